From an optimization exercise on the open Yosys and OpenROAD flow, aimed at a short achievable clock period and few clock cycles; shortcuts taken in it are not production practice.
Where RTL was checked, it was by simulation tests only, not by an equivalence proof against the original.
The runs stand in the order in which they began. Some may have run side by side, so a run need not build on the results above it, and the first need not be the original design.
The series may have gaps, and a smaller design here may also do less where the tests do not look.
For runs 3 to 5 and 7, only the layout was checked, not whether the RTL still works.
Power is estimated from default activity; no workload was simulated.

==> flow/design.v <==
module extender (imm, imm_ext);
  input [15:0] imm;
  output reg [32-1:0] imm_ext;
  always @(*)
    if (imm[15] == 1)
      imm_ext = {16'b1111111111111111, imm};
    else
      imm_ext = {16'b0000000000000000, imm};
endmodule
module alu (val1, val2, opration, aluOut, zero, shamt);
    input [32-1:0] val1, val2;
    input [4-1:0] opration;
    input [4:0] shamt;
    output reg [32-1:0] aluOut;
    output zero;
    assign zero = (aluOut == 0);
    always @ ( * ) begin
    case (opration)
        4'b0001: aluOut <= val1 + val2;
        4'b0010: aluOut <= val1 - val2;
        4'b0100: aluOut <= val1 & val2;
        4'b0101:  aluOut <= val1 | val2;
        4'b1000: aluOut <= (val1 < val2) ? 1 : 0;
        4'b1110: aluOut <= ($unsigned(val1) < $unsigned(val2)) ? 1 : 0;
        4'b0011: aluOut <= val2 << shamt;
        4'b0110: aluOut <= val2 >> shamt;
        4'b0111: aluOut <= val2 << 16;
        4'b1010: aluOut <= val1 ^ val2;
        4'b1011: aluOut <= ~(val1 | val2);
        4'b1001: aluOut <= val1;
        4'b1100: aluOut <= $unsigned(val1) + $unsigned(val2);
        4'b1101: aluOut <= $unsigned(val1) - $unsigned(val2);
        4'b0000: aluOut <= 0;
        default: aluOut <= 0;
    endcase
    end
endmodule  
module decoder (
    input [32-1:0] instruction,
    output [6-1:0] opcode,
    output [6-1:0] funct,
    output [5-1:0] rs,
    output [5-1:0] rt,
    output [5-1:0] rd,
    output [16-1:0] imm,
    output [25:0] daddr,
    output [10:6] shamt
    );
    assign rs = instruction[25:21];
    assign rt = instruction[20:16];
    assign rd = instruction[15:11];
    assign funct = instruction[6-1:0];
    assign opcode = instruction[32-1:26];
    assign imm = instruction[16-1:0];
    assign daddr = instruction[25:0];
    assign shamt = instruction[10:6];
endmodule
module controller (opcode, funct, branch, jump, alu_op, mem_to_reg, mem_write, reg_dst, reg_write, alu_src, is_eq, jmp_src, jal);
    input [6-1:0] opcode;
    input [6-1:0] funct;
    output reg branch, jump ,reg_write, mem_to_reg, mem_write, reg_dst, alu_src, is_eq,jmp_src, jal;
    output reg [4-1:0] alu_op;
    always @ ( * ) begin
        jal <= 0;
        is_eq <= 0;
        reg_write <= 0;
        mem_to_reg <= 0;
        mem_write <= 0;
        reg_dst <= 0;
        alu_src <= 0;
        alu_op <= 0;
        branch <= 0;
        jump <= 0;
        jmp_src <= 0;
        if (opcode == 6'b000000) begin
            reg_write <= 1'b1;
            reg_dst <= 1'b1;
            jmp_src <= 1'b1;
            alu_op <= 4'b0000;
            case (funct)
                6'b100000: begin alu_op <= 4'b0001; end
                6'b100010: begin alu_op <= 4'b0010; end
                6'b100100: begin alu_op <= 4'b0100; end
                6'b100101: begin alu_op <= 4'b0101; end
                6'b101010: begin alu_op <= 4'b1000; end
                6'b101011: begin alu_op <= 4'b1110; end
                6'b100001: begin alu_op <= 4'b1100; end
                6'b100011: begin alu_op <= 4'b1101; end
                6'b000000: begin alu_op <= 4'b0011; end
                6'b000010: begin alu_op <= 4'b0110; end
                6'b100110: begin alu_op <= 4'b1010; end
                6'b100111: begin alu_op <= 4'b1011; end
                6'b001000: begin jump <= 1'b1; end
                6'b001001: begin jump <= 1'b1; jal <= 1'b1; alu_op <= 4'b1001; end
                default: begin alu_op <= 4'b0000; end
            endcase
        end else if (opcode == 6'b000101) begin 
            branch <= 1'b1;
            alu_op <= 4'b0010;
            is_eq <= 1'b0;
        end else if (opcode == 6'b100011) begin
            reg_write <= 1'b1;
            mem_to_reg <= 1'b1;
            alu_src <= 1'b1;
            alu_op <= 4'b0001;
        end else if (opcode == 6'b101011) begin
            mem_write <= 1'b1;
            alu_src <= 1'b1;
            alu_op <= 4'b0001;
        end else if (opcode == 6'b001000) begin
            reg_write <= 1'b1;
            alu_src <= 1'b1;
            alu_op <= 4'b0001;
        end else if(opcode == 6'b001001) begin
            reg_write <= 1'b1;
            alu_src <= 1'b1;
            alu_op <= 4'b1100;
        end else if (opcode == 6'b001010) begin
            reg_write <= 1'b1;
            alu_src <= 1'b1;
            alu_op <= 4'b1000;
        end else if (opcode == 6'b001100) begin
            reg_write <= 1'b1;
            alu_src <= 1'b1;
            alu_op <= 4'b0100;
        end else if (opcode == 6'b001101) begin
            reg_write <= 1'b1;
            alu_src <= 1'b1;
            alu_op <= 4'b0101;
        end else if (opcode == 6'b001111) begin
            reg_write <= 1'b1;
            alu_src <= 1'b1;
            alu_op <= 4'b0111;
        end else if (opcode == 6'b000100) begin
            branch <= 1'b1;
            alu_op <= 4'b0010;
            is_eq <= 1'b1;
        end else if (opcode == 6'b000010) begin
            jump <= 1'b1;
        end else if (opcode == 6'b000011) begin
            jump <= 1'b1;
            jal <= 1'b1;
            alu_op <= 4'b1001;
            reg_write <= 1'b1;
        end else begin
            reg_write <= 1'b0;
            mem_to_reg <= 1'b0;
            mem_write <= 1'b0;
            reg_dst <= 1'b0;
            alu_src <= 1'b0;
            alu_op <= 1'b0;
            branch <= 1'b0;
            jump <= 1'b0;
            is_eq <= 1'b0;
        end
    end
endmodule
module regfile (
    input         clk  ,
    input  [ 4:0] addr1,
    input  [ 4:0] addr2,
    output [31:0] data1,
    output [31:0] data2,
    input         write,
    input  [ 4:0] dest,
    input  [31:0] wdata
);
    reg [32-1:0] regMem [31:0];
    always @ (negedge clk) begin
      if (write) regMem[dest] <= wdata;
      regMem[0] <= 0;
    end
    assign data1 = (regMem[addr1]);
    assign data2 = (regMem[addr2]);
endmodule  
module mips_core (clk, rst, iaddr, idata, daddr, dwr, ddout, ddin);
	input  clk;
	input  rst;
	output [32-1:0]  iaddr;
	input  [32-1:0] idata;
	output [32-1:0]  daddr;
	output [32-1:0] ddout;
	input  [32-1:0] ddin;
	output        dwr;
	wire branch, jump, is_eq, jmp_src, jal;
	wire [25:0] address;
	wire [32-1:0] imm_ext;
	wire [5-1:0] rs;
	wire [5-1:0] rt;
	wire [5-1:0] rd;
	wire [15:0] imm;
	wire [6-1:0] opcode;
	wire [6-1:0] funct;
	wire reg_write, mem_to_reg, mem_write, reg_dst, alu_src;
	wire [4-1:0] alu_op;
	wire [4:0] shamt;
	wire [32-1:0] data1, data2;
	reg [5-1:0] write_reg;
	wire [32-1:0] result;
	wire [32-1:0] src_a;
	wire [32-1:0] src_b;
	wire [4-1:0] alucontrol;
	wire zero;
	wire [32-1:0] alu_out;
	reg [32-1:0] pc, pc_next;
	reg [32-1:0] instruction_pipeline_reg_fetch;
	reg [32-1:0] pc_plus_pipeline_reg_fetch;
	reg [5-1:0] rs_pipeline_reg_decode;
	reg [5-1:0] rt_pipeline_reg_decode;
	reg [5-1:0] rd_pipeline_reg_decode;
	reg [32-1:0] data1_pipeline_reg_decode;
	reg [32-1:0] data2_pipeline_reg_decode;
	reg [32-1:0] imm_ext_pipeline_reg_decode;
	reg [4-1:0] alu_op_pipeline_reg_decode;
	reg [4:0] shamt_pipeline_reg_decode;
	reg [4:0] write_reg_pipeline_reg_decode;
	reg reg_write_pipeline_reg_decode;
	reg mem_to_reg_pipeline_reg_decode;
	reg mem_write_pipeline_reg_decode;
	reg alu_src_pipeline_reg_decode;
	reg [32-1:0] data2_pipeline_reg_execute;
	reg [4:0] write_reg_pipeline_reg_execute;
	reg reg_write_pipeline_reg_execute;
	reg mem_to_reg_pipeline_reg_execute;
	reg mem_write_pipeline_reg_execute;
	reg [32-1:0] alu_out_pipeline_reg_execute;
	reg reg_write_pipeline_reg_memory;
	reg mem_to_reg_pipeline_reg_memory;
	reg [4:0] write_reg_pipeline_reg_memory;
	reg [32-1:0] alu_out_pipeline_reg_memory;
	reg [32-1:0] readdata_pipeline_reg_memory;
	reg lw_stall, branchstall;
	reg [1:0] ForwardAE, ForwardBE;
	reg taken;
	wire  flush_execute, stall_decode, stall_fetch;
	assign flush_execute = lw_stall | branchstall;
	assign stall_decode = lw_stall | branchstall;
	assign stall_fetch = lw_stall | branchstall;
	wire [32-1:0] real_data1, real_data2;
	wire ForwardAD, ForwardBD;
	always @(*) begin
		branchstall = 0;
		if (branch) begin
			if (reg_write_pipeline_reg_decode && 
				((write_reg_pipeline_reg_decode == rs) || (write_reg_pipeline_reg_decode == rt))) begin
				branchstall = 1;
			end 
			else begin
				if (mem_to_reg_pipeline_reg_execute && 
					((write_reg_pipeline_reg_execute == rs) || (write_reg_pipeline_reg_execute == rt)))
					branchstall = 1;
			end
			end else if (jump && jmp_src) begin 
			if (reg_write_pipeline_reg_decode && (write_reg_pipeline_reg_decode == rs)) begin
				branchstall = 1;
			end 
			else begin
				if (mem_to_reg_pipeline_reg_execute && (write_reg_pipeline_reg_execute == rs))
					branchstall = 1;
			end
		end
	end 
	always @(*) begin
		lw_stall <= 1'b0;
		if ((rs == rt_pipeline_reg_decode) || (rt == rt_pipeline_reg_decode)) begin
			if (mem_to_reg_pipeline_reg_decode) begin
				lw_stall <= 1'b1;
			end
		end
		if (rst)
			lw_stall <= 1'b0;
	end 
	always @(*) begin
		if ((rs_pipeline_reg_decode != 0) &&
		    (rs_pipeline_reg_decode == write_reg_pipeline_reg_execute) &&
			reg_write_pipeline_reg_execute) begin
			ForwardAE <= 2'b10;
		end
		else if ((rs_pipeline_reg_decode != 0) &&
				 (rs_pipeline_reg_decode == write_reg_pipeline_reg_memory) &&
				 reg_write_pipeline_reg_memory) begin
			ForwardAE <= 2'b01;
		end
		else begin
			ForwardAE <= 2'b00;
		end
		if ((rt_pipeline_reg_decode != 0) &&
			(rt_pipeline_reg_decode == write_reg_pipeline_reg_execute) &&
			reg_write_pipeline_reg_execute) begin
			ForwardBE <= 2'b10;
		end
		else if ((rt_pipeline_reg_decode != 0) &&
				 (rt_pipeline_reg_decode == write_reg_pipeline_reg_memory) &&
				 reg_write_pipeline_reg_memory) begin
			ForwardBE <= 2'b01;
		end
		else begin
			ForwardBE <= 2'b00;
		end
		if (rst) begin 
			ForwardBE <= 2'b00;
			ForwardAE <= 2'b00;
		end 
	end 
	assign ForwardAD = (rs != 0) && (rs == write_reg_pipeline_reg_execute) && reg_write_pipeline_reg_execute;
	assign ForwardBD = (rt != 0) && (rt == write_reg_pipeline_reg_execute) && reg_write_pipeline_reg_execute;
	always @(posedge clk) begin
		if (!stall_decode) begin 
			if (taken) begin
				instruction_pipeline_reg_fetch <= 0;
				pc_plus_pipeline_reg_fetch <= 0;
			end
			else begin
			instruction_pipeline_reg_fetch <= idata;
			pc_plus_pipeline_reg_fetch <= pc + 1;
			end
		end 
		if (!flush_execute) begin
			rs_pipeline_reg_decode <= (jal)? 5'b00000 : rs;
			rt_pipeline_reg_decode <= rt;
			rd_pipeline_reg_decode <= rd;
			shamt_pipeline_reg_decode <= shamt;
			data1_pipeline_reg_decode <= (jal)? pc_plus_pipeline_reg_fetch : data1;
			data2_pipeline_reg_decode <= data2;
			imm_ext_pipeline_reg_decode <= imm_ext;
			alu_op_pipeline_reg_decode <= alu_op;
			write_reg_pipeline_reg_decode <= write_reg;
			reg_write_pipeline_reg_decode <= reg_write;
			mem_to_reg_pipeline_reg_decode <= mem_to_reg;
			mem_write_pipeline_reg_decode <= mem_write;
			alu_src_pipeline_reg_decode <= alu_src;
		end 
		else begin
			rs_pipeline_reg_decode <= 0;
			rt_pipeline_reg_decode <= 0;
			rd_pipeline_reg_decode <= 0;
			data1_pipeline_reg_decode <= 0;
			data2_pipeline_reg_decode <= 0;
			shamt_pipeline_reg_decode <= 0;
			imm_ext_pipeline_reg_decode <= 0;
			alu_op_pipeline_reg_decode <= 0;
			write_reg_pipeline_reg_decode <= 0;
			reg_write_pipeline_reg_decode <= 0;
			mem_to_reg_pipeline_reg_decode <= 0;
			mem_write_pipeline_reg_decode <= 0;
			alu_src_pipeline_reg_decode <= 0;
		end
		data2_pipeline_reg_execute <= val2;
		write_reg_pipeline_reg_execute <= write_reg_pipeline_reg_decode;
		reg_write_pipeline_reg_execute <= reg_write_pipeline_reg_decode;
		mem_to_reg_pipeline_reg_execute <= mem_to_reg_pipeline_reg_decode;
		mem_write_pipeline_reg_execute <= mem_write_pipeline_reg_decode;
		alu_out_pipeline_reg_execute <= alu_out;
		reg_write_pipeline_reg_memory <= reg_write_pipeline_reg_execute;
		mem_to_reg_pipeline_reg_memory <= mem_to_reg_pipeline_reg_execute;
		write_reg_pipeline_reg_memory <= write_reg_pipeline_reg_execute;
		alu_out_pipeline_reg_memory <= alu_out_pipeline_reg_execute;
		readdata_pipeline_reg_memory <= ddin;
		if (rst)
		begin
			instruction_pipeline_reg_fetch <= 0;
			pc_plus_pipeline_reg_fetch <= 0;
			data1_pipeline_reg_decode <= 0;
			data2_pipeline_reg_decode <= 0;
			imm_ext_pipeline_reg_decode <= 0;
			alu_op_pipeline_reg_decode <= 0;
			shamt_pipeline_reg_decode <= 0;
			write_reg_pipeline_reg_decode <= 0;
			reg_write_pipeline_reg_decode <= 0;
			mem_to_reg_pipeline_reg_decode <= 0;
			mem_write_pipeline_reg_decode <= 0;
			alu_src_pipeline_reg_decode <= 0;
			data2_pipeline_reg_execute <= 0;
			write_reg_pipeline_reg_execute <= 0;
			reg_write_pipeline_reg_execute <= 0;
			mem_to_reg_pipeline_reg_execute <= 0;
			mem_write_pipeline_reg_execute <= 0;
			alu_out_pipeline_reg_execute <= 0;
			reg_write_pipeline_reg_memory <= 0;
			mem_to_reg_pipeline_reg_memory <= 0;
			write_reg_pipeline_reg_memory <= 0;
			alu_out_pipeline_reg_memory <= 0;
			readdata_pipeline_reg_memory <= 0;
		end
	end
	always @(posedge clk)
	begin
		if(rst)
			pc <= 0;
		else if (!stall_fetch)
			pc <= pc_next;
	end
	assign iaddr = pc;
	decoder decoder1(
		instruction_pipeline_reg_fetch,
		opcode,
		funct,
		rs,
		rt,
		rd,
		imm,
		address,
		shamt
	);
	controller controller(
		.opcode(opcode),
		.funct(funct),
		.branch(branch),
		.jump(jump),
		.alu_op(alu_op),
		.mem_to_reg(mem_to_reg),
		.mem_write(mem_write),
		.reg_dst(reg_dst), 
		.reg_write(reg_write),
		.alu_src(alu_src),
		.is_eq(is_eq),
		.jmp_src(jmp_src),
		.jal(jal)
	);
	always @(*)begin
		if (jal)begin
			write_reg = 5'b11111;
		end
		else if (reg_dst)begin
			write_reg = rd;
		end
		else begin
			write_reg = rt;
		end
	end 
	regfile regfile (
	.clk  (clk         ),
	.write(reg_write_pipeline_reg_memory),
	.addr1(rs          ),	
	.addr2(rt          ),
	.dest (write_reg_pipeline_reg_memory), 
	.wdata(result      ),
	.data1(data1	   ),
	.data2(data2	   )
	);
	assign real_data1 = (ForwardAD)? alu_out_pipeline_reg_execute : data1;
	assign real_data2 = (ForwardBD)? alu_out_pipeline_reg_execute : data2;
	always @(*)
	begin
		taken = 1'b1;
		if(jump) begin
			if (jmp_src)
				pc_next = real_data1;
			else
				pc_next = {pc_plus_pipeline_reg_fetch[31:13], address[12:0]};
		end else if(branch && ((is_eq && real_data1 == real_data2) || (!is_eq && real_data1 != real_data2))) begin 
				pc_next = pc_plus_pipeline_reg_fetch + imm_ext;
		end 
		else begin
			pc_next = pc + 1;
			taken = 1'b0;
		end 
		if(rst)
			taken = 1'b0;
	end
	extender extender (
		.imm(imm),
		.imm_ext(imm_ext)
	);
	wire [31:0] val1, val2;
	wire [4:0] shamtE;
	assign shamtE = shamt_pipeline_reg_decode;
	assign val1 = (ForwardAE[1])? alu_out_pipeline_reg_execute : (ForwardAE[0])? result : data1_pipeline_reg_decode;
	assign val2 = (ForwardBE[1])? alu_out_pipeline_reg_execute : (ForwardBE[0])? result : data2_pipeline_reg_decode;
	assign src_a = val1;
	assign src_b = alu_src_pipeline_reg_decode ? imm_ext_pipeline_reg_decode : val2;
	assign alucontrol = alu_op_pipeline_reg_decode;
	alu alu (
		.val1     (src_a     ),
		.val2     (src_b     ),
		.opration (alucontrol),
		.zero     (zero      ),
		.aluOut   (alu_out   ),
		.shamt	  (shamtE    )
	);
	assign daddr = alu_out_pipeline_reg_execute; 					  			 
	assign ddout = data2_pipeline_reg_execute;									 
	assign dwr   = mem_write_pipeline_reg_execute;
	assign result = mem_to_reg_pipeline_reg_memory ? readdata_pipeline_reg_memory : alu_out_pipeline_reg_memory;
endmodule 
==> flow/run.sh <==
#!/bin/bash
# synth_recipe.tcl (not shown) runs the flow's synth.tcl, then flattens the netlist and writes it again
# the make line also repeats each setting of config.mk as NAME=value (left out here)
make -C /OpenROAD-flow-scripts/flow DESIGN_CONFIG=/design/flow/config.mk WORK_HOME=/design/flow/orfs CLKGATE_MAP_FILE= SYNTH_SCRIPT=/design/flow/synth_recipe.tcl finish
==> flow/config.mk <==
export PLATFORM = sky130hd
export DESIGN_NAME = mips_core
export DESIGN_NICKNAME = mips_core
export VERILOG_FILES = /design/flow/design.v
export SDC_FILE = /design/flow/constraint.sdc
export NUM_CORES = 4
export LEC_CHECK = 0
export CAP_MARGIN = 20
export CORE_MARGIN = 2
export CORE_UTILIZATION = 40
export PLACE_DENSITY = 0.6
export SLEW_MARGIN = 20
==> flow/constraint.sdc <==
create_clock -name core_clock -period 11.0 [get_ports {clk}]
set_input_delay 2.2000 -clock core_clock [delete_from_list [all_inputs] [get_ports {clk}]]
set_output_delay 2.2000 -clock core_clock [all_outputs]
set_load 0.01 [all_outputs]
==> results by group, run 1 <==
Outcome
  • Status: timing/DRC/antenna clean

Setup path
  • CP Cell Sequence: mux2i_1, a22o_1, a221oi_1, o22ai_1, a211oi_2, a22o_1, mux2i_1, a211o_1, nor4_4, a31oi_4, nor2_8, buf_12, mux2i_1, a221o_1
  • Worst EP required: 11.71 ns
  • WS Path Type: register to register
  • Worst path bufs/invs: 1
  • Max incr delay on CP: 0.91 ns
  • CP delay by family, top: compound AO/OA/AOI/OAI gates
  • Crit path DAT: 11.15 ns
  • CP most frequent cell: mux2i_1
  • CP endpoint kind: register
  • Slowest-stage cell, CP: a211oi_2
  • Startpoint types: register
  • Max Fanout on Critical Path: 38

Routing
  • Initial DRC count: 9682
  • Routed met1 length: 113 mm
  • Wire per inst: 32.9 um
  • Met3 wire len: 37.5 mm
  • Via count: 62.4k
  • Detail Route Antenna Nets: 0
  • Number of iterations in the first detailed-routing pass: 9
  • Vias per cell: 6.47
  • Post-route DRC: 0
  • WL final: 318 mm
  • Met2 wire len: 142 mm
  • Top sig layer: met5

Global route
  • First-pass GRT wire length: 441 mm
  • Vias in the first global route: 61.2k
  • Gr ovfl total: 0
  • Initial antenna violation count: 27
  • Total Routing Usage GR: 0.331
  • Largest net degree at the start of global routing: 118

Power and ir drop
  • Total power: 0.0152 W
  • Power per cell area: 175 mW/mm^2
  • VDD IR-drop max: 0.134 mV
  • Leakage: 33.2 nW

Place
  • IO buf count: 162
  • Routability cong.: 0.994
  • Placed cells: 8364
  • HPWL Detailed: 207 mm
  • Pre-CTS setup slack: 0.748 ns

Clock tree
  • H-tree level count: 4
  • Clock latency on the worst-skew pair: 0.82 ns
  • Clock sinks: 1334
  • Setup Buffers After CTS: 0
  • Root Buffer: clkbuf_16
  • Num CTS Buffers: 154
  • CTS resizes: 0
  • Hold Buf Count CTS: 0
  • Worst-case clock buffer depth: 3
  • CTS tree: built
  • Reg clk slew, reported paths: 0.06 ns

Yosys
  • EDFF count, synth: 992
  • Mapped Cells: 6114
  • Number of synthesized register bits: 1334
  • Register area share after synthesis: 0.499
  • Ys Warns: 5
  • Main synth FF type: edfxtp_1
  • Syn avg cell area: 12.0 um^2
  • Netlist Area Pre-Place: 0.0734 mm^2
  • Async SR Flop Fraction: 0
  • Post-synthesis net count: 6317
  • Yosys cell types: 108

Timing
  • Pins Over Slew Limit: 0
  • Final worst setup slack: 0.559 ns
  • Worst-Margin Slew: 1.32 ns
  • Worst hold slack: 0.453 ns
  • RSZ-0062 raised after global routing: no
  • Max-slew headroom: 0.119
  • Hold Vio Cnt, Final: 0
  • Final Skew: 0.0663 ns
  • Endpoints failing setup: 0
  • Setup_tns: 0 ns

Die
  • IO Pins: 163
  • Die width: 432 um
  • Die Area: 0.187 mm^2
  • Die Y: 432 um
  • FP Rows: 157
  • Starting Density: 0.402
  • Core Area: 0.183 mm^2

Layout
  • Area Overhead vs Synth: 18.4%
  • Reg area: 0.0367 mm^2
  • Most frequent cells in the layout: inv_1, edfxtp_1, nor2_1
  • Fill cell count: 16.5k
  • Cell Count, Final, Fillers Out: 9654
  • Share of cells above drive strength 1: 0.148
  • Area of the multi-input gates: 0.0342 mm^2
  • Nets: 7334
  • Commonest non-fill, non-tap cell in the layout: inv_1

Flow run
  • MaxCap Viol Count: 0

Hold path
  • Worst min path class: register to register
path summary, 6_finish.rpt:
| check | start | end | slack [ns] | cells after the start |
|---|---|---|---|---|
| setup reg to reg | regfile.regMem[7][25] | pc[23] | 0.56 | 14 |
| setup / recovery | regfile.regMem[7][25] | pc[23] | 0.56 | 14 |
| hold reg to reg | mem_write_pipeline_reg_decode | mem_write_pipeline_reg_execute | 0.45 | 1 |
| hold / removal | mem_write_pipeline_reg_decode | mem_write_pipeline_reg_execute | 0.45 | 1 |
power by group:
part / leakage [nW] / internal (W) / total, W / switching, W
registers: 11.6 / 0.00547 / 0.00561 / 0.000146
clock network: 7.98 / 0.00379 / 0.00706 / 0.00326
logic: 13.6 / 0.000874 / 0.00252 / 0.00165
routing by layer:
layer  vias to the layer above  track usage
met5                         -            0
met4                        16        0.237
met3                      1011        0.102
met2                      4571        0.501
met1                     30906        0.400
li1                      25919            -
kinds of logic (layout without fill, tap and decap cells):
| logic type | Yosys count | count (layout) | share of synthesized area |
|---|---|---|---|
| compound gates | 1521 | 1521 | 0.144 |
| xor+xnor | 173 | 173 | 0.0206 |
| fa+ha+maj | 137 | 137 | 0.0236 |
| buf+inv | 633 | 1779 | 0.0412 |
| flops | 1334 | 1334 | 0.499 |
| mux | 856 | 856 | 0.176 |
| other cells | 0 | 9 | 0 |
| simple gates | 1460 | 1460 | 0.0951 |
stage by stage:
step,util,area [um^2]
floorplan,-,73400
global placement,0.424,77500
detailed placement,0.425,77600
CTS,0.475,86800
global route,0.476,86900
finish,0.476,87000
sequential cells by signal (all words and copies together), names as in the netlist, 4 cells and up:
register,count
regfile.regMem,992
data2_pipeline_reg_decode,32
pc,32
write_reg_pipeline_reg_memory,5
write_reg_pipeline_reg_decode,5
alu_op_pipeline_reg_decode,4
rs_pipeline_reg_decode,5
data2_pipeline_reg_execute,32
write_reg_pipeline_reg_execute,5
alu_out_pipeline_reg_execute,32
alu_out_pipeline_reg_memory,32
data1_pipeline_reg_decode,32
rt_pipeline_reg_decode,5
instruction_pipeline_reg_fetch,32
imm_ext_pipeline_reg_decode,16
readdata_pipeline_reg_memory,32
pc_plus_pipeline_reg_fetch,32
Yosys cell counts, types with 28 or more instances:
| master | instances | area [um^2] |
|---|---|---|
| a211oi_1 | 73 | 548 |
| a21oi_1 | 337 | 1690 |
| a221o_1 | 52 | 521 |
| a221oi_1 | 106 | 928 |
| a22oi_1 | 137 | 1030 |
| a31oi_1 | 59 | 369 |
| and3_1 | 48 | 300 |
| buf_1 | 42 | 158 |
| buf_2 | 83 | 415 |
| buf_4 | 56 | 420 |
| buf_6 | 41 | 462 |
| clkbuf_1 | 271 | 1020 |
| dfxtp_1 | 342 | 6850 |
| edfxtp_1 | 992 | 29800 |
| ha_1 | 135 | 1690 |
| inv_1 | 132 | 495 |
| mux2_2 | 111 | 1250 |
| mux2i_1 | 406 | 4060 |
| mux4_2 | 339 | 7630 |
| nand2_1 | 382 | 1430 |
| nand2b_1 | 35 | 219 |
| nand3_1 | 94 | 470 |
| nand4_1 | 70 | 438 |
| nor2_1 | 470 | 1760 |
| nor2b_1 | 118 | 738 |
| nor3_1 | 79 | 395 |
| nor4_1 | 31 | 194 |
| o211ai_1 | 49 | 368 |
| o21ai_0 | 231 | 1160 |
| o22ai_1 | 89 | 557 |
| or3_1 | 28 | 175 |
| xnor2_1 | 99 | 867 |
| xor2_1 | 74 | 648 |
final cells by class:
cell class                      count  area share
Clock buffer                      165      0.0454
Clock inverter                   1112      0.0606
Sequential cell                  1334       0.422
Inverter                          136     0.00587
Multi-Input combinational cell   4147       0.393
Antenna cell                        9    0.000259
Timing Repair Buffer              366      0.0385
Tap cell                         2385      0.0343
Testbench counts, summed over its fixed seeds: cycles 15,090.
==> run 2: changes to the inputs <==
==> flow/design.v (replaced) <==
module mips_core (clk, rst, iaddr, idata, daddr, dwr, ddout, ddin);
	input  clk;
	input  rst;
	output [31:0] iaddr;
	input  [31:0] idata;
	output [31:0] daddr;
	output        dwr;
	output [31:0] ddout;
	input  [31:0] ddin;
	reg [31:0] pc;
	reg        vD;
	reg [31:0] irD;
	reg [31:0] pcp1D;
	reg        vE;
	reg [31:0] aE, bE, sdE;
	reg        fA_M, fA_W, fB_M, fB_W, fS_M, fS_W;
	reg [4:0]  shE;
	reg        opAddE, opSubE, opSltE, opAndE, opOrE, opXorE, opNorE, opSllE, opSrlE, opPassE;
	reg        wenE, memtoregE, swE, brE, jregE;
	reg [4:0]  wdE;
	reg [31:0] altE, predE;
	reg [31:0] resM, sdM;
	reg        wenM, memtoregM, dwrM;
	reg [4:0]  wdM;
	reg [31:0] resW;
	reg        wenW;
	reg [4:0]  wdW;
	reg [31:0] rf [1:31];
	reg [31:0] ras;
	assign iaddr = pc;
	wire [31:0] pcp1 = pc + 32'd1;
	wire [5:0] opD = irD[31:26];
	wire [5:0] fnD = irD[5:0];
	wire [4:0] rsD = irD[25:21];
	wire [4:0] rtD = irD[20:16];
	wire [4:0] rdD = irD[15:11];
	wire [31:0] seD = {{16{irD[15]}}, irD[15:0]};
	wire rtypeD = (opD == 6'h00);
	wire fAddD  = rtypeD & ((fnD == 6'h20) | (fnD == 6'h21));
	wire fSubD  = rtypeD & ((fnD == 6'h22) | (fnD == 6'h23));
	wire fAndD  = rtypeD & (fnD == 6'h24);
	wire fOrD   = rtypeD & (fnD == 6'h25);
	wire fXorD  = rtypeD & (fnD == 6'h26);
	wire fNorD  = rtypeD & (fnD == 6'h27);
	wire fSltD  = rtypeD & ((fnD == 6'h2a) | (fnD == 6'h2b));
	wire fSllD  = rtypeD & (fnD == 6'h00);
	wire fSrlD  = rtypeD & (fnD == 6'h02);
	wire jrD    = rtypeD & (fnD == 6'h08);
	wire jalrD  = rtypeD & (fnD == 6'h09);
	wire rRegD  = fAddD | fSubD | fAndD | fOrD | fXorD | fNorD | fSltD;
	wire iAddD  = (opD == 6'h08) | (opD == 6'h09);
	wire iAndD  = (opD == 6'h0c);
	wire iOrD   = (opD == 6'h0d);
	wire iSltD  = (opD == 6'h0a);
	wire luiD   = (opD == 6'h0f);
	wire lwD    = (opD == 6'h23);
	wire swD    = (opD == 6'h2b);
	wire beqD   = (opD == 6'h04);
	wire bneD   = (opD == 6'h05);
	wire jD     = (opD == 6'h02);
	wire jalD   = (opD == 6'h03);
	wire usesRsD = rRegD | jrD | jalrD | iAddD | iAndD | iOrD | iSltD | lwD | swD | beqD | bneD;
	wire usesRtD = rRegD | fSllD | fSrlD | swD | beqD | bneD;
	wire [4:0] wdD = (jalD | jalrD) ? 5'd31 : rtypeD ? rdD : rtD;
	wire writesD = rtypeD | iAddD | iAndD | iOrD | iSltD | luiD | lwD | jalD;
	wire wenD = writesD & (wdD != 5'd0);
	wire [31:0] rfA = (rsD == 5'd0) ? 32'd0 : rf[rsD];
	wire [31:0] rfB = (rtD == 5'd0) ? 32'd0 : rf[rtD];
	wire [31:0] rsvD = (wenW && wdW == rsD) ? resW : rfA;
	wire [31:0] rtvD = (wenW && wdW == rtD) ? resW : rfB;
	wire stallD = vD & vE & memtoregE & wenE &
	              ((usesRsD & (wdE == rsD)) | (usesRtD & (wdE == rtD)));
	wire [31:0] brTgtD = pcp1D + seD;
	wire [31:0] jTgtD  = {pcp1D[31:13], irD[12:0]};
	wire immZeroD = (irD[15:0] == 16'd0);
	wire jSeqD = (irD[12:0] == pcp1D[12:0]);
	wire redirKindD = ((jD | jalD) & ~jSeqD) | (bneD & ~immZeroD) | jrD;
	wire [31:0] tgtD = (jD | jalD) ? jTgtD : bneD ? brTgtD : ras;
	wire [31:0] A  = fA_M ? resM : fA_W ? resW : aE;
	wire [31:0] B  = fB_M ? resM : fB_W ? resW : bE;
	wire [31:0] SD = fS_M ? resM : fS_W ? resW : sdE;
	wire subE = opSubE | opSltE;
	wire [32:0] sumE = {1'b0, A} + {1'b0, B ^ {32{subE}}} + {32'd0, subE};
	wire ltE = ~sumE[32];
	wire [31:0] resE =
		({32{opAddE | opSubE}} & sumE[31:0]) |
		({32{opSltE}} & {31'd0, ltE}) |
		({32{opAndE}} & (A & B)) |
		({32{opOrE}}  & (A | B)) |
		({32{opXorE}} & (A ^ B)) |
		({32{opNorE}} & ~(A | B)) |
		({32{opSllE}} & (B << shE)) |
		({32{opSrlE}} & (B >> shE)) |
		({32{opPassE}} & bE);
	wire eqE = (A == B);
	wire redirE = vE & ((brE & eqE) | (jregE & (A != predE)));
	wire [31:0] tgtE = jregE ? A : altE;
	wire redirD = vD & ~stallD & ~redirE & redirKindD;
	wire advD = vD & ~stallD & ~redirE;
	assign daddr = resM;
	assign ddout = sdM;
	assign dwr   = dwrM;
	always @(posedge clk) begin
		if (rst) begin
			pc <= 32'd0;
			vD <= 1'b0;
		end else if (redirE) begin
			pc <= tgtE;
			vD <= 1'b0;
		end else if (stallD) begin
			pc <= pc;
		end else if (redirD) begin
			pc <= tgtD;
			vD <= 1'b0;
		end else begin
			pc <= pcp1;
			vD <= 1'b1;
			irD <= idata;
			pcp1D <= pcp1;
		end
		if (rst) begin
			vE <= 1'b0;
			wenE <= 1'b0;
			memtoregE <= 1'b0;
			swE <= 1'b0;
			brE <= 1'b0;
			jregE <= 1'b0;
		end else begin
			vE <= advD;
			wenE <= advD & wenD;
			memtoregE <= advD & lwD;
			swE <= advD & swD;
			brE <= advD & (beqD | bneD) & ~immZeroD;
			jregE <= advD & (jrD | jalrD);
		end
		wdE <= wdD;
		aE <= rsvD;
		bE <= luiD ? {irD[15:0], 16'd0} :
		      (jalD | jalrD) ? pcp1D :
		      (iAddD | iAndD | iOrD | iSltD | lwD | swD) ? seD :
		      (rRegD | fSllD | fSrlD | beqD | bneD) ? rtvD : 32'd0;
		sdE <= rtvD;
		shE <= irD[10:6];
		fA_M <= wenE & (wdE == rsD);
		fA_W <= wenM & (wdM == rsD);
		fB_M <= (rRegD | fSllD | fSrlD | beqD | bneD) & wenE & (wdE == rtD);
		fB_W <= (rRegD | fSllD | fSrlD | beqD | bneD) & wenM & (wdM == rtD);
		fS_M <= wenE & (wdE == rtD);
		fS_W <= wenM & (wdM == rtD);
		opAddE <= fAddD | iAddD | lwD | swD;
		opSubE <= fSubD;
		opSltE <= fSltD | iSltD;
		opAndE <= fAndD | iAndD;
		opOrE  <= fOrD | iOrD;
		opXorE <= fXorD;
		opNorE <= fNorD;
		opSllE <= fSllD;
		opSrlE <= fSrlD;
		opPassE <= luiD | jalD | jalrD | (rtypeD & ~rRegD & ~fSllD & ~fSrlD);
		altE <= beqD ? brTgtD : pcp1D;
		predE <= jrD ? ras : pcp1D;
		if (rst)
			ras <= 32'd0;
		else if (advD & (jalD | jalrD))
			ras <= pcp1D;
		if (rst) begin
			wenM <= 1'b0;
			memtoregM <= 1'b0;
			dwrM <= 1'b0;
		end else begin
			wenM <= wenE;
			memtoregM <= memtoregE;
			dwrM <= swE;
		end
		wdM <= wdE;
		resM <= resE;
		sdM <= SD;
		if (rst)
			wenW <= 1'b0;
		else
			wenW <= wenM;
		wdW <= wdM;
		resW <= memtoregM ? ddin : resM;
		if (wenW)
			rf[wdW] <= resW;
	end
endmodule
--- a/flow/config.mk
+++ b/flow/config.mk
@@ -5,8 +5,10 @@
 export SDC_FILE = /design/flow/constraint.sdc
 export NUM_CORES = 4
 export LEC_CHECK = 0
+export ABC_CLOCK_PERIOD_IN_PS = 3000
 export CAP_MARGIN = 20
 export CORE_MARGIN = 2
-export CORE_UTILIZATION = 40
-export PLACE_DENSITY = 0.6
+export CORE_UTILIZATION = 30
+export PLACE_DENSITY = 0.5
+export SETUP_SLACK_MARGIN = 5
 export SLEW_MARGIN = 20
==> run 2 against run 1 <==
Against the previous run: sequential power rose by 9.1%; synthesized cell count shrank 11%; combinational power fell by 17%; clock-buffer cell count is 47 higher; routed wire length fell by 5.3%; highest routed layer unchanged; still clean on timing, DRC and antenna; clock skew fell by 0.0091 ns; final cell count is 7.6% lower; first-iteration DRC count decreased by 34%; largest cell class unchanged; power decreased by 11%; die area up 34%; critical path type unchanged.
==> results by group, run 2 <==
Clock tree
  • Clock sinks: 1433
  • Hold Buf Count CTS: 0
  • Reg clk slew, reported paths: 0.06 ns
  • H-tree level count: 4
  • Root Buffer: clkbuf_16
  • Worst-case clock buffer depth: 3
  • CTS tree: built
  • Clock latency on the worst-skew pair: 0.83 ns
  • Setup Buffers After CTS: 0
  • Num CTS Buffers: 161

Global route
  • Largest net degree at the start of global routing: 129
  • Initial antenna violation count: 26
  • Gr ovfl total: 0
  • Total Routing Usage GR: 0.235
  • First-pass GRT wire length: 415 mm
  • Vias in the first global route: 51.4k

Yosys
  • Yosys cell types: 89
  • Syn avg cell area: 13.5 um^2
  • Main synth FF type: edfxtp_1
  • Top cells by area, synth: edfxtp_1, mux4_2, dfxtp_1, mux2i_1, nand2_1
  • Async SR Flop Fraction: 0
  • Netlist Area Pre-Place: 0.0737 mm^2
  • Most frequent cell after synthesis: edfxtp_1
  • Number of synthesized register bits: 1433
  • EDFF count, synth: 1056
  • Register area share after synthesis: 0.532
  • Ys Warns: 1
  • Yosys top cell area share: 0.430
  • Post-synthesis net count: 5649
  • Top cells by count, synth: edfxtp_1, mux4_2, nand2_1
  • Cell taking the most area after synthesis: edfxtp_1
  • Mapped Cells: 5454

Routing
  • Initial DRC count: 6396
  • Via count: 51.8k
  • Vias per cell: 5.80
  • Post-route DRC: 0
  • WL final: 301 mm
  • Wire per inst: 33.7 um
  • Number of iterations in the first detailed-routing pass: 8
  • Detail Route Antenna Nets: 0

Timing
  • Worst hold slack: 0.396 ns
  • Setup_tns: 0 ns
  • Max-slew headroom: 0.104
  • Final period utilization: 0.535
  • Final Skew: 0.0572 ns
  • RSZ-0062 raised after global routing: no
  • Pins Over Slew Limit: 0
  • Hold Vio Cnt, Final: 0
  • Minimum clock period: 5.89 ns
  • Endpoints failing setup: 0
  • Worst-Margin Slew: 1.34 ns
  • Final worst setup slack: 5.11 ns
  • Peak Freq: 170 MHz

Layout
  • Largest register by flop count: rf
  • Share of cells above drive strength 1: 0.208
  • Area of the multi-input gates: 0.0328 mm^2
  • Commonest non-fill, non-tap cell in the layout: edfxtp_1
  • Fill cell count: 23.5k
  • Area Overhead vs Synth: 15.1%
  • Max reg flops: 992
  • Nets: 5758
  • Most frequent cells in the layout: edfxtp_1, mux4_2, nand2_1
  • Reg area: 0.0393 mm^2
  • Cell Count, Final, Fillers Out: 8925

Die
  • Die Y: 500 um
  • Core Area: 0.245 mm^2
  • Die Area: 0.250 mm^2
  • Starting Density: 0.301
  • Die width: 500 um
  • FP Rows: 182
  • IO Pins: 163

Setup path
  • Max incr delay on CP: 0.79 ns
  • Startpoint types: register
  • CP most frequent cell: buf_4
  • CP delay by family, top: simple AND/OR/NAND/NOR gates
  • Worst EP required: 11.70 ns
  • WS Path Type: register to register
  • Worst path bufs/invs: 5
  • R2R setup slack: 5.11 ns
  • Slowest-stage cell, CP: nor4_1
  • Max Fanout on Critical Path: 42
  • Crit path DAT: 6.59 ns
  • CP Cell Sequence: buf_4, mux2i_1, o21ai_0, buf_4, inv_1, ha_1, nor4_1, nand4_1, nor3_1, a21oi_4, buf_4, nand2_1, nor2_4, buf_4, mux2_1
  • CP endpoint kind: register

Power and ir drop
  • Switching power: 0.00382 W
  • Comb pwr share: 0.154
  • Reg power frac: 0.453
  • Internal power: 0.00969 W
  • Power per cell area: 159 mW/mm^2
  • VDD IR-drop max: 0.170 mV
  • Clock share of power: 0.393
  • Total power: 0.0135 W
  • Leakage: 28.8 nW
  • Sw frac: 0.283

Place
  • Pre-CTS setup slack: 4.84 ns
  • HPWL Detailed: 205 mm
  • Placed cells: 8619
  • Routability cong.: 0.950
  • IO buf count: 162

Hold path
  • Worst min path class: register to register

Flow run
  • MaxCap Viol Count: 0

Outcome
  • Status: timing/DRC/antenna clean
-- run 2: cell count changes after synthesis, moves of 69 or more --
cell / before / now
a21oi_1: 337 / 236
a221oi_1: 106 / 7
a22oi_1: 137 / 12
mux2i_1: 406 / 332
mux4_2: 339 / 589
nand2_1: 382 / 585
nor2_1: 470 / 271
nor2b_1: 118 / 45
o22ai_1: 89 / 20
-- run 2: final cells by class --
type / instances / share of cell area
Timing Repair Buffer: 358 / 0.0374
Inverter: 112 / 0.00495
Multi-Input combinational cell: 3497 / 0.386
Clock buffer: 212 / 0.0512
Tap cell: 3220 / 0.0475
Antenna cell: 7 / 0.000206
Sequential cell: 1433 / 0.463
Clock inverter: 86 / 0.00933
-- run 2: what timing repair did --
item                       CTS  global route
resized for setup            2             4
setup endpoints to repair   10            43
cloned                       0             1
pin swaps                    0             1
-- run 2: cells by family after synthesis --
kind of cell,count (synthesis),share of synthesized area
fa+ha+maj,129,0.0221
buf+inv,525,0.0278
simple gates,1190,0.0722
mux,992,0.236
compound gates,1046,0.0932
flops,1433,0.532
xor+xnor,139,0.0165
-- run 2: final timing paths --
| kind | endpoint | startpoint | depth (start not counted) |
|---|---|---|---|
| max | register | fA_W | 15 |
| min | wdM[3] | wdE[3] | 0 |
| max reg2reg | register | fA_W | 15 |
| min reg2reg | wdM[3] | wdE[3] | 0 |
-- run 2: stage by stage --
stage / area [um^2] / utilization
final: 84900 / 0.346
after global routing: 84900 / 0.346
after CTS: 84800 / 0.346
after detailed placement: 79700 / 0.325
after global placement: 79600 / 0.325
after floorplan: 73700 / -
-- run 2: per-layer routing --
metal,global-route usage,up-vias,routed length [um]
li1,-,21712,-
met1,0.313,26888,123000
met2,0.375,2619,139000
met3,0.0378,565,22600
met4,0.111,4,16200
met5,0,-,22
-- run 2: power by group through the flow --
stage	Clock [W]	Sequential (W)	Combinational (W)
after floorplan	0	0.00615	0.00119
after global placement	0	0.00623	0.00205
after detailed placement	0	0.00623	0.00205
after CTS	0.00541	0.00612	0.00206
after global routing	0.00561	0.00612	0.00218
final	0.00532	0.00612	0.00208
-- run 2: worst register-to-register path, stage by stage, from the launching register on --
cell	delay [ns]
dfxtp_2	0.31
buf_4	0.48
mux2i_1	0.55
o21ai_0	0.15
buf_4	0.25
inv_1	0.08
ha_1	0.29
nor4_1	0.79
nand4_1	0.19
nor3_1	0.63
a21oi_4	0.10
buf_4	0.30
nand2_1	0.54
nor2_4	0.26
buf_4	0.37
mux2_1	0.47
Testbench counts for the RTL of run 2, summed over its fixed seeds: cycles 14,659.
==> run 3: changes to the inputs <==
--- a/flow/design.v
+++ b/flow/design.v
@@ -11,6 +11,7 @@
 	reg        vD;
 	reg [31:0] irD;
 	reg [31:0] pcp1D;
+	reg [31:0] predD;
 	reg        vE;
 	reg [31:0] aE, bE, sdE;
 	reg        fA_M, fA_W, fB_M, fB_W, fS_M, fS_W;
@@ -27,8 +28,20 @@
 	reg [4:0]  wdW;
 	reg [31:0] rf [1:31];
 	reg [31:0] ras;
+	reg [31:0] jt [0:3];
+	reg [1:0]  pcloD, pcloE;
+	reg        jalrE;
 	assign iaddr = pc;
 	wire [31:0] pcp1 = pc + 32'd1;
+	wire [5:0] opF = idata[31:26];
+	wire [5:0] fnF = idata[5:0];
+	wire jF   = (opF == 6'h02) | (opF == 6'h03);
+	wire bneF = (opF == 6'h05) & (idata[15:0] != 16'd0);
+	wire jrF  = (opF == 6'h00) & (fnF == 6'h08);
+	wire jalrF = (opF == 6'h00) & (fnF == 6'h09);
+	wire [31:0] jTgtF = {pcp1[31:13], idata[12:0]};
+	wire [32:0] bTgtF = {pc, 1'b1} + {{16{idata[15]}}, idata[15:0], 1'b1};
+	wire [31:0] nextF = jF ? jTgtF : bneF ? bTgtF[32:1] : jrF ? ras : jalrF ? jt[pc[1:0]] : pcp1;
 	wire [5:0] opD = irD[31:26];
 	wire [5:0] fnD = irD[5:0];
 	wire [4:0] rsD = irD[25:21];
@@ -71,11 +84,7 @@
 	wire stallD = vD & vE & memtoregE & wenE &
 	              ((usesRsD & (wdE == rsD)) | (usesRtD & (wdE == rtD)));
 	wire [31:0] brTgtD = pcp1D + seD;
-	wire [31:0] jTgtD  = {pcp1D[31:13], irD[12:0]};
 	wire immZeroD = (irD[15:0] == 16'd0);
-	wire jSeqD = (irD[12:0] == pcp1D[12:0]);
-	wire redirKindD = ((jD | jalD) & ~jSeqD) | (bneD & ~immZeroD) | jrD;
-	wire [31:0] tgtD = (jD | jalD) ? jTgtD : bneD ? brTgtD : ras;
 	wire [31:0] A  = fA_M ? resM : fA_W ? resW : aE;
 	wire [31:0] B  = fB_M ? resM : fB_W ? resW : bE;
 	wire [31:0] SD = fS_M ? resM : fS_W ? resW : sdE;
@@ -95,7 +104,6 @@
 	wire eqE = (A == B);
 	wire redirE = vE & ((brE & eqE) | (jregE & (A != predE)));
 	wire [31:0] tgtE = jregE ? A : altE;
-	wire redirD = vD & ~stallD & ~redirE & redirKindD;
 	wire advD = vD & ~stallD & ~redirE;
 	assign daddr = resM;
 	assign ddout = sdM;
@@ -107,16 +115,15 @@
 		end else if (redirE) begin
 			pc <= tgtE;
 			vD <= 1'b0;
-		end else if (stallD) begin
-			pc <= pc;
-		end else if (redirD) begin
-			pc <= tgtD;
-			vD <= 1'b0;
-		end else begin
-			pc <= pcp1;
+		end else if (!stallD) begin
+			pc <= nextF;
 			vD <= 1'b1;
+		end
+		if (!stallD) begin
 			irD <= idata;
 			pcp1D <= pcp1;
+			predD <= nextF;
+			pcloD <= pc[1:0];
 		end
 		if (rst) begin
 			vE <= 1'b0;
@@ -125,7 +132,9 @@
 			swE <= 1'b0;
 			brE <= 1'b0;
 			jregE <= 1'b0;
+			jalrE <= 1'b0;
 		end else begin
+			jalrE <= advD & jalrD;
 			vE <= advD;
 			wenE <= advD & wenD;
 			memtoregE <= advD & lwD;
@@ -158,7 +167,15 @@
 		opSrlE <= fSrlD;
 		opPassE <= luiD | jalD | jalrD | (rtypeD & ~rRegD & ~fSllD & ~fSrlD);
 		altE <= beqD ? brTgtD : pcp1D;
-		predE <= jrD ? ras : pcp1D;
+		predE <= predD;
+		pcloE <= pcloD;
+		if (rst) begin
+			jt[0] <= 32'd0;
+			jt[1] <= 32'd0;
+			jt[2] <= 32'd0;
+			jt[3] <= 32'd0;
+		end else if (jalrE)
+			jt[pcloE] <= A;
 		if (rst)
 			ras <= 32'd0;
 		else if (advD & (jalD | jalrD))
==> flow/flow/run.sh (new file) <==
#!/bin/bash
# The standard layout, with the timing repair passes aiming for a setup slack
# well beyond the clock period's (the constraints themselves are unchanged).
set -euo pipefail
bash standard.sh SETUP_SLACK_MARGIN=7.5 TNS_END_PERCENT=20 finish > standard.log 2>&1
==> flow/standard.sh (new file) <==
#!/bin/bash
# synth_recipe.tcl (not shown) runs the flow's synth.tcl, then flattens the netlist and writes it again
# the make line also repeats each setting of config.mk as NAME=value (left out here)
make -C /OpenROAD-flow-scripts/flow DESIGN_CONFIG=/design/flow/config.mk WORK_HOME=/design/flow/orfs CLKGATE_MAP_FILE= SYNTH_SCRIPT=/design/flow/synth_recipe.tcl "${@:-finish}"
--- a/flow/config.mk
+++ b/flow/config.mk
@@ -10,5 +10,4 @@
 export CORE_MARGIN = 2
 export CORE_UTILIZATION = 30
 export PLACE_DENSITY = 0.5
-export SETUP_SLACK_MARGIN = 5
 export SLEW_MARGIN = 20
removed: flow/run.sh
==> run 3 against run 2 <==
Against the previous run: final area grew 16%; non-clock buffer count grew 271; sequential share of layout area shrank 0.96 points; clock skew grew 0.026 ns; power grew 9.7%; clock power grew 17%; sequential power grew about 10%; flip-flop and latch count grew 167; register-to-register slack gained 1.9 ns; routed wire length grew 10%; via count grew 8.9%; critical path depth grew 3.
==> results by group, run 3 <==
Timing
  • RSZ-0062 raised after global routing: yes
  • Setup_tns: 0 ns
  • Final period utilization: 0.400
  • Max-slew headroom: 0.244
  • Pins Over Slew Limit: 0
  • Minimum clock period: 4.40 ns
  • Worst-Margin Slew: 1.13 ns
  • Endpoints failing setup: 0
  • Hold Vio Cnt, Final: 0
  • Final Skew: 0.0831 ns
  • Final worst setup slack: 6.60 ns
  • Peak Freq: 227 MHz

Routing
  • Number of iterations in the first detailed-routing pass: 9
  • Detail Route Antenna Nets: 0
  • WL final: 331 mm
  • Post-route DRC: 0
  • Vias per cell: 5.69
  • Wire per inst: 33.4 um
  • Initial DRC count: 6495
  • Via count: 56.4k

Layout
  • Commonest non-fill, non-tap cell in the layout: edfxtp_1
  • Top flop regs: rf: 992 flops, jt: 128 flops
  • Most frequent cells in the layout: edfxtp_1, mux4_2, nor2_1
  • Share of cells above drive strength 1: 0.304
  • Final Util: 0.367
  • Fill cell count: 25.4k
  • Max reg flops: 992
  • Nets: 6420
  • Area Overhead vs Synth: 21.8%
  • Largest register by flop count: rf

Die
  • Die width: 522 um
  • Die Y: 522 um
  • Core Area: 0.267 mm^2
  • Starting Density: 0.301
  • FP Rows: 190
  • Die Area: 0.273 mm^2
  • IO Pins: 163

Yosys
  • Syn avg cell area: 13.9 um^2
  • Top cells by count, synth: edfxtp_1, mux4_2, nor2_1
  • Yosys top cell area share: 0.454
  • Async SR Flop Fraction: 0
  • Register area share after synthesis: 0.549
  • Cell taking the most area after synthesis: edfxtp_1
  • EDFF count, synth: 1218
  • Top cells by area, synth: edfxtp_1, mux4_2, dfxtp_1, mux2i_1, ha_1
  • Netlist Area Pre-Place: 0.0805 mm^2
  • Post-synthesis net count: 6035
  • Number of synthesized register bits: 1600
  • Mapped Cells: 5808
  • Main synth FF type: edfxtp_1
  • Yosys cell types: 90
  • Most frequent cell after synthesis: edfxtp_1
  • Ys Warns: 1

Hold path
  • Worst min path class: register to register
  • Hold path start: predD[30]

Setup path
  • RR Startpoint: fB_W
  • Crit path DAT: 5.17 ns
  • Max incr delay on CP: 0.37 ns
  • CP endpoint kind: register
  • CP Cell Sequence: buf_8, buf_12, inv_12, ha_4, inv_2, fa_2, a211oi_2, o211ai_1, buf_4, buf_6, a2111oi_4, nor3_2, a41oi_2, buf_4, xor2_4, a222oi_1, mux2_4, o21a_1
  • Slowest-stage cell, CP: fa_2
  • CP most frequent cell: buf_4
  • Worst setup path startpoint: idata[0]
  • R2R setup slack: 7.02 ns
  • WS Path Type: primary input to register
  • CP delay by family, top: compound AO/OA/AOI/OAI gates
  • Max Fanout on Critical Path: 3
  • Worst EP required: 11.77 ns
  • Worst path bufs/invs: 7
  • Startpoint types: primary input

Power and ir drop
  • Clock share of power: 0.418
  • Leakage: 34.1 nW
  • Power per cell area: 151 mW/mm^2
  • Total power: 0.0148 W
  • VDD IR-drop max: 0.139 mV
  • Sw frac: 0.266
  • Reg power frac: 0.455
  • Switching power: 0.00395 W
  • Internal power: 0.0109 W
  • Comb pwr share: 0.127

Global route
  • Total Routing Usage GR: 0.236
  • Gr ovfl total: 0
  • First-pass GRT wire length: 451 mm
  • Initial antenna violation count: 20
  • Vias in the first global route: 55.2k
  • Largest net degree at the start of global routing: 111

Clock tree
  • Num CTS Buffers: 181
  • CTS tree: built
  • Clock latency on the worst-skew pair: 0.88 ns
  • Root Buffer: clkbuf_16
  • H-tree level count: 4
  • Clock sinks: 1600
  • Reg clk slew, reported paths: 0.06 ns
  • Hold Buf Count CTS: 0
  • Worst-case clock buffer depth: 3

Flow run
  • MaxCap Viol Count: 0

Place
  • Pre-CTS setup slack: 4.52 ns
  • HPWL Detailed: 204 mm
  • Routability cong.: 0.945
  • IO buf count: 162

Outcome
  • Status: timing/DRC/antenna clean
## run 3: changes by cell type after synthesis, sizes merged, moves of 23 or more
| cell | before | now |
|---|---|---|
| nor2 | 271 | 481 |
| nand2 | 586 | 418 |
| edfxtp | 1056 | 1218 |
| buf | 117 | 151 |
| a21oi | 237 | 270 |
| ha | 127 | 158 |
| o211ai | 77 | 48 |
| xnor2 | 75 | 102 |
| nor2b | 45 | 19 |
| o21a | 32 | 56 |
| xor2 | 64 | 88 |
| mux4 | 589 | 612 |
## run 3: cell families (layout without fill, tap and decap cells)
logic type | after synthesis | in the layout | synth area share
flops | 1600 | 1600 | 0.549
simple gates | 1199 | 1200 | 0.0653
compound gates | 1060 | 1061 | 0.0854
mux | 1043 | 1043 | 0.227
buf+inv | 554 | 1088 | 0.0274
xor+xnor | 190 | 190 | 0.0207
fa+ha+maj | 162 | 162 | 0.0254
other cells | 0 | 20 | 0
## run 3: worst paths after layout
kind                             endpoint  cells after the start
worst max register to register   resM[29]                     14
worst min register to register  predE[30]                      0
worst max-delay path               pc[18]                     18
worst min-delay path            predE[30]                      0
## run 3: metal layers
metal | vias up | part of all wire | global-route usage
met5 | - | 0.000066 | 0
met2 | 2667 | 0.48 | 0.385
met4 | 4 | 0.064 | 0.131
met3 | 635 | 0.072 | 0.0356
li1 | 23566 | - | -
met1 | 29538 | 0.39 | 0.300
## run 3: area by class of cell
cell class | instances | area [um^2] | area share
inverter | 124 | 544 | 0.00555
antenna | 20 | 50.0 | 0.000510
timing repair buffer | 629 | 6400 | 0.0652
sequential | 1600 | 44500 | 0.454
timing repair inverter | 1 | 8.76 | 0.0000893
clock inverter | 95 | 1130 | 0.0115
tap | 3552 | 4440 | 0.0453
clock buffer | 239 | 4920 | 0.0502
multi-input combinational | 3656 | 36100 | 0.368
## run 3: what timing repair did
item | in CTS | in global routing
setup endpoints to repair | 637 | 580
pin swaps | 152 | 33
gates cloned | 19 | 4
setup buffers | 170 | 109
gates resized for setup | 618 | 331
## run 3: power by group through the flow
stage	clock network, W	logic, W	registers [W]
floorplan	0	0.000924	0.00682
global placement	0	0.00159	0.00690
detailed placement	0	0.00159	0.00690
CTS	0.00630	0.00180	0.00676
global route	0.00652	0.00196	0.00675
finish	0.00620	0.00188	0.00674
## run 3: through the flow
step / hold slack [ns] / instances / cell area, um^2
floorplan: 0.323 / 5808 / 80600
global placement: 0.325 / 9259 / 86600
detailed placement: 0.329 / 9260 / 86600
CTS: 0.321 / 9783 / 96600
global route: 0.325 / 9908 / 98100
finish: 0.336 / 9916 / 98100
==> run 4: changes to the inputs <==
--- a/flow/design.v
+++ b/flow/design.v
@@ -27,6 +27,7 @@
 	reg        wenW;
 	reg [4:0]  wdW;
 	reg [31:0] rf [1:31];
+	reg [31:0] rsOH, rtOH;    
 	reg [31:0] ras;
 	reg [31:0] jt [0:3];
 	reg [1:0]  pcloD, pcloE;
@@ -40,8 +41,22 @@
 	wire jrF  = (opF == 6'h00) & (fnF == 6'h08);
 	wire jalrF = (opF == 6'h00) & (fnF == 6'h09);
 	wire [31:0] jTgtF = {pcp1[31:13], idata[12:0]};
-	wire [32:0] bTgtF = {pc, 1'b1} + {{16{idata[15]}}, idata[15:0], 1'b1};
-	wire [31:0] nextF = jF ? jTgtF : bneF ? bTgtF[32:1] : jrF ? ras : jalrF ? jt[pc[1:0]] : pcp1;
+	wire [15:0] bg0 = {pc[15:1] & idata[15:1], pc[0] | idata[0]};
+	wire [15:0] bp0 = pc[15:0] ^ idata[15:0];
+	wire [15:0] bg1 = bg0 | (bp0 & {bg0[14:0], 1'b0});
+	wire [15:0] bp1 = bp0 & {bp0[14:0], 1'b0};
+	wire [15:0] bg2 = bg1 | (bp1 & {bg1[13:0], 2'b0});
+	wire [15:0] bp2 = bp1 & {bp1[13:0], 2'b0};
+	wire [15:0] bg3 = bg2 | (bp2 & {bg2[11:0], 4'b0});
+	wire [15:0] bp3 = bp2 & {bp2[11:0], 4'b0};
+	wire [15:0] bg4 = bg3 | (bp3 & {bg3[7:0], 8'b0});
+	wire [15:0] bTgtLo = bp0 ^ {bg4[14:0], 1'b1};
+	wire bC16 = bg4[15];
+	wire [15:0] pcHiP1 = pc[31:16] + 16'd1;
+	wire [15:0] pcHiM1 = pc[31:16] - 16'd1;
+	wire [15:0] bTgtHi = idata[15] ? (bC16 ? pc[31:16] : pcHiM1) : (bC16 ? pcHiP1 : pc[31:16]);
+	wire [31:0] bTgtF = {bTgtHi, bTgtLo};
+	wire [31:0] nextF = jF ? jTgtF : bneF ? bTgtF : jrF ? ras : jalrF ? jt[pc[1:0]] : pcp1;
 	wire [5:0] opD = irD[31:26];
 	wire [5:0] fnD = irD[5:0];
 	wire [4:0] rsD = irD[25:21];
@@ -77,8 +92,16 @@
 	wire [4:0] wdD = (jalD | jalrD) ? 5'd31 : rtypeD ? rdD : rtD;
 	wire writesD = rtypeD | iAddD | iAndD | iOrD | iSltD | luiD | lwD | jalD;
 	wire wenD = writesD & (wdD != 5'd0);
-	wire [31:0] rfA = (rsD == 5'd0) ? 32'd0 : rf[rsD];
-	wire [31:0] rfB = (rtD == 5'd0) ? 32'd0 : rf[rtD];
+	reg [31:0] rfA, rfB;
+	integer ri;
+	always @(*) begin
+		rfA = 32'd0;
+		rfB = 32'd0;
+		for (ri = 1; ri < 32; ri = ri + 1) begin
+			rfA = rfA | ({32{rsOH[ri]}} & rf[ri]);
+			rfB = rfB | ({32{rtOH[ri]}} & rf[ri]);
+		end
+	end
 	wire [31:0] rsvD = (wenW && wdW == rsD) ? resW : rfA;
 	wire [31:0] rtvD = (wenW && wdW == rtD) ? resW : rfB;
 	wire stallD = vD & vE & memtoregE & wenE &
@@ -102,6 +125,20 @@
 		({32{opSrlE}} & (B >> shE)) |
 		({32{opPassE}} & bE);
 	wire eqE = (A == B);
+	wire rsFromE = wenE & (wdE == rsD);
+	wire rtFromE = wenE & (wdE == rtD);
+	wire sumOpE = (opAddE | opSubE) & ~memtoregE;
+	wire [31:0] Ysum = B ^ {32{opSubE}};
+	wire [31:0] psum = A ^ Ysum;
+	wire [31:0] csum = {psum[30:0] | A[30:0], opSubE};
+	wire sumZeroD = (psum == csum);
+	wire resolvD = (rsD == rtD) |
+	               (sumOpE & rsFromE & (rtD == 5'd0)) |
+	               (sumOpE & rtFromE & (rsD == 5'd0));
+	wire eqD = (rsD == rtD) | sumZeroD;
+	wire brMayD = (beqD | bneD) & ~immZeroD;
+	wire redirD = vD & brMayD & resolvD & eqD & ~stallD & ~redirE;
+	wire [31:0] tgtD = beqD ? brTgtD : pcp1D;
 	wire redirE = vE & ((brE & eqE) | (jregE & (A != predE)));
 	wire [31:0] tgtE = jregE ? A : altE;
 	wire advD = vD & ~stallD & ~redirE;
@@ -115,12 +152,17 @@
 		end else if (redirE) begin
 			pc <= tgtE;
 			vD <= 1'b0;
+		end else if (redirD) begin
+			pc <= tgtD;
+			vD <= 1'b0;
 		end else if (!stallD) begin
 			pc <= nextF;
 			vD <= 1'b1;
 		end
 		if (!stallD) begin
 			irD <= idata;
+			rsOH <= 32'd1 << idata[25:21];
+			rtOH <= 32'd1 << idata[20:16];
 			pcp1D <= pcp1;
 			predD <= nextF;
 			pcloD <= pc[1:0];
@@ -139,7 +181,7 @@
 			wenE <= advD & wenD;
 			memtoregE <= advD & lwD;
 			swE <= advD & swD;
-			brE <= advD & (beqD | bneD) & ~immZeroD;
+			brE <= advD & brMayD & ~resolvD;
 			jregE <= advD & (jrD | jalrD);
 		end
 		wdE <= wdD;
==> flow/flow/run.sh (replaced) <==
#!/bin/bash
# The standard layout, with two changes to how it is made:
#  - the timing repair passes aim for a setup slack well beyond the clock
#    period's (the constraints themselves are unchanged);
#  - adders are left to ABC's delay-driven mapping instead of being mapped
#    to full-adder cells first (the registers are unchanged).
set -euo pipefail
bash standard.sh SETUP_SLACK_MARGIN=7.5 TNS_END_PERCENT=20 ADDER_MAP_FILE= finish > standard.log 2>&1
--- a/flow/config.mk
+++ b/flow/config.mk
@@ -5,7 +5,7 @@
 export SDC_FILE = /design/flow/constraint.sdc
 export NUM_CORES = 4
 export LEC_CHECK = 0
-export ABC_CLOCK_PERIOD_IN_PS = 3000
+export ABC_CLOCK_PERIOD_IN_PS = 1500
 export CAP_MARGIN = 20
 export CORE_MARGIN = 2
 export CORE_UTILIZATION = 30
==> run 4 against run 3 <==
Against the previous run: still clean; combinational power is 34% higher; clock power is essentially flat; area after synthesis shrank 2.4%; final cell count increased by 7.9%; global-route usage is 8.1 points higher; sequential power up 8.5%; hold slack got worse by 0.014 ns; die area down 2.4%; power rose by 8.1%; non-clock buffer count rose by 103.
==> results by group, run 4 <==
Outcome
  • Status: timing/DRC/antenna clean

Yosys
  • Number of synthesized register bits: 1652
  • Register area share after synthesis: 0.584
  • Top cells by count, synth: edfxtp_1, nor2_1, clkbuf_1
  • Ys Warns: 1
  • Post-synthesis net count: 6760
  • Most frequent cell after synthesis: edfxtp_1
  • Top cells by area, synth: edfxtp_1, dfxtp_1, a22oi_1, a221oi_1, a22o_1
  • Syn avg cell area: 11.7 um^2
  • Cell taking the most area after synthesis: edfxtp_1
  • Mapped Cells: 6694
  • Netlist Area Pre-Place: 0.0785 mm^2
  • EDFF count, synth: 1280
  • Yosys top cell area share: 0.489
  • Main synth FF type: edfxtp_1
  • Yosys cell types: 89
  • Async SR Flop Fraction: 0

Power and ir drop
  • VDD IR-drop max: 0.179 mV
  • Leakage: 32.3 nW
  • Power per cell area: 166 mW/mm^2
  • Total power: 0.0160 W

Place
  • Routability cong.: 0.992
  • Cell area after placement: 0.0851 mm^2
  • Placed cells: 10.1k
  • IO buf count: 162
  • HPWL Detailed: 262 mm

Setup path
  • Slowest-stage cell, CP: dfxtp_1
  • Max incr delay on CP: 0.76 ns
  • WS Path Type: register to register
  • Crit path DAT: 5.28 ns
  • CP Cell Sequence: mux2i_1, o21ai_2, nand2_1, and2_2, a221o_1, a221oi_1, nand3_1, o21ai_2, nand4_1, a2111oi_4, buf_6, buf_6, buf_12, buf_16, buf_6, mux2i_1, o21ai_1, nor2b_2
  • Startpoint types: register
  • CP endpoint kind: register
  • Worst EP required: 11.69 ns
  • Max Fanout on Critical Path: 8
  • CP most frequent cell: buf_6

Timing
  • Worst hold slack: 0.322 ns
  • Setup_tns: 0 ns
  • Pins Over Slew Limit: 0
  • Hold Vio Cnt, Final: 0
  • Minimum clock period: 4.59 ns
  • Peak Freq: 218 MHz
  • RSZ-0062 raised after global routing: yes
  • Max-slew headroom: 0.0896
  • Final period utilization: 0.417
  • Endpoints failing setup: 0
  • Worst-Margin Slew: 1.36 ns
  • Final Skew: 0.0892 ns

Layout
  • Most frequent cells in the layout: edfxtp_1, nor2_1, buf_4
  • Largest register by flop count: rf
  • Max reg flops: 992
  • Area Overhead vs Synth: 22.7%
  • Commonest non-fill, non-tap cell in the layout: edfxtp_1
  • Share of cells above drive strength 1: 0.198
  • Cell Count, Final, Fillers Out: 10.7k
  • Nets: 7105
  • Final Instance Area: 0.0963 mm^2
  • Top flop regs: rf: 992 flops, jt: 128 flops

Die
  • Die Y: 516 um
  • Die Area: 0.266 mm^2
  • FP Rows: 187
  • Core Area: 0.260 mm^2
  • Die width: 516 um
  • IO Pins: 163
  • Starting Density: 0.302

Clock tree
  • Clock latency on the worst-skew pair: 0.90 ns
  • Num CTS Buffers: 178
  • CTS tree: built
  • Reg clk slew, reported paths: 0.06 ns
  • Worst-case clock buffer depth: 3
  • Clock sinks: 1652
  • Hold Buf Count CTS: 0
  • H-tree level count: 4
  • Root Buffer: clkbuf_16

Global route
  • First-pass GRT wire length: 579 mm
  • Gr ovfl total: 0
  • Largest net degree at the start of global routing: 79
  • Initial antenna violation count: 37
  • Vias in the first global route: 66.7k
  • Total Routing Usage GR: 0.317

Routing
  • WL final: 435 mm
  • Via count: 70.3k
  • Detail Route Antenna Nets: 0
  • Initial DRC count: 13.5k
  • Post-route DRC: 0
  • Vias per cell: 6.57
  • Wire per inst: 40.7 um
  • Number of iterations in the first detailed-routing pass: 10

Flow run
  • MaxCap Viol Count: 0

Hold path
  • Worst min path class: register to register
## run 4: cell types whose count changed in the layout (fill, tap and decap cells not counted), sizes merged, moves of 116 or more
| cell | change |
|---|---|
| nand4 | +141 |
| a22o | +251 |
| mux4 | -535 |
| mux2i | -160 |
| a221oi | +257 |
| a22oi | +441 |
| xnor2 | +116 |
| ha | -158 |
## run 4: area by class of cell
type,instances,area [um^2]
diodes,13,32.5
clock buffers,228,4760
clock inverters,105,1170
fillers,25145,164000
inverters,73,280
multi-input cells,4401,32800
flip-flops and latches,1652,45900
well taps,3496,4370
repair buffers,732,7030
repair inverters,1,5.00
## run 4: critical path: cells and delay by family (launching register included)
kind                   cells  cell delay (ns)
flip-flops                 1             0.76
multiplexers               2             0.40
AND/OR/NAND/NOR            5             1.03
AO/OA/AOI/OAI              6             1.65
buffers and inverters      5             0.60
## run 4: power by group
part	switching [W]	internal, W
registers	0.000259	0.00705
logic	0.00169	0.000823
clock network	0.00273	0.00348
## run 4: logic make-up after synthesis
kind of cell	after synthesis	share of synthesized area
multiplexers	337	0.0568
adder cells (fa/ha/maj)	26	0.00331
AO/OA/AOI/OAI	2042	0.191
AND/OR/NAND/NOR	1685	0.0982
flip-flops	1652	0.584
buffers and inverters	643	0.0320
XOR/XNOR	309	0.0345
## run 4: timing repair
item,4_1_cts,5_1_grt
endpoints found under the hold margin,0,0
buffers inserted,189,55
endpoints found under the setup margin,519,523
resized for setup,613,78
pin swaps,125,57
cloned,20,1
## run 4: per-layer routing
metal  vias to the layer above  track usage  wire length (um)
met1                     34799        0.389            154000
li1                      27162            -                 -
met2                      6574        0.462            182000
met4                        34        0.224             38300
met5                         -            0               250
met3                      1726        0.110             61200
## run 4: stage by stage
step | worst slack [ns] | utilization
3_5_place_dp | 4.78 | 0.327
2_1_floorplan | 6.24 | -
4_1_cts | 6.58 | 0.367
5_1_grt | 6.33 | 0.371
6_report | 6.41 | 0.371
3_3_place_gp | 4.75 | 0.327
## run 4: path summary, 6_finish.rpt
path	cells past startpoint	slack, ns	startpoint	to
setup / recovery	18	6.41	bE[27]	register
hold / removal	0	0.32	predD[7]	predE[7]
setup reg to reg	18	6.41	bE[27]	register
hold reg to reg	0	0.32	predD[7]	predE[7]
==> run 5: changes to the inputs <==
--- a/flow/design.v
+++ b/flow/design.v
@@ -15,9 +15,10 @@
 	reg        vE;
 	reg [31:0] aE, bE, sdE;
 	reg        fA_M, fA_W, fB_M, fB_W, fS_M, fS_W;
+	reg        fA_L, fB_L, fS_L;    
 	reg [4:0]  shE;
 	reg        opAddE, opSubE, opSltE, opAndE, opOrE, opXorE, opNorE, opSllE, opSrlE, opPassE;
-	reg        wenE, memtoregE, swE, brE, jregE;
+	reg        wenE, memtoregE, swE, brE, brNtE, jregE;
 	reg [4:0]  wdE;
 	reg [31:0] altE, predE;
 	reg [31:0] resM, sdM;
@@ -37,24 +38,23 @@
 	wire [5:0] opF = idata[31:26];
 	wire [5:0] fnF = idata[5:0];
 	wire jF   = (opF == 6'h02) | (opF == 6'h03);
-	wire bneF = (opF == 6'h05) & (idata[15:0] != 16'd0);
+	wire shortF = (idata[15:7] == 9'h000) | (idata[15:7] == 9'h1ff);
+	wire bneF = (opF == 6'h05) & (idata[15:0] != 16'd0) & shortF;
 	wire jrF  = (opF == 6'h00) & (fnF == 6'h08);
 	wire jalrF = (opF == 6'h00) & (fnF == 6'h09);
 	wire [31:0] jTgtF = {pcp1[31:13], idata[12:0]};
-	wire [15:0] bg0 = {pc[15:1] & idata[15:1], pc[0] | idata[0]};
-	wire [15:0] bp0 = pc[15:0] ^ idata[15:0];
-	wire [15:0] bg1 = bg0 | (bp0 & {bg0[14:0], 1'b0});
-	wire [15:0] bp1 = bp0 & {bp0[14:0], 1'b0};
-	wire [15:0] bg2 = bg1 | (bp1 & {bg1[13:0], 2'b0});
-	wire [15:0] bp2 = bp1 & {bp1[13:0], 2'b0};
-	wire [15:0] bg3 = bg2 | (bp2 & {bg2[11:0], 4'b0});
-	wire [15:0] bp3 = bp2 & {bp2[11:0], 4'b0};
-	wire [15:0] bg4 = bg3 | (bp3 & {bg3[7:0], 8'b0});
-	wire [15:0] bTgtLo = bp0 ^ {bg4[14:0], 1'b1};
-	wire bC16 = bg4[15];
-	wire [15:0] pcHiP1 = pc[31:16] + 16'd1;
-	wire [15:0] pcHiM1 = pc[31:16] - 16'd1;
-	wire [15:0] bTgtHi = idata[15] ? (bC16 ? pc[31:16] : pcHiM1) : (bC16 ? pcHiP1 : pc[31:16]);
+	wire [7:0] bg0 = {pc[7:1] & idata[7:1], pc[0] | idata[0]};
+	wire [7:0] bp0 = pc[7:0] ^ idata[7:0];
+	wire [7:0] bg1 = bg0 | (bp0 & {bg0[6:0], 1'b0});
+	wire [7:0] bp1 = bp0 & {bp0[6:0], 1'b0};
+	wire [7:0] bg2 = bg1 | (bp1 & {bg1[5:0], 2'b0});
+	wire [7:0] bp2 = bp1 & {bp1[5:0], 2'b0};
+	wire [7:0] bg3 = bg2 | (bp2 & {bg2[3:0], 4'b0});
+	wire [7:0] bTgtLo = bp0 ^ {bg3[6:0], 1'b1};
+	wire bC8 = bg3[7];
+	wire [23:0] pcHiP1 = pc[31:8] + 24'd1;
+	wire [23:0] pcHiM1 = pc[31:8] - 24'd1;
+	wire [23:0] bTgtHi = idata[7] ? (bC8 ? pc[31:8] : pcHiM1) : (bC8 ? pcHiP1 : pc[31:8]);
 	wire [31:0] bTgtF = {bTgtHi, bTgtLo};
 	wire [31:0] nextF = jF ? jTgtF : bneF ? bTgtF : jrF ? ras : jalrF ? jt[pc[1:0]] : pcp1;
 	wire [5:0] opD = irD[31:26];
@@ -104,18 +104,20 @@
 	end
 	wire [31:0] rsvD = (wenW && wdW == rsD) ? resW : rfA;
 	wire [31:0] rtvD = (wenW && wdW == rtD) ? resW : rfB;
-	wire stallD = vD & vE & memtoregE & wenE &
-	              ((usesRsD & (wdE == rsD)) | (usesRtD & (wdE == rtD)));
+	wire stallD = 1'b0;
 	wire [31:0] brTgtD = pcp1D + seD;
 	wire immZeroD = (irD[15:0] == 16'd0);
-	wire [31:0] A  = fA_M ? resM : fA_W ? resW : aE;
-	wire [31:0] B  = fB_M ? resM : fB_W ? resW : bE;
-	wire [31:0] SD = fS_M ? resM : fS_W ? resW : sdE;
-	wire subE = opSubE | opSltE;
-	wire [32:0] sumE = {1'b0, A} + {1'b0, B ^ {32{subE}}} + {32'd0, subE};
-	wire ltE = ~sumE[32];
+	wire [31:0] Anl = fA_M ? resM : fA_W ? resW : aE;
+	wire [31:0] Bnl = fB_M ? resM : fB_W ? resW : bE;
+	wire [31:0] A  = fA_L ? ddin : Anl;
+	wire [31:0] B  = fB_L ? ddin : Bnl;
+	wire [31:0] SD = fS_L ? ddin : fS_M ? resM : fS_W ? resW : sdE;
+	wire [31:0] addE = A + B;
+	wire [31:0] subE = A - B;
+	wire ltE = (A < B);
 	wire [31:0] resE =
-		({32{opAddE | opSubE}} & sumE[31:0]) |
+		({32{opAddE}} & addE) |
+		({32{opSubE}} & subE) |
 		({32{opSltE}} & {31'd0, ltE}) |
 		({32{opAndE}} & (A & B)) |
 		({32{opOrE}}  & (A | B)) |
@@ -124,22 +126,43 @@
 		({32{opSllE}} & (B << shE)) |
 		({32{opSrlE}} & (B >> shE)) |
 		({32{opPassE}} & bE);
-	wire eqE = (A == B);
+	wire aR = ~fA_L & ~fA_M & ~fA_W;
+	wire aW = ~fA_L & ~fA_M & fA_W;
+	wire bR = ~fB_L & ~fB_M & ~fB_W;
+	wire bW = ~fB_L & ~fB_M & fB_W;
+	wire eqRegE = (aR & bR & (aE == bE)) |
+	           (aR & fB_M & (aE == resM)) |
+	           (aR & bW & (aE == resW)) |
+	           (fA_M & bR & (resM == bE)) |
+	           (fA_M & fB_M) |
+	           (fA_M & bW & (resM == resW)) |
+	           (aW & bR & (resW == bE)) |
+	           (aW & fB_M & (resW == resM)) |
+	           (aW & bW);
+	wire eqE = fA_L ? (fB_L | (ddin == Bnl)) : fB_L ? (ddin == Anl) : eqRegE;
+	wire predOkE = fA_L ? (ddin == predE) :
+	               (aR & (aE == predE)) | (fA_M & (resM == predE)) | (aW & (resW == predE));
 	wire rsFromE = wenE & (wdE == rsD);
 	wire rtFromE = wenE & (wdE == rtD);
 	wire sumOpE = (opAddE | opSubE) & ~memtoregE;
-	wire [31:0] Ysum = B ^ {32{opSubE}};
-	wire [31:0] psum = A ^ Ysum;
-	wire [31:0] csum = {psum[30:0] | A[30:0], opSubE};
-	wire sumZeroD = (psum == csum);
+	wire [31:0] Ysum = bE ^ {32{opSubE}};
+	wire [31:0] pszR = aE ^ Ysum;
+	wire [31:0] pszM = resM ^ Ysum;
+	wire [31:0] pszW = resW ^ Ysum;
+	wire szR = (pszR == {pszR[30:0] | aE[30:0], opSubE});
+	wire szM = (pszM == {pszM[30:0] | resM[30:0], opSubE});
+	wire szW = (pszW == {pszW[30:0] | resW[30:0], opSubE});
+	wire sumZeroD = (aR & szR) | (fA_M & szM) | (aW & szW);
 	wire resolvD = (rsD == rtD) |
-	               (sumOpE & rsFromE & (rtD == 5'd0)) |
-	               (sumOpE & rtFromE & (rsD == 5'd0));
+	               (sumOpE & ~fA_L & bR & rsFromE & (rtD == 5'd0)) |
+	               (sumOpE & ~fA_L & bR & rtFromE & (rsD == 5'd0));
 	wire eqD = (rsD == rtD) | sumZeroD;
 	wire brMayD = (beqD | bneD) & ~immZeroD;
-	wire redirD = vD & brMayD & resolvD & eqD & ~stallD & ~redirE;
-	wire [31:0] tgtD = beqD ? brTgtD : pcp1D;
-	wire redirE = vE & ((brE & eqE) | (jregE & (A != predE)));
+	wire shortD = (irD[15:7] == 9'h000) | (irD[15:7] == 9'h1ff);
+	wire brNtD = beqD | ~shortD;
+	wire redirD = vD & brMayD & resolvD & (eqD ^ (bneD & ~shortD)) & ~stallD & ~redirE;
+	wire [31:0] tgtD = brNtD ? brTgtD : pcp1D;
+	wire redirE = vE & ((brE & (eqE ^ brNtE)) | (jregE & ~predOkE));
 	wire [31:0] tgtE = jregE ? A : altE;
 	wire advD = vD & ~stallD & ~redirE;
 	assign daddr = resM;
@@ -173,6 +196,7 @@
 			memtoregE <= 1'b0;
 			swE <= 1'b0;
 			brE <= 1'b0;
+			brNtE <= 1'b0;
 			jregE <= 1'b0;
 			jalrE <= 1'b0;
 		end else begin
@@ -182,6 +206,7 @@
 			memtoregE <= advD & lwD;
 			swE <= advD & swD;
 			brE <= advD & brMayD & ~resolvD;
+			brNtE <= bneD & ~shortD;
 			jregE <= advD & (jrD | jalrD);
 		end
 		wdE <= wdD;
@@ -192,11 +217,14 @@
 		      (rRegD | fSllD | fSrlD | beqD | bneD) ? rtvD : 32'd0;
 		sdE <= rtvD;
 		shE <= irD[10:6];
-		fA_M <= wenE & (wdE == rsD);
+		fA_L <= wenE & memtoregE & (wdE == rsD);
+		fA_M <= wenE & ~memtoregE & (wdE == rsD);
 		fA_W <= wenM & (wdM == rsD);
-		fB_M <= (rRegD | fSllD | fSrlD | beqD | bneD) & wenE & (wdE == rtD);
+		fB_L <= (rRegD | fSllD | fSrlD | beqD | bneD) & wenE & memtoregE & (wdE == rtD);
+		fB_M <= (rRegD | fSllD | fSrlD | beqD | bneD) & wenE & ~memtoregE & (wdE == rtD);
 		fB_W <= (rRegD | fSllD | fSrlD | beqD | bneD) & wenM & (wdM == rtD);
-		fS_M <= wenE & (wdE == rtD);
+		fS_L <= wenE & memtoregE & (wdE == rtD);
+		fS_M <= wenE & ~memtoregE & (wdE == rtD);
 		fS_W <= wenM & (wdM == rtD);
 		opAddE <= fAddD | iAddD | lwD | swD;
 		opSubE <= fSubD;
@@ -208,7 +236,7 @@
 		opSllE <= fSllD;
 		opSrlE <= fSrlD;
 		opPassE <= luiD | jalD | jalrD | (rtypeD & ~rRegD & ~fSllD & ~fSrlD);
-		altE <= beqD ? brTgtD : pcp1D;
+		altE <= brNtD ? brTgtD : pcp1D;
 		predE <= predD;
 		pcloE <= pcloD;
 		if (rst) begin
@@ -220,7 +248,7 @@
 			jt[pcloE] <= A;
 		if (rst)
 			ras <= 32'd0;
-		else if (advD & (jalD | jalrD))
+		else if (vD & ~stallD & (jalD | jalrD))
 			ras <= pcp1D;
 		if (rst) begin
 			wenM <= 1'b0;
==> flow/flow/run.sh (replaced) <==
#!/bin/bash
# The standard layout, with these changes to how it is made:
#  - the timing repair passes aim for a setup slack well beyond the clock
#    period's (the constraints themselves are unchanged), over all endpoints;
#  - adders are left to ABC's delay-driven mapping instead of being mapped
#    to full-adder cells first (the registers are unchanged);
#  - every input and output port still gets its own buffer, but a buf_8
#    rather than the default smallest buffer.
set -euo pipefail
bash standard.sh SETUP_SLACK_MARGIN=7.5 TNS_END_PERCENT=100 ADDER_MAP_FILE= \
  'BUFFER_PORTS_ARGS=-buffer_cell sky130_fd_sc_hd__buf_8' finish > standard.log 2>&1
==> run 5 against run 4 <==
Against the previous run: synthesized cell count up 21%; flip-flop and latch count up 2; utilization up 0.17 points; final area up 10%; via count up 15%; critical path depth down 1; final cell count up 14%; clock-buffer cell count down 7; clock skew up 0.015 ns; routed wire length up 13%; non-clock buffer count up 44.
==> results by group, run 5 <==
Outcome
  • Status: timing/DRC/antenna clean

Die
  • Core Area: 0.285 mm^2
  • Die Y: 540 um
  • Starting Density: 0.302
  • IO Pins: 163
  • Die Area: 0.291 mm^2
  • FP Rows: 196
  • Die width: 540 um

Setup path
  • Max Fanout on Critical Path: 7
  • Crit path DAT: 5.47 ns
  • Max incr delay on CP: 0.44 ns
  • CP endpoint kind: register
  • Startpoint types: primary input
  • Slowest-stage cell, CP: a221oi_4
  • CP most frequent cell: buf_6
  • WS Path Type: primary input to register
  • CP delay by family, top: compound AO/OA/AOI/OAI gates
  • CP Cell Sequence: buf_8, xnor2_1, a221oi_4, nand2_2, o41ai_4, buf_4, a41oi_4, nand4bb_4, o221ai_4, a31oi_4, buf_6, buf_6, buf_6, o2111a_1, a31oi_1, a311oi_1, nand4b_1
  • Worst path bufs/invs: 5
  • Worst EP required: 11.68 ns

Power and ir drop
  • Switching power: 0.00536 W
  • VDD IR-drop max: 0.131 mV
  • Internal power: 0.0120 W
  • Power per cell area: 164 mW/mm^2
  • Total power: 0.0174 W
  • Comb pwr share: 0.197
  • Clock share of power: 0.387
  • Reg power frac: 0.417
  • Leakage: 36.2 nW
  • Sw frac: 0.309

Timing
  • Peak Freq: 209 MHz
  • Worst-Margin Slew: 1.36 ns
  • Endpoints failing setup: 0
  • Setup_tns: 0 ns
  • Max-slew headroom: 0.0925
  • Hold Vio Cnt, Final: 0
  • Minimum clock period: 4.79 ns
  • Final Skew: 0.104 ns
  • Final period utilization: 0.435
  • Final worst setup slack: 6.21 ns
  • RSZ-0062 raised after global routing: yes
  • Pins Over Slew Limit: 0

Clock tree
  • Reg clk slew, reported paths: 0.06 ns
  • Num CTS Buffers: 195
  • H-tree level count: 4
  • CTS tree: built
  • Root Buffer: clkbuf_16
  • Clock latency on the worst-skew pair: 0.90 ns
  • Worst-case clock buffer depth: 4
  • Clock sinks: 1654

Routing
  • Top sig layer: met5
  • Via count: 80.5k
  • Detail Route Antenna Nets: 0
  • Post-route DRC: 0
  • WL final: 491 mm
  • Vias per cell: 6.58
  • Met2 wire len: 195 mm
  • Wire per inst: 40.1 um
  • Met3 wire len: 74.5 mm
  • Routed met1 length: 189 mm
  • Number of iterations in the first detailed-routing pass: 14
  • Initial DRC count: 16.3k

Yosys
  • Number of synthesized register bits: 1654
  • Main synth FF type: edfxtp_1
  • Yosys cell types: 130
  • Top cells by area, synth: edfxtp_1, dfxtp_1, xnor2_1, a22oi_1, nor2_1
  • EDFF count, synth: 1120
  • Top cells by count, synth: edfxtp_1, nor2_1, clkbuf_1, nand2_1, dfxtp_1
  • Yosys top cell area share: 0.391
  • Syn avg cell area: 10.6 um^2
  • Post-synthesis net count: 8154
  • Ys Warns: 1
  • Most frequent cell after synthesis: edfxtp_1
  • Mapped Cells: 8088
  • Register area share after synthesis: 0.515
  • Async SR Flop Fraction: 0
  • Cell taking the most area after synthesis: edfxtp_1
  • Netlist Area Pre-Place: 0.0860 mm^2

Layout
  • Reg area: 0.0448 mm^2
  • Largest register by flop count: rf
  • Top flop regs: rf: 992 flops, jt: 128 flops
  • Final Util: 0.372
  • Fill cell count: 27.8k
  • Most frequent cells in the layout: edfxtp_1, nor2_1, nand2_1
  • Share of cells above drive strength 1: 0.241
  • Nets: 8366
  • Commonest non-fill, non-tap cell in the layout: edfxtp_1
  • Max reg flops: 992
  • Area Overhead vs Synth: 23.4%
  • Area of the multi-input gates: 0.0414 mm^2

Global route
  • First-pass GRT wire length: 651 mm
  • Gr ovfl total: 0
  • Total Routing Usage GR: 0.321
  • Initial antenna violation count: 24
  • Largest net degree at the start of global routing: 104
  • Vias in the first global route: 75.1k

Place
  • IO buf count: 162
  • Pre-CTS setup slack: 4.65 ns
  • Routability cong.: 0.973
  • HPWL Detailed: 298 mm

Hold path
  • Worst min path class: register to register

Flow run
  • MaxCap Viol Count: 0
==> run 5: changes by cell type after synthesis, sizes merged, moves of 46 or more <==
cell | before | now
nand2 | 457 | 573
a21oi | 294 | 449
nand3 | 145 | 191
nor2 | 557 | 673
nand4 | 160 | 207
xor2 | 91 | 235
dfxtp | 372 | 534
buf | 105 | 164
mux2i | 181 | 258
clkbuf | 465 | 608
edfxtp | 1280 | 1120
nor4 | 34 | 92
xnor2 | 218 | 433
==> run 5: per-layer routing <==
metal / up-vias / global-route usage
li1: 31473 / -
met5: - / 0
met3: 1635 / 0.118
met4: 4 / 0.167
met2: 7286 / 0.447
met1: 40130 / 0.431
==> run 5: final timing paths <==
check / startpoint / to / slack, ns / depth (start not counted)
max: ddin[6] / resM[28] / 6.21 / 17
min: predD[12] / predE[12] / 0.29 / 0
max reg2reg: fA_L / resM[28] / 6.28 / 20
min reg2reg: predD[12] / predE[12] / 0.29 / 0
==> run 5: power by group through the flow <==
| stage | logic, W | registers [W] | clock network [W] |
|---|---|---|---|
| floorplan | 0.00165 | 0.00720 | 0 |
| global placement | 0.00284 | 0.00736 | 0 |
| detailed placement | 0.00285 | 0.00736 | 0 |
| CTS | 0.00314 | 0.00721 | 0.00673 |
| global route | 0.00351 | 0.00722 | 0.00696 |
| finish | 0.00342 | 0.00723 | 0.00671 |
==> run 5: what timing repair did <==
action	in CTS	in global routing
gates cloned	20	4
endpoints found under the setup margin	464	256
hold buffers	0	0
buffers inserted	230	97
hold endpoints to repair	0	0
pin swaps	121	155
gates resized for setup	595	310
==> run 5: stage by stage <==
step | hold WS [ns] | instances | cell area (um^2)
5_1_grt | 0.307 | 12218 | 106000
4_1_cts | 0.290 | 12113 | 104000
2_1_floorplan | 0.310 | 8088 | 87000
3_5_place_dp | 0.312 | 11512 | 92800
3_3_place_gp | 0.310 | 11512 | 92700
6_report | 0.288 | 12230 | 106000
==> run 5: cell type report <==
type | instances | area share
antenna | 14 | 0.000330
clock buffer | 221 | 0.0482
clock inverter | 130 | 0.0126
inverter | 88 | 0.00354
multi-input combinational | 5585 | 0.390
sequential | 1654 | 0.422
tap | 3762 | 0.0443
timing repair buffer | 776 | 0.0793
==> run 5: cell families after synthesis <==
kind of cell	count (synthesis)	share of synthesized area
xor gates and xnor gates	668	0.0680
DFF	1654	0.515
adders and majority gates	38	0.00454
muxes	364	0.0510
buffers and inverters	860	0.0450
AOI/OAI and AO/OA	2304	0.195
and+or+nand+nor	2200	0.121
==> run 6: changes to the inputs <==
--- a/flow/design.v
+++ b/flow/design.v
@@ -30,7 +30,7 @@
 	reg [31:0] rf [1:31];
 	reg [31:0] rsOH, rtOH;    
 	reg [31:0] ras;
-	reg [31:0] jt [0:3];
+	reg [31:0] jt0, jt1, jt2, jt3;    
 	reg [1:0]  pcloD, pcloE;
 	reg        jalrE;
 	assign iaddr = pc;
@@ -56,7 +56,8 @@
 	wire [23:0] pcHiM1 = pc[31:8] - 24'd1;
 	wire [23:0] bTgtHi = idata[7] ? (bC8 ? pc[31:8] : pcHiM1) : (bC8 ? pcHiP1 : pc[31:8]);
 	wire [31:0] bTgtF = {bTgtHi, bTgtLo};
-	wire [31:0] nextF = jF ? jTgtF : bneF ? bTgtF : jrF ? ras : jalrF ? jt[pc[1:0]] : pcp1;
+	wire [31:0] jtF = pc[1] ? (pc[0] ? jt3 : jt2) : (pc[0] ? jt1 : jt0);
+	wire [31:0] nextF = jF ? jTgtF : bneF ? bTgtF : jrF ? ras : jalrF ? jtF : pcp1;
 	wire [5:0] opD = irD[31:26];
 	wire [5:0] fnD = irD[5:0];
 	wire [4:0] rsD = irD[25:21];
@@ -104,13 +105,16 @@
 	end
 	wire [31:0] rsvD = (wenW && wdW == rsD) ? resW : rfA;
 	wire [31:0] rtvD = (wenW && wdW == rtD) ? resW : rfB;
-	wire stallD = 1'b0;
+	wire aluRsD = usesRsD & ~(beqD | bneD | jrD | jalrD);
+	wire aluRtD = usesRtD & ~(beqD | bneD | swD);
+	wire stallD = vD & vE & memtoregE & wenE &
+	              ((aluRsD & (wdE == rsD)) | (aluRtD & (wdE == rtD)));
 	wire [31:0] brTgtD = pcp1D + seD;
 	wire immZeroD = (irD[15:0] == 16'd0);
 	wire [31:0] Anl = fA_M ? resM : fA_W ? resW : aE;
 	wire [31:0] Bnl = fB_M ? resM : fB_W ? resW : bE;
-	wire [31:0] A  = fA_L ? ddin : Anl;
-	wire [31:0] B  = fB_L ? ddin : Bnl;
+	wire [31:0] A  = Anl;    
+	wire [31:0] B  = Bnl;
 	wire [31:0] SD = fS_L ? ddin : fS_M ? resM : fS_W ? resW : sdE;
 	wire [31:0] addE = A + B;
 	wire [31:0] subE = A - B;
@@ -163,7 +167,7 @@
 	wire redirD = vD & brMayD & resolvD & (eqD ^ (bneD & ~shortD)) & ~stallD & ~redirE;
 	wire [31:0] tgtD = brNtD ? brTgtD : pcp1D;
 	wire redirE = vE & ((brE & (eqE ^ brNtE)) | (jregE & ~predOkE));
-	wire [31:0] tgtE = jregE ? A : altE;
+	wire [31:0] tgtE = jregE ? (fA_L ? ddin : Anl) : altE;
 	wire advD = vD & ~stallD & ~redirE;
 	assign daddr = resM;
 	assign ddout = sdM;
@@ -240,12 +244,16 @@
 		predE <= predD;
 		pcloE <= pcloD;
 		if (rst) begin
-			jt[0] <= 32'd0;
-			jt[1] <= 32'd0;
-			jt[2] <= 32'd0;
-			jt[3] <= 32'd0;
-		end else if (jalrE)
-			jt[pcloE] <= A;
+			jt0 <= 32'd0;
+			jt1 <= 32'd0;
+			jt2 <= 32'd0;
+			jt3 <= 32'd0;
+		end else if (jalrE) begin
+			if (pcloE == 2'd0) jt0 <= fA_L ? ddin : Anl;
+			if (pcloE == 2'd1) jt1 <= fA_L ? ddin : Anl;
+			if (pcloE == 2'd2) jt2 <= fA_L ? ddin : Anl;
+			if (pcloE == 2'd3) jt3 <= fA_L ? ddin : Anl;
+		end
 		if (rst)
 			ras <= 32'd0;
 		else if (vD & ~stallD & (jalD | jalrD))
==> run 6 against run 5 <==
Against the previous run: area after synthesis is 2.0% higher; global-route usage up 2.1 points; critical path type is now register to register; largest cell class unchanged; maximum frequency grew 14%; combinational power grew 17%.
==> results by group, run 6 <==
Timing
  • Pins Over Slew Limit: 0
  • Minimum clock period: 4.21 ns
  • Peak Freq: 238 MHz
  • Setup_tns: 0 ns
  • Final Skew: 0.113 ns
  • Max-slew headroom: 0.0699
  • Final period utilization: 0.382
  • Worst hold slack: 0.300 ns
  • RSZ-0062 raised after global routing: yes
  • Hold Vio Cnt, Final: 0
  • Worst-Margin Slew: 1.39 ns
  • Endpoints failing setup: 0

Yosys
  • Most frequent cell after synthesis: edfxtp_1
  • Register area share after synthesis: 0.509
  • Netlist Area Pre-Place: 0.0878 mm^2
  • Yosys top cell area share: 0.394
  • Number of synthesized register bits: 1654
  • Syn avg cell area: 10.5 um^2
  • EDFF count, synth: 1152
  • Main synth FF type: edfxtp_1
  • Async SR Flop Fraction: 0
  • Ys Warns: 1
  • Top cells by count, synth: edfxtp_1, nor2_1, clkbuf_1
  • Cell taking the most area after synthesis: edfxtp_1
  • Mapped Cells: 8389
  • Post-synthesis net count: 8455
  • Top cells by area, synth: edfxtp_1, dfxtp_1, xnor2_1, a22oi_1, nor2_1
  • Yosys cell types: 111

Setup path
  • CP Cell Sequence: buf_4, xnor2_4, nand4_1, or4_1, nor4_4, nor4_2, a32oi_4, mux2_4, a21boi_4, buf_4, buf_6, buf_12, buf_16, a22oi_1, o22ai_1
  • FF-to-FF path depth: 15
  • Reg2reg end: pc[23]
  • WS Path Type: register to register
  • Max incr delay on CP: 0.62 ns
  • R2R setup slack: 6.79 ns
  • Worst EP required: 11.75 ns
  • CP most frequent cell: buf_4
  • CP endpoint kind: register
  • CP delay by family, top: simple AND/OR/NAND/NOR gates
  • Worst setup path startpoint: bE[6]
  • Max Fanout on Critical Path: 17
  • Slowest-stage cell, CP: or4_1
  • Startpoint types: register
  • RR Startpoint: bE[6]
  • Crit path DAT: 4.95 ns
  • Worst path bufs/invs: 5

Layout
  • Max reg flops: 992
  • Fill cell count: 28.2k
  • Share of cells above drive strength 1: 0.249
  • Commonest non-fill, non-tap cell in the layout: edfxtp_1
  • Final Util: 0.385
  • Largest register by flop count: rf
  • Area Overhead vs Synth: 27.5%
  • Most frequent cells in the layout: edfxtp_1, nor2_1, buf_4
  • Final Instance Area: 0.112 mm^2
  • Nets: 8826
  • Cell Count, Final, Fillers Out: 12.8k

Die
  • Core Area: 0.291 mm^2
  • Die width: 545 um
  • Starting Density: 0.302
  • IO Pins: 163
  • Die Area: 0.297 mm^2
  • FP Rows: 198
  • Die Y: 545 um

Power and ir drop
  • Clock share of power: 0.363
  • VDD IR-drop max: 0.116 mV
  • Power per cell area: 157 mW/mm^2
  • Leakage: 37.8 nW
  • Internal power: 0.0120 W
  • Comb pwr share: 0.226
  • Reg power frac: 0.411
  • Sw frac: 0.320
  • Switching power: 0.00563 W

Global route
  • Largest net degree at the start of global routing: 103
  • Gr ovfl total: 0
  • First-pass GRT wire length: 699 mm
  • Total Routing Usage GR: 0.342
  • Initial antenna violation count: 24
  • Vias in the first global route: 79.6k

Routing
  • WL final: 532 mm
  • Wire per inst: 41.4 um
  • Via count: 86.5k
  • Post-route DRC: 0
  • Number of iterations in the first detailed-routing pass: 10
  • Vias per cell: 6.74
  • Detail Route Antenna Nets: 0
  • Initial DRC count: 17.4k

Hold path
  • Worst min path class: register to register
  • Hold path start: predD[0]
  • WHS Endpoint: predE[0]
  • Hold path depth: 0

Clock tree
  • H-tree level count: 4
  • Root Buffer: clkbuf_16
  • Worst-case clock buffer depth: 4
  • Clock latency on the worst-skew pair: 0.92 ns
  • Reg clk slew, reported paths: 0.06 ns
  • Hold Buf Count CTS: 0
  • Clock sinks: 1654
  • CTS tree: built
  • Num CTS Buffers: 188

Flow run
  • MaxCap Viol Count: 0

Place
  • IO buf count: 162
  • Cell area after placement: 0.0954 mm^2
  • Routability cong.: 1.01
  • HPWL Detailed: 323 mm
  • Placed cells: 12.0k

Outcome
  • Status: timing/DRC/antenna clean
run 6: cell count changes in the layout (fill, tap and decap cells not counted), moves of 43 or more:
cell,previous run,this run
nor2b_1,25,83
buf_4,440,593
buf_12,45,94
mux2i_1,207,159
nand2_1,541,498
o211ai_1,56,99
a211oi_1,54,194
nor2_1,617,698
xnor2_1,395,351
run 6: area by class of cell:
cell class	count	area, um^2	share of cell area
repair inverters	1	7.51	0.0000671
diodes	41	103	0.000916
inverters	59	231	0.00207
clock buffers	242	5150	0.0460
repair buffers	1003	11500	0.102
well taps	3900	4880	0.0436
multi-input cells	5853	44300	0.396
clock inverters	95	855	0.00763
flip-flops and latches	1654	45000	0.402
run 6: kinds of logic after synthesis:
logic type | Yosys count | synth area share
compound gates | 2525 | 0.210
simple gates | 2352 | 0.129
flops | 1654 | 0.509
buf+inv | 886 | 0.0402
xor+xnor | 598 | 0.0599
mux | 332 | 0.0470
fa+ha+maj | 42 | 0.00487
run 6: worst max-delay path by stage:
stage	cells after the start	endpoint	slack, ns
after floorplan	15	ras[26]	5.92
after global placement	11	pc[12]	4.76
after detailed placement	11	pc[12]	4.74
after CTS	13	pc[30]	6.95
after global routing	14	pc[12]	6.84
final	15	pc[23]	6.79
run 6: power groups by stage:
| stage | combinational, W | clock [W] | sequential (W) |
|---|---|---|---|
| 6_report | 0.00399 | 0.00639 | 0.00725 |
| 3_3_place_gp | 0.00311 | 0 | 0.00736 |
| 4_1_cts | 0.00368 | 0.00638 | 0.00722 |
| 3_5_place_dp | 0.00312 | 0 | 0.00736 |
| 2_1_floorplan | 0.00165 | 0 | 0.00725 |
| 5_1_grt | 0.00403 | 0.00661 | 0.00723 |
run 6: stage by stage:
| step | setup WS [ns] | total power [W] |
|---|---|---|
| final | 6.79 | 0.0176 |
| after global routing | 6.84 | 0.0179 |
| after detailed placement | 4.74 | 0.0105 |
| after global placement | 4.76 | 0.0105 |
| after CTS | 6.95 | 0.0173 |
| after floorplan | 5.92 | 0.00890 |
run 6: repair_timing:
item / 4_1_cts / 5_1_grt
setup buffers: 358 / 89
pin swaps: 186 / 131
setup endpoints to repair: 446 / 327
hold endpoints to repair: 0 / 0
gates cloned: 35 / 9
gates resized for setup: 1028 / 250
run 6: metal layers:
metal	up-vias	GRT usage	part of all wire
li1	33310	-	-
met1	42938	0.450	0.38
met2	8291	0.472	0.40
met3	1995	0.122	0.15
met4	14	0.215	0.078
met5	-	0.000974	0.00016
Testbench counts for the RTL of run 6, summed over its fixed seeds: cycles 12,979.
==> run 7: changes to the inputs <==
--- a/flow/design.v
+++ b/flow/design.v
@@ -14,10 +14,11 @@
 	reg [31:0] predD;
 	reg        vE;
 	reg [31:0] aE, bE, sdE;
-	reg        fA_M, fA_W, fB_M, fB_W, fS_M, fS_W;
+	reg        fA_M, fB_M, fS_M;    
 	reg        fA_L, fB_L, fS_L;    
 	reg [4:0]  shE;
-	reg        opAddE, opSubE, opSltE, opAndE, opOrE, opXorE, opNorE, opSllE, opSrlE, opPassE;
+	reg        opAddE, opSubE, opSltE, opLogE, opSllE, opSrlE;
+	reg [3:0]  lutE;    
 	reg        wenE, memtoregE, swE, brE, brNtE, jregE;
 	reg [4:0]  wdE;
 	reg [31:0] altE, predE;
@@ -103,60 +104,50 @@
 			rfB = rfB | ({32{rtOH[ri]}} & rf[ri]);
 		end
 	end
-	wire [31:0] rsvD = (wenW && wdW == rsD) ? resW : rfA;
-	wire [31:0] rtvD = (wenW && wdW == rtD) ? resW : rfB;
+	wire [31:0] mvalD = memtoregM ? ddin : resM;
+	wire [31:0] rsvD = (wenM && wdM == rsD) ? mvalD : (wenW && wdW == rsD) ? resW : rfA;
+	wire [31:0] rtvD = (wenM && wdM == rtD) ? mvalD : (wenW && wdW == rtD) ? resW : rfB;
 	wire aluRsD = usesRsD & ~(beqD | bneD | jrD | jalrD);
 	wire aluRtD = usesRtD & ~(beqD | bneD | swD);
 	wire stallD = vD & vE & memtoregE & wenE &
 	              ((aluRsD & (wdE == rsD)) | (aluRtD & (wdE == rtD)));
 	wire [31:0] brTgtD = pcp1D + seD;
 	wire immZeroD = (irD[15:0] == 16'd0);
-	wire [31:0] Anl = fA_M ? resM : fA_W ? resW : aE;
-	wire [31:0] Bnl = fB_M ? resM : fB_W ? resW : bE;
-	wire [31:0] A  = Anl;    
-	wire [31:0] B  = Bnl;
-	wire [31:0] SD = fS_L ? ddin : fS_M ? resM : fS_W ? resW : sdE;
+	wire [31:0] A  = fA_M ? resM : aE;    
+	wire [31:0] B  = fB_M ? resM : bE;
+	wire [31:0] SD = fS_L ? ddin : fS_M ? resM : sdE;
 	wire [31:0] addE = A + B;
 	wire [31:0] subE = A - B;
 	wire ltE = (A < B);
+	reg [31:0] logE;
+	integer li;
+	always @(*)
+		for (li = 0; li < 32; li = li + 1)
+			logE[li] = lutE[{A[li], B[li]}];
 	wire [31:0] resE =
 		({32{opAddE}} & addE) |
 		({32{opSubE}} & subE) |
 		({32{opSltE}} & {31'd0, ltE}) |
-		({32{opAndE}} & (A & B)) |
-		({32{opOrE}}  & (A | B)) |
-		({32{opXorE}} & (A ^ B)) |
-		({32{opNorE}} & ~(A | B)) |
+		({32{opLogE}} & logE) |
 		({32{opSllE}} & (B << shE)) |
-		({32{opSrlE}} & (B >> shE)) |
-		({32{opPassE}} & bE);
-	wire aR = ~fA_L & ~fA_M & ~fA_W;
-	wire aW = ~fA_L & ~fA_M & fA_W;
-	wire bR = ~fB_L & ~fB_M & ~fB_W;
-	wire bW = ~fB_L & ~fB_M & fB_W;
+		({32{opSrlE}} & (B >> shE));
+	wire aR = ~fA_L & ~fA_M;
+	wire bR = ~fB_L & ~fB_M;
 	wire eqRegE = (aR & bR & (aE == bE)) |
-	           (aR & fB_M & (aE == resM)) |
-	           (aR & bW & (aE == resW)) |
-	           (fA_M & bR & (resM == bE)) |
-	           (fA_M & fB_M) |
-	           (fA_M & bW & (resM == resW)) |
-	           (aW & bR & (resW == bE)) |
-	           (aW & fB_M & (resW == resM)) |
-	           (aW & bW);
-	wire eqE = fA_L ? (fB_L | (ddin == Bnl)) : fB_L ? (ddin == Anl) : eqRegE;
-	wire predOkE = fA_L ? (ddin == predE) :
-	               (aR & (aE == predE)) | (fA_M & (resM == predE)) | (aW & (resW == predE));
+	              (aR & fB_M & (aE == resM)) |
+	              (fA_M & bR & (resM == bE)) |
+	              (fA_M & fB_M);
+	wire eqE = fA_L ? (fB_L | (ddin == B)) : fB_L ? (ddin == A) : eqRegE;
+	wire predOkE = fA_L ? (ddin == predE) : fA_M ? (resM == predE) : (aE == predE);
 	wire rsFromE = wenE & (wdE == rsD);
 	wire rtFromE = wenE & (wdE == rtD);
 	wire sumOpE = (opAddE | opSubE) & ~memtoregE;
 	wire [31:0] Ysum = bE ^ {32{opSubE}};
 	wire [31:0] pszR = aE ^ Ysum;
 	wire [31:0] pszM = resM ^ Ysum;
-	wire [31:0] pszW = resW ^ Ysum;
 	wire szR = (pszR == {pszR[30:0] | aE[30:0], opSubE});
 	wire szM = (pszM == {pszM[30:0] | resM[30:0], opSubE});
-	wire szW = (pszW == {pszW[30:0] | resW[30:0], opSubE});
-	wire sumZeroD = (aR & szR) | (fA_M & szM) | (aW & szW);
+	wire sumZeroD = (aR & szR) | (fA_M & szM);
 	wire resolvD = (rsD == rtD) |
 	               (sumOpE & ~fA_L & bR & rsFromE & (rtD == 5'd0)) |
 	               (sumOpE & ~fA_L & bR & rtFromE & (rsD == 5'd0));
@@ -167,7 +158,7 @@
 	wire redirD = vD & brMayD & resolvD & (eqD ^ (bneD & ~shortD)) & ~stallD & ~redirE;
 	wire [31:0] tgtD = brNtD ? brTgtD : pcp1D;
 	wire redirE = vE & ((brE & (eqE ^ brNtE)) | (jregE & ~predOkE));
-	wire [31:0] tgtE = jregE ? (fA_L ? ddin : Anl) : altE;
+	wire [31:0] tgtE = jregE ? (fA_L ? ddin : A) : altE;
 	wire advD = vD & ~stallD & ~redirE;
 	assign daddr = resM;
 	assign ddout = sdM;
@@ -223,23 +214,21 @@
 		shE <= irD[10:6];
 		fA_L <= wenE & memtoregE & (wdE == rsD);
 		fA_M <= wenE & ~memtoregE & (wdE == rsD);
-		fA_W <= wenM & (wdM == rsD);
 		fB_L <= (rRegD | fSllD | fSrlD | beqD | bneD) & wenE & memtoregE & (wdE == rtD);
 		fB_M <= (rRegD | fSllD | fSrlD | beqD | bneD) & wenE & ~memtoregE & (wdE == rtD);
-		fB_W <= (rRegD | fSllD | fSrlD | beqD | bneD) & wenM & (wdM == rtD);
 		fS_L <= wenE & memtoregE & (wdE == rtD);
 		fS_M <= wenE & ~memtoregE & (wdE == rtD);
-		fS_W <= wenM & (wdM == rtD);
 		opAddE <= fAddD | iAddD | lwD | swD;
 		opSubE <= fSubD;
 		opSltE <= fSltD | iSltD;
-		opAndE <= fAndD | iAndD;
-		opOrE  <= fOrD | iOrD;
-		opXorE <= fXorD;
-		opNorE <= fNorD;
+		opLogE <= fAndD | iAndD | fOrD | iOrD | fXorD | fNorD | luiD | jalD | jalrD |
+		          (rtypeD & ~rRegD & ~fSllD & ~fSrlD);
+		lutE <= (fAndD | iAndD) ? 4'b1000 :
+		        (fOrD | iOrD)   ? 4'b1110 :
+		        fXorD           ? 4'b0110 :
+		        fNorD           ? 4'b0001 : 4'b1010;
 		opSllE <= fSllD;
 		opSrlE <= fSrlD;
-		opPassE <= luiD | jalD | jalrD | (rtypeD & ~rRegD & ~fSllD & ~fSrlD);
 		altE <= brNtD ? brTgtD : pcp1D;
 		predE <= predD;
 		pcloE <= pcloD;
@@ -249,10 +238,10 @@
 			jt2 <= 32'd0;
 			jt3 <= 32'd0;
 		end else if (jalrE) begin
-			if (pcloE == 2'd0) jt0 <= fA_L ? ddin : Anl;
-			if (pcloE == 2'd1) jt1 <= fA_L ? ddin : Anl;
-			if (pcloE == 2'd2) jt2 <= fA_L ? ddin : Anl;
-			if (pcloE == 2'd3) jt3 <= fA_L ? ddin : Anl;
+			if (pcloE == 2'd0) jt0 <= fA_L ? ddin : A;
+			if (pcloE == 2'd1) jt1 <= fA_L ? ddin : A;
+			if (pcloE == 2'd2) jt2 <= fA_L ? ddin : A;
+			if (pcloE == 2'd3) jt3 <= fA_L ? ddin : A;
 		end
 		if (rst)
 			ras <= 32'd0;
==> flow/flow/run.sh (replaced) <==
#!/bin/bash
# The standard layout, with these changes to how it is made:
#  - the timing repair passes aim for a setup slack well beyond the clock
#    period's (the constraints themselves are unchanged), over all endpoints,
#    and may resize cells to other footprints;
#  - adders are left to ABC's delay-driven mapping instead of being mapped
#    to full-adder cells first (the registers are unchanged);
#  - every input and output port still gets its own buffer, but a buf_8
#    rather than the default smallest buffer.
set -euo pipefail
bash standard.sh SETUP_SLACK_MARGIN=7.5 TNS_END_PERCENT=100 ADDER_MAP_FILE= MATCH_CELL_FOOTPRINT=0 \
  'BUFFER_PORTS_ARGS=-buffer_cell sky130_fd_sc_hd__buf_8' finish > standard.log 2>&1
==> run 7 against run 6 <==
Against the previous run: still clean on timing, DRC and antenna; clock skew decreased by 0.031 ns; power down 11%; clock power fell by 2%; hold slack worse by 0.012 ns.
==> results by group, run 7 <==
Outcome
  • Status: timing/DRC/antenna clean

Routing
  • Post-route DRC: 0
  • Initial DRC count: 15.4k
  • Detail Route Antenna Nets: 0
  • Vias per cell: 6.58
  • Number of iterations in the first detailed-routing pass: 14
  • WL final: 496 mm
  • Wire per inst: 41.9 um
  • Via count: 77.9k

Yosys
  • Cell taking the most area after synthesis: edfxtp_1
  • Netlist Area Pre-Place: 0.0833 mm^2
  • Top cells by area, synth: edfxtp_1, dfxtp_1, a22oi_1, nand2_1, xnor2_1
  • Syn avg cell area: 11.0 um^2
  • Mapped Cells: 7562
  • Post-synthesis net count: 7628
  • Number of synthesized register bits: 1651
  • EDFF count, synth: 1152
  • Top cells by count, synth: edfxtp_1, nand2_1, dfxtp_1
  • Yosys top cell area share: 0.415
  • Register area share after synthesis: 0.535
  • Ys Warns: 1
  • Yosys cell types: 121
  • Async SR Flop Fraction: 0
  • Main synth FF type: edfxtp_1
  • Most frequent cell after synthesis: edfxtp_1

Clock tree
  • Num CTS Buffers: 180
  • Reg clk slew, reported paths: 0.06 ns
  • CTS tree: built
  • Clock latency on the worst-skew pair: 0.89 ns
  • Hold Buf Count CTS: 0
  • Root Buffer: clkbuf_16
  • Worst-case clock buffer depth: 3
  • Clock sinks: 1651
  • H-tree level count: 4

Layout
  • Nets: 8029
  • Max reg flops: 992
  • Share of cells above drive strength 1: 0.247
  • Final Util: 0.379
  • Area Overhead vs Synth: 25.6%
  • Cell Count, Final, Fillers Out: 11.8k
  • Fill cell count: 26.6k
  • Commonest non-fill, non-tap cell in the layout: edfxtp_1
  • Largest register by flop count: rf
  • Most frequent cells in the layout: edfxtp_1, nand2_1, buf_4

Power and ir drop
  • Power per cell area: 151 mW/mm^2
  • Leakage: 35.5 nW
  • VDD IR-drop max: 0.144 mV

Global route
  • First-pass GRT wire length: 654 mm
  • Initial antenna violation count: 31
  • Largest net degree at the start of global routing: 125
  • Total Routing Usage GR: 0.339
  • Vias in the first global route: 73.1k
  • Gr ovfl total: 0

Timing
  • Pins Over Slew Limit: 0
  • Peak Freq: 241 MHz
  • Minimum clock period: 4.14 ns
  • RSZ-0062 raised after global routing: yes
  • Worst-Margin Slew: 1.25 ns
  • Hold Vio Cnt, Final: 0
  • Endpoints failing setup: 0
  • Setup_tns: 0 ns
  • Final Skew: 0.0817 ns
  • Max-slew headroom: 0.163
  • Final period utilization: 0.377
  • Final worst setup slack: 6.86 ns

Die
  • FP Rows: 193
  • IO Pins: 163
  • Starting Density: 0.301
  • Die width: 531 um
  • Die Y: 531 um
  • Core Area: 0.276 mm^2
  • Die Area: 0.282 mm^2

Setup path
  • RR Startpoint: aE[29]
  • Crit path DAT: 4.87 ns
  • Startpoint types: primary input
  • Worst EP required: 11.72 ns
  • Reg2reg end: pc[9]
  • FF-to-FF path depth: 14
  • R2R setup slack: 7.05 ns
  • Max Fanout on Critical Path: 4
  • CP endpoint kind: register
  • WS Path Type: primary input to register

Place
  • HPWL Detailed: 300 mm
  • Routability cong.: 0.999
  • Pre-CTS setup slack: 5.15 ns
  • IO buf count: 162
  • Placed cells: 11.1k

Hold path
  • Hold path start: predD[16]
  • Hold path depth: 0
  • WHS Endpoint: predE[16]
  • Worst min path class: register to register

Flow run
  • MaxCap Viol Count: 0
==> run 7: changes by cell type after synthesis, moves of 62 or more <==
cell,change
a211oi_1,-162
xor2_1,-85
xnor2_1,-74
o21ai_0,+62
nand2_1,+254
nor2_1,-365
clkbuf_1,-125
==> run 7: timing repair <==
item,in CTS,in global routing
endpoints found under the setup margin,404,289
gates cloned,40,1
pin swaps,119,105
endpoints found under the hold margin,0,0
resized for setup,724,210
buffers inserted,286,79
==> run 7: cells by family (layout without fill, tap and decap cells) <==
group / after synthesis / count (layout) / synth area share
AND/OR/NAND/NOR: 2024 / 2034 / 0.113
buffers and inverters: 737 / 1284 / 0.0362
XOR/XNOR: 441 / 441 / 0.0471
other: 0 / 18 / 0
flip-flops: 1651 / 1651 / 0.535
AO/OA/AOI/OAI: 2196 / 2196 / 0.192
adder cells (fa/ha/maj): 44 / 44 / 0.00536
multiplexers: 469 / 469 / 0.0712
==> run 7: metal layers <==
metal	part of all wire	vias to the layer above	global-route usage
met5	0.0010	-	0.0103
met4	0.083	30	0.223
met3	0.14	1961	0.120
met2	0.42	7103	0.502
met1	0.36	38596	0.414
li1	-	30250	-
==> run 7: per-stage QoR <==
step                      hold WS, ns  power [W]  instance area, um^2
final                           0.288     0.0158               105000
after global routing            0.304     0.0161               105000
after CTS                       0.290     0.0156               103000
after detailed placement        0.327    0.00917                90700
after global placement          0.324    0.00918                90700
after floorplan                 0.323    0.00812                83800
==> run 7: area by class of cell <==
class | count | area (um^2) | share of cell area
flip-flops and latches | 1651 | 44900 | 0.429
multi-input cells | 5184 | 39400 | 0.377
repair buffers | 849 | 9270 | 0.0885
clock buffers | 253 | 5060 | 0.0483
well taps | 3705 | 4640 | 0.0443
clock inverters | 85 | 961 | 0.00918
inverters | 96 | 387 | 0.00369
diodes | 18 | 45.0 | 0.000430
repair inverters | 1 | 16.3 | 0.000155
==> run 7: how the worst max path moves through the flow <==
stage	startpoint	endpoint	depth (start not counted)
final	idata[1]	pc[31]	13
after global routing	idata[1]	pc[27]	14
after CTS	idata[1]	pc[31]	12
after detailed placement	fB_M	pc[19]	14
after global placement	fB_M	pc[3]	14
after floorplan	irD[28]	pc[19]	12
==> run 7: critical path, stage by stage <==
cell,delay [ns]
buf_12,0.11
o22ai_4,0.18
a31oi_4,0.11
maj3_2,0.37
o21a_4,0.24
buf_4,0.13
or3_4,0.35
o41ai_4,0.25
mux2i_1,0.23
nand4_1,0.29
nand2b_4,0.24
o221ai_1,0.07
a211oi_1,0.09
==> run 7: where the power goes <==
group | switching (W) | internal [W] | total, W
sequential | 0.000263 | 0.00674 | 0.00700
combinational | 0.00157 | 0.000914 | 0.00249
clock | 0.00280 | 0.00347 | 0.00627
==> run 8: changes to the inputs <==
==> flow/design.v (replaced) <==
module mips_core (clk, rst, iaddr, idata, daddr, dwr, ddout, ddin);
	input  clk;
	input  rst;
	output [31:0] iaddr;
	input  [31:0] idata;
	output [31:0] daddr;
	output        dwr;
	output [31:0] ddout;
	input  [31:0] ddin;
	reg [31:0] pc;
	reg        vD;
	reg [31:0] irD;
	reg [31:0] pcp1D;
	reg [31:0] predD;
	reg        vE;
	reg [31:0] aE, bE, sdE;
	reg        fA_M, fB_M, fS_M;    
	reg        fS_L;    
	reg [4:0]  shE;
	reg        opAddE, opSubE, opSltE, opLogE, opSllE, opSrlE;
	reg [3:0]  lutE;    
	reg        wenE, memtoregE, swE, brE, jregE;
	reg [4:0]  wdE;
	reg [31:0] altE, predE;
	reg [31:0] resM, sdM;
	reg        wenM, memtoregM, dwrM;
	reg [4:0]  wdM;
	reg [31:0] resW;
	reg        wenW;
	reg [4:0]  wdW;
	reg [31:0] rf [1:31];
	reg [31:0] rsOH, rtOH;    
	reg        usesRsQ, usesRtQ;    
	reg [31:0] ras;
	reg [31:0] jt0, jt1, jt2, jt3;    
	reg [7:0]  pcloD;    
	reg [1:0]  pcloE;
	reg        jalrE;
	reg        aZeroE;    
	assign iaddr = pc;
	wire [31:0] pcp1;
	wire [5:0] opF = idata[31:26];
	wire [5:0] fnF = idata[5:0];
	wire rRegF = (opF == 6'h00) & ((fnF[5:3] == 3'b100) | (fnF == 6'h2a) | (fnF == 6'h2b));
	wire usesRsF = rRegF | ((opF == 6'h00) & ((fnF == 6'h08) | (fnF == 6'h09))) |
	               (opF == 6'h08) | (opF == 6'h09) | (opF == 6'h0c) | (opF == 6'h0d) |
	               (opF == 6'h0a) | (opF == 6'h23) | (opF == 6'h2b) | (opF == 6'h04) | (opF == 6'h05);
	wire usesRtF = rRegF | ((opF == 6'h00) & ((fnF == 6'h00) | (fnF == 6'h02))) |
	               (opF == 6'h04) | (opF == 6'h05);
	wire [31:0] jtF = pc[1] ? (pc[0] ? jt3 : jt2) : (pc[0] ? jt1 : jt0);
	wire [31:0] nextF;
	fetch_next fetch_next (
		.idata(idata), .pc(pc), .ras(ras), .jt(jtF), .pcp1(pcp1), .next(nextF)
	);
	wire [5:0] opD = irD[31:26];
	wire [5:0] fnD = irD[5:0];
	wire [4:0] rsD = irD[25:21];
	wire [4:0] rtD = irD[20:16];
	wire [4:0] rdD = irD[15:11];
	wire [31:0] seD = {{16{irD[15]}}, irD[15:0]};
	wire rtypeD = (opD == 6'h00);
	wire fAddD  = rtypeD & ((fnD == 6'h20) | (fnD == 6'h21));
	wire fSubD  = rtypeD & ((fnD == 6'h22) | (fnD == 6'h23));
	wire fAndD  = rtypeD & (fnD == 6'h24);
	wire fOrD   = rtypeD & (fnD == 6'h25);
	wire fXorD  = rtypeD & (fnD == 6'h26);
	wire fNorD  = rtypeD & (fnD == 6'h27);
	wire fSltD  = rtypeD & ((fnD == 6'h2a) | (fnD == 6'h2b));
	wire fSllD  = rtypeD & (fnD == 6'h00);
	wire fSrlD  = rtypeD & (fnD == 6'h02);
	wire jrD    = rtypeD & (fnD == 6'h08);
	wire jalrD  = rtypeD & (fnD == 6'h09);
	wire rRegD  = fAddD | fSubD | fAndD | fOrD | fXorD | fNorD | fSltD;
	wire iAddD  = (opD == 6'h08) | (opD == 6'h09);
	wire iAndD  = (opD == 6'h0c);
	wire iOrD   = (opD == 6'h0d);
	wire iSltD  = (opD == 6'h0a);
	wire luiD   = (opD == 6'h0f);
	wire lwD    = (opD == 6'h23);
	wire swD    = (opD == 6'h2b);
	wire beqD   = (opD == 6'h04);
	wire bneD   = (opD == 6'h05);
	wire jD     = (opD == 6'h02);
	wire jalD   = (opD == 6'h03);
	wire usesRsD = rRegD | jrD | jalrD | iAddD | iAndD | iOrD | iSltD | lwD | swD | beqD | bneD;
	wire usesRtD = rRegD | fSllD | fSrlD | swD | beqD | bneD;
	wire [4:0] wdD = (jalD | jalrD) ? 5'd31 : rtypeD ? rdD : rtD;
	wire writesD = rtypeD | iAddD | iAndD | iOrD | iSltD | luiD | lwD | jalD;
	wire wenD = writesD & (wdD != 5'd0);
	reg [31:0] rfA, rfB;
	integer ri;
	always @(*) begin
		rfA = 32'd0;
		rfB = 32'd0;
		for (ri = 1; ri < 32; ri = ri + 1) begin
			rfA = rfA | ({32{rsOH[ri]}} & rf[ri]);
			rfB = rfB | ({32{rtOH[ri]}} & rf[ri]);
		end
	end
	wire [31:0] mvalD = memtoregM ? ddin : resM;
	wire [31:0] rsvD = (wenM && wdM == rsD) ? mvalD : (wenW && wdW == rsD) ? resW : rfA;
	wire [31:0] rtvD = (wenM && wdM == rtD) ? mvalD : (wenW && wdW == rtD) ? resW : rfB;
	wire aluRsD = usesRsQ;
	wire aluRtD = usesRtQ;
	wire stallD = vD & vE & memtoregE & wenE &
	              ((aluRsD & (wdE == rsD)) | (aluRtD & (wdE == rtD)));
	wire [31:0] brTgtD = pcp1D + seD;
	wire immZeroD = (irD[15:0] == 16'd0);
	wire [31:0] SD = fS_L ? ddin : fS_M ? resM : sdE;
	wire [31:0] A, B, resE;
	alu_e alu_e (
		.aE(aE), .bE(bE), .resM(resM), .fA_M(fA_M), .fB_M(fB_M),
		.opAdd(opAddE), .opSub(opSubE), .opSlt(opSltE), .opLog(opLogE),
		.opSll(opSllE), .opSrl(opSrlE), .lut(lutE), .sh(shE),
		.A(A), .B(B), .res(resE)
	);
	wire aR = ~fA_M;
	wire bR = ~fB_M;
	wire eqRegE = (aR & bR & (aE == bE)) |
	              (aR & fB_M & (aE == resM)) |
	              (fA_M & bR & (resM == bE)) |
	              (fA_M & fB_M);
	wire eqE = eqRegE;
	wire predOkE = fA_M ? (resM == predE) : (aE == predE);
	wire rsFromE = wenE & (wdE == rsD);
	wire rtFromE = wenE & (wdE == rtD);
	wire sumOpE = (opAddE | opSubE) & ~memtoregE;
	wire [31:0] Ysum = bE ^ {32{opSubE}};
	wire [31:0] pszR = aE ^ Ysum;
	wire [31:0] pszM = resM ^ Ysum;
	wire szR = (pszR == {pszR[30:0] | aE[30:0], opSubE});
	wire szM = (pszM == {pszM[30:0] | resM[30:0], opSubE});
	wire sumZeroD = (aR & szR) | (fA_M & szM);
	wire resolvD = (rsD == rtD) |
	               (sumOpE & bR & rsFromE & (rtD == 5'd0)) |
	               (sumOpE & bR & rtFromE & (rsD == 5'd0));
	wire eqD = (rsD == rtD) | sumZeroD;
	wire brMayD = (beqD | bneD) & ~immZeroD;
	wire shortD = (irD[15:7] == 9'h000) | (irD[15:7] == 9'h1ff);
	wire [8:0] lowSumD = {1'b0, pcloD} + {1'b0, irD[7:0]} + 9'd1;
	wire guessOkD = shortD & (lowSumD[8] == irD[7]);
	wire bneNtD = resolvD & eqD;    
	wire jresD = jalrD & rsFromE & opAddE & ~memtoregE & aZeroE & ~fB_M;
	wire jmissD = jresD & (bE != predD);
	wire bneRedirD = bneD & (bneNtD ? ~(immZeroD & guessOkD) : ~guessOkD);
	wire beqRedirD = beqD & ~immZeroD & resolvD & eqD;
	wire redirD = vD & (beqRedirD | bneRedirD | jmissD) & ~stallD & ~redirE;
	wire [31:0] tgtD = jalrD ? bE : (beqD | (bneD & ~bneNtD)) ? brTgtD : pcp1D;
	wire redirE = vE & ((brE & eqE) | (jregE & ~predOkE));
	wire [31:0] tgtE = jregE ? A : altE;
	wire advD = vD & ~stallD;
	assign daddr = resM;
	assign ddout = sdM;
	assign dwr   = dwrM;
	always @(posedge clk) begin
		if (rst) begin
			pc <= 32'd0;
			vD <= 1'b0;
		end else if (redirE) begin
			pc <= tgtE;
			vD <= 1'b0;
		end else if (redirD) begin
			pc <= tgtD;
			vD <= 1'b0;
		end else if (!stallD) begin
			pc <= nextF;
			vD <= 1'b1;
		end
		if (!stallD) begin
			irD <= idata;
			rsOH <= 32'd1 << idata[25:21];
			usesRsQ <= usesRsF;
			usesRtQ <= usesRtF;
			rtOH <= 32'd1 << idata[20:16];
			pcp1D <= pcp1;
			predD <= nextF;
			pcloD <= pc[7:0];
		end
		if (rst) begin
			vE <= 1'b0;
			wenE <= 1'b0;
			memtoregE <= 1'b0;
			swE <= 1'b0;
			brE <= 1'b0;
			jregE <= 1'b0;
			jalrE <= 1'b0;
		end else begin
			jalrE <= advD & jalrD;
			vE <= advD & ~redirE;
			wenE <= advD & wenD;
			memtoregE <= advD & lwD;
			swE <= advD & swD;
			brE <= advD & brMayD & ~resolvD;
			jregE <= advD & (jrD | jalrD);
		end
		wdE <= wdD;
		aE <= rsvD;
		bE <= luiD ? {irD[15:0], 16'd0} :
		      (jalD | jalrD) ? pcp1D :
		      (iAddD | iAndD | iOrD | iSltD | lwD | swD) ? seD :
		      (rRegD | fSllD | fSrlD | beqD | bneD) ? rtvD : 32'd0;
		sdE <= rtvD;
		shE <= irD[10:6];
		fA_M <= wenE & ~memtoregE & (wdE == rsD);
		fB_M <= (rRegD | fSllD | fSrlD | beqD | bneD) & wenE & ~memtoregE & (wdE == rtD);
		fS_L <= wenE & memtoregE & (wdE == rtD);
		fS_M <= wenE & ~memtoregE & (wdE == rtD);
		opAddE <= fAddD | iAddD | lwD | swD;
		opSubE <= fSubD;
		opSltE <= fSltD | iSltD;
		opLogE <= fAndD | iAndD | fOrD | iOrD | fXorD | fNorD | luiD | jalD | jalrD |
		          (rtypeD & ~rRegD & ~fSllD & ~fSrlD);
		lutE <= (fAndD | iAndD) ? 4'b1000 :
		        (fOrD | iOrD)   ? 4'b1110 :
		        fXorD           ? 4'b0110 :
		        fNorD           ? 4'b0001 : 4'b1010;
		opSllE <= fSllD;
		opSrlE <= fSrlD;
		altE <= beqD ? brTgtD : pcp1D;
		predE <= jresD ? bE : predD;
		aZeroE <= (rsD == 5'd0);
		pcloE <= pcloD[1:0];
		if (rst) begin
			jt0 <= 32'd0;
			jt1 <= 32'd0;
			jt2 <= 32'd0;
			jt3 <= 32'd0;
		end else if (vE & jalrE) begin
			if (pcloE == 2'd0) jt0 <= A;
			if (pcloE == 2'd1) jt1 <= A;
			if (pcloE == 2'd2) jt2 <= A;
			if (pcloE == 2'd3) jt3 <= A;
		end
		if (rst)
			ras <= 32'd0;
		else if (vD & ~stallD & (jalD | jalrD))
			ras <= pcp1D;
		if (rst) begin
			wenM <= 1'b0;
			memtoregM <= 1'b0;
			dwrM <= 1'b0;
		end else begin
			wenM <= vE & wenE;
			memtoregM <= vE & memtoregE;
			dwrM <= vE & swE;
		end
		wdM <= wdE;
		resM <= resE;
		sdM <= SD;
		if (rst)
			wenW <= 1'b0;
		else
			wenW <= wenM;
		wdW <= wdM;
		resW <= memtoregM ? ddin : resM;
		if (wenW)
			rf[wdW] <= resW;
	end
endmodule
module fetch_next (idata, pc, ras, jt, pcp1, next);
	input  [31:0] idata;
	input  [31:0] pc;
	input  [31:0] ras;
	input  [31:0] jt;
	output [31:0] pcp1;
	output [31:0] next;
	assign pcp1 = pc + 32'd1;
	wire [5:0] op = idata[31:26];
	wire [5:0] fn = idata[5:0];
	wire isJ    = (op == 6'h02) | (op == 6'h03);
	wire isBne  = (op == 6'h05);
	wire isJr   = (op == 6'h00) & (fn == 6'h08);
	wire isJalr = (op == 6'h00) & (fn == 6'h09);
	wire [8:0] lo = {pc[7:0], 1'b1} + {idata[7:0], 1'b1};
	assign next = isJ    ? {pcp1[31:13], idata[12:0]} :
	              isBne  ? {pc[31:8], lo[8:1]} :
	              isJr   ? ras :
	              isJalr ? jt : pcp1;
endmodule
module alu_e (aE, bE, resM, fA_M, fB_M, opAdd, opSub, opSlt, opLog, opSll, opSrl, lut, sh,
              A, B, res);
	input  [31:0] aE, bE, resM;
	input         fA_M, fB_M;
	input         opAdd, opSub, opSlt, opLog, opSll, opSrl;
	input  [3:0]  lut;    
	input  [4:0]  sh;
	output [31:0] A, B, res;
	assign A = fA_M ? resM : aE;
	assign B = fB_M ? resM : bE;
	wire [31:0] sum  = A + B;
	wire [31:0] diff = A - B;
	wire lt = (A < B);
	reg [31:0] logic_out;
	integer i;
	always @(*)
		for (i = 0; i < 32; i = i + 1)
			logic_out[i] = lut[{A[i], B[i]}];
	assign res =
		({32{opAdd}} & sum) |
		({32{opSub}} & diff) |
		({32{opSlt}} & {31'd0, lt}) |
		({32{opLog}} & logic_out) |
		({32{opSll}} & (B << sh)) |
		({32{opSrl}} & (B >> sh));
endmodule
==> flow/flow/run.sh (replaced) <==
#!/bin/bash
# The standard layout, with these changes to how it is made:
#  - synthesis keeps the fetch-address logic and the ALU (modules fetch_next
#    and alu_e, no registers)
#    apart while mapping, so that it is mapped for depth, and adders are left
#    to ABC instead of being mapped to full-adder cells first; the design is
#    flattened afterwards as usual and the registers are unchanged;
#  - the timing repair passes aim for a setup slack well beyond the clock
#    period's (the constraints themselves are unchanged), over all endpoints,
#    and may resize cells to other footprints;
#  - every input and output port still gets its own buffer, but a buf_8
#    rather than the default smallest buffer.
set -euo pipefail
bash standard.sh SETUP_SLACK_MARGIN=7.5 TNS_END_PERCENT=100 ADDER_MAP_FILE= MATCH_CELL_FOOTPRINT=0 \
  "SYNTH_KEEP_MODULES=fetch_next alu_e" \
  'BUFFER_PORTS_ARGS=-buffer_cell sky130_fd_sc_hd__buf_8' finish > standard.log 2>&1
==> run 8 against run 7 <==
Against the previous run: combinational power is 9.2% lower; maximum frequency is 8.5% higher; worst setup slack better by 0.32 ns; via count is 0.28% lower; flip-flop and latch count is 6 higher; area after synthesis is 0.66% higher; critical path type is now register to register; critical endpoint is now resM[30]; largest power group unchanged.
==> results by group, run 8 <==
Die
  • Starting Density: 0.301
  • FP Rows: 194
  • Die Y: 533 um
  • Die Area: 0.284 mm^2
  • Core Area: 0.279 mm^2
  • Die width: 533 um
  • IO Pins: 163

Setup path
  • CP endpoint kind: register
  • CP Cell Sequence: buf_16, mux2i_1, clkinvlp_4, xnor2_1, nand2_1, nand3_1, o21ai_0, a222oi_1, o21ai_0, a221o_1
  • CP most frequent cell: o21ai_0
  • Worst EP required: 11.73 ns
  • Max incr delay on CP: 0.68 ns
  • R2R setup slack: 7.18 ns
  • RR Startpoint: fA_M
  • Startpoint types: register
  • Critical path capture point: resM[30]
  • WS Path Type: register to register
  • Max Fanout on Critical Path: 16
  • Reg2reg end: resM[30]
  • Crit path DAT: 4.54 ns
  • Worst setup path startpoint: fA_M
  • Slowest-stage cell, CP: mux2i_1
  • FF-to-FF path depth: 10

Layout
  • Max reg flops: 992
  • Area Overhead vs Synth: 24.1%
  • Commonest non-fill, non-tap cell in the layout: edfxtp_1
  • Share of cells above drive strength 1: 0.234
  • Largest register by flop count: rf
  • Nets: 8068
  • Most frequent cells in the layout: edfxtp_1, nand2_1, buf_4

Yosys
  • Yosys cell types: 110
  • Number of synthesized register bits: 1657
  • Cell taking the most area after synthesis: edfxtp_1
  • Yosys top cell area share: 0.415
  • Mapped Cells: 7634
  • Main synth FF type: edfxtp_1
  • Compound-Gate Fraction of Synth Area: 0.191
  • Ys Warns: 2
  • Top cells by area, synth: edfxtp_1, dfxtp_1, a22oi_1, nand2_1, mux2i_1
  • Largest family of logic cells by synthesized area: compound AO/OA/AOI/OAI gates
  • Post-synthesis mux area share: 0.0692
  • Post-synthesis net count: 7700
  • EDFF count, synth: 1160
  • Top cells by count, synth: edfxtp_1, nand2_1, clkbuf_1, dfxtp_1, a22oi_1
  • Async SR Flop Fraction: 0
  • Most frequent cell after synthesis: edfxtp_1
  • Netlist Area Pre-Place: 0.0839 mm^2
  • Adder-cell share of the synthesized area: 0.00592
  • Simple-gate share of the synthesized area: 0.116
  • Post-synthesis xor/xnor area fraction: 0.0460
  • Register area share after synthesis: 0.534
  • Syn avg cell area: 11.0 um^2

Routing
  • Met2 wire len: 199 mm
  • Initial DRC count: 15.2k
  • Vias per cell: 6.53
  • Top sig layer: met5
  • Number of iterations in the first detailed-routing pass: 11
  • Post-route DRC: 0
  • Detail Route Antenna Nets: 0
  • Wire per inst: 39.2 um
  • Via count: 77.7k
  • Routed met1 length: 167 mm
  • WL final: 466 mm
  • Met3 wire len: 57.6 mm

Clock tree
  • Root Buffer: clkbuf_16
  • Clock sinks: 1657
  • Reg clk slew, reported paths: 0.07 ns
  • CTS tree: built
  • Clock latency on the worst-skew pair: 0.91 ns
  • H-tree level count: 4
  • Worst-case clock buffer depth: 3
  • Hold Buf Count CTS: 0
  • Num CTS Buffers: 185

Power and ir drop
  • Clock share of power: 0.412
  • Leakage: 35.7 nW
  • Reg power frac: 0.444
  • Internal power: 0.0112 W
  • Switching power: 0.00454 W
  • VDD IR-drop max: 0.137 mV
  • Power per cell area: 151 mW/mm^2
  • Comb pwr share: 0.143
  • Sw frac: 0.288

Timing
  • Final Skew: 0.112 ns
  • Endpoints failing setup: 0
  • Peak Freq: 262 MHz
  • Hold Vio Cnt, Final: 0
  • Worst hold slack: 0.372 ns
  • Setup_tns: 0 ns
  • Final period utilization: 0.347
  • Minimum clock period: 3.82 ns
  • RSZ-0062 raised after global routing: yes
  • Pins Over Slew Limit: 0
  • Max-slew headroom: 0.101
  • Worst-Margin Slew: 1.35 ns

Global route
  • Total Routing Usage GR: 0.313
  • First-pass GRT wire length: 622 mm
  • Initial antenna violation count: 22
  • Largest net degree at the start of global routing: 112
  • Vias in the first global route: 72.5k
  • Gr ovfl total: 0

Place
  • IO buf count: 162
  • Routability cong.: 0.977
  • HPWL Detailed: 282 mm

Hold path
  • Worst min path class: register to register
  • Hold path start: wdE[1]

Flow run
  • MaxCap Viol Count: 0

Outcome
  • Status: timing/DRC/antenna clean
[run 8: worst min path at each step]
stage                         to  slack [ns]  depth (start not counted)
after CTS                 wdM[1]        0.38                          0
after floorplan           shE[1]        0.34                          0
after global placement    wdM[0]        0.40                          0
after detailed placement  wdM[0]        0.39                          0
final                     wdM[1]        0.37                          0
after global routing      wdM[1]        0.39                          0
[run 8: stage by stage]
step,worst slack (ns),instances,util,area (um^2),total power [W]
2_1_floorplan,7.11,7634,-,84100,0.00805
3_3_place_gp,5.81,11160,0.327,91000,0.00901
3_5_place_dp,5.67,11161,0.327,91000,0.00900
4_1_cts,7.26,11783,0.366,102000,0.0156
5_1_grt,7.19,11890,0.374,104000,0.0161
6_report,7.18,11903,0.374,104000,0.0158
[run 8: kinds of logic after synthesis]
group	after synthesis
xor gates and xnor gates	437
AOI/OAI and AO/OA	2211
buffers and inverters	800
muxes	454
DFF	1657
adders and majority gates	49
and+or+nand+nor	2026
[run 8: per-module statistics from Yosys, one instance, submodules excluded]
module	area [um^2]	cells	copies in the design	flip-flops and latches
alu_e	8640	1188	1	0
fetch_next	2280	368	1	0
mips_core	73000	6078	1	1657
[run 8: final cells by class]
type / count / area, um^2
antenna: 14 / 35.0
sequential: 1657 / 45100
timing repair buffer: 819 / 8670
clock buffer: 245 / 5000
timing repair inverter: 2 / 12.5
multi-input combinational: 5181 / 38700
tap: 3724 / 4660
inverter: 156 / 652
fill: 27319 / 175000
clock inverter: 105 / 1260
[run 8: metal layers]
layer	up-vias	global-route usage
met5	-	0
met4	24	0.227
met3	1866	0.0853
met2	6887	0.468
met1	38472	0.387
li1	30470	-
[run 8: worst max-delay path, delay by kind of cell, from the launching register on]
| kind | cells | cell delay (ns) |
|---|---|---|
| and+or+nand+nor | 2 | 0.39 |
| AOI/OAI and AO/OA | 4 | 1.01 |
| xor gates and xnor gates | 1 | 0.59 |
| buffers and inverters | 2 | 0.56 |
| DFF | 1 | 0.48 |
| muxes | 1 | 0.68 |
[run 8: what timing repair did]
item | 4_1_cts | 5_1_grt
buffers inserted | 251 | 93
pin swaps | 57 | 127
gates cloned | 21 | 11
setup endpoints to repair | 290 | 292
resized for setup | 621 | 213
[run 8: power groups by stage]
stage / sequential (W) / combinational (W) / clock (W)
2_1_floorplan: 0.00697 / 0.00108 / 0
3_3_place_gp: 0.00715 / 0.00186 / 0
3_5_place_dp: 0.00715 / 0.00185 / 0
4_1_cts: 0.00699 / 0.00207 / 0.00651
5_1_grt: 0.00700 / 0.00232 / 0.00675
6_report: 0.00700 / 0.00226 / 0.00650
Testbench counts for the RTL of run 8, summed over its fixed seeds: cycles 12,963.
==> run 9: changes to the inputs <==
--- a/flow/design.v
+++ b/flow/design.v
@@ -29,6 +29,7 @@
 	reg        wenW;
 	reg [4:0]  wdW;
 	reg [31:0] rf [1:31];
+	reg [31:0] wOHW;    
 	reg [31:0] rsOH, rtOH;    
 	reg        usesRsQ, usesRtQ;    
 	reg [31:0] ras;
@@ -88,7 +89,7 @@
 	wire writesD = rtypeD | iAddD | iAndD | iOrD | iSltD | luiD | lwD | jalD;
 	wire wenD = writesD & (wdD != 5'd0);
 	reg [31:0] rfA, rfB;
-	integer ri;
+	integer ri, wi;
 	always @(*) begin
 		rfA = 32'd0;
 		rfB = 32'd0;
@@ -252,9 +253,14 @@
 		else
 			wenW <= wenM;
 		wdW <= wdM;
+		if (rst)
+			wOHW <= 32'd0;
+		else
+			wOHW <= wenM ? (32'd1 << wdM) : 32'd0;
 		resW <= memtoregM ? ddin : resM;
-		if (wenW)
-			rf[wdW] <= resW;
+		for (wi = 1; wi < 32; wi = wi + 1)
+			if (wOHW[wi])
+				rf[wi] <= resW;
 	end
 endmodule
 module fetch_next (idata, pc, ras, jt, pcp1, next);
==> run 9 against run 8 <==
Against the previous run: via count decreased by 1.1%; power increased by 0.28%; combinational power about the same; die area about the same; final cell count decreased by 0.61%; final area decreased by 0.19%.
==> results by group, run 9 <==
Clock tree
  • Worst-case clock buffer depth: 3
  • H-tree level count: 4
  • Clock latency on the worst-skew pair: 0.91 ns
  • Clock sinks: 1688
  • CTS tree: built
  • Root Buffer: clkbuf_16
  • Num CTS Buffers: 185
  • Reg clk slew, reported paths: 0.06 ns

Layout
  • Nets: 8000
  • Most frequent cells in the layout: edfxtp_1, nand2_1, buf_4
  • Largest register by flop count: rf
  • Area Overhead vs Synth: 23.9%
  • Cell Count, Final, Fillers Out: 11.8k
  • Commonest non-fill, non-tap cell in the layout: edfxtp_1
  • Max reg flops: 992
  • Final Util: 0.373
  • Share of cells above drive strength 1: 0.236

Hold path
  • Hold path start: wdE[2]
  • Hold path depth: 0
  • WHS Endpoint: wdM[2]
  • Worst min path class: register to register

Global route
  • First-pass GRT wire length: 614 mm
  • Initial antenna violation count: 24
  • Vias in the first global route: 71.7k
  • Largest net degree at the start of global routing: 100
  • Total Routing Usage GR: 0.309
  • Gr ovfl total: 0

Die
  • Die Y: 533 um
  • Core Area: 0.279 mm^2
  • IO Pins: 163
  • FP Rows: 194
  • Starting Density: 0.301
  • Die Area: 0.284 mm^2
  • Die width: 533 um

Timing
  • Peak Freq: 252 MHz
  • Minimum clock period: 3.96 ns
  • Endpoints failing setup: 0
  • Setup_tns: 0 ns
  • Final period utilization: 0.360
  • Hold Vio Cnt, Final: 0
  • Final Skew: 0.111 ns
  • Pins Over Slew Limit: 0
  • RSZ-0062 raised after global routing: yes
  • Worst-Margin Slew: 1.25 ns
  • Max-slew headroom: 0.165

Yosys
  • Number of synthesized register bits: 1688
  • Async SR Flop Fraction: 0
  • Ys Warns: 3
  • Register area share after synthesis: 0.541
  • Syn avg cell area: 11.1 um^2
  • EDFF count, synth: 1160
  • Mapped Cells: 7574
  • Netlist Area Pre-Place: 0.0839 mm^2
  • Post-synthesis net count: 7640
  • Main synth FF type: edfxtp_1
  • Most frequent cell after synthesis: edfxtp_1
  • Cell taking the most area after synthesis: edfxtp_1
  • Top cells by area, synth: edfxtp_1, dfxtp_1, a22oi_1, nand2_1, mux2i_1
  • Yosys top cell area share: 0.415
  • Top cells by count, synth: edfxtp_1, nand2_1, dfxtp_1
  • Yosys cell types: 112

Routing
  • Vias per cell: 6.50
  • Wire per inst: 38.9 um
  • Detail Route Antenna Nets: 0
  • Number of iterations in the first detailed-routing pass: 10
  • Post-route DRC: 0
  • Initial DRC count: 14.2k
  • WL final: 460 mm
  • Via count: 76.9k

Power and ir drop
  • VDD IR-drop max: 0.136 mV
  • Leakage: 35.7 nW
  • Power per cell area: 152 mW/mm^2

Setup path
  • FF-to-FF path depth: 16
  • CP endpoint kind: register
  • Max Fanout on Critical Path: 13
  • WS Path Type: register to register
  • Reg2reg end: pc[24]
  • R2R setup slack: 7.04 ns
  • RR Startpoint: bE[9]
  • Crit path DAT: 4.74 ns
  • Slowest-stage cell, CP: a21oi_1
  • Worst setup path startpoint: bE[9]
  • Startpoint types: register
  • CP Cell Sequence: buf_4, xnor2_1, or3_1, a21oi_1, nor4b_2, and4_2, a21oi_4, buf_6, buf_6, a21oi_4, buf_12, buf_8, clkbuf_16, or3_1, a311o_1, a21oi_1
  • Worst EP required: 11.78 ns
  • Max incr delay on CP: 0.37 ns

Place
  • Routability cong.: 1.01
  • IO buf count: 162
  • HPWL Detailed: 272 mm
  • Placed cells: 11.1k

Outcome
  • Status: timing/DRC/antenna clean

Flow run
  • MaxCap Viol Count: 0
## run 9: changes by cell type in the layout (fill, tap and decap cells not counted), sizes merged, moves of 13 or more
| cell | change |
|---|---|
| nand4 | -16 |
| xnor2 | +15 |
| nand3b | -19 |
| dfxtp | +31 |
| mux2 | +13 |
| buf | -31 |
| xor2 | -20 |
| nor2 | -14 |
| nand2 | -16 |
| a21oi | +25 |
## run 9: power breakdown
| part | switching, W | internal [W] | leakage (nW) | total, W |
|---|---|---|---|---|
| clock network | 0.00288 | 0.00353 | 3.03 | 0.00641 |
| logic | 0.00143 | 0.000861 | 17.1 | 0.00229 |
| registers | 0.000247 | 0.00686 | 15.6 | 0.00710 |
## run 9: area by class of cell
| type | instances | area, um^2 |
|---|---|---|
| fill | 27018 | 175000 |
| multi-input combinational | 5104 | 38100 |
| sequential | 1688 | 45800 |
| clock buffer | 231 | 4990 |
| inverter | 165 | 672 |
| tap | 3724 | 4660 |
| timing repair buffer | 790 | 8520 |
| antenna | 10 | 25.0 |
| clock inverter | 118 | 1240 |
## run 9: per-module statistics from Yosys, one instance, submodules excluded
| module | cell area [um^2] | times used | flip-flops and latches | cells |
|---|---|---|---|---|
| fetch_next | 2280 | 1 | 0 | 368 |
| mips_core | 73000 | 1 | 1688 | 6018 |
| alu_e | 8640 | 1 | 0 | 1188 |
## run 9: critical path: cells and delay by family, from the launching register on
kind	cells	cell delay [ns]
AO/OA/AOI/OAI	5	1.16
XOR/XNOR	1	0.27
buffers and inverters	6	1.03
flip-flops	1	0.31
AND/OR/NAND/NOR	4	1.10
## run 9: logic make-up after synthesis
| family | after synthesis | share of synthesized area |
|---|---|---|
| compound gates | 2240 | 0.193 |
| simple gates | 1920 | 0.109 |
| flops | 1688 | 0.541 |
| buf+inv | 790 | 0.0372 |
| mux | 454 | 0.0687 |
| xor+xnor | 432 | 0.0455 |
| fa+ha+maj | 50 | 0.00604 |
## run 9: how the worst max path moves through the flow
stage | end | slack, ns | cells after the start
2_1_floorplan | pc[21] | 7.20 | 10
3_3_place_gp | pc[23] | 5.55 | 13
3_5_place_dp | pc[23] | 5.62 | 13
4_1_cts | pc[23] | 7.02 | 15
5_1_grt | pc[4] | 6.99 | 14
6_report | pc[24] | 7.04 | 16
## run 9: metrics by stage
step / instance area [um^2] / hold slack (ns) / setup slack (ns) / power, W
final: 104000 / 0.400 / 7.04 / 0.0158
after global routing: 104000 / 0.417 / 6.99 / 0.0162
after floorplan: 84300 / 0.346 / 7.20 / 0.00816
after CTS: 102000 / 0.406 / 7.02 / 0.0156
after detailed placement: 90900 / 0.390 / 5.62 / 0.00909
after global placement: 90900 / 0.395 / 5.55 / 0.00910
## run 9: metal layers
layer | track usage | up-vias | part of all wire
li1 | - | 30217 | -
met1 | 0.384 | 37971 | 0.36
met2 | 0.462 | 6826 | 0.43
met3 | 0.0853 | 1849 | 0.13
met4 | 0.217 | 14 | 0.087
met5 | 0 | - | 0.00021
## run 9: repair_timing
action	in CTS	in global routing
gates resized for setup	611	243
hold buffers	0	0
gates cloned	28	4
setup buffers	241	95
setup endpoints to repair	219	217
pin swaps	105	88
Testbench counts for the RTL of run 9, summed over its fixed seeds: cycles 12,963.
==> run 10: changes to the inputs <==
--- a/flow/design.v
+++ b/flow/design.v
@@ -21,7 +21,7 @@
 	reg [3:0]  lutE;    
 	reg        wenE, memtoregE, swE, brE, jregE;
 	reg [4:0]  wdE;
-	reg [31:0] altE, predE;
+	reg [31:0] altE;
 	reg [31:0] resM, sdM;
 	reg        wenM, memtoregM, dwrM;
 	reg [4:0]  wdM;
@@ -29,7 +29,6 @@
 	reg        wenW;
 	reg [4:0]  wdW;
 	reg [31:0] rf [1:31];
-	reg [31:0] wOHW;    
 	reg [31:0] rsOH, rtOH;    
 	reg        usesRsQ, usesRtQ;    
 	reg [31:0] ras;
@@ -38,6 +37,13 @@
 	reg [1:0]  pcloE;
 	reg        jalrE;
 	reg        aZeroE;    
+	reg        eqE, predOkE;    
+	reg        zeroE;    
+	reg        longE;    
+	reg [31:0] alt2E;    
+	reg [23:0] pcHiD;    
+	reg [23:1] pcHiP1D, pcHiM1D;    
+	reg        shortQ, brMayQ, rsEqRtQ, rsZeroQ, rtZeroQ;    
 	assign iaddr = pc;
 	wire [31:0] pcp1;
 	wire [5:0] opF = idata[31:26];
@@ -48,10 +54,12 @@
 	               (opF == 6'h0a) | (opF == 6'h23) | (opF == 6'h2b) | (opF == 6'h04) | (opF == 6'h05);
 	wire usesRtF = rRegF | ((opF == 6'h00) & ((fnF == 6'h00) | (fnF == 6'h02))) |
 	               (opF == 6'h04) | (opF == 6'h05);
+	wire [23:0] pcHiP1F, pcHiM1F;
 	wire [31:0] jtF = pc[1] ? (pc[0] ? jt3 : jt2) : (pc[0] ? jt1 : jt0);
 	wire [31:0] nextF;
 	fetch_next fetch_next (
-		.idata(idata), .pc(pc), .ras(ras), .jt(jtF), .pcp1(pcp1), .next(nextF)
+		.idata(idata), .pc(pc), .ras(ras), .jt(jtF), .pcp1(pcp1), .next(nextF),
+		.hiP1(pcHiP1F), .hiM1(pcHiM1F)
 	);
 	wire [5:0] opD = irD[31:26];
 	wire [5:0] fnD = irD[5:0];
@@ -89,7 +97,7 @@
 	wire writesD = rtypeD | iAddD | iAndD | iOrD | iSltD | luiD | lwD | jalD;
 	wire wenD = writesD & (wdD != 5'd0);
 	reg [31:0] rfA, rfB;
-	integer ri, wi;
+	integer ri;
 	always @(*) begin
 		rfA = 32'd0;
 		rfB = 32'd0;
@@ -103,9 +111,12 @@
 	wire [31:0] rtvD = (wenM && wdM == rtD) ? mvalD : (wenW && wdW == rtD) ? resW : rfB;
 	wire aluRsD = usesRsQ;
 	wire aluRtD = usesRtQ;
-	wire stallD = vD & vE & memtoregE & wenE &
-	              ((aluRsD & (wdE == rsD)) | (aluRtD & (wdE == rtD)));
 	wire [31:0] brTgtD = pcp1D + seD;
+	wire [31:0] bD = luiD ? {irD[15:0], 16'd0} :
+	                 (jalD | jalrD) ? pcp1D :
+	                 (iAddD | iAndD | iOrD | iSltD | lwD | swD) ? seD :
+	                 (rRegD | fSllD | fSrlD | beqD | bneD) ? rtvD : 32'd0;
+	wire [31:0] pzD = rsvD ^ bD ^ {32{fSubD}};
 	wire immZeroD = (irD[15:0] == 16'd0);
 	wire [31:0] SD = fS_L ? ddin : fS_M ? resM : sdE;
 	wire [31:0] A, B, resE;
@@ -115,40 +126,34 @@
 		.opSll(opSllE), .opSrl(opSrlE), .lut(lutE), .sh(shE),
 		.A(A), .B(B), .res(resE)
 	);
-	wire aR = ~fA_M;
-	wire bR = ~fB_M;
-	wire eqRegE = (aR & bR & (aE == bE)) |
-	              (aR & fB_M & (aE == resM)) |
-	              (fA_M & bR & (resM == bE)) |
-	              (fA_M & fB_M);
-	wire eqE = eqRegE;
-	wire predOkE = fA_M ? (resM == predE) : (aE == predE);
 	wire rsFromE = wenE & (wdE == rsD);
 	wire rtFromE = wenE & (wdE == rtD);
 	wire sumOpE = (opAddE | opSubE) & ~memtoregE;
-	wire [31:0] Ysum = bE ^ {32{opSubE}};
-	wire [31:0] pszR = aE ^ Ysum;
-	wire [31:0] pszM = resM ^ Ysum;
-	wire szR = (pszR == {pszR[30:0] | aE[30:0], opSubE});
-	wire szM = (pszM == {pszM[30:0] | resM[30:0], opSubE});
-	wire sumZeroD = (aR & szR) | (fA_M & szM);
-	wire resolvD = (rsD == rtD) |
-	               (sumOpE & bR & rsFromE & (rtD == 5'd0)) |
-	               (sumOpE & bR & rtFromE & (rsD == 5'd0));
-	wire eqD = (rsD == rtD) | sumZeroD;
-	wire brMayD = (beqD | bneD) & ~immZeroD;
-	wire shortD = (irD[15:7] == 9'h000) | (irD[15:7] == 9'h1ff);
+	wire zOkE = ~fA_M & ~fB_M;    
+	wire shortD = shortQ;
+	wire resolvD = shortD & (rsEqRtQ |
+	               (sumOpE & zOkE & ((rsFromE & rtZeroQ) | (rtFromE & rsZeroQ))));
+	wire eqD = rsEqRtQ | zeroE;
+	wire brMayD = brMayQ;
 	wire [8:0] lowSumD = {1'b0, pcloD} + {1'b0, irD[7:0]} + 9'd1;
 	wire guessOkD = shortD & (lowSumD[8] == irD[7]);
+	wire [23:0] pcHiP1Dx = {pcHiP1D, ~pcHiD[0]};
+	wire [23:0] pcHiM1Dx = {pcHiM1D, ~pcHiD[0]};
+	wire [31:0] tgtShortD = {irD[7] ? (lowSumD[8] ? pcHiD : pcHiM1Dx) : (lowSumD[8] ? pcHiP1Dx : pcHiD),
+	                         lowSumD[7:0]};
 	wire bneNtD = resolvD & eqD;    
 	wire jresD = jalrD & rsFromE & opAddE & ~memtoregE & aZeroE & ~fB_M;
 	wire jmissD = jresD & (bE != predD);
-	wire bneRedirD = bneD & (bneNtD ? ~(immZeroD & guessOkD) : ~guessOkD);
+	wire brDepD = brMayD & ~resolvD & (rsFromE | rtFromE);
+	wire jDepD = (jrD | jalrD) & rsFromE & ~jresD;
+	wire stallD = vD & vE & ((memtoregE & wenE & ((aluRsD & (wdE == rsD)) | (aluRtD & (wdE == rtD)))) |
+	                         brDepD | jDepD);
+	wire bneRedirD = bneD & shortD & (bneNtD ? ~(immZeroD & guessOkD) : ~guessOkD);
 	wire beqRedirD = beqD & ~immZeroD & resolvD & eqD;
 	wire redirD = vD & (beqRedirD | bneRedirD | jmissD) & ~stallD & ~redirE;
-	wire [31:0] tgtD = jalrD ? bE : (beqD | (bneD & ~bneNtD)) ? brTgtD : pcp1D;
-	wire redirE = vE & ((brE & eqE) | (jregE & ~predOkE));
-	wire [31:0] tgtE = jregE ? A : altE;
+	wire [31:0] tgtD = jalrD ? bE : (beqD | (bneD & ~bneNtD)) ? tgtShortD : pcp1D;
+	wire redirE = vE & ((brE & (eqE | longE)) | (jregE & ~predOkE));
+	wire [31:0] tgtE = jregE ? A : (longE & ~eqE) ? alt2E : altE;
 	wire advD = vD & ~stallD;
 	assign daddr = resM;
 	assign ddout = sdM;
@@ -175,6 +180,14 @@
 			rtOH <= 32'd1 << idata[20:16];
 			pcp1D <= pcp1;
 			predD <= nextF;
+			pcHiD <= pc[31:8];
+			pcHiP1D <= pcHiP1F[23:1];
+			pcHiM1D <= pcHiM1F[23:1];
+			shortQ <= (idata[15:7] == 9'h000) | (idata[15:7] == 9'h1ff);
+			brMayQ <= ((opF == 6'h04) | (opF == 6'h05)) & (idata[15:0] != 16'd0);
+			rsEqRtQ <= (idata[25:21] == idata[20:16]);
+			rsZeroQ <= (idata[25:21] == 5'd0);
+			rtZeroQ <= (idata[20:16] == 5'd0);
 			pcloD <= pc[7:0];
 		end
 		if (rst) begin
@@ -192,14 +205,16 @@
 			memtoregE <= advD & lwD;
 			swE <= advD & swD;
 			brE <= advD & brMayD & ~resolvD;
-			jregE <= advD & (jrD | jalrD);
+			jregE <= advD & (jrD | (jalrD & ~jresD));
 		end
 		wdE <= wdD;
 		aE <= rsvD;
-		bE <= luiD ? {irD[15:0], 16'd0} :
-		      (jalD | jalrD) ? pcp1D :
-		      (iAddD | iAndD | iOrD | iSltD | lwD | swD) ? seD :
-		      (rRegD | fSllD | fSrlD | beqD | bneD) ? rtvD : 32'd0;
+		bE <= bD;
+		eqE <= (rsvD == rtvD);
+		predOkE <= (rsvD == predD);
+		zeroE <= (pzD == {pzD[30:0] | rsvD[30:0], fSubD});
+		longE <= bneD & ~shortD;
+		alt2E <= brTgtD;
 		sdE <= rtvD;
 		shE <= irD[10:6];
 		fA_M <= wenE & ~memtoregE & (wdE == rsD);
@@ -218,7 +233,6 @@
 		opSllE <= fSllD;
 		opSrlE <= fSrlD;
 		altE <= beqD ? brTgtD : pcp1D;
-		predE <= jresD ? bE : predD;
 		aZeroE <= (rsD == 5'd0);
 		pcloE <= pcloD[1:0];
 		if (rst) begin
@@ -253,24 +267,22 @@
 		else
 			wenW <= wenM;
 		wdW <= wdM;
-		if (rst)
-			wOHW <= 32'd0;
-		else
-			wOHW <= wenM ? (32'd1 << wdM) : 32'd0;
 		resW <= memtoregM ? ddin : resM;
-		for (wi = 1; wi < 32; wi = wi + 1)
-			if (wOHW[wi])
-				rf[wi] <= resW;
+		if (wenW)
+			rf[wdW] <= resW;
 	end
 endmodule
-module fetch_next (idata, pc, ras, jt, pcp1, next);
+module fetch_next (idata, pc, ras, jt, pcp1, next, hiP1, hiM1);
 	input  [31:0] idata;
 	input  [31:0] pc;
 	input  [31:0] ras;
 	input  [31:0] jt;
 	output [31:0] pcp1;
 	output [31:0] next;
+	output [23:0] hiP1, hiM1;    
 	assign pcp1 = pc + 32'd1;
+	assign hiP1 = pc[31:8] + 24'd1;
+	assign hiM1 = pc[31:8] - 24'd1;
 	wire [5:0] op = idata[31:26];
 	wire [5:0] fn = idata[5:0];
 	wire isJ    = (op == 6'h02) | (op == 6'h03);
==> run 10 against run 9 <==
Against the previous run: sequential power rose by 2%; flip-flop and latch count is 48 higher; hold slack better by 0.0068 ns; maximum frequency is 2.9% higher; worst setup slack improved by 0.11 ns; utilization increased by 1.6 points; power rose by 4.7%; register-to-register slack improved by 0.11 ns; critical path type unchanged.
==> results by group, run 10 <==
Outcome
  • Status: timing/DRC/antenna clean

Timing
  • Minimum clock period: 3.85 ns
  • Peak Freq: 260 MHz
  • Pins Over Slew Limit: 0
  • Setup_tns: 0 ns
  • Final period utilization: 0.350
  • Hold Vio Cnt, Final: 0
  • Worst-Margin Slew: 1.32 ns
  • Final Skew: 0.124 ns
  • RSZ-0062 raised after global routing: yes
  • Max-slew headroom: 0.109
  • Endpoints failing setup: 0

Routing
  • Wire per inst: 40.7 um
  • WL final: 487 mm
  • Vias per cell: 6.56
  • Via count: 78.4k
  • Detail Route Antenna Nets: 0
  • Post-route DRC: 0
  • Number of iterations in the first detailed-routing pass: 14
  • Initial DRC count: 15.7k

Place
  • IO buf count: 162
  • Routability cong.: 0.987
  • HPWL Detailed: 293 mm

Clock tree
  • CTS tree: built
  • Num CTS Buffers: 198
  • Clock latency on the worst-skew pair: 0.96 ns
  • Root Buffer: clkbuf_16
  • Reg clk slew, reported paths: 0.07 ns
  • Hold Buf Count CTS: 0
  • Worst-case clock buffer depth: 4
  • Clock sinks: 1736
  • H-tree level count: 4

Global route
  • Initial antenna violation count: 24
  • First-pass GRT wire length: 637 mm
  • Vias in the first global route: 72.1k
  • Total Routing Usage GR: 0.321
  • Gr ovfl total: 0
  • Largest net degree at the start of global routing: 107

Power and ir drop
  • Sw frac: 0.279
  • Reg power frac: 0.438
  • VDD IR-drop max: 0.132 mV
  • Clock share of power: 0.416
  • Internal power: 0.0119 W
  • Comb pwr share: 0.146
  • Switching power: 0.00463 W
  • Power per cell area: 151 mW/mm^2
  • Leakage: 38.5 nW

Layout
  • Area of the multi-input gates: 0.0394 mm^2
  • Share of cells above drive strength 1: 0.281
  • Nets: 8094
  • Reg area: 0.0474 mm^2
  • Largest register by flop count: rf
  • Max reg flops: 992
  • Final Util: 0.389
  • Area Overhead vs Synth: 29.2%
  • Most frequent cells in the layout: edfxtp_1, nand2_1, buf_4
  • Commonest non-fill, non-tap cell in the layout: edfxtp_1
  • Fill cell count: 26.8k

Setup path
  • Max Fanout on Critical Path: 32
  • Worst EP required: 11.87 ns
  • WS Path Type: register to register
  • CP endpoint kind: register
  • Crit path DAT: 4.72 ns
  • Startpoint types: register

Yosys
  • Netlist Area Pre-Place: 0.0849 mm^2
  • Mapped Cells: 7450
  • Ys Warns: 2
  • Syn avg cell area: 11.4 um^2
  • Post-synthesis net count: 7516

Die
  • Die Y: 536 um
  • Die width: 536 um
  • Core Area: 0.282 mm^2
  • Die Area: 0.287 mm^2
  • Starting Density: 0.301
  • IO Pins: 163
  • FP Rows: 195

Hold path
  • Worst min path class: register to register

Flow run
  • MaxCap Viol Count: 0
run 10: changes by cell type in the layout (fill, tap and decap cells not counted), moves of 42 or more:
cell	delta
dfxtp_2	-58
a221oi_2	+49
a22oi_1	-67
edfxtp_1	+75
a21oi_2	+42
a21oi_1	-50
buf_4	+63
nand3_1	-70
o211ai_1	-67
run 10: final cells by class:
type                    count  area share
diodes                     26    0.000593
clock buffers             261      0.0504
clock inverters           106     0.00954
inverters                 172     0.00639
multi-input cells        4973       0.359
flip-flops and latches   1736       0.433
well taps                3743      0.0427
repair buffers            947      0.0986
run 10: power by group through the flow:
| stage | registers (W) | clock network, W | logic (W) |
|---|---|---|---|
| after floorplan | 0.00731 | 0 | 0.00104 |
| after global placement | 0.00741 | 0 | 0.00185 |
| after detailed placement | 0.00741 | 0 | 0.00184 |
| after CTS | 0.00724 | 0.00689 | 0.00215 |
| after global routing | 0.00726 | 0.00713 | 0.00248 |
| final | 0.00726 | 0.00688 | 0.00242 |
run 10: metrics by stage:
stage	hold WS, ns	power [W]	setup slack, ns	cells	area [um^2]
global route	0.430	0.0169	7.12	11939	110000
global placement	0.394	0.00926	4.90	11032	92100
CTS	0.402	0.0163	7.24	11719	105000
finish	0.407	0.0166	7.15	11964	110000
floorplan	0.346	0.00835	6.37	7450	85300
detailed placement	0.390	0.00925	5.64	11036	92200
run 10: worst max-delay path, cell delays in order, from the launching register on:
cell and delay, ns:
edfxtp_1 0.39, buf_8 0.25, a22o_1 0.33, a221oi_2 0.23
nand4_1 0.26, nor3_4 0.32, o31ai_2 0.11, buf_4 0.19
a222oi_1 0.33, buf_4 0.24, a211oi_1 0.10, nor4b_2 0.27
nand4_1 0.13, or4_4 0.45, nor4_2 0.14
run 10: timing repair:
item / 4_1_cts / 5_1_grt
buffers inserted: 286 / 200
gates resized for setup: 889 / 507
setup endpoints to repair: 488 / 400
gates cloned: 30 / 19
pin swaps: 131 / 194
run 10: path summary, 6_finish.rpt:
kind,start,end,slack [ns],cells past startpoint
max,rtOH[13],zeroE,7.15,14
max reg2reg,rtOH[13],zeroE,7.15,14
min reg2reg,wdE[1],wdM[1],0.41,0
min,wdE[1],wdM[1],0.41,0
run 10: routing by layer:
| layer | vias to the layer above | GRT usage | wire length [um] |
|---|---|---|---|
| met5 | - | 0.00550 | 455 |
| met4 | 20 | 0.219 | 43800 |
| met3 | 2130 | 0.106 | 65500 |
| met2 | 7294 | 0.467 | 201000 |
| met1 | 38734 | 0.403 | 177000 |
| li1 | 30271 | - | - |
Testbench counts for the RTL of run 10, summed over its fixed seeds: cycles 13,055.
==> run 11: changes to the inputs <==
--- a/flow/config.mk
+++ b/flow/config.mk
@@ -8,6 +8,6 @@
 export ABC_CLOCK_PERIOD_IN_PS = 1500
 export CAP_MARGIN = 20
 export CORE_MARGIN = 2
-export CORE_UTILIZATION = 30
-export PLACE_DENSITY = 0.5
+export CORE_UTILIZATION = 25
+export PLACE_DENSITY = 0.45
 export SLEW_MARGIN = 20
==> run 11 against run 10 <==
Against the previous run: still clean; final cell count increased by 6.9%; via count grew 1.1%; routed wire length increased by 4.2%; worst setup slack lost 0.18 ns; sequential power barely moved; critical path type unchanged.
==> results by group, run 11 <==
Flow run
  • MaxCap Viol Count: 0

Power and ir drop
  • Power per cell area: 151 mW/mm^2
  • Clock share of power: 0.421
  • VDD IR-drop max: 0.138 mV
  • Leakage: 39.1 nW
  • Sw frac: 0.281
  • Switching power: 0.00472 W
  • Reg power frac: 0.432
  • Total power: 0.0168 W
  • Internal power: 0.0121 W
  • Comb pwr share: 0.147

Setup path
  • Max Fanout on Critical Path: 20
  • Max incr delay on CP: 0.52 ns
  • Worst setup path startpoint: rtOH[16]
  • CP Cell Sequence: buf_12, a22o_1, a221oi_2, nand4_1, nor3_4, a21oi_2, a22oi_2, nand3_2, xnor2_2, xnor2_2, nand4_1, or4_4, nor4_4
  • CP endpoint kind: register
  • Startpoint types: register
  • Crit path DAT: 4.81 ns
  • R2R setup slack: 6.97 ns
  • RR Startpoint: rtOH[16]
  • Worst EP required: 11.78 ns
  • Slowest-stage cell, CP: a22oi_2
  • WS Path Type: register to register

Clock tree
  • Clock latency on the worst-skew pair: 0.96 ns
  • Worst-case clock buffer depth: 4
  • Root Buffer: clkbuf_16
  • Reg clk slew, reported paths: 0.07 ns
  • Num CTS Buffers: 199
  • H-tree level count: 4
  • Clock sinks: 1736
  • CTS tree: built

Timing
  • Minimum clock period: 4.03 ns
  • Setup_tns: 0 ns
  • Pins Over Slew Limit: 0
  • Max-slew headroom: 0.140
  • Peak Freq: 248 MHz
  • Final worst setup slack: 6.97 ns
  • RSZ-0062 raised after global routing: yes
  • Hold Vio Cnt, Final: 0
  • Final period utilization: 0.367
  • Worst-Margin Slew: 1.29 ns
  • Final Skew: 0.140 ns
  • Endpoints failing setup: 0

Routing
  • WL final: 508 mm
  • Initial DRC count: 15.7k
  • Vias per cell: 6.20
  • Via count: 79.3k
  • Number of iterations in the first detailed-routing pass: 10
  • Post-route DRC: 0
  • Wire per inst: 39.7 um
  • Detail Route Antenna Nets: 0

Place
  • Pre-CTS setup slack: 5.44 ns
  • Routability cong.: 0.974
  • HPWL Detailed: 304 mm
  • Placed cells: 11.8k
  • IO buf count: 162

Global route
  • Total Routing Usage GR: 0.278
  • Vias in the first global route: 72.9k
  • Gr ovfl total: 0
  • First-pass GRT wire length: 661 mm
  • Largest net degree at the start of global routing: 105
  • Initial antenna violation count: 37

Layout
  • Max reg flops: 992
  • Share of cells above drive strength 1: 0.280
  • Area of the multi-input gates: 0.0391 mm^2
  • Nets: 8142
  • Area Overhead vs Synth: 31.4%
  • Fill cell count: 33.7k
  • Largest register by flop count: rf
  • Most frequent cells in the layout: edfxtp_1, nand2_1, buf_4
  • Commonest non-fill, non-tap cell in the layout: edfxtp_1
  • Reg area: 0.0474 mm^2
  • Cell Count, Final, Fillers Out: 12.8k

Die
  • IO Pins: 163
  • Core Area: 0.337 mm^2
  • FP Rows: 213
  • Die Y: 587 um
  • Starting Density: 0.252
  • Die width: 587 um
  • Die Area: 0.344 mm^2

Yosys
  • Post-synthesis net count: 7516
  • Ys Warns: 2
  • Syn avg cell area: 11.4 um^2
  • Mapped Cells: 7450
  • Netlist Area Pre-Place: 0.0849 mm^2

Hold path
  • Worst min path class: register to register
  • Hold path start: wdE[3]

Outcome
  • Status: timing/DRC/antenna clean
run 11: power groups by stage:
stage / clock network, W / registers, W / logic [W]
global route: 0.00735 / 0.00726 / 0.00251
finish: 0.00707 / 0.00726 / 0.00247
global placement: 0 / 0.00741 / 0.00186
floorplan: 0 / 0.00731 / 0.00104
CTS: 0.00711 / 0.00725 / 0.00222
detailed placement: 0 / 0.00741 / 0.00185
run 11: per-stage QoR:
stage	utilization	hold WS (ns)	instance area, um^2
5_1_grt	0.330	0.318	111000
2_1_floorplan	-	0.346	85300
3_5_place_dp	0.276	0.390	93300
3_3_place_gp	0.276	0.382	93200
4_1_cts	0.321	0.314	108000
6_report	0.331	0.281	112000
run 11: what timing repair did:
action                      CTS  global route
setup buffers               354           167
setup endpoints to repair   509           220
pin swaps                   161           167
hold buffers                  0             0
gates resized for setup    1051           358
gates cloned                 38             9
run 11: layout make-up:
class,count,share of cell area
diodes,34,0.000763
clock buffers,248,0.0493
clock inverters,119,0.0113
inverters,172,0.00609
multi-input cells,4971,0.350
flip-flops and latches,1736,0.425
well taps,4515,0.0506
repair buffers,996,0.107
run 11: worst max-delay path, delay by kind of cell, from the launching register on:
family / cells / cell delay (ns)
flip-flops: 1 / 0.42
AO/OA/AOI/OAI: 4 / 1.18
XOR/XNOR: 2 / 0.47
AND/OR/NAND/NOR: 6 / 1.51
buffers and inverters: 1 / 0.20
run 11: worst paths after layout:
path,cells after the start,endpoint
worst max-delay path,13,zeroE
worst min-delay path,0,wdM[3]
worst max register to register,13,zeroE
worst min register to register,0,wdM[3]
run 11: layer usage:
metal / up-vias / track usage / routed length, um
met5: - / 0.00388 / 422
met3: 1996 / 0.116 / 75900
met1: 39556 / 0.348 / 187000
li1: 30406 / - / -
met2: 7356 / 0.392 / 202000
met4: 30 / 0.175 / 41900
==> run 12: changes to the inputs <==
==> flow/design.v: back to that of run 8 <==
--- a/flow/config.mk
+++ b/flow/config.mk
@@ -8,6 +8,6 @@
 export ABC_CLOCK_PERIOD_IN_PS = 1500
 export CAP_MARGIN = 20
 export CORE_MARGIN = 2
-export CORE_UTILIZATION = 25
-export PLACE_DENSITY = 0.45
+export CORE_UTILIZATION = 30
+export PLACE_DENSITY = 0.62
 export SLEW_MARGIN = 20
==> run 12 against run 11 <==
Against the previous run: hold slack improved by 0.12 ns; largest cell class unchanged; utilization increased by 4.4 points; non-clock buffer count decreased by 162; routed wire length decreased by 12%; final cell count decreased by 7.0%; still clean; clock-buffer cell count decreased by 25; critical path type unchanged; sequential power decreased by 3.7%; highest routed layer unchanged; power decreased by 7.6%.
==> results by group, run 12 <==
Layout
  • Most frequent cells in the layout: edfxtp_1, nand2_1, buf_4
  • Share of cells above drive strength 1: 0.234
  • Fill cell count: 27.0k
  • Largest register by flop count: rf
  • Final Instance Area: 0.104 mm^2
  • Max reg flops: 992
  • Area Overhead vs Synth: 24.3%
  • Reg area: 0.0451 mm^2
  • Nets: 8072
  • Commonest non-fill, non-tap cell in the layout: edfxtp_1
  • Area of the multi-input gates: 0.0388 mm^2

Global route
  • Initial antenna violation count: 17
  • Gr ovfl total: 0
  • Vias in the first global route: 73.0k
  • Largest net degree at the start of global routing: 90
  • Total Routing Usage GR: 0.296
  • First-pass GRT wire length: 596 mm

Outcome
  • Status: timing/DRC/antenna clean

Die
  • Die width: 533 um
  • FP Rows: 194
  • Die Y: 533 um
  • Die Area: 0.284 mm^2
  • Starting Density: 0.301
  • IO Pins: 163
  • Core Area: 0.279 mm^2

Yosys
  • Cell taking the most area after synthesis: edfxtp_1
  • Main synth FF type: edfxtp_1
  • Number of synthesized register bits: 1657
  • Top cells by area, synth: edfxtp_1, dfxtp_1, a22oi_1, nand2_1, mux2i_1
  • Post-synthesis net count: 7700
  • Syn avg cell area: 11.0 um^2
  • Async SR Flop Fraction: 0
  • Yosys cell types: 110
  • Register area share after synthesis: 0.534
  • Top cells by count, synth: edfxtp_1, nand2_1, clkbuf_1, dfxtp_1, a22oi_1
  • Netlist Area Pre-Place: 0.0839 mm^2
  • EDFF count, synth: 1160
  • Most frequent cell after synthesis: edfxtp_1
  • Mapped Cells: 7634
  • Yosys top cell area share: 0.415
  • Ys Warns: 2

Timing
  • Final period utilization: 0.338
  • Peak Freq: 269 MHz
  • Max-slew headroom: 0.178
  • Final Skew: 0.106 ns
  • Hold Vio Cnt, Final: 0
  • Pins Over Slew Limit: 0
  • Endpoints failing setup: 0
  • Worst-Margin Slew: 1.23 ns
  • Setup_tns: 0 ns
  • Minimum clock period: 3.72 ns
  • RSZ-0062 raised after global routing: yes

Clock tree
  • Clock latency on the worst-skew pair: 0.91 ns
  • Hold Buf Count CTS: 0
  • H-tree level count: 4
  • Reg clk slew, reported paths: 0.07 ns
  • Num CTS Buffers: 176
  • Root Buffer: clkbuf_16
  • Worst-case clock buffer depth: 3
  • Clock sinks: 1657
  • CTS tree: built

Setup path
  • Critical path capture point: resM[13]
  • Crit path DAT: 4.39 ns
  • RR Startpoint: fB_M
  • Worst setup path startpoint: fB_M
  • Max Fanout on Critical Path: 6
  • R2R setup slack: 7.28 ns
  • Worst EP required: 11.67 ns
  • CP endpoint kind: register
  • WS Path Type: register to register
  • Reg2reg end: resM[13]
  • FF-to-FF path depth: 14
  • Startpoint types: register

Hold path
  • Worst min path class: register to register

Place
  • Routability cong.: 0.996
  • IO buf count: 162
  • HPWL Detailed: 262 mm
  • Cell area after placement: 0.0909 mm^2

Routing
  • Wire per inst: 37.6 um
  • Vias per cell: 6.66
  • WL final: 447 mm
  • Via count: 79.2k
  • Number of iterations in the first detailed-routing pass: 12
  • Post-route DRC: 0
  • Initial DRC count: 16.2k
  • Detail Route Antenna Nets: 0

Power and ir drop
  • Power per cell area: 149 mW/mm^2
  • VDD IR-drop max: 0.131 mV
  • Leakage: 35.8 nW

Flow run
  • MaxCap Viol Count: 0
## run 12: per-layer routing
metal / track usage / share of wire
met4: 0.211 / 0.094
met1: 0.359 / 0.34
met5: 0.00135 / 0.00036
met3: 0.118 / 0.16
met2: 0.425 / 0.41
## run 12: where the power goes
group / switching, W / internal (W)
clock: 0.00280 / 0.00347
sequential: 0.000246 / 0.00675
combinational: 0.00142 / 0.000843
total: 0.00447 / 0.0111
## run 12: cell families after synthesis
family	Yosys count	share of synthesized area
AO/OA/AOI/OAI	2211	0.191
XOR/XNOR	437	0.0460
adder cells (fa/ha/maj)	49	0.00592
buffers and inverters	800	0.0380
flip-flops	1657	0.534
multiplexers	454	0.0692
AND/OR/NAND/NOR	2026	0.116
## run 12: cell type report
cell class / count / area share
clock inverter: 104 / 0.0121
timing repair buffer: 834 / 0.0874
tap: 3724 / 0.0447
clock buffer: 223 / 0.0454
multi-input combinational: 5181 / 0.372
sequential: 1657 / 0.433
antenna: 11 / 0.000264
inverter: 156 / 0.00596
## run 12: Yosys stat by module, one instance, submodules excluded
module      copies in the design  cell area, um^2
alu_e                          1             8640
fetch_next                     1             2280
mips_core                      1            73000
## run 12: how the worst min path moves through the flow
stage            from  slack (ns)  depth (start not counted)     end
6_report       wdE[0]        0.41                          0  wdM[0]
5_1_grt        wdM[4]        0.41                          0  wdW[4]
4_1_cts        wdM[4]        0.41                          0  wdW[4]
3_5_place_dp   wdM[4]        0.39                          0  wdW[4]
3_3_place_gp   wdM[3]        0.39                          0  wdW[3]
2_1_floorplan  irD[7]        0.34                          0  shE[1]
## run 12: per-stage QoR
stage / hold WS (ns) / utilization / total power [W] / instances / setup WS (ns)
2_1_floorplan: 0.343 / - / 0.00805 / 7634 / 7.11
3_3_place_gp: 0.392 / 0.326 / 0.00893 / 11133 / 5.83
3_5_place_dp: 0.393 / 0.326 / 0.00894 / 11133 / 5.76
4_1_cts: 0.405 / 0.365 / 0.0152 / 11730 / 7.30
5_1_grt: 0.414 / 0.374 / 0.0158 / 11883 / 7.22
6_report: 0.406 / 0.374 / 0.0155 / 11890 / 7.28
## run 12: what timing repair did
action | in CTS | in global routing
buffers inserted | 239 | 140
gates resized for setup | 614 | 246
setup endpoints to repair | 364 | 417
gates cloned | 31 | 9
pin swaps | 77 | 105
## run 12: critical path: stages, from the launching register on
cell and delay (ns):
dfxtp_4 0.44, buf_16 0.16, mux2i_4 0.28, inv_2 0.07, a222oi_1 0.51, nand3b_1 0.22
a41oi_4 0.15, o32ai_4 0.36, a311oi_4 0.19, nand2b_4 0.20, o21bai_4 0.16, a31oi_4 0.11
xor2_2 0.15, a221oi_2 0.37, o21ai_1 0.16
Testbench counts for the RTL of run 12, summed over its fixed seeds: cycles 12,963.

-- afterwards: timing with drivers on the ports --
No port has a modelled driver above. Below, the same layouts with a new extraction and two added sets of constraints.
Step 1 assumes that a clkbuf_16 drives the clock port and a buf_2 every other input.
Step 2 times the ports against the registers' clock, not the clock port: input delays grow and output delays shrink by t, the midpoint of the rising clock arrivals with the driver on.
Three values: ideal ports, drivers, drivers and shift; two values: the first two.
run	shift t [ns]	slack for setup (ns)	hold slack, ns	latest minus earliest clock arrival (ns)	worst register clock-pin slew, ns
run 2	0.896	5.114 / 5.114 / 5.114	0.396 / 0.396 / 0.396	0.064 / 0.064	0.07 / 0.07
run 3	0.936	6.597 / 6.639 / 5.703	0.336 / 0.336 / 0.336	0.091 / 0.091	0.07 / 0.07
run 4	0.951	6.411 / 6.411 / 5.746	0.322 / 0.322 / 0.322	0.094 / 0.094	0.07 / 0.07
run 5	0.943	6.212 / 6.198 / 5.256	0.288 / 0.288 / 0.288	0.120 / 0.119	0.08 / 0.08
run 6	0.965	6.795 / 6.795 / 5.875	0.300 / 0.300 / 0.300	0.114 / 0.114	0.08 / 0.08
run 7	0.951	6.857 / 6.810 / 5.859	0.288 / 0.288 / 0.288	0.086 / 0.086	0.07 / 0.07
run 8	0.958	7.182 / 7.182 / 6.464	0.372 / 0.372 / 0.372	0.116 / 0.116	0.07 / 0.07
run 9	0.945	7.035 / 7.035 / 6.195	0.400 / 0.400 / 0.400	0.112 / 0.112	0.07 / 0.07
run 10	0.993	7.148 / 7.135 / 6.142	0.407 / 0.407 / 0.407	0.125 / 0.124	0.07 / 0.07
run 11	0.992	6.965 / 6.965 / 6.113	0.281 / 0.281 / 0.281	0.141 / 0.141	0.07 / 0.07
run 12	0.958	7.281 / 7.228 / 6.395	0.406 / 0.406 / 0.406	0.112 / 0.112	0.09 / 0.09
After both steps setup and hold are still met in every run listed. For run 10, which loses most, drivers alone change the setup slack by -0.013 ns; drivers and shift together by -1.006 ns.
